Background: an optimization exercise with open tools, aiming at a short achievable clock period and few clock cycles per item. Do not read the settings as production practice.
Where RTL was checked, it was by simulation tests only, not by an equivalence proof against the original.
Order is by start time. A run may have started before the one above it ended, and the first run may already hold edits.
Some runs may be left out. An edit can pass the tests and still lose a function that they never use.
No functional check of the RTL was part of runs 2 and 3.

## flow/run.sh

```bash
#!/bin/bash
# synth_recipe.tcl (not shown) runs the flow's synth.tcl, then flattens the netlist and writes it again
# the make line also repeats each setting of config.mk as NAME=value (left out here)
make -C /OpenROAD-flow-scripts/flow DESIGN_CONFIG=/design/flow/config.mk WORK_HOME=/design/flow/orfs CLKGATE_MAP_FILE= SYNTH_SCRIPT=/design/flow/synth_recipe.tcl finish
```

## flow/design.v

```verilog
typedef enum logic[6:0]
{
    LUI = 7'b0110111,
    AUIPC = 7'b0010111,
    JAL = 7'b1101111,
    JALR = 7'b1100111,
    BRANCH = 7'b1100011 
} opcode_t;
typedef struct packed 
{
    logic [24:0]    body;
    opcode_t        opcode;
} any_type_instr_t;
typedef struct packed 
{
    logic [19:0]    imm;
    logic [4:0]     rd;
    opcode_t        opcode;
} u_type_instr_t;
typedef struct packed 
{
    logic [11:0]    imm;
    logic [4:0]     rs1;
    logic [2:0]     funct3;
    logic [4:0]     rd;
    opcode_t        opcode;
} i_type_instr_t;
typedef struct packed
{   
    logic [6:0]     imm_pt2;
    logic [4:0]     rs2;
    logic [4:0]     rs1;
    logic [2:0]     funct3;
    logic [4:0]     imm_pt1;
    opcode_t        opcode;
} b_type_instr_t;
typedef union packed
{
    logic [31:0]        word;
    any_type_instr_t    any;
    u_type_instr_t      utype;
    i_type_instr_t      itype;
    b_type_instr_t      btype;
} instr_t;
typedef struct packed
{
    logic       pc_in_sel;
    logic [1:0] rd_in_sel;
    logic [2:0] alu_sel;
    logic       rs1_sel;
    logic       rs2_sel;
    logic       regfile_we;
} decoder_ctl_signals_t;
typedef enum logic [2:0]
{
    ADD = 0,
    SUB = 1,
    XOR = 2,
    OR  = 3,
    AND = 4,
    LSR = 5,
    LSL = 6
} alu_op_t;
typedef struct packed 
{
    logic zero;
    logic sign;
    logic overflow;
} alu_flags_t;
typedef enum logic [2:0]
{
    BEQ = 3'b000,
    BNE = 3'b001,
    BLT = 3'b100,
    BGE = 3'b101,
    BLTU = 3'b110,
    BGEU = 3'b111
} branch_t;
typedef struct packed
{
    logic alu_ce;
    logic gp_regfile_we;
    logic fetch_en;
    logic memory_ce;
    logic gp_regfile_ce;
    logic instrdec_ce;
    logic pc_inc;
    logic branch_taken;
} main_ctl_signals;
module main_ctl 
(
    input clk,
    input ce,
    input reset,
    input instr_t instr,
    input alu_flags_t alu_flags,
    output main_ctl_signals ctl_signals
);
    typedef enum reg[2:0] {RESET, FETCH, DECODE, EXECUTE, WRITEBACK} state_t;
    state_t state, next_state;
    always @ (posedge clk)
    begin
        if (reset)
        begin
            state <= RESET;
        end 
        else if (ce)
        begin
            state <= next_state;
        end 
    end
    logic branch_taken;
    assign branch_taken = (instr.any.opcode == BRANCH) && ( 
       ( (instr.btype.funct3 == BEQ) && alu_flags.zero )    ||
       ( (instr.btype.funct3 == BNE) && !alu_flags.zero )   ||
       ( (instr.btype.funct3 == BLT) && alu_flags.sign )    ||
       ( (instr.btype.funct3 == BGE) && !alu_flags.sign) 
    );
    assign ctl_signals.branch_taken = branch_taken;     
    always @ (state, instr)
    begin
        case (state)
            RESET: next_state = FETCH;
            FETCH: next_state = DECODE; 
            DECODE: next_state = EXECUTE;
            EXECUTE: next_state = (instr.any.opcode == LUI) ? FETCH : WRITEBACK;
            WRITEBACK: next_state = FETCH;
            default: next_state = RESET;
        endcase
    end
    assign ctl_signals.memory_ce     = (state == WRITEBACK || state == FETCH) ? 1 : 0;
    assign ctl_signals.gp_regfile_ce = (state == DECODE || state == EXECUTE  || state == WRITEBACK) ? 1 : 0;
    assign ctl_signals.instrdec_ce   = (state == DECODE) ? 1 : 0;
    assign ctl_signals.pc_inc        = (state == EXECUTE && 
                                        instr.any.opcode != JAL &&
                                        instr.any.opcode != JALR &&
                                        instr.any.opcode != BRANCH ) ||
                                        (state == WRITEBACK && (
                                        instr.any.opcode == JAL || 
                                        instr.any.opcode == JALR ||
                                        instr.any.opcode == BRANCH)
                                        ) ? 1 : 0;
    assign ctl_signals.fetch_en      = (state == FETCH) ? 1 : 0;
    assign ctl_signals.gp_regfile_we = (state == WRITEBACK && instr.any.opcode == AUIPC) ||
                                       (state == EXECUTE && (
                                            instr.any.opcode == JAL ||
                                            instr.any.opcode == JALR 
                                        )) ? 1 : 0;
    assign ctl_signals.alu_ce        = (state == EXECUTE && instr.any.opcode != LUI ) ? 1 : 0;
endmodule
module instr_decoder
(
    input clk,
    input ce,
    input instr_t instr,
    output decoder_ctl_signals_t ctl_signals,
    output [4:0] rd_idx,
    output [4:0] rs1_idx,
    output [4:0] rs2_idx,
    output [31:0] rd_in
);
    assign ctl_signals.regfile_we = (instr.any.opcode == LUI) ? 1 : 0;
    assign rs1_idx = (instr.any.opcode == JALR ||
                      instr.any.opcode == BRANCH) ? instr.itype.rs1 : 5'b0;
    assign rs2_idx = (instr.any.opcode == BRANCH) ? instr.btype.rs2 : 5'b0;
    assign rd_idx = (
            instr.any.opcode == LUI
        ||  instr.any.opcode == AUIPC
        ||  instr.any.opcode == JAL
        ||  instr.any.opcode == JALR
    ) ? instr.utype.rd : 5'b0; 
    wire signed [31:0] jimm;
    assign jimm[20] = instr.utype.imm[19];
    assign jimm[10:1] = instr.utype.imm[18:9];
    assign jimm[0] = 0;
    assign jimm[11] = instr.utype.imm[8];
    assign jimm[19:12] = instr.utype.imm[7:0];
    assign jimm[31:21] = (instr.utype.imm[19]) ? 11'h7FF : 11'b0;
    wire signed [31:0] iimm;
    assign iimm[11:0] = instr.itype.imm;
    assign iimm[31:12] = (instr.itype.imm[11]) ? 20'hFFFFF : 20'b0;
    wire signed [31:0] bimm;
    assign bimm[31:12] = (instr.btype.imm_pt2[6]) ? 20'hFFFFF : 20'b0;
    assign bimm[10:5] = instr.btype.imm_pt2[5:0];
    assign bimm[4:1] = instr.btype.imm_pt1[4:1];
    assign bimm[0] = 0;
    assign bimm[11] = instr.btype.imm_pt1[0];
    assign rd_in = 
        (instr.any.opcode == LUI || instr.any.opcode == AUIPC) ? { instr.utype.imm, 12'b0 } :
        (instr.any.opcode == JAL) ? jimm :
        (instr.any.opcode == JALR) ? iimm : 
        (instr.any.opcode == BRANCH) ? bimm :
        32'b0;    
    assign ctl_signals.rs1_sel = (instr.any.opcode == AUIPC || instr.any.opcode == JAL) ? 0 : 1;
    assign ctl_signals.rs2_sel = (instr.any.opcode == AUIPC || instr.any.opcode == JAL || instr.any.opcode == JALR) ? 0 : 1;
    assign ctl_signals.rd_in_sel  = (instr.any.opcode == AUIPC) ? 2'b10 : 
                                    (instr.any.opcode == JAL || instr.any.opcode == JALR) ? 2'b00 : 2'b01;
    assign ctl_signals.alu_sel = (instr.any.opcode == AUIPC) ? ADD :
                                 (instr.any.opcode == BRANCH ) ? SUB : 0;
    assign ctl_signals.pc_in_sel = (instr.any.opcode == JAL || instr.any.opcode == JALR) ? 0 : 1; 
endmodule
module alu
(
    input clk,
    input ce,
    input alu_op_t op_sel,
    input [31:0] operand1,
    input [31:0] operand2,
    output reg [31:0] result,
    output alu_flags_t flags
);
    reg overflow;
    always @ (posedge clk)
    begin
            if (ce)
            begin
                overflow <= 0;
                case (op_sel)
                    ADD: {overflow, result} <= operand1 + operand2;
                    SUB: {overflow, result} <= operand1 - operand2;
                    XOR: result <= operand1 ^ operand2;
                    OR: result <= operand1 | operand2;
                    AND: result <= operand1 & operand2;
                    LSR: result <= operand1 >> operand2;
                    LSL: result <= operand1 << operand2;
                    default: result <= 32'b0;
                endcase
            end 
    end
    assign flags.zero = result == 32'b0;
    assign flags.sign = result[31];
    assign flags.overflow = overflow;
endmodule 
module register_file #(
    parameter REGISTER_WIDTH = 32,
    NREGS = 32
)
(
    input clk,
    input ce,
    input [4:0] rd_idx,
    input [REGISTER_WIDTH-1:0] data_in,
    input write_en,
    input [4:0] rs1_idx,
    input [4:0] rs2_idx,
    output reg [REGISTER_WIDTH-1:0] rs1,
    output reg [REGISTER_WIDTH-1:0] rs2
);
    reg [REGISTER_WIDTH-1:0] regs[NREGS-1:1];
    always @ (posedge clk)
    begin
        if (ce)
        begin
            if (write_en && rd_idx != 5'b0)
            begin
                regs[rd_idx] <= data_in;
            end
            rs1 <= (rs1_idx == 5'b0) ? {REGISTER_WIDTH{1'b0}} : regs[rs1_idx];
            rs2 <= (rs2_idx == 5'b0) ? {REGISTER_WIDTH{1'b0}} : regs[rs2_idx];
        end 
    end
endmodule
module core
(
    input clk,
    input ce,
    input reset,
    input [31:0] memout,
    output [31:0] memaddr,
    output memrd
);
    reg [31:0] pc;  
    reg [31:0] ir;  
    main_ctl_signals mctl_signals;
    decoder_ctl_signals_t dctl_signals;
    wire [4:0] rd_idx;
    wire [4:0] rs1_idx;
    wire [4:0] rs2_idx;
    wire [31:0] rs1;
    wire [31:0] rs2;
    wire [31:0] rd_in;
    wire [31:0] imm;
    wire [31:0] alu_lhs;
    wire [31:0] alu_rhs;
    wire [31:0] alu_result;
    alu_flags_t alu_flags; 
    assign memaddr = pc;
    assign memrd = mctl_signals.fetch_en;
    always @ (posedge clk)
    begin
        if (ce)
        begin
            if (mctl_signals.pc_inc)
            begin
                if (dctl_signals.pc_in_sel)
                begin
                    if (mctl_signals.branch_taken)
                    begin
                        pc <= pc + imm;
                    end
                    else
                    begin
                        pc <= pc + 4;
                    end
                end 
                else
                    pc <= {alu_result[31:1], 1'b0};
            end
            if (mctl_signals.fetch_en)
            begin
                ir <= memout;
            end
        end
        if (reset)
        begin   
                pc <= 32'b0;
                ir <= 32'b0;
        end
    end  
    main_ctl mctl(
        .clk(clk),
        .ce(ce),
        .reset(reset),
        .instr(ir),
        .ctl_signals(mctl_signals),
        .alu_flags(alu_flags)
    );
    instr_decoder id(
        .clk(clk),
        .ce(mctl_signals.instrdec_ce),
        .instr(ir),
        .ctl_signals(dctl_signals),
        .rd_idx(rd_idx),
        .rs1_idx(rs1_idx),
        .rs2_idx(rs2_idx),
        .rd_in(imm)
    ); 
    register_file gp_regfile(
        .clk(clk),
        .ce(ce & mctl_signals.gp_regfile_ce),
        .rd_idx(rd_idx),
        .data_in(rd_in),
        .write_en(dctl_signals.regfile_we | mctl_signals.gp_regfile_we),
        .rs1_idx(rs1_idx),
        .rs2_idx(rs2_idx),
        .rs1(rs1),
        .rs2(rs2)
    );
    alu main_alu(
        .clk(clk),
        .ce(ce & mctl_signals.alu_ce),
        .op_sel(dctl_signals.alu_sel),
        .operand1(alu_lhs),
        .operand2(alu_rhs),
        .result(alu_result),
        .flags(alu_flags)
    );
    assign alu_lhs = dctl_signals.rs1_sel ? rs1 : pc;
    assign alu_rhs = dctl_signals.rs2_sel ? rs2 : imm;
    assign rd_in =  dctl_signals.rd_in_sel == 2'b01  ? imm : 
                    dctl_signals.rd_in_sel == 2'b10  ? alu_result :
                                                       pc + 4; 
endmodule
```

## flow/constraint.sdc

```tcl
create_clock -name core_clock -period 10.0 [get_ports {clk}]
set_input_delay 2.0000 -clock core_clock [delete_from_list [all_inputs] [get_ports {clk}]]
set_output_delay 2.0000 -clock core_clock [all_outputs]
set_load 0.01 [all_outputs]
```

## flow/config.mk

```make
export PLATFORM = sky130hd
export DESIGN_NAME = core
export DESIGN_NICKNAME = core
export VERILOG_FILES = /design/flow/design.v
export SDC_FILE = /design/flow/constraint.sdc
export NUM_CORES = 4
export LEC_CHECK = 0
export CAP_MARGIN = 20
export CORE_MARGIN = 2
export CORE_UTILIZATION = 40
export PLACE_DENSITY = 0.6
export SLEW_MARGIN = 20
```

==> results of run 1 <==
-- worst paths after layout --
path / endpoint
worst max-delay path: main_alu.result[28]
worst min-delay path: ir[0]
worst max register to register: main_alu.result[28]
worst min register to register: ir[0]
-- cell type report --
cell class                      instances  share of cell area [%]
Sequential cell                      1155                    51.3
Multi-Input combinational cell       3486                    35.8
Clock buffer                          151                    4.87
Tap cell                             1917                    3.62
Timing Repair Buffer                  203                    2.70
Clock inverter                         77                    1.42
Inverter                               43                   0.245
Antenna cell                            3                  0.0113
-- worst register-to-register path, delay by kind of cell (launching register included) --
family / cells / cell delay [ns]
compound gates: 12 / 2.43
buf+inv: 2 / 1.05
simple gates: 2 / 1.01
flops: 1 / 0.69
fa+ha+maj: 2 / 0.66
xor+xnor: 2 / 0.32
-- kinds of logic (layout without fill, tap and decap cells) --
group / Yosys count / in the layout / synth area share [%]
compound gates: 1354 / 1354 / 15.4
other cells: 0 / 3 / 0
xor+xnor: 110 / 110 / 1.64
flops: 1155 / 1155 / 57.9
simple gates: 1613 / 1613 / 12.0
buf+inv: 445 / 474 / 2.98
fa+ha+maj: 66 / 66 / 1.43
mux: 343 / 343 / 8.65
-- state kept, by name, summed over array words and instances, names as in the netlist --
name / flops
main_alu.result: 32
gp_regfile.regs: 992
pc: 32
gp_regfile.rs2: 32
ir: 32
mctl.state: 3
gp_regfile.rs1: 32
-- through the flow --
stage          instances  hold slack (ns)  setup slack [ns]  area [um2]  util (%)
6_report            7035            0.509              3.61       66300      45.5
4_1_cts             7032            0.511              3.68       66300      45.5
3_3_place_gp        6803            0.490              3.78       62100      42.6
3_5_place_dp        6804            0.500              3.70       62100      42.6
2_1_floorplan       5086            0.458              2.07       58800         -
5_1_grt             7032            0.531              3.13       66300      45.5
-- per-layer routing --
metal / GRT usage, % / vias up / routed length (um)
li1: - / 19600 / -
met1: 36.8 / 22800 / 82300
met2: 41.7 / 2950 / 92900
met3: 5.94 / 503 / 24100
met4: 9.66 / 8 / 7630
met5: 0 / - / 54
-- cell usage after synthesis, types with 85 or more instances --
| cell | count |
|---|---|
| edfxtp_1 | 1088 |
| nand2_1 | 791 |
| nor2_1 | 333 |
| a21oi_1 | 311 |
| clkbuf_1 | 297 |
| a211oi_1 | 187 |
| o21ai_0 | 182 |
| mux2i_1 | 173 |
| nand3_1 | 168 |
| o22ai_1 | 163 |
| o221ai_1 | 143 |
| mux4_2 | 128 |
| nor2b_1 | 99 |
| a31oi_1 | 85 |
==> results by group, run 1 <==
Die
  – Die area: 150000 um2
  – Die width: 387 um
  – Die Ht: 387 um
  – IO Count: 68
  – Core Footprint: 146000 um2
  – Starting Density: 40.3%
  – Rows: 140

Synth
  – Post-synth ARST share: 0%
  – Yosys warns: 4
  – Register area share after synthesis: 57.9%
  – Synth area leader: edfxtp_1
  – Count of cell types in the netlist: 79
  – Top cells by area, synth: edfxtp_1 (56%), nand2_1 (5.1%), mux4_2 (4.9%)
  – Dominant synthesized flop cell: edfxtp_1
  – Avg Cell Area, Syn: 11.6 um2
  – Mapped Cells: 5086
  – Post-Syn Area: 58800 um2
  – EDFF count, synth: 1088
  – Synth top area share: 55.6%
  – Register bit count reported by yosys: 1155

Timing
  – Final Setup Violations: 0
  – Max Slew Vio Count: 0
  – Slew HR: 15.6%
  – Final Hold Fails: 0
  – Min Tclk post-route: 6.39 ns
  – RSZ-0062 raised after global routing: no
  – Worst-margin pin slew: 1.25 ns
  – Setup Skew: 0.0279 ns
  – Period utilization: 63.9%
  – TNS Setup: 0 ns
  – Max Clk Rate: 0.156 GHz

Clock network
  – H-tree levels: 3
  – Register clock-pin slew on the reported worst setup and hold paths: 0.06 ns
  – Post-CTS Setup Inserts: 0
  – Clock Path Buffers: 3
  – Clock Sinks: 1155
  – Clock Latency Late Sink: 0.75 ns
  – CTS tree: done
  – CTS resizes: 0
  – Hold buffers post-CTS: 0
  – Clk Tree Root Cell: clkbuf_16
  – Clock buffer count from CTS: 121

Place
  – HPWL Detailed: 123000 um
  – RD Place Congestion: 0.913
  – PortBufs: 67

Final layout
  – Share of layout cells above drive strength 1: 11.8%
  – Area Overhead vs Synth: 12.8%
  – Commonest non-fill, non-tap cell in the layout: edfxtp_1
  – Commonest non-fill, non-tap cells in the layout: edfxtp_1 (1088), nand2_1 (779), a21oi_1 (306)
  – FILL cells: 13200
  – Sequential cell area: 34000 um2
  – Post-layout net count: 5111
  – Area occupied by multi-input gates: 23800 um2

Min path
  – HP Start: ir[0]
  – Worst hold path depth: 2
  – Class of the worst hold path: flip-flop to flip-flop

Worst setup path
  – Levels on crit path: 20
  – R2R setup slack: 3.61 ns
  – Setup Crit Path Kind: flip-flop to flip-flop
  – Slowest cell on crit path: buf_4
  – WP data arrival: 6.88 ns
  – Worst Setup End Kind: flip-flop
  – CP startpoint: ir[2]
  – Dominant delay contributor by cell family on the critical path: compound AO/OA/AOI/OAI gates
  – Crit path max fanout: 54
  – Critical path cell sequence: inv_1 > nor3_4 > buf_4 > a22oi_1 > ha_1 > o311a_1 > o2111ai_1 > a21o_1 > o31ai_1 > xor2_1 > ha_1 > o21ai_0 > o21bai_1 > a21o_1 > a21o_1 > o21ai_0 > nor4b_1 > o21ai_0 > o41ai_1 > xnor2_1
  – Register-to-Register Path Depth: 20
  – R2R Path Start: ir[2]
  – Worst path required time: 10.49 ns
  – CP Launch Type: flip-flop
  – Buf/Inv on CP: 2
  – CP peak stage delay: 0.78 ns

Flow run
  – # Max-Cap Violations: 0

Global routing
  – Largest net degree at the start of global routing: 146
  – First-pass GRT wire length: 299000 um
  – Vias in the first global route: 43800
  – Initial antenna violation count: 6
  – GRT overflow: 0
  – GRT Util Overall: 26.8%

Drt
  – WL/cell: 29.4 um
  – Vias per cell: 6.52
  – # DRC: 0
  – Final wirelength: 207000 um
  – Final antenna-violating net count: 0
  – Initial DRC count: 6247
  – Vias: 45900
  – Pre-antenna DRT Iters: 8

Outcome
  – Outcome: finished clean
Testbench counts, summed over its fixed seeds: cycles 122,637, fetches 32,768.
Power of run 1 is not shown: the default activity estimate is doubtful for this run.
==> run 2: changes to the inputs <==
==> flow/design.v (replaced) <==
typedef enum logic[6:0]
{
    LUI = 7'b0110111,
    AUIPC = 7'b0010111,
    JAL = 7'b1101111,
    JALR = 7'b1100111,
    BRANCH = 7'b1100011 
} opcode_t;
typedef struct packed 
{
    logic [24:0]    body;
    opcode_t        opcode;
} any_type_instr_t;
typedef struct packed 
{
    logic [19:0]    imm;
    logic [4:0]     rd;
    opcode_t        opcode;
} u_type_instr_t;
typedef struct packed 
{
    logic [11:0]    imm;
    logic [4:0]     rs1;
    logic [2:0]     funct3;
    logic [4:0]     rd;
    opcode_t        opcode;
} i_type_instr_t;
typedef struct packed
{   
    logic [6:0]     imm_pt2;
    logic [4:0]     rs2;
    logic [4:0]     rs1;
    logic [2:0]     funct3;
    logic [4:0]     imm_pt1;
    opcode_t        opcode;
} b_type_instr_t;
typedef union packed
{
    logic [31:0]        word;
    any_type_instr_t    any;
    u_type_instr_t      utype;
    i_type_instr_t      itype;
    b_type_instr_t      btype;
} instr_t;
typedef struct packed
{
    logic       pc_in_sel;
    logic [1:0] rd_in_sel;
    logic [2:0] alu_sel;
    logic       rs1_sel;
    logic       rs2_sel;
    logic       regfile_we;
} decoder_ctl_signals_t;
typedef enum logic [2:0]
{
    ADD = 0,
    SUB = 1,
    XOR = 2,
    OR  = 3,
    AND = 4,
    LSR = 5,
    LSL = 6
} alu_op_t;
typedef struct packed 
{
    logic zero;
    logic sign;
    logic overflow;
} alu_flags_t;
typedef enum logic [2:0]
{
    BEQ = 3'b000,
    BNE = 3'b001,
    BLT = 3'b100,
    BGE = 3'b101,
    BLTU = 3'b110,
    BGEU = 3'b111
} branch_t;
module core
(
    input clk,
    input ce,
    input reset,
    input [31:0] memout,
    output [31:0] memaddr,
    output memrd
);
    reg [31:0] pc;
    reg run;
    reg [31:0] regs [1:31];
    wire [6:0] op  = memout[6:0];
    wire [4:0] rd  = memout[11:7];
    wire [2:0] f3  = memout[14:12];
    wire [4:0] rs1 = memout[19:15];
    wire [4:0] rs2 = memout[24:20];
    wire is_lui   = op == 7'b0110111;
    wire is_auipc = op == 7'b0010111;
    wire is_jal   = op == 7'b1101111;
    wire is_jalr  = op == 7'b1100111;
    wire is_br    = op == 7'b1100011;
    wire [31:0] uimm = {memout[31:12], 12'b0};
    wire [31:0] iimm = {{20{memout[31]}}, memout[31:20]};
    wire [31:0] jimm = {{12{memout[31]}}, memout[19:12], memout[20], memout[30:21], 1'b0};
    wire [31:0] bimm = {{20{memout[31]}}, memout[7], memout[30:25], memout[11:8], 1'b0};
    wire [31:0] a = (rs1 == 5'd0) ? 32'd0 : regs[rs1];
    wire [31:0] b = (rs2 == 5'd0) ? 32'd0 : regs[rs2];
    wire [31:0] pc4   = pc + 32'd4;
    wire [31:0] jal_t = pc + jimm;
    wire [31:0] br_t  = pc + bimm;
    wire [31:0] jalr_t = a + iimm;
    wire [31:0] diff = a - b;
    wire eq = a == b;
    reg taken;
    always @*
    begin
        case (f3)
            3'b000: taken = eq;
            3'b001: taken = !eq;
            3'b100: taken = diff[31];
            3'b101: taken = !diff[31];
            default: taken = 1'b0;
        endcase
    end
    wire [31:0] npc = is_jalr ? {jalr_t[31:1], 1'b0} :
                      is_jal  ? {jal_t[31:1], 1'b0} :
                      (is_br && taken) ? br_t : pc4;
    wire we = is_lui | is_auipc | is_jal | is_jalr;
    wire [31:0] wdata = is_lui   ? uimm :
                        is_auipc ? pc + uimm : pc4;
    assign memaddr = pc;
    assign memrd = run;
    always @ (posedge clk)
    begin
        if (reset)
        begin
            pc <= 32'd0;
            run <= 1'b1;
        end
        else if (ce)
        begin
            pc <= npc;
            if (we && rd != 5'd0)
                regs[rd] <= wdata;
        end
    end
endmodule
==> run 2 against run 1 <==
Net effect: still clean; die area is 6.3% lower; worst setup slack got worse by 1.5 ns; final cell count down 17%; sequential cell count decreased by 132; utilization fell by 0.13 points; non-clock buffer count increased by 13; synthesized cell count down 24%; routed wire length shrank 7.4%; first-iteration DRC count decreased by 16%; critical endpoint is now pc[28]; largest cell class unchanged; highest routed layer is now met4.
==> results by group, run 2 <==
Outcome
  – Outcome: finished clean

Clock network
  – Clk Tree Root Cell: clkbuf_16
  – Clock Path Buffers: 3
  – Clock buffer count from CTS: 105
  – CTS resizes: 0
  – Post-CTS Setup Inserts: 0
  – CTS tree: done
  – Clock Latency Late Sink: 0.74 ns
  – Clock Sinks: 1023
  – Hold buffers post-CTS: 0
  – H-tree levels: 3
  – Register clock-pin slew on the reported worst setup and hold paths: 0.07 ns

Worst setup path
  – WP data arrival: 8.52 ns
  – Worst path required time: 10.61 ns
  – Crit path max fanout: 52
  – Reg2reg end: pc[28]
  – R2R Path Start: regs[18][25]
  – R2R setup slack: 4.21 ns
  – CP Launch Type: primary input
  – Setup Crit Path Kind: primary input to flip-flop
  – Dominant delay contributor by cell family on the critical path: compound AO/OA/AOI/OAI gates
  – CP peak stage delay: 0.92 ns
  – Buf/Inv on CP: 2
  – Critical path cell sequence: buf_8 > buf_12 > mux2_2 > a21oi_1 > o21ai_0 > o22ai_1 > nor3b_1 > o21ai_0 > ha_1 > nand4_1 > nor3_1 > nand2_1 > nor4b_2 > nand4_1 > o211ai_2 > xor2_1 > a21oi_2 > mux2i_2 > mux2_1 > o21ai_1 > o31ai_1
  – Register-to-Register Path Depth: 19
  – Worst Setup End Kind: flip-flop
  – Slowest cell on crit path: mux2i_2

Die
  – Starting Density: 40.2%
  – Die Ht: 375 um
  – Core Footprint: 137000 um2
  – Die area: 141000 um2
  – IO Count: 68
  – Rows: 136
  – Die width: 375 um

Min path
  – Hold endpoint: pc[10]
  – Class of the worst hold path: flip-flop to flip-flop
  – Worst hold path depth: 2
  – HP Start: pc[10]

Timing
  – Worst-margin pin slew: 1.33 ns
  – Slew HR: 11.2%
  – RSZ-0062 raised after global routing: no
  – Max Clk Rate: 0.127 GHz
  – Period utilization: 79.0%
  – Min Tclk post-route: 7.90 ns
  – Final Hold Fails: 0
  – TNS Setup: 0 ns
  – Max Slew Vio Count: 0
  – Setup Skew: 0.0414 ns
  – Final Setup Violations: 0

Drt
  – Initial DRC count: 5229
  – Pre-antenna DRT Iters: 6
  – Vias per cell: 6.58
  – Final wirelength: 192000 um
  – Final antenna-violating net count: 0
  – WL/cell: 33.0 um
  – Vias: 38300
  – # DRC: 0

Final layout
  – Post-layout net count: 4076
  – Max reg flops: 992
  – Share of layout cells above drive strength 1: 19.9%
  – Largest Register: regs
  – Commonest non-fill, non-tap cells in the layout: edfxtp_1 (992), mux2i_1 (356), mux4_2 (341)
  – Area Overhead vs Synth: 12.9%
  – Non-Filler Cell Area, Final: 62200 um2
  – Top Registers: regs: 992 flops, pc: 31 flops
  – Commonest non-fill, non-tap cell in the layout: edfxtp_1

Synth
  – Count of cell types in the netlist: 95
  – Register area share after synthesis: 55.3%
  – Post-synth top cells: edfxtp_1 (992), mux2i_1 (356), mux4_2 (341), a21oi_1 (239), nor2_1 (232)
  – Register bit count reported by yosys: 1023
  – Avg Cell Area, Syn: 14.3 um2
  – Synth area leader: edfxtp_1
  – Post-synth ARST share: 0%
  – Post-Syn Area: 55000 um2
  – Yosys warns: 1
  – Top-count cell post-synth: edfxtp_1
  – EDFF count, synth: 992
  – Top cells by area, synth: edfxtp_1 (54%), mux4_2 (14%), mux2i_1 (6.5%)
  – Mapped Cells: 3855
  – Synth top area share: 54.1%
  – Dominant synthesized flop cell: edfxtp_1

Place
  – RD Place Congestion: 0.919
  – Post-DP Area: 58600 um2
  – PortBufs: 65
  – HPWL Detailed: 117000 um

Global routing
  – First-pass GRT wire length: 271000 um
  – Initial antenna violation count: 6
  – GRT overflow: 0
  – GRT Util Overall: 26.8%
  – Vias in the first global route: 36800
  – Largest net degree at the start of global routing: 110

Flow run
  – # Max-Cap Violations: 0
==> run 2: cell count changes in the layout (fill, tap and decap cells not counted), moves of 41 or more <==
cell / before / now
nand2_1: 779 / 151
mux4_2: 128 / 341
mux2i_1: 173 / 356
nand3_1: 168 / 41
a211oi_1: 186 / 78
edfxtp_1: 1088 / 992
nor2_1: 297 / 201
o221ai_1: 143 / 57
a21oi_1: 306 / 221
nor2b_1: 99 / 26
o22ai_1: 163 / 92
a31oi_1: 84 / 24
a221oi_1: 52 / 10
o21ai_0: 178 / 137
==> run 2: logic make-up after synthesis <==
| family | share of synthesized area (%) |
|---|---|
| AOI/OAI and AO/OA | 10.6 |
| DFF | 55.3 |
| xor gates and xnor gates | 2.02 |
| other | 0.0136 |
| and+or+nand+nor | 5.62 |
| muxes | 21.4 |
| buffers and inverters | 2.50 |
| adders and majority gates | 2.68 |
==> run 2: layout make-up <==
cell class,count,area (um2)
inverters,38,145
fillers,11900,74800
flip-flops and latches,1023,30400
clock buffers,119,2680
diodes,1,2.50
repair buffers,216,1950
clock inverters,74,925
multi-input cells,2550,23800
well taps,1794,2240
==> run 2: worst max path at each step <==
stage	startpoint	end	slack, ns	cells past startpoint
3_5_place_dp	memout[16]	pc[28]	1.52	19
4_1_cts	memout[16]	pc[28]	2.31	19
5_1_grt	memout[20]	pc[28]	1.99	21
2_1_floorplan	memout[15]	pc[30]	1.93	27
3_3_place_gp	memout[16]	pc[7]	1.56	20
6_report	memout[20]	pc[28]	2.10	21
==> run 2: per-stage QoR <==
stage | utilization (%) | instances | hold WS, ns | setup WS (ns)
after global placement | 42.7 | 5621 | 0.593 | 1.56
final | 45.4 | 5815 | 0.608 | 2.10
after global routing | 45.4 | 5814 | 0.634 | 1.99
after floorplan | - | 3886 | 0.541 | 1.93
after CTS | 45.4 | 5814 | 0.606 | 2.31
after detailed placement | 42.7 | 5621 | 0.596 | 1.52
==> run 2: worst register-to-register path: cells and delay by family (launching register included) <==
kind | cells | cell delay, ns
and+or+nand+nor | 6 | 1.49
xor gates and xnor gates | 1 | 0.09
DFF | 1 | 0.40
adders and majority gates | 1 | 0.28
AOI/OAI and AO/OA | 8 | 1.83
muxes | 3 | 1.60
==> run 2: routing by layer <==
layer,wire (um),GRT usage (%)
met4,9480,12.5
met5,0,0
met2,87600,42.0
met1,75100,36.5
met3,19400,4.68
Power of run 2 is not shown: the default activity estimate is doubtful for this run.
==> run 3: changes to the inputs <==
--- a/flow/config.mk
+++ b/flow/config.mk
@@ -5,8 +5,11 @@
 export SDC_FILE = /design/flow/constraint.sdc
 export NUM_CORES = 4
 export LEC_CHECK = 0
+export ABC_CLOCK_PERIOD_IN_PS = 4000
 export CAP_MARGIN = 20
 export CORE_MARGIN = 2
 export CORE_UTILIZATION = 40
 export PLACE_DENSITY = 0.6
+export SETUP_SLACK_MARGIN = 5
 export SLEW_MARGIN = 20
+export TNS_END_PERCENT = 100
==> run 3 against run 2 <==
Net effect: the layout now fails its checks (capacitance limit, slew limit); first-iteration DRC count grew 13%; critical path depth decreased by 2; clock skew increased by 0.019 ns; critical path type unchanged; largest cell class unchanged; highest routed layer is now met5.
==> results by group, run 3 <==
Synth
  – Register area share after synthesis: 55.3%
  – Top cells by area, synth: edfxtp_1 (54%), mux4_2 (14%), mux2i_1 (6.5%)
  – Top-count cell post-synth: edfxtp_1
  – Avg Cell Area, Syn: 14.3 um2
  – Synth area leader: edfxtp_1
  – Count of cell types in the netlist: 95
  – Post-synth ARST share: 0%
  – Post-Syn Area: 55000 um2
  – Synth top area share: 54.1%
  – Register bit count reported by yosys: 1023
  – Dominant synthesized flop cell: edfxtp_1
  – Post-synth top cells: edfxtp_1 (992), mux2i_1 (356), mux4_2 (341), a21oi_1 (239), nor2_1 (232)
  – Yosys warns: 1
  – Mapped Cells: 3855
  – EDFF count, synth: 992

Final layout
  – Area Overhead vs Synth: 21.2%
  – Core Util, Final: 48.7%
  – Top Registers: regs: 992 flops, pc: 31 flops
  – Commonest non-fill, non-tap cell in the layout: edfxtp_1
  – Fin cells: 6011
  – Largest Register: regs
  – Max reg flops: 992
  – Commonest non-fill, non-tap cells in the layout: edfxtp_1 (992), mux2i_1 (346), mux4_2 (341)
  – Post-layout net count: 4265
  – Share of layout cells above drive strength 1: 27.3%

Timing
  – Final Hold Fails: 0
  – Slew HR: -3.12%
  – Max Slew Vio Count: 4
  – Min Tclk post-route: 6.30 ns
  – Max Clk Rate: 0.159 GHz
  – TNS Setup: 0 ns
  – Final Setup Violations: 0
  – Worst-margin pin slew: 1.54 ns
  – Period utilization: 63.0%
  – Setup Skew: 0.0606 ns
  – RSZ-0062 raised after global routing: yes

Global routing
  – Initial antenna violation count: 3
  – Vias in the first global route: 38300
  – First-pass GRT wire length: 290000 um
  – Largest net degree at the start of global routing: 55
  – GRT overflow: 0
  – GRT Util Overall: 29.1%

Drt
  – Initial DRC count: 5887
  – Vias: 40000
  – WL/cell: 35.0 um
  – Pre-antenna DRT Iters: 6
  – Vias per cell: 6.65
  – Final antenna-violating net count: 0
  – # DRC: 0
  – Final wirelength: 211000 um

Clock network
  – Clock buffer count from CTS: 107
  – Clock Path Buffers: 3
  – CTS tree: done
  – H-tree levels: 3
  – Register clock-pin slew on the reported worst setup and hold paths: 0.06 ns
  – Clk Tree Root Cell: clkbuf_16
  – Hold buffers post-CTS: 0
  – Clock Latency Late Sink: 0.76 ns
  – Clock Sinks: 1023

Worst setup path
  – Crit path max fanout: 19
  – Worst Setup End Kind: flip-flop
  – Worst path required time: 10.65 ns
  – CP Launch Type: primary input
  – WP data arrival: 6.94 ns
  – Setup Crit Path Kind: primary input to flip-flop

Outcome
  – Layout check failures: capacitance limit, slew limit
  – Outcome: finished with violations

Die
  – Core Footprint: 137000 um2
  – Die area: 141000 um2
  – Die Ht: 375 um
  – Die width: 375 um
  – Starting Density: 40.2%
  – Rows: 136
  – IO Count: 68

Place
  – HPWL Detailed: 116000 um
  – Placed insts: 5622
  – RD Place Congestion: 0.906
  – PortBufs: 65

Min path
  – Class of the worst hold path: flip-flop to flip-flop

Flow run
  – # Max-Cap Violations: 1
==> run 3: critical path, stage by stage <==
cell	delay, ns
buf_4	0.22
inv_4	0.24
buf_6	0.39
buf_4	0.46
a211oi_1	0.15
o21ai_0	0.26
ha_1	0.30
a21o_1	0.26
maj3_1	0.41
a221oi_4	0.39
o211ai_2	0.16
xor2_2	0.18
a21oi_4	0.28
mux2i_4	0.35
buf_4	0.17
buf_12	0.13
mux2i_2	0.21
a211oi_1	0.07
a221o_1	0.26
==> run 3: cell type report <==
class,instances,area (um2)
antenna,3,7.51
clock buffer,124,2760
clock inverter,76,749
fill,11500,70300
inverter,38,161
multi-input combinational,2558,25000
sequential,1023,30400
tap,1794,2240
timing repair buffer,395,5330
==> run 3: timing repair <==
item | CTS | global route
gates resized for setup | 313 | 128
setup buffers | 95 | 45
gates cloned | 39 | 7
pin swaps | 68 | 59
setup endpoints to repair | 1362 | 1052
==> run 3: worst paths after layout <==
| kind | start | slack (ns) | cells after the start | endpoint |
|---|---|---|---|---|
| worst max-delay path | memout[22] | 3.70 | 19 | pc[16] |
| worst min-delay path | pc[20] | 0.59 | 2 | pc[20] |
| worst max register to register | regs[11][25] | 4.96 | 20 | pc[16] |
| worst min register to register | pc[20] | 0.59 | 2 | pc[20] |
==> run 3: through the flow <==
| stage | instance area, um2 | hold WS [ns] | setup slack, ns |
|---|---|---|---|
| 2_1_floorplan | 55800 | 0.541 | 2.99 |
| 3_3_place_gp | 58600 | 0.564 | 1.43 |
| 3_5_place_dp | 58700 | 0.574 | 1.44 |
| 4_1_cts | 65500 | 0.583 | 3.82 |
| 5_1_grt | 66700 | 0.604 | 3.58 |
| 6_report | 66700 | 0.589 | 3.70 |
==> run 3: routing by layer <==
layer / vias to the layer above / share of wire, % / track usage (%)
li1: 16200 / - / -
met1: 20500 / 37 / 38.4
met2: 2667 / 45 / 45.5
met3: 578 / 11 / 5.79
met4: 2 / 5.8 / 15.1
met5: - / 0.0062 / 0
==> run 3: cell families after synthesis <==
logic type	after synthesis	synth area share, %
AOI/OAI and AO/OA	887	10.6
xor gates and xnor gates	127	2.02
adders and majority gates	118	2.68
buffers and inverters	313	2.50
DFF	1023	55.3
muxes	742	21.4
other	2	0.0136
and+or+nand+nor	643	5.62
Power of run 3 is not shown: the default activity estimate is doubtful for this run.
==> run 4: changes to the inputs <==
--- a/flow/design.v
+++ b/flow/design.v
@@ -76,6 +76,252 @@
     BLTU = 3'b110,
     BGEU = 3'b111
 } branch_t;
+module pg_node_p
+(
+    input g_hi, p_hi, g_lo, p_lo,
+    output ng, np
+);
+    assign ng = ~(g_hi | (p_hi & g_lo));
+    assign np = ~(p_hi & p_lo);
+endmodule
+module pg_node_n
+(
+    input ng_hi, np_hi, ng_lo, np_lo,
+    output g, p
+);
+    assign g = ~(ng_hi & (np_hi | ng_lo));
+    assign p = ~(np_hi | np_lo);
+endmodule
+module pg_inv
+(
+    input g_in, p_in,
+    output g, p
+);
+    assign g = ~g_in;
+    assign p = ~p_in;
+endmodule
+module add_gp
+(
+    input a, b,
+    output g, p
+);
+    assign g = a & b;
+    assign p = a | b;
+endmodule
+module bit_xor
+(
+    input a, b,
+    output x
+);
+    assign x = a ^ b;
+endmodule
+module add32
+(
+    input [31:0] a,
+    input [31:0] b,
+    output [31:0] s
+);
+    wire [31:0] x;
+    wire [31:0] g0, p0, g1, p1, g2, p2, g3, p3, g4, p4, g5, p5;
+    genvar i;
+    generate
+        for (i = 0; i < 32; i = i + 1)
+        begin : lv0
+            add_gp l (.a(a[i]), .b(b[i]), .g(g0[i]), .p(p0[i]));
+            bit_xor xl (.a(a[i]), .b(b[i]), .x(x[i]));
+        end
+        for (i = 0; i < 32; i = i + 1)
+        begin : lv1
+            if (i >= 1)
+                pg_node_p n (.g_hi(g0[i]), .p_hi(p0[i]), .g_lo(g0[i-1]), .p_lo(p0[i-1]), .ng(g1[i]), .np(p1[i]));
+            else
+                pg_inv n (.g_in(g0[i]), .p_in(p0[i]), .g(g1[i]), .p(p1[i]));
+        end
+        for (i = 0; i < 32; i = i + 1)
+        begin : lv2
+            if (i >= 2)
+                pg_node_n n (.ng_hi(g1[i]), .np_hi(p1[i]), .ng_lo(g1[i-2]), .np_lo(p1[i-2]), .g(g2[i]), .p(p2[i]));
+            else
+                pg_inv n (.g_in(g1[i]), .p_in(p1[i]), .g(g2[i]), .p(p2[i]));
+        end
+        for (i = 0; i < 32; i = i + 1)
+        begin : lv3
+            if (i >= 4)
+                pg_node_p n (.g_hi(g2[i]), .p_hi(p2[i]), .g_lo(g2[i-4]), .p_lo(p2[i-4]), .ng(g3[i]), .np(p3[i]));
+            else
+                pg_inv n (.g_in(g2[i]), .p_in(p2[i]), .g(g3[i]), .p(p3[i]));
+        end
+        for (i = 0; i < 32; i = i + 1)
+        begin : lv4
+            if (i >= 8)
+                pg_node_n n (.ng_hi(g3[i]), .np_hi(p3[i]), .ng_lo(g3[i-8]), .np_lo(p3[i-8]), .g(g4[i]), .p(p4[i]));
+            else
+                pg_inv n (.g_in(g3[i]), .p_in(p3[i]), .g(g4[i]), .p(p4[i]));
+        end
+        for (i = 0; i < 32; i = i + 1)
+        begin : lv5
+            if (i >= 16)
+                pg_node_p n (.g_hi(g4[i]), .p_hi(p4[i]), .g_lo(g4[i-16]), .p_lo(p4[i-16]), .ng(g5[i]), .np(p5[i]));
+            else
+                pg_inv n (.g_in(g4[i]), .p_in(p4[i]), .g(g5[i]), .p(p5[i]));
+        end
+    endgenerate
+    assign s = {x[31:1] ^ ~g5[30:0], x[0]};
+endmodule
+module cmp_leaf
+(
+    input [1:0] a,
+    input [1:0] b,
+    input [1:0] e,
+    output lt,
+    output eq
+);
+    wire lt1 = ~a[1] & b[1];
+    wire lt0 = ~a[0] & b[0];
+    assign lt = lt1 | (e[1] & lt0);
+    assign eq = e[1] & e[0];
+endmodule
+module cmp31
+(
+    input [30:0] a,
+    input [30:0] b,
+    output lt_low,
+    output eq_low
+);
+    wire [31:0] ta = {1'b0, a};
+    wire [31:0] tb = {1'b0, b};
+    wire [31:0] te;
+    assign te[31] = 1'b1;
+    wire [15:0] lt1, eq1;
+    wire [7:0]  nlt2, neq2;
+    wire [3:0]  lt3, eq3;
+    wire [1:0]  nlt4, neq4;
+    genvar gi;
+    generate
+        for (gi = 0; gi < 31; gi = gi + 1)
+        begin : g0
+            bit_xor xb (.a(a[gi]), .b(~b[gi]), .x(te[gi]));
+        end
+        for (gi = 0; gi < 16; gi = gi + 1)
+        begin : g1
+            cmp_leaf n (.a(ta[2*gi +: 2]), .b(tb[2*gi +: 2]), .e(te[2*gi +: 2]), .lt(lt1[gi]), .eq(eq1[gi]));
+        end
+        for (gi = 0; gi < 8; gi = gi + 1)
+        begin : g2
+            pg_node_p n (.g_hi(lt1[2*gi+1]), .p_hi(eq1[2*gi+1]), .g_lo(lt1[2*gi]), .p_lo(eq1[2*gi]),
+                         .ng(nlt2[gi]), .np(neq2[gi]));
+        end
+        for (gi = 0; gi < 4; gi = gi + 1)
+        begin : g3
+            pg_node_n n (.ng_hi(nlt2[2*gi+1]), .np_hi(neq2[2*gi+1]), .ng_lo(nlt2[2*gi]), .np_lo(neq2[2*gi]),
+                         .g(lt3[gi]), .p(eq3[gi]));
+        end
+        for (gi = 0; gi < 2; gi = gi + 1)
+        begin : g4
+            pg_node_p n (.g_hi(lt3[2*gi+1]), .p_hi(eq3[2*gi+1]), .g_lo(lt3[2*gi]), .p_lo(eq3[2*gi]),
+                         .ng(nlt4[gi]), .np(neq4[gi]));
+        end
+    endgenerate
+    pg_node_n g5 (.ng_hi(nlt4[1]), .np_hi(neq4[1]), .ng_lo(nlt4[0]), .np_lo(neq4[0]),
+                  .g(lt_low), .p(eq_low));
+endmodule
+module late_sel
+(
+    input eq_low, lt_low,
+    input v_eq, v_lt, v_ge,
+    output q
+);
+    assign q = eq_low ? v_eq : (lt_low ? v_lt : v_ge);
+endmodule
+module rf_dec
+(
+    input [4:0] idx,
+    output [31:0] sel
+);
+    genvar gi;
+    generate
+        for (gi = 0; gi < 32; gi = gi + 1)
+        begin : d
+            assign sel[gi] = (gi != 0) && (idx == gi);
+        end
+    endgenerate
+endmodule
+module g_aoi22
+(
+    input s0, d0, s1, d1,
+    output y
+);
+    assign y = ~((s0 & d0) | (s1 & d1));
+endmodule
+module g_nand4
+(
+    input a, b, c, d,
+    output y
+);
+    assign y = ~(a & b & c & d);
+endmodule
+module g_nor2
+(
+    input a, b,
+    output y
+);
+    assign y = ~(a | b);
+endmodule
+module g_nand2
+(
+    input a, b,
+    output y
+);
+    assign y = ~(a & b);
+endmodule
+module rf_bit
+(
+    input [31:0] sel,
+    input [31:0] d,
+    output q
+);
+    wire [15:0] t;
+    wire [3:0] u;
+    wire [1:0] v;
+    genvar gi;
+    generate
+        for (gi = 0; gi < 16; gi = gi + 1)
+        begin : a
+            g_aoi22 g (.s0(sel[2*gi]), .d0(d[2*gi]), .s1(sel[2*gi+1]), .d1(d[2*gi+1]), .y(t[gi]));
+        end
+        for (gi = 0; gi < 4; gi = gi + 1)
+        begin : b
+            g_nand4 g (.a(t[4*gi]), .b(t[4*gi+1]), .c(t[4*gi+2]), .d(t[4*gi+3]), .y(u[gi]));
+        end
+        for (gi = 0; gi < 2; gi = gi + 1)
+        begin : c
+            g_nor2 g (.a(u[2*gi]), .b(u[2*gi+1]), .y(v[gi]));
+        end
+    endgenerate
+    g_nand2 g (.a(v[0]), .b(v[1]), .y(q));
+endmodule
+module rf_read
+(
+    input [31*32-1:0] regs,
+    input [4:0] idx,
+    output [31:0] q
+);
+    wire [31:0] sel;
+    rf_dec dec (.idx(idx), .sel(sel));
+    genvar gb, gi;
+    generate
+        for (gb = 0; gb < 32; gb = gb + 1)
+        begin : bit_
+            wire [31:0] d;
+            assign d[0] = 1'b0;
+            for (gi = 1; gi < 32; gi = gi + 1)
+            begin : r
+                assign d[gi] = regs[(gi-1)*32 + gb];
+            end
+            rf_bit rb (.sel(sel), .d(d), .q(q[gb]));
+        end
+    endgenerate
+endmodule
 module core
 (
     input clk,
@@ -85,9 +331,21 @@
     output [31:0] memaddr,
     output memrd
 );
-    reg [31:0] pc;
+    reg [31:0] seq_r;     
+    reg [31:0] tgt_r;     
+    reg [31:0] jalr_r;    
+    reg use_tgt, use_jalr;
     reg run;
     reg [31:0] regs [1:31];
+    wire [31*32-1:0] regs_flat;
+    genvar gi;
+    generate
+        for (gi = 1; gi < 32; gi = gi + 1)
+        begin : flat
+            assign regs_flat[(gi-1)*32 +: 32] = regs[gi];
+        end
+    endgenerate
+    wire [31:0] pc = use_jalr ? jalr_r : use_tgt ? tgt_r : seq_r;
     wire [6:0] op  = memout[6:0];
     wire [4:0] rd  = memout[11:7];
     wire [2:0] f3  = memout[14:12];
@@ -102,45 +360,58 @@
     wire [31:0] iimm = {{20{memout[31]}}, memout[31:20]};
     wire [31:0] jimm = {{12{memout[31]}}, memout[19:12], memout[20], memout[30:21], 1'b0};
     wire [31:0] bimm = {{20{memout[31]}}, memout[7], memout[30:25], memout[11:8], 1'b0};
-    wire [31:0] a = (rs1 == 5'd0) ? 32'd0 : regs[rs1];
-    wire [31:0] b = (rs2 == 5'd0) ? 32'd0 : regs[rs2];
-    wire [31:0] pc4   = pc + 32'd4;
-    wire [31:0] jal_t = pc + jimm;
-    wire [31:0] br_t  = pc + bimm;
-    wire [31:0] jalr_t = a + iimm;
-    wire [31:0] diff = a - b;
-    wire eq = a == b;
-    reg taken;
+    wire [31:0] a, b;
+    rf_read rd_a (.regs(regs_flat), .idx(rs1), .q(a));
+    rf_read rd_b (.regs(regs_flat), .idx(rs2), .q(b));
+    wire lt_low, eq_low;
+    cmp31 cmp (.a(a[30:0]), .b(b[30:0]), .lt_low(lt_low), .eq_low(eq_low));
+    wire sdiff = a[31] ^ b[31];
+    reg t_eq, t_lt, t_ge;
     always @*
     begin
         case (f3)
-            3'b000: taken = eq;
-            3'b001: taken = !eq;
-            3'b100: taken = diff[31];
-            3'b101: taken = !diff[31];
-            default: taken = 1'b0;
+            3'b000: begin t_eq = !sdiff; t_lt = 1'b0;    t_ge = 1'b0;    end
+            3'b001: begin t_eq = sdiff;  t_lt = 1'b1;    t_ge = 1'b1;    end
+            3'b100: begin t_eq = sdiff;  t_lt = !sdiff;  t_ge = sdiff;   end
+            3'b101: begin t_eq = !sdiff; t_lt = sdiff;   t_ge = !sdiff;  end
+            default: begin t_eq = 1'b0;  t_lt = 1'b0;    t_ge = 1'b0;    end
         endcase
     end
-    wire [31:0] npc = is_jalr ? {jalr_t[31:1], 1'b0} :
-                      is_jal  ? {jal_t[31:1], 1'b0} :
-                      (is_br && taken) ? br_t : pc4;
+    wire go = ce & !reset;
+    wire use_tgt_d;
+    late_sel ls (.eq_low(eq_low), .lt_low(lt_low),
+                 .v_eq(go & (is_jal | (is_br & t_eq))),
+                 .v_lt(go & (is_jal | (is_br & t_lt))),
+                 .v_ge(go & (is_jal | (is_br & t_ge))),
+                 .q(use_tgt_d));
+    wire [31:0] pc4, tgt, jalr_t, pc_u;
+    add32 add_seq  (.a(pc), .b(32'd4), .s(pc4));
+    add32 add_tgt  (.a(pc), .b(is_jal ? jimm : bimm), .s(tgt));
+    add32 add_jalr (.a(a), .b(iimm), .s(jalr_t));
+    add32 add_u    (.a(pc), .b(uimm), .s(pc_u));
     wire we = is_lui | is_auipc | is_jal | is_jalr;
     wire [31:0] wdata = is_lui   ? uimm :
-                        is_auipc ? pc + uimm : pc4;
+                        is_auipc ? pc_u : pc4;
     assign memaddr = pc;
     assign memrd = run;
     always @ (posedge clk)
     begin
+        tgt_r <= tgt;
+        jalr_r <= {jalr_t[31:1], 1'b0};
+        use_tgt <= use_tgt_d;
+        use_jalr <= go & is_jalr;
         if (reset)
         begin
-            pc <= 32'd0;
+            seq_r <= 32'd0;
             run <= 1'b1;
         end
         else if (ce)
         begin
-            pc <= npc;
+            seq_r <= pc4;
             if (we && rd != 5'd0)
                 regs[rd] <= wdata;
         end
+        else
+            seq_r <= pc;
     end
 endmodule
--- a/flow/config.mk
+++ b/flow/config.mk
@@ -5,11 +5,12 @@
 export SDC_FILE = /design/flow/constraint.sdc
 export NUM_CORES = 4
 export LEC_CHECK = 0
-export ABC_CLOCK_PERIOD_IN_PS = 4000
 export CAP_MARGIN = 20
 export CORE_MARGIN = 2
 export CORE_UTILIZATION = 40
 export PLACE_DENSITY = 0.6
 export SETUP_SLACK_MARGIN = 5
 export SLEW_MARGIN = 20
+export SYNTH_HIERARCHICAL = 1
+export SYNTH_MINIMUM_KEEP_SIZE = 0
 export TNS_END_PERCENT = 100
==> run 4 against run 3 <==
Net effect: the run now finishes clean; area after synthesis up 11%; worst setup slack better by 1.3 ns; fmax up 25%; utilization down 0.87 points; clock skew down 0.0081 ns; final area up 8.8%; synthesized cell count up 21%; register-to-register slack better by 0.74 ns; final cell count up 23%; die area up 11%; critical path depth up 1; hold slack better by 0.084 ns.
==> results by group, run 4 <==
Global routing
  – Grt peak-use layer: met2
  – GRT Util Overall: 29.2%
  – GRT overflow: 0
  – Initial antenna violation count: 10
  – Met1 Use GR: 39.5%
  – Met2 Use GR: 44.4%
  – First-pass GRT wire length: 324000 um
  – Largest net degree at the start of global routing: 68
  – Met3 Resource Use GR: 5.76%
  – Vias in the first global route: 43400

Timing
  – Max Slew Vio Count: 0
  – Max Clk Rate: 0.199 GHz
  – Final Hold Fails: 0
  – Final Setup Violations: 0
  – RSZ-0062 raised after global routing: no
  – Worst-margin pin slew: 1.22 ns
  – TNS Setup: 0 ns
  – Period utilization: 50.2%
  – Final Worst Setup Slack: 4.98 ns
  – Min Tclk post-route: 5.02 ns
  – Setup Skew: 0.0525 ns
  – Slew HR: 18.7%

Place
  – PortBufs: 66
  – RD Place Congestion: 0.979
  – Setup WS pre-CTS: 2.78 ns
  – Post-DP Area: 66400 um2
  – HPWL Detailed: 150000 um

Drt
  – WL/cell: 32.1 um
  – Final wirelength: 238000 um
  – Vias: 45400
  – Initial DRC count: 5159
  – Vias per cell: 6.14
  – Pre-antenna DRT Iters: 6
  – # DRC: 0
  – Final antenna-violating net count: 0

Die
  – Core Footprint: 152000 um2
  – Rows: 143
  – Starting Density: 40.2%
  – IO Count: 68
  – Die area: 156000 um2
  – Die width: 395 um
  – Die Ht: 395 um

Final layout
  – Share of layout cells above drive strength 1: 45.9%
  – Commonest non-fill, non-tap cells in the layout: a22oi_2 (1024), edfxtp_1 (992), nand2_1 (325)
  – Commonest non-fill, non-tap cell in the layout: a22oi_2
  – Area Overhead vs Synth: 18.9%
  – Core Util, Final: 47.8%
  – FILL cells: 13600
  – Max reg flops: 992
  – Non-Filler Cell Area, Final: 72600 um2
  – Post-layout net count: 5311
  – Largest Register: regs
  – Top Registers: regs: 992 flops, seq_r: 32 flops, tgt_r: 32 flops

Clock network
  – CTS tree: done
  – H-tree levels: 3
  – Clock Path Buffers: 3
  – Clk Tree Root Cell: clkbuf_16
  – Register clock-pin slew on the reported worst setup and hold paths: 0.06 ns
  – Clock Latency Late Sink: 0.80 ns
  – Clock buffer count from CTS: 117
  – Hold buffers post-CTS: 0
  – Clock Sinks: 1089

Worst setup path
  – CP peak stage delay: 0.45 ns
  – Crit path max fanout: 16
  – Worst path required time: 10.64 ns
  – Slowest cell on crit path: clkdlybuf4s50_1
  – CP Launch Type: primary input
  – WP data arrival: 5.66 ns
  – R2R setup slack: 5.70 ns
  – Critical path cell sequence: clkdlybuf4s50_1 > buf_12 > or3b_4 > nor2_4 > buf_4 > buf_12 > buf_4 > a22oi_2 > nand4_1 > nor2_2 > nand2_1 > inv_1 > xor2_1 > and2_1 > nand2_1 > o21ai_2 > a21oi_2 > o21ai_4 > mux2i_1 > o21ai_1
  – Worst Setup End Kind: flip-flop
  – Setup Crit Path Kind: primary input to flip-flop

Synth
  – Mapped Cells: 4673
  – Avg Cell Area, Syn: 13.1 um2
  – Yosys warns: 7
  – Post-Syn Area: 61000 um2

Min path
  – Class of the worst hold path: flip-flop to flip-flop

Flow run
  – # Max-Cap Violations: 0

Outcome
  – Outcome: finished clean
[run 4: metal layers]
metal  routed length (um)  vias to the layer above
li1                     -                    19400
met1                96800                    23100
met2               104000                     2356
met3                22300                      489
met4                14100                        4
met5                   46                        -
[run 4: metrics by stage]
step                      instances  hold slack (ns)
final                          7396            0.673
after global placement         7047            0.659
after global routing           7391            0.734
after floorplan                4866            0.623
after CTS                      7335            0.682
after detailed placement       7047            0.658
[run 4: layout make-up]
class                      count  area [um2]  area share, %
antenna                        7        17.5         0.0241
clock buffer                 155        3100           4.27
clock inverter                47         467          0.643
inverter                     173         649          0.895
multi-input combinational   3558       30600           42.1
sequential                  1089       31700           43.7
tap                         2030        2540           3.50
timing repair buffer         337        3490           4.81
[run 4: worst paths after layout]
| path | startpoint | end | cells after the start |
|---|---|---|---|
| worst max register to register | use_tgt | regs[23][23] | 12 |
| worst max-delay path | memout[22] | use_tgt | 20 |
| worst min-delay path | use_jalr | seq_r[0] | 3 |
| worst min register to register | use_jalr | seq_r[0] | 3 |
[run 4: repair_timing]
item	CTS	global route
setup buffers	82	44
resized for setup	209	173
pin swaps	59	64
endpoints found under the setup margin	36	28
gates cloned	4	8
[run 4: critical path: cells and delay by family]
kind | cells | cell delay, ns
AOI/OAI and AO/OA | 5 | 0.61
xor gates and xnor gates | 1 | 0.17
buffers and inverters | 6 | 1.14
muxes | 1 | 0.21
and+or+nand+nor | 7 | 1.48
Testbench counts for the RTL of run 4, summed over its fixed seeds: cycles 32,896, fetches 32,768.
Power of run 4 is not shown: the default activity estimate is doubtful for this run.
==> run 5: changes to the inputs <==
==> flow/flow/run.sh (new file) <==
#!/bin/bash
set -euo pipefail
bash standard.sh SETUP_SLACK_MARGIN=6.2 MATCH_CELL_FOOTPRINT=0 finish > flow_make.log 2>&1
==> flow/standard.sh (new file) <==
#!/bin/bash
# synth_recipe.tcl (not shown) runs the flow's synth.tcl, then flattens the netlist and writes it again
# the make line also repeats each setting of config.mk as NAME=value (left out here)
make -C /OpenROAD-flow-scripts/flow DESIGN_CONFIG=/design/flow/config.mk WORK_HOME=/design/flow/orfs CLKGATE_MAP_FILE= SYNTH_SCRIPT=/design/flow/synth_recipe.tcl "${@:-finish}"
--- a/flow/config.mk
+++ b/flow/config.mk
@@ -9,7 +9,6 @@
 export CORE_MARGIN = 2
 export CORE_UTILIZATION = 40
 export PLACE_DENSITY = 0.6
-export SETUP_SLACK_MARGIN = 5
 export SLEW_MARGIN = 20
 export SYNTH_HIERARCHICAL = 1
 export SYNTH_MINIMUM_KEEP_SIZE = 0
removed: flow/run.sh
==> run 5 against run 4 <==
Net effect: still clean; final cell count is 3.6% higher; final area increased by 7.9%; non-clock buffer count increased by 242; die area unchanged; fmax increased by 6.9%; clock skew increased by 0.0046 ns; sequential cell count stayed put; area after synthesis is the same; utilization is 3.8 points higher; worst setup slack better by 0.33 ns; synthesized cell count did not move; largest cell class is now multi-input gates.
==> results by group, run 5 <==
Final layout
  – FILL cells: 13000
  – Largest Register: regs
  – Post-layout net count: 5561
  – Commonest non-fill, non-tap cell in the layout: a22oi_2
  – Commonest non-fill, non-tap cells in the layout: a22oi_2 (1024), edfxtp_1 (992), buf_4 (278)
  – Max reg flops: 992
  – Top Registers: regs: 992 flops, seq_r: 32 flops, tgt_r: 32 flops
  – Share of layout cells above drive strength 1: 53.3%
  – Non-Filler Cell Area, Final: 78300 um2
  – Area Overhead vs Synth: 28.3%

Clock network
  – Hold buffers post-CTS: 0
  – Register clock-pin slew on the reported worst setup and hold paths: 0.06 ns
  – Clk Tree Root Cell: clkbuf_16
  – CTS tree: done
  – Clock Path Buffers: 3
  – Clock buffer count from CTS: 116
  – Clock Sinks: 1089
  – Clock Latency Late Sink: 0.79 ns
  – H-tree levels: 3

Timing
  – Setup Skew: 0.0571 ns
  – Slew HR: 37.4%
  – Worst-margin pin slew: 0.940 ns
  – Max Slew Vio Count: 0
  – Final Hold Fails: 0
  – TNS Setup: 0 ns
  – Period utilization: 47.0%
  – Final Setup Violations: 0
  – RSZ-0062 raised after global routing: yes
  – Min Tclk post-route: 4.70 ns
  – Max Clk Rate: 0.213 GHz

Synth
  – Avg Cell Area, Syn: 13.1 um2
  – Post-Syn Area: 61000 um2
  – Mapped Cells: 4673
  – Yosys warns: 7

Drt
  – Final wirelength: 258000 um
  – Initial DRC count: 5714
  – WL/cell: 33.7 um
  – Vias per cell: 6.24
  – Final antenna-violating net count: 0
  – Pre-antenna DRT Iters: 6
  – Vias: 47800
  – # DRC: 0

Worst setup path
  – R2R setup slack: 5.92 ns
  – Crit path max fanout: 32
  – WP data arrival: 5.37 ns
  – Buf/Inv on CP: 4
  – Slowest cell on crit path: nand4_1
  – CP peak stage delay: 0.50 ns
  – CP Launch Type: primary input
  – Dominant delay contributor by cell family on the critical path: simple AND/OR/NAND/NOR gates
  – Worst Setup End Kind: flip-flop
  – Setup Crit Path Kind: primary input to flip-flop
  – Critical path cell sequence: clkbuf_4 > nand3b_1 > buf_4 > nor2_4 > buf_6 > a22oi_2 > nand4_1 > nor2_4 > nand2_2 > inv_1 > xor2_1 > and2_1 > a21oi_2 > o21ai_2 > a21oi_2 > o21ai_2 > mux2i_1 > o21ai_1
  – Worst path required time: 10.68 ns

Place
  – Post-DP Area: 67200 um2
  – RD Place Congestion: 0.947
  – HPWL Detailed: 154000 um
  – PortBufs: 66

Die
  – Rows: 143
  – IO Count: 68
  – Die area: 156000 um2
  – Starting Density: 40.2%
  – Die Ht: 395 um
  – Core Footprint: 152000 um2
  – Die width: 395 um

Outcome
  – Outcome: finished clean

Global routing
  – GRT overflow: 0
  – Vias in the first global route: 45700
  – Largest net degree at the start of global routing: 64
  – Initial antenna violation count: 13
  – GRT Util Overall: 31.9%
  – First-pass GRT wire length: 351000 um

Flow run
  – # Max-Cap Violations: 0

Min path
  – Class of the worst hold path: flip-flop to flip-flop
[run 5: what timing repair did]
action                                   CTS  global route
endpoints found under the setup margin  2016           860
cloned                                    33             6
gates resized for setup                  812           179
pin swaps                                276            91
setup buffers                            291            59
[run 5: path summary, 6_finish.rpt]
path / end / cells past startpoint / start
max: use_tgt / 18 / memout[22]
min: seq_r[0] / 4 / seq_r[0]
max reg2reg: regs[17][31] / 21 / use_tgt
min reg2reg: seq_r[0] / 4 / seq_r[0]
[run 5: metrics by stage]
stage,std cells,utilization (%),hold slack [ns],worst slack (ns)
finish,7663,51.6,0.776,5.30
global route,7658,51.6,0.804,5.33
CTS,7589,50.6,0.705,5.55
detailed placement,7049,44.3,0.674,2.95
global placement,7049,44.3,0.662,3.03
floorplan,4866,-,0.623,5.34
[run 5: worst reg2reg max path, cell delays in order (launching register included)]
cell	delay, ns
dfxtp_4	0.44
buf_6	0.13
clkbuf_16	0.14
buf_6	0.11
mux2_4	0.30
mux2_4	0.33
buf_6	0.13
buf_6	0.11
buf_12	0.13
or2_4	0.28
a21oi_4	0.17
buf_6	0.12
o21ai_4	0.07
a21oi_2	0.19
buf_4	0.13
buf_4	0.11
o21ai_2	0.06
a21oi_2	0.11
xnor2_1	0.15
mux2i_1	0.15
o21ai_4	0.20
buf_12	0.23
[run 5: final cells by class]
| class | count | area, um2 | share of cell area [%] |
|---|---|---|---|
| inverters | 173 | 667 | 0.852 |
| well taps | 2030 | 2540 | 3.24 |
| multi-input cells | 3567 | 32800 | 41.9 |
| repair buffers | 579 | 6750 | 8.62 |
| flip-flops and latches | 1089 | 31700 | 40.5 |
| diodes | 9 | 22.5 | 0.0288 |
| clock inverters | 79 | 728 | 0.930 |
| clock buffers | 137 | 3010 | 3.84 |
[run 5: routing by layer]
layer	vias to the layer above	wire, um	GRT usage, %
met2	2716	112000	47.4
met4	0	18100	18.9
li1	20000	-	-
met3	676	28900	8.56
met1	24400	98900	41.5
met5	-	0	0
Power of run 5 is not shown: the default activity estimate is doubtful for this run.
==> run 6: changes to the inputs <==
--- a/flow/design.v
+++ b/flow/design.v
@@ -168,70 +168,272 @@
     endgenerate
     assign s = {x[31:1] ^ ~g5[30:0], x[0]};
 endmodule
-module cmp_leaf
+module lt_leaf
 (
-    input [1:0] a,
-    input [1:0] b,
-    input [1:0] e,
-    output lt,
-    output eq
-);
-    wire lt1 = ~a[1] & b[1];
-    wire lt0 = ~a[0] & b[0];
-    assign lt = lt1 | (e[1] & lt0);
-    assign eq = e[1] & e[0];
+    input a, b,
+    output lt, le
+);
+    assign lt = ~a & b;
+    assign le = ~a | b;
+endmodule
+module lt_node_p
+(
+    input lt_hi, le_hi, lt_lo, le_lo,
+    output nlt, nle
+);
+    assign nlt = ~(lt_hi | (le_hi & lt_lo));
+    assign nle = ~(lt_hi | (le_hi & le_lo));
+endmodule
+module lt_node_n
+(
+    input nlt_hi, nle_hi, nlt_lo, nle_lo,
+    output lt, le
+);
+    assign lt = ~(nlt_hi & (nle_hi | nlt_lo));
+    assign le = ~(nlt_hi & (nle_hi | nle_lo));
+endmodule
+module bit_xnor
+(
+    input a, b,
+    output e
+);
+    assign e = ~(a ^ b);
+endmodule
+module g_mux2i
+(
+    input s, a1, a0,
+    output y
+);
+    assign y = ~(s ? a1 : a0);
+endmodule
+module g_a21oi
+(
+    input a1, a2, b1,
+    output y
+);
+    assign y = ~((a1 & a2) | b1);
+endmodule
+module late_sel
+(
+    input lt_hi, le_hi, lt_lo,
+    input eq_low,
+    input v_eq, v_lt, v_ge,
+    output q
+);
+    wire nlt, nw;
+    g_a21oi l (.a1(le_hi), .a2(lt_lo), .b1(lt_hi), .y(nlt));
+    g_mux2i m1 (.s(nlt), .a1(v_ge), .a0(v_lt), .y(nw));
+    g_mux2i m2 (.s(eq_low), .a1(~v_eq), .a0(nw), .y(q));
 endmodule
 module cmp31
 (
     input [30:0] a,
     input [30:0] b,
-    output lt_low,
+    output lt_hi, le_hi, lt_lo, le_lo,
     output eq_low
 );
-    wire [31:0] ta = {1'b0, a};
-    wire [31:0] tb = {1'b0, b};
-    wire [31:0] te;
-    assign te[31] = 1'b1;
-    wire [15:0] lt1, eq1;
-    wire [7:0]  nlt2, neq2;
-    wire [3:0]  lt3, eq3;
-    wire [1:0]  nlt4, neq4;
+    wire [31:0] lt0, le0;
+    assign lt0[31] = 1'b0;
+    assign le0[31] = 1'b1;
+    wire [15:0] nlt1, nle1;
+    wire [7:0]  lt2, le2;
+    wire [3:0]  nlt3, nle3;
+    wire [1:0]  lt4, le4;
+    wire [30:0] e;
+    wire [7:0] ne1;
+    wire [3:0] eq2;
+    wire [1:0] neq3;
     genvar gi;
     generate
         for (gi = 0; gi < 31; gi = gi + 1)
         begin : g0
-            bit_xor xb (.a(a[gi]), .b(~b[gi]), .x(te[gi]));
+            lt_leaf l (.a(a[gi]), .b(b[gi]), .lt(lt0[gi]), .le(le0[gi]));
+            bit_xnor x (.a(a[gi]), .b(b[gi]), .e(e[gi]));
         end
         for (gi = 0; gi < 16; gi = gi + 1)
         begin : g1
-            cmp_leaf n (.a(ta[2*gi +: 2]), .b(tb[2*gi +: 2]), .e(te[2*gi +: 2]), .lt(lt1[gi]), .eq(eq1[gi]));
+            lt_node_p n (.lt_hi(lt0[2*gi+1]), .le_hi(le0[2*gi+1]), .lt_lo(lt0[2*gi]), .le_lo(le0[2*gi]),
+                         .nlt(nlt1[gi]), .nle(nle1[gi]));
         end
         for (gi = 0; gi < 8; gi = gi + 1)
         begin : g2
-            pg_node_p n (.g_hi(lt1[2*gi+1]), .p_hi(eq1[2*gi+1]), .g_lo(lt1[2*gi]), .p_lo(eq1[2*gi]),
-                         .ng(nlt2[gi]), .np(neq2[gi]));
+            lt_node_n n (.nlt_hi(nlt1[2*gi+1]), .nle_hi(nle1[2*gi+1]), .nlt_lo(nlt1[2*gi]), .nle_lo(nle1[2*gi]),
+                         .lt(lt2[gi]), .le(le2[gi]));
         end
         for (gi = 0; gi < 4; gi = gi + 1)
         begin : g3
-            pg_node_n n (.ng_hi(nlt2[2*gi+1]), .np_hi(neq2[2*gi+1]), .ng_lo(nlt2[2*gi]), .np_lo(neq2[2*gi]),
-                         .g(lt3[gi]), .p(eq3[gi]));
+            lt_node_p n (.lt_hi(lt2[2*gi+1]), .le_hi(le2[2*gi+1]), .lt_lo(lt2[2*gi]), .le_lo(le2[2*gi]),
+                         .nlt(nlt3[gi]), .nle(nle3[gi]));
         end
         for (gi = 0; gi < 2; gi = gi + 1)
         begin : g4
-            pg_node_p n (.g_hi(lt3[2*gi+1]), .p_hi(eq3[2*gi+1]), .g_lo(lt3[2*gi]), .p_lo(eq3[2*gi]),
-                         .ng(nlt4[gi]), .np(neq4[gi]));
+            lt_node_n n (.nlt_hi(nlt3[2*gi+1]), .nle_hi(nle3[2*gi+1]), .nlt_lo(nlt3[2*gi]), .nle_lo(nle3[2*gi]),
+                         .lt(lt4[gi]), .le(le4[gi]));
+        end
+        for (gi = 0; gi < 8; gi = gi + 1)
+        begin : e1
+            if (gi < 7)
+                g_nand4 n (.a(e[4*gi]), .b(e[4*gi+1]), .c(e[4*gi+2]), .d(e[4*gi+3]), .y(ne1[gi]));
+            else
+                g_nand4 n (.a(e[28]), .b(e[29]), .c(e[30]), .d(1'b1), .y(ne1[gi]));
+        end
+        for (gi = 0; gi < 4; gi = gi + 1)
+        begin : e2
+            g_nor2 n (.a(ne1[2*gi]), .b(ne1[2*gi+1]), .y(eq2[gi]));
+        end
+        for (gi = 0; gi < 2; gi = gi + 1)
+        begin : e3
+            g_nand2 n (.a(eq2[2*gi]), .b(eq2[2*gi+1]), .y(neq3[gi]));
         end
     endgenerate
-    pg_node_n g5 (.ng_hi(nlt4[1]), .np_hi(neq4[1]), .ng_lo(nlt4[0]), .np_lo(neq4[0]),
-                  .g(lt_low), .p(eq_low));
+    g_nor2 e4 (.a(neq3[0]), .b(neq3[1]), .y(eq_low));
+    assign lt_hi = lt4[1];
+    assign le_hi = le4[1];
+    assign lt_lo = lt4[0];
+    assign le_lo = le4[0];
 endmodule
-module late_sel
+module jalr_hi_bit
 (
-    input eq_low, lt_low,
-    input v_eq, v_lt, v_ge,
-    output q
+    input h, inc, dec, s, is_jalr, tgt,
+    output y1, y0
 );
-    assign q = eq_low ? v_eq : (lt_low ? v_lt : v_ge);
+    assign y1 = is_jalr ? (s ? h : inc) : tgt;
+    assign y0 = is_jalr ? (s ? dec : h) : tgt;
+endmodule
+module bit_xnor2
+(
+    input a, b,
+    output y
+);
+    assign y = ~(a ^ b);
+endmodule
+module jalr_hi
+(
+    input [19:0] h,
+    input s,
+    input is_jalr,
+    input [19:0] tgt,
+    output [19:0] y1,     
+    output [19:0] y0
+);
+    wire [19:0] o1, o2, o3, o4, o5, z1, z2, z3, z4, z5;
+    wire [19:0] inc, dec;
+    genvar i;
+    generate
+        for (i = 0; i < 20; i = i + 1)
+        begin : t
+            if (i >= 1) begin : l1
+                g_nand2 a (.a(h[i]), .b(h[i-1]), .y(o1[i]));
+                g_nor2  b (.a(h[i]), .b(h[i-1]), .y(z1[i]));
+            end else begin : l1p
+                assign o1[i] = ~h[i];
+                assign z1[i] = ~h[i];
+            end
+            if (i >= 2) begin : l2
+                g_nor2  a (.a(o1[i]), .b(o1[i-2]), .y(o2[i]));
+                g_nand2 b (.a(z1[i]), .b(z1[i-2]), .y(z2[i]));
+            end else begin : l2p
+                assign o2[i] = ~o1[i];
+                assign z2[i] = ~z1[i];
+            end
+            if (i >= 4) begin : l3
+                g_nand2 a (.a(o2[i]), .b(o2[i-4]), .y(o3[i]));
+                g_nor2  b (.a(z2[i]), .b(z2[i-4]), .y(z3[i]));
+            end else begin : l3p
+                assign o3[i] = ~o2[i];
+                assign z3[i] = ~z2[i];
+            end
+            if (i >= 8) begin : l4
+                g_nor2  a (.a(o3[i]), .b(o3[i-8]), .y(o4[i]));
+                g_nand2 b (.a(z3[i]), .b(z3[i-8]), .y(z4[i]));
+            end else begin : l4p
+                assign o4[i] = ~o3[i];
+                assign z4[i] = ~z3[i];
+            end
+            if (i >= 16) begin : l5
+                g_nand2 a (.a(o4[i]), .b(o4[i-16]), .y(o5[i]));
+                g_nor2  b (.a(z4[i]), .b(z4[i-16]), .y(z5[i]));
+            end else begin : l5p
+                assign o5[i] = ~o4[i];
+                assign z5[i] = ~z4[i];
+            end
+            if (i == 0) begin : b0
+                assign inc[i] = ~h[i];
+                assign dec[i] = ~h[i];
+            end else begin : bn
+                bit_xnor2 xi (.a(h[i]), .b(o5[i-1]), .y(inc[i]));
+                bit_xor   xd (.a(h[i]), .b(z5[i-1]), .x(dec[i]));
+            end
+            jalr_hi_bit hb (.h(h[i]), .inc(inc[i]), .dec(dec[i]), .s(s), .is_jalr(is_jalr), .tgt(tgt[i]),
+                            .y1(y1[i]), .y0(y0[i]));
+        end
+    endgenerate
+endmodule
+module csel
+(
+    input c, y1, y0,
+    output y
+);
+    assign y = c ? y1 : y0;
+endmodule
+module jalr_sel
+(
+    input [31:0] a,
+    input [11:0] imm,
+    input is_jalr,
+    input [31:0] tgt,
+    output [31:0] d
+);
+    wire [11:0] x, g0, p0, g1, p1, g2, p2, g3, p3, g4, p4;
+    genvar i;
+    generate
+        for (i = 0; i < 12; i = i + 1)
+        begin : lv0
+            add_gp l (.a(a[i]), .b(imm[i]), .g(g0[i]), .p(p0[i]));
+            bit_xor xl (.a(a[i]), .b(imm[i]), .x(x[i]));
+        end
+        for (i = 0; i < 12; i = i + 1)
+        begin : lv1
+            if (i >= 1)
+                pg_node_p n (.g_hi(g0[i]), .p_hi(p0[i]), .g_lo(g0[i-1]), .p_lo(p0[i-1]), .ng(g1[i]), .np(p1[i]));
+            else
+                pg_inv n (.g_in(g0[i]), .p_in(p0[i]), .g(g1[i]), .p(p1[i]));
+        end
+        for (i = 0; i < 12; i = i + 1)
+        begin : lv2
+            if (i >= 2)
+                pg_node_n n (.ng_hi(g1[i]), .np_hi(p1[i]), .ng_lo(g1[i-2]), .np_lo(p1[i-2]), .g(g2[i]), .p(p2[i]));
+            else
+                pg_inv n (.g_in(g1[i]), .p_in(p1[i]), .g(g2[i]), .p(p2[i]));
+        end
+        for (i = 0; i < 12; i = i + 1)
+        begin : lv3
+            if (i >= 4)
+                pg_node_p n (.g_hi(g2[i]), .p_hi(p2[i]), .g_lo(g2[i-4]), .p_lo(p2[i-4]), .ng(g3[i]), .np(p3[i]));
+            else
+                pg_inv n (.g_in(g2[i]), .p_in(p2[i]), .g(g3[i]), .p(p3[i]));
+        end
+        for (i = 0; i < 12; i = i + 1)
+        begin : lv4
+            if (i >= 8)
+                pg_node_n n (.ng_hi(g3[i]), .np_hi(p3[i]), .ng_lo(g3[i-8]), .np_lo(p3[i-8]), .g(g4[i]), .p(p4[i]));
+            else
+                pg_inv n (.g_in(g3[i]), .p_in(p3[i]), .g(g4[i]), .p(p4[i]));
+        end
+        for (i = 1; i < 12; i = i + 1)
+        begin : lo
+            csel c (.c(g4[i-1]), .y1(is_jalr ? ~x[i] : tgt[i]), .y0(is_jalr ? x[i] : tgt[i]), .y(d[i]));
+        end
+    endgenerate
+    assign d[0] = is_jalr ? 1'b0 : tgt[0];
+    wire [19:0] y1, y0;
+    jalr_hi hi (.h(a[31:12]), .s(imm[11]), .is_jalr(is_jalr), .tgt(tgt[31:12]), .y1(y1), .y0(y0));
+    generate
+        for (i = 12; i < 32; i = i + 1)
+        begin : hi_sel
+            csel c (.c(g4[11]), .y1(y1[i-12]), .y0(y0[i-12]), .y(d[i]));
+        end
+    endgenerate
 endmodule
 module rf_dec
 (
@@ -332,9 +534,9 @@
     output memrd
 );
     reg [31:0] seq_r;     
-    reg [31:0] tgt_r;     
-    reg [31:0] jalr_r;    
-    reg use_tgt, use_jalr;
+    reg [31:0] alt_r;     
+    reg use_alt;
+    reg [3:0] use_alt_o;  
     reg run;
     reg [31:0] regs [1:31];
     wire [31*32-1:0] regs_flat;
@@ -345,7 +547,14 @@
             assign regs_flat[(gi-1)*32 +: 32] = regs[gi];
         end
     endgenerate
-    wire [31:0] pc = use_jalr ? jalr_r : use_tgt ? tgt_r : seq_r;
+    wire [31:0] pc = use_alt ? alt_r : seq_r;
+    genvar gk;
+    generate
+        for (gk = 0; gk < 4; gk = gk + 1)
+        begin : out_sel
+            assign memaddr[8*gk +: 8] = use_alt_o[gk] ? alt_r[8*gk +: 8] : seq_r[8*gk +: 8];
+        end
+    endgenerate
     wire [6:0] op  = memout[6:0];
     wire [4:0] rd  = memout[11:7];
     wire [2:0] f3  = memout[14:12];
@@ -363,8 +572,9 @@
     wire [31:0] a, b;
     rf_read rd_a (.regs(regs_flat), .idx(rs1), .q(a));
     rf_read rd_b (.regs(regs_flat), .idx(rs2), .q(b));
-    wire lt_low, eq_low;
-    cmp31 cmp (.a(a[30:0]), .b(b[30:0]), .lt_low(lt_low), .eq_low(eq_low));
+    wire lt_hi, le_hi, lt_lo, le_lo, eq_low;
+    cmp31 cmp (.a(a[30:0]), .b(b[30:0]), .lt_hi(lt_hi), .le_hi(le_hi), .lt_lo(lt_lo), .le_lo(le_lo),
+               .eq_low(eq_low));
     wire sdiff = a[31] ^ b[31];
     reg t_eq, t_lt, t_ge;
     always @*
@@ -378,28 +588,35 @@
         endcase
     end
     wire go = ce & !reset;
-    wire use_tgt_d;
-    late_sel ls (.eq_low(eq_low), .lt_low(lt_low),
-                 .v_eq(go & (is_jal | (is_br & t_eq))),
-                 .v_lt(go & (is_jal | (is_br & t_lt))),
-                 .v_ge(go & (is_jal | (is_br & t_ge))),
-                 .q(use_tgt_d));
-    wire [31:0] pc4, tgt, jalr_t, pc_u;
+    wire jump = is_jal | is_jalr;
+    wire v_eq = go & (jump | (is_br & t_eq));
+    wire v_lt = go & (jump | (is_br & t_lt));
+    wire v_ge = go & (jump | (is_br & t_ge));
+    wire use_alt_d;
+    wire [3:0] use_alt_o_d;
+    late_sel ls (.lt_hi(lt_hi), .le_hi(le_hi), .lt_lo(lt_lo), .eq_low(eq_low),
+                 .v_eq(v_eq), .v_lt(v_lt), .v_ge(v_ge), .q(use_alt_d));
+    generate
+        for (gk = 0; gk < 4; gk = gk + 1)
+        begin : out_dec
+            late_sel ls (.lt_hi(lt_hi), .le_hi(le_hi), .lt_lo(lt_lo), .eq_low(eq_low),
+                         .v_eq(v_eq), .v_lt(v_lt), .v_ge(v_ge), .q(use_alt_o_d[gk]));
+        end
+    endgenerate
+    wire [31:0] pc4, tgt, pc_u, alt_d;
+    jalr_sel js (.a(a), .imm(memout[31:20]), .is_jalr(is_jalr), .tgt(tgt), .d(alt_d));
     add32 add_seq  (.a(pc), .b(32'd4), .s(pc4));
     add32 add_tgt  (.a(pc), .b(is_jal ? jimm : bimm), .s(tgt));
-    add32 add_jalr (.a(a), .b(iimm), .s(jalr_t));
     add32 add_u    (.a(pc), .b(uimm), .s(pc_u));
     wire we = is_lui | is_auipc | is_jal | is_jalr;
     wire [31:0] wdata = is_lui   ? uimm :
                         is_auipc ? pc_u : pc4;
-    assign memaddr = pc;
     assign memrd = run;
     always @ (posedge clk)
     begin
-        tgt_r <= tgt;
-        jalr_r <= {jalr_t[31:1], 1'b0};
-        use_tgt <= use_tgt_d;
-        use_jalr <= go & is_jalr;
+        alt_r <= alt_d;
+        use_alt <= use_alt_d;
+        use_alt_o <= use_alt_o_d;
         if (reset)
         begin
             seq_r <= 32'd0;
==> run 6 against run 5 <==
Net effect: worst setup slack better by 0.16 ns; fmax is 3.6% higher; area after synthesis is 0.85% higher; still clean on timing, DRC and antenna; critical path type unchanged.
==> results by group, run 6 <==
Outcome
  – Outcome: finished clean

Place
  – HPWL Detailed: 149000 um
  – RD Place Congestion: 0.936
  – PortBufs: 66

Drt
  – Vias per cell: 6.30
  – Pre-antenna DRT Iters: 6
  – Final antenna-violating net count: 0
  – Final wirelength: 257000 um
  – Initial DRC count: 5757
  – WL/cell: 33.5 um
  – # DRC: 0
  – Vias: 48400

Die
  – Die width: 396 um
  – Starting Density: 40.4%
  – Core Footprint: 152000 um2
  – IO Count: 68
  – Die Ht: 396 um
  – Rows: 143
  – Die area: 157000 um2

Timing
  – Slew HR: 15.8%
  – Max Clk Rate: 0.221 GHz
  – Setup Skew: 0.0446 ns
  – TNS Setup: 0 ns
  – Final Setup Violations: 0
  – Period utilization: 45.3%
  – RSZ-0062 raised after global routing: yes
  – Worst-margin pin slew: 1.26 ns
  – Min Tclk post-route: 4.53 ns
  – Final Hold Fails: 0
  – Max Slew Vio Count: 0

Synth
  – Yosys warns: 7
  – Post-Syn Area: 61500 um2
  – Avg Cell Area, Syn: 12.9 um2
  – Mapped Cells: 4759

Global routing
  – First-pass GRT wire length: 346000 um
  – Largest net degree at the start of global routing: 67
  – Vias in the first global route: 46700
  – GRT Util Overall: 30.7%
  – GRT overflow: 0
  – Initial antenna violation count: 12

Final layout
  – Sequential cell area: 31200 um2
  – Top Registers: regs: 992 flops, alt_r: 32 flops, seq_r: 32 flops
  – Max reg flops: 992
  – Post-layout net count: 5593
  – Area occupied by multi-input gates: 34500 um2
  – Commonest non-fill, non-tap cell in the layout: a22oi_2
  – Commonest non-fill, non-tap cells in the layout: a22oi_2 (1024), edfxtp_1 (992), nand2_1 (279)
  – Share of layout cells above drive strength 1: 51.2%
  – FILL cells: 12900
  – Core Util, Final: 51.5%
  – Area Overhead vs Synth: 27.7%
  – Largest Register: regs

Worst setup path
  – Worst Setup End Kind: flip-flop
  – Worst path required time: 10.60 ns
  – WP data arrival: 5.13 ns
  – Setup Crit Path Kind: primary input to flip-flop
  – CP Launch Type: primary input
  – Crit path max fanout: 8

Flow run
  – # Max-Cap Violations: 0

Clock network
  – Clock Sinks: 1061
  – Clk Tree Root Cell: clkbuf_16
  – H-tree levels: 3
  – Clock Latency Late Sink: 0.77 ns
  – Hold buffers post-CTS: 0
  – Clock Path Buffers: 3
  – Clock buffer count from CTS: 116
  – CTS tree: done
  – Register clock-pin slew on the reported worst setup and hold paths: 0.06 ns

Min path
  – Class of the worst hold path: flip-flop to flip-flop
[run 6: final cells by class]
class | instances | area share (%)
diodes | 6 | 0.0191
clock inverters | 73 | 1.02
flip-flops and latches | 1061 | 39.7
well taps | 2030 | 3.23
inverters | 139 | 0.675
repair buffers | 495 | 7.68
multi-input cells | 3745 | 43.9
clock buffers | 140 | 3.82
[run 6: metrics by stage]
step	hold slack, ns	cells	area, um2	worst slack, ns
after floorplan	0.658	4953	63400	4.92
after global placement	0.749	7108	67100	2.87
after detailed placement	0.755	7108	67100	2.82
after CTS	0.778	7591	76700	5.61
after global routing	0.826	7683	78600	5.42
final	0.793	7689	78600	5.47
[run 6: what timing repair did]
action                                  in CTS  in global routing
setup buffers                              210                 71
gates resized for setup                    797                288
endpoints found under the hold margin        0                  0
cloned                                      60                 21
endpoints found under the setup margin    2053                766
pin swaps                                  231                131
[run 6: metal layers]
| metal | share of wire (%) | GRT usage [%] | up-vias | wire length [um] |
|---|---|---|---|---|
| met4 | 6.7 | 15.8 | 4 | 17200 |
| met2 | 44 | 47.6 | 2747 | 113000 |
| met5 | 0.011 | 0 | - | 28 |
| met1 | 40 | 40.9 | 24800 | 103000 |
| met3 | 9.6 | 6.06 | 595 | 24600 |
| li1 | - | - | 20300 | - |
[run 6: worst paths after layout]
path	startpoint	endpoint	slack, ns	cells after the start
worst max-delay path	memout[22]	use_alt_o[1]	5.47	18
worst min register to register	seq_r[31]	seq_r[31]	0.79	3
worst max register to register	use_alt	regs[13][23]	6.02	10
worst min-delay path	seq_r[31]	seq_r[31]	0.79	3
[run 6: critical path, stage by stage]
cell and delay, ns:
buf_8 0.12, buf_8 0.15, or3b_4 0.32, nor2_4 0.07, buf_12 0.15, buf_8 0.18
a22oi_2 0.20, nand4_1 0.20, nor2_2 0.23, nand2_1 0.14, nand2b_1 0.16, a21oi_1 0.17
o21ai_2 0.12, a21oi_4 0.30, o21ai_4 0.13, a21oi_2 0.17, mux2i_1 0.19, mux2i_1 0.10
Testbench counts for the RTL of run 6, summed over its fixed seeds: cycles 32,896, fetches 32,768.
Power of run 6 is not shown: the default activity estimate is doubtful for this run.
==> run 7: changes to the inputs <==
--- a/flow/design.v
+++ b/flow/design.v
@@ -435,16 +435,49 @@
         end
     endgenerate
 endmodule
+module g_nand3
+(
+    input a, b, c,
+    output y
+);
+    assign y = ~(a & b & c);
+endmodule
+module g_inv
+(
+    input a,
+    output y
+);
+    assign y = ~a;
+endmodule
 module rf_dec
 (
     input [4:0] idx,
     output [31:0] sel
 );
+    wire [4:0] n;
+    wire [3:0] p2;
+    wire [7:0] p3;
     genvar gi;
     generate
+        for (gi = 0; gi < 5; gi = gi + 1)
+        begin : iv
+            g_inv v (.a(idx[gi]), .y(n[gi]));
+        end
+        for (gi = 0; gi < 4; gi = gi + 1)
+        begin : d2
+            g_nand2 g (.a(gi[0] ? idx[0] : n[0]), .b(gi[1] ? idx[1] : n[1]), .y(p2[gi]));
+        end
+        for (gi = 0; gi < 8; gi = gi + 1)
+        begin : d3
+            g_nand3 g (.a(gi[0] ? idx[2] : n[2]), .b(gi[1] ? idx[3] : n[3]), .c(gi[2] ? idx[4] : n[4]),
+                       .y(p3[gi]));
+        end
         for (gi = 0; gi < 32; gi = gi + 1)
         begin : d
-            assign sel[gi] = (gi != 0) && (idx == gi);
+            if (gi == 0)
+                assign sel[gi] = 1'b0;
+            else
+                g_nor2 g (.a(p3[gi / 4]), .b(p2[gi % 4]), .y(sel[gi]));
         end
     endgenerate
 endmodule
@@ -483,24 +516,31 @@
     output q
 );
     wire [15:0] t;
-    wire [3:0] u;
-    wire [1:0] v;
+    wire [7:0] u;
+    wire [3:0] v;
+    wire [1:0] w;
+    wire nq;
     genvar gi;
     generate
         for (gi = 0; gi < 16; gi = gi + 1)
         begin : a
             g_aoi22 g (.s0(sel[2*gi]), .d0(d[2*gi]), .s1(sel[2*gi+1]), .d1(d[2*gi+1]), .y(t[gi]));
         end
-        for (gi = 0; gi < 4; gi = gi + 1)
+        for (gi = 0; gi < 8; gi = gi + 1)
         begin : b
-            g_nand4 g (.a(t[4*gi]), .b(t[4*gi+1]), .c(t[4*gi+2]), .d(t[4*gi+3]), .y(u[gi]));
+            g_nand2 g (.a(t[2*gi]), .b(t[2*gi+1]), .y(u[gi]));
         end
-        for (gi = 0; gi < 2; gi = gi + 1)
+        for (gi = 0; gi < 4; gi = gi + 1)
         begin : c
             g_nor2 g (.a(u[2*gi]), .b(u[2*gi+1]), .y(v[gi]));
         end
+        for (gi = 0; gi < 2; gi = gi + 1)
+        begin : d_
+            g_nand2 g (.a(v[2*gi]), .b(v[2*gi+1]), .y(w[gi]));
+        end
     endgenerate
-    g_nand2 g (.a(v[0]), .b(v[1]), .y(q));
+    g_nor2 g (.a(w[0]), .b(w[1]), .y(nq));
+    g_inv gq (.a(nq), .y(q));
 endmodule
 module rf_read
 (
==> run 7 against run 6 <==
Net effect: synthesized cell count grew 12%; die area increased by 2.4%; critical endpoint is now use_alt_o[3]; register-to-register slack gained 0.13 ns; highest routed layer unchanged; clock skew rose by 0.0094 ns; critical path type unchanged; utilization is 0.23 points higher; worst setup slack got worse by 0.17 ns; sequential share of layout area decreased by 1.2 points; hold slack got worse by 0.0075 ns; final area up 3.0%; routed wire length increased by 4.3%.
==> results by group, run 7 <==
Final layout
  – Post-layout net count: 6170
  – Share of layout cells above drive strength 1: 49.3%
  – Commonest non-fill, non-tap cell in the layout: a22oi_2
  – Largest Register: regs
  – Area Overhead vs Synth: 28.5%
  – Core Util, Final: 51.8%
  – Commonest non-fill, non-tap cells in the layout: a22oi_2 (1024), edfxtp_1 (992), nand2_1 (801)
  – Max reg flops: 992
  – Top Registers: regs: 992 flops, alt_r: 32 flops, seq_r: 32 flops

Timing
  – Final Setup Violations: 0
  – Period utilization: 47.0%
  – Max Clk Rate: 0.213 GHz
  – Worst-margin pin slew: 1.02 ns
  – Max Slew Vio Count: 0
  – Slew HR: 31.8%
  – Min Tclk post-route: 4.70 ns
  – RSZ-0062 raised after global routing: yes
  – TNS Setup: 0 ns
  – Setup Skew: 0.0540 ns
  – Final Hold Fails: 0
  – Hold_ws: 0.786 ns

Global routing
  – Grt peak-use layer: met2
  – Largest net degree at the start of global routing: 85
  – Met2 Use GR: 44.1%
  – GRT overflow: 0
  – Initial antenna violation count: 26
  – GRT Util Overall: 31.0%
  – First-pass GRT wire length: 357000 um
  – Met3 Resource Use GR: 7.81%
  – Met1 Use GR: 43.5%
  – Vias in the first global route: 47600

Die
  – Core Footprint: 156000 um2
  – IO Count: 68
  – Die Ht: 401 um
  – Rows: 145
  – Starting Density: 40.3%
  – Die area: 161000 um2
  – Die width: 401 um

Drt
  – Final antenna-violating net count: 0
  – Vias: 50800
  – # DRC: 0
  – Pre-antenna DRT Iters: 6
  – WL/cell: 32.3 um
  – Vias per cell: 6.11
  – Final wirelength: 268000 um
  – Initial DRC count: 7289

Clock network
  – Clock Sinks: 1061
  – Hold buffers post-CTS: 0
  – Clock buffer count from CTS: 119
  – Clock Latency Late Sink: 0.77 ns
  – H-tree levels: 3
  – Register clock-pin slew on the reported worst setup and hold paths: 0.06 ns
  – Clock Path Buffers: 3
  – CTS tree: done
  – Clk Tree Root Cell: clkbuf_16

Place
  – HPWL Detailed: 155000 um
  – RD Place Congestion: 0.936
  – PortBufs: 66

Worst setup path
  – Critical path cell sequence: clkbuf_2 > buf_12 > clkinvlp_4 > nand2_8 > buf_4 > nor2_4 > clkbuf_16 > a22oi_2 > nand2_1 > nor2_4 > nand2_1 > nor2_1 > inv_1 > nor2b_2 > a21oi_1 > o21ai_2 > a21oi_4 > o21ai_4 > a21oi_2 > mux2i_1 > mux2i_1
  – Slowest cell on crit path: nor2_4
  – CP peak stage delay: 0.26 ns
  – Crit path max fanout: 8
  – Worst path required time: 10.61 ns
  – Setup Crit Path Kind: primary input to flip-flop
  – CP Launch Type: primary input
  – Worst Setup End Kind: flip-flop
  – WP data arrival: 5.32 ns

Outcome
  – Outcome: finished clean

Synth
  – Mapped Cells: 5339
  – Avg Cell Area, Syn: 11.8 um2
  – Yosys warns: 7
  – Post-Syn Area: 63000 um2

Flow run
  – # Max-Cap Violations: 0

Min path
  – Class of the worst hold path: flip-flop to flip-flop
## run 7: what timing repair did
item	in CTS	in global routing
resized for setup	1020	282
setup endpoints to repair	1960	1396
cloned	57	28
buffers inserted	213	50
pin swaps	211	104
## run 7: per-layer routing
metal	vias to the layer above	part of all wire, %
met3	611	13
met1	25600	40
met2	3112	41
met5	-	0.027
met4	12	6.4
li1	21400	-
## run 7: layout make-up
type | count | area (um2)
fillers | 13300 | 75400
diodes | 14 | 35.0
well taps | 2058 | 2570
multi-input cells | 4258 | 36500
clock inverters | 75 | 706
repair buffers | 482 | 5970
clock buffers | 145 | 3120
inverters | 213 | 883
flip-flops and latches | 1061 | 31200
## run 7: final timing paths
check	cells after the start	slack, ns	startpoint	to
worst min register to register	3	0.79	seq_r[31]	seq_r[31]
worst max-delay path	21	5.30	memout[20]	use_alt_o[3]
worst max register to register	10	6.15	use_alt	regs[22][22]
worst min-delay path	3	0.79	seq_r[31]	seq_r[31]
## run 7: stage by stage
| step | cell area, um2 | setup WS, ns | instances |
|---|---|---|---|
| global route | 80900 | 5.28 | 8294 |
| detailed placement | 68700 | 2.71 | 7724 |
| global placement | 68700 | 2.53 | 7724 |
| floorplan | 64900 | 5.04 | 5533 |
| finish | 81000 | 5.30 | 8306 |
| CTS | 79100 | 5.54 | 8214 |
## run 7: worst max-delay path: cells and delay by family
kind	cells	cell delay, ns
AO/OA/AOI/OAI	6	1.01
AND/OR/NAND/NOR	7	1.07
multiplexers	2	0.30
buffers and inverters	6	0.91
Testbench counts for the RTL of run 7, summed over its fixed seeds: cycles 32,896, fetches 32,768.
Power of run 7 is not shown: the default activity estimate is doubtful for this run.
==> run 8: changes to the inputs <==
--- a/flow/design.v
+++ b/flow/design.v
@@ -294,11 +294,16 @@
 endmodule
 module jalr_hi_bit
 (
-    input h, inc, dec, s, is_jalr, tgt,
-    output y1, y0
+    input h, na, z, s, is_jalr, tgt, c,
+    output y
 );
-    assign y1 = is_jalr ? (s ? h : inc) : tgt;
-    assign y0 = is_jalr ? (s ? dec : h) : tgt;
+    wire k1 = is_jalr ? (s ? h : ~h) : tgt;    
+    wire k0 = is_jalr ? h : tgt;               
+    wire m1 = is_jalr ? (s ? ~h : h) : tgt;    
+    wire y1n, y0n;
+    g_mux2i p1 (.s(na), .a1(k0), .a0(k1), .y(y1n));
+    g_mux2i p0 (.s(z), .a1(m1), .a0(k0), .y(y0n));
+    g_mux2i pc (.s(c), .a1(y1n), .a0(y0n), .y(y));
 endmodule
 module bit_xnor2
 (
@@ -313,11 +318,10 @@
     input s,
     input is_jalr,
     input [19:0] tgt,
-    output [19:0] y1,     
-    output [19:0] y0
+    input c,              
+    output [19:0] y
 );
     wire [19:0] o1, o2, o3, o4, o5, z1, z2, z3, z4, z5;
-    wire [19:0] inc, dec;
     genvar i;
     generate
         for (i = 0; i < 20; i = i + 1)
@@ -358,14 +362,12 @@
                 assign z5[i] = ~z4[i];
             end
             if (i == 0) begin : b0
-                assign inc[i] = ~h[i];
-                assign dec[i] = ~h[i];
+                jalr_hi_bit hb (.h(h[i]), .na(1'b0), .z(1'b1), .s(s), .is_jalr(is_jalr), .tgt(tgt[i]), .c(c),
+                                .y(y[i]));
             end else begin : bn
-                bit_xnor2 xi (.a(h[i]), .b(o5[i-1]), .y(inc[i]));
-                bit_xor   xd (.a(h[i]), .b(z5[i-1]), .x(dec[i]));
+                jalr_hi_bit hb (.h(h[i]), .na(o5[i-1]), .z(z5[i-1]), .s(s), .is_jalr(is_jalr), .tgt(tgt[i]), .c(c),
+                                .y(y[i]));
             end
-            jalr_hi_bit hb (.h(h[i]), .inc(inc[i]), .dec(dec[i]), .s(s), .is_jalr(is_jalr), .tgt(tgt[i]),
-                            .y1(y1[i]), .y0(y0[i]));
         end
     endgenerate
 endmodule
@@ -422,18 +424,11 @@
         end
         for (i = 1; i < 12; i = i + 1)
         begin : lo
-            csel c (.c(g4[i-1]), .y1(is_jalr ? ~x[i] : tgt[i]), .y0(is_jalr ? x[i] : tgt[i]), .y(d[i]));
+            g_mux2i c (.s(g4[i-1]), .a1(is_jalr ? x[i] : ~tgt[i]), .a0(is_jalr ? ~x[i] : ~tgt[i]), .y(d[i]));
         end
     endgenerate
     assign d[0] = is_jalr ? 1'b0 : tgt[0];
-    wire [19:0] y1, y0;
-    jalr_hi hi (.h(a[31:12]), .s(imm[11]), .is_jalr(is_jalr), .tgt(tgt[31:12]), .y1(y1), .y0(y0));
-    generate
-        for (i = 12; i < 32; i = i + 1)
-        begin : hi_sel
-            csel c (.c(g4[11]), .y1(y1[i-12]), .y0(y0[i-12]), .y(d[i]));
-        end
-    endgenerate
+    jalr_hi hi (.h(a[31:12]), .s(imm[11]), .is_jalr(is_jalr), .tgt(tgt[31:12]), .c(g4[11]), .y(d[31:12]));
 endmodule
 module g_nand3
 (
@@ -548,10 +543,13 @@
     input [4:0] idx,
     output [31:0] q
 );
-    wire [31:0] sel;
-    rf_dec dec (.idx(idx), .sel(sel));
+    wire [4*32-1:0] sel;
     genvar gb, gi;
     generate
+        for (gb = 0; gb < 4; gb = gb + 1)
+        begin : dec_
+            rf_dec dec (.idx(idx), .sel(sel[32*gb +: 32]));
+        end
         for (gb = 0; gb < 32; gb = gb + 1)
         begin : bit_
             wire [31:0] d;
@@ -560,7 +558,7 @@
             begin : r
                 assign d[gi] = regs[(gi-1)*32 + gb];
             end
-            rf_bit rb (.sel(sel), .d(d), .q(q[gb]));
+            rf_bit rb (.sel(sel[32*(gb/8) +: 32]), .d(d), .q(q[gb]));
         end
     endgenerate
 endmodule
==> run 8 against run 7 <==
Net effect: still clean on timing, DRC and antenna; sequential cell count is the same; fmax grew 4.8%; clock skew grew 0.016 ns; critical path type unchanged.
==> results by group, run 8 <==
Worst setup path
  – WP data arrival: 5.14 ns
  – Crit path max fanout: 8
  – Worst Setup End Kind: flip-flop
  – Setup Crit Path Kind: primary input to flip-flop
  – Worst path required time: 10.65 ns
  – CP Launch Type: primary input

Place
  – Post-DP Area: 71700 um2
  – PortBufs: 66
  – HPWL Detailed: 163000 um
  – RD Place Congestion: 0.994
  – Setup WS pre-CTS: 3.62 ns

Global routing
  – Initial antenna violation count: 10
  – Vias in the first global route: 49100
  – First-pass GRT wire length: 342000 um
  – GRT overflow: 0
  – GRT Util Overall: 28.8%
  – Largest net degree at the start of global routing: 80

Clock network
  – Clock Sinks: 1061
  – Clock buffer count from CTS: 118
  – CTS tree: done
  – Clock Latency Late Sink: 0.80 ns
  – Clock Path Buffers: 3
  – Clk Tree Root Cell: clkbuf_16
  – Register clock-pin slew on the reported worst setup and hold paths: 0.06 ns
  – H-tree levels: 3

Synth
  – Post-Syn Area: 64400 um2
  – Avg Cell Area, Syn: 11.4 um2
  – Yosys warns: 7
  – Mapped Cells: 5632

Timing
  – Final Setup Violations: 0
  – Final Worst Setup Slack: 5.51 ns
  – Slew HR: 20.9%
  – TNS Setup: 0 ns
  – RSZ-0062 raised after global routing: yes
  – Period utilization: 44.9%
  – Max Slew Vio Count: 0
  – Setup Skew: 0.0701 ns
  – Final Hold Fails: 0
  – Max Clk Rate: 0.223 GHz
  – Min Tclk post-route: 4.49 ns
  – Worst-margin pin slew: 1.19 ns

Drt
  – Initial DRC count: 4710
  – Pre-antenna DRT Iters: 8
  – Top layer in use: met5
  – Metal2 WL: 111000 um
  – Vias: 49900
  – WL met3: 17800 um
  – Vias per cell: 5.79
  – WL/cell: 28.5 um
  – Final wirelength: 245000 um
  – Final antenna-violating net count: 0
  – M1 WL: 103000 um
  – # DRC: 0

Final layout
  – Max reg flops: 992
  – Non-Filler Cell Area, Final: 82400 um2
  – Largest Register: regs
  – Commonest non-fill, non-tap cells in the layout: a22oi_2 (1024), edfxtp_1 (992), nand2_1 (818)
  – Post-layout net count: 6385
  – Area Overhead vs Synth: 28.1%
  – Top Registers: regs: 992 flops, alt_r: 32 flops, seq_r: 32 flops
  – Share of layout cells above drive strength 1: 49.3%
  – Commonest non-fill, non-tap cell in the layout: a22oi_2

Die
  – Die width: 405 um
  – Starting Density: 40.2%
  – Rows: 147
  – Core Footprint: 160000 um2
  – Die area: 164000 um2
  – IO Count: 68
  – Die Ht: 405 um

Flow run
  – # Max-Cap Violations: 0

Min path
  – Class of the worst hold path: flip-flop to flip-flop

Outcome
  – Outcome: finished clean
run 8: cell type report:
type	instances	area [um2]
sequential	1061	31200
tap	2160	2700
clock buffer	139	3100
fill	13900	77800
inverter	242	1040
multi-input combinational	4491	38800
antenna	8	20.0
clock inverter	81	992
timing repair buffer	436	4610
run 8: timing repair:
action	4_1_cts	5_1_grt
buffers inserted	160	147
gates resized for setup	508	298
setup endpoints to repair	2053	1067
pin swaps	148	216
cloned	25	9
hold buffers	0	0
run 8: path summary, 6_finish.rpt:
check	start	end	slack, ns	cells after the start
worst min-delay path	seq_r[31]	seq_r[31]	0.74	3
worst max-delay path	memout[22]	use_alt_o[2]	5.51	20
worst min register to register	seq_r[31]	seq_r[31]	0.74	3
worst max register to register	use_alt	regs[23][25]	5.60	9
run 8: worst max-delay path, cell delays in order:
cell        delay [ns]
buf_12            0.12
buf_16            0.20
clkinvlp_4        0.31
nand3_4           0.22
buf_4             0.14
nor2_4            0.07
a22oi_2           0.17
nand2_1           0.07
nor2_1            0.19
nand2_2           0.15
nor2_2            0.12
inv_1             0.09
nor2b_2           0.17
a21oi_2           0.18
o21ai_2           0.11
a21oi_2           0.17
o21ai_4           0.12
a21oi_2           0.19
mux2i_1           0.22
mux2i_1           0.09
run 8: routing by layer:
layer / up-vias / GRT usage (%)
met2: 2033 / 45.6
met3: 552 / 5.01
met5: - / 0
li1: 22200 / -
met1: 25100 / 38.4
met4: 4 / 13.2
run 8: metrics by stage:
step | hold slack [ns] | instances | utilization [%]
finish | 0.738 | 8618 | 51.5
global route | 0.801 | 8613 | 51.4
detailed placement | 0.715 | 8049 | 44.7
floorplan | 0.658 | 5826 | -
global placement | 0.695 | 8048 | 44.7
CTS | 0.730 | 8454 | 49.9
Testbench counts for the RTL of run 8, summed over its fixed seeds: cycles 32,896, fetches 32,768.
Power of run 8 is not shown: the default activity estimate is doubtful for this run.
==> run 9: changes to the inputs <==
--- a/flow/design.v
+++ b/flow/design.v
@@ -225,12 +225,14 @@
     g_mux2i m1 (.s(nlt), .a1(v_ge), .a0(v_lt), .y(nw));
     g_mux2i m2 (.s(eq_low), .a1(~v_eq), .a0(nw), .y(q));
 endmodule
-module cmp31
+module cmp31 #(
+    parameter NC = 1      
+)
 (
     input [30:0] a,
     input [30:0] b,
-    output lt_hi, le_hi, lt_lo, le_lo,
-    output eq_low
+    output [NC-1:0] lt_hi, le_hi, lt_lo, le_lo,
+    output [NC-1:0] eq_low
 );
     wire [31:0] lt0, le0;
     assign lt0[31] = 1'b0;
@@ -238,7 +240,6 @@
     wire [15:0] nlt1, nle1;
     wire [7:0]  lt2, le2;
     wire [3:0]  nlt3, nle3;
-    wire [1:0]  lt4, le4;
     wire [30:0] e;
     wire [7:0] ne1;
     wire [3:0] eq2;
@@ -265,10 +266,13 @@
             lt_node_p n (.lt_hi(lt2[2*gi+1]), .le_hi(le2[2*gi+1]), .lt_lo(lt2[2*gi]), .le_lo(le2[2*gi]),
                          .nlt(nlt3[gi]), .nle(nle3[gi]));
         end
-        for (gi = 0; gi < 2; gi = gi + 1)
+        for (gi = 0; gi < NC; gi = gi + 1)
         begin : g4
-            lt_node_n n (.nlt_hi(nlt3[2*gi+1]), .nle_hi(nle3[2*gi+1]), .nlt_lo(nlt3[2*gi]), .nle_lo(nle3[2*gi]),
-                         .lt(lt4[gi]), .le(le4[gi]));
+            lt_node_n nh (.nlt_hi(nlt3[3]), .nle_hi(nle3[3]), .nlt_lo(nlt3[2]), .nle_lo(nle3[2]),
+                          .lt(lt_hi[gi]), .le(le_hi[gi]));
+            lt_node_n nl (.nlt_hi(nlt3[1]), .nle_hi(nle3[1]), .nlt_lo(nlt3[0]), .nle_lo(nle3[0]),
+                          .lt(lt_lo[gi]), .le(le_lo[gi]));
+            g_nor2 e4 (.a(neq3[0]), .b(neq3[1]), .y(eq_low[gi]));
         end
         for (gi = 0; gi < 8; gi = gi + 1)
         begin : e1
@@ -286,11 +290,6 @@
             g_nand2 n (.a(eq2[2*gi]), .b(eq2[2*gi+1]), .y(neq3[gi]));
         end
     endgenerate
-    g_nor2 e4 (.a(neq3[0]), .b(neq3[1]), .y(eq_low));
-    assign lt_hi = lt4[1];
-    assign le_hi = le4[1];
-    assign lt_lo = lt4[0];
-    assign le_lo = le4[0];
 endmodule
 module jalr_hi_bit
 (
@@ -430,6 +429,28 @@
     assign d[0] = is_jalr ? 1'b0 : tgt[0];
     jalr_hi hi (.h(a[31:12]), .s(imm[11]), .is_jalr(is_jalr), .tgt(tgt[31:12]), .c(g4[11]), .y(d[31:12]));
 endmodule
+module vcalc
+(
+    input go, jump, is_br,
+    input [2:0] f3,
+    input sdiff,
+    output v_eq, v_lt, v_ge
+);
+    reg t_eq, t_lt, t_ge;
+    always @*
+    begin
+        case (f3)
+            3'b000: begin t_eq = !sdiff; t_lt = 1'b0;    t_ge = 1'b0;    end
+            3'b001: begin t_eq = sdiff;  t_lt = 1'b1;    t_ge = 1'b1;    end
+            3'b100: begin t_eq = sdiff;  t_lt = !sdiff;  t_ge = sdiff;   end
+            3'b101: begin t_eq = !sdiff; t_lt = sdiff;   t_ge = !sdiff;  end
+            default: begin t_eq = 1'b0;  t_lt = 1'b0;    t_ge = 1'b0;    end
+        endcase
+    end
+    assign v_eq = go & (jump | (is_br & t_eq));
+    assign v_lt = go & (jump | (is_br & t_lt));
+    assign v_ge = go & (jump | (is_br & t_ge));
+endmodule
 module g_nand3
 (
     input a, b, c,
@@ -444,14 +465,13 @@
 );
     assign y = ~a;
 endmodule
-module rf_dec
+module rf_predec
 (
     input [4:0] idx,
-    output [31:0] sel
+    output [3:0] p2,
+    output [7:0] p3
 );
     wire [4:0] n;
-    wire [3:0] p2;
-    wire [7:0] p3;
     genvar gi;
     generate
         for (gi = 0; gi < 5; gi = gi + 1)
@@ -467,6 +487,16 @@
             g_nand3 g (.a(gi[0] ? idx[2] : n[2]), .b(gi[1] ? idx[3] : n[3]), .c(gi[2] ? idx[4] : n[4]),
                        .y(p3[gi]));
         end
+    endgenerate
+endmodule
+module rf_dec
+(
+    input [3:0] p2,
+    input [7:0] p3,
+    output [31:0] sel
+);
+    genvar gi;
+    generate
         for (gi = 0; gi < 32; gi = gi + 1)
         begin : d
             if (gi == 0)
@@ -544,11 +574,14 @@
     output [31:0] q
 );
     wire [4*32-1:0] sel;
+    wire [3:0] p2;
+    wire [7:0] p3;
+    rf_predec pd (.idx(idx), .p2(p2), .p3(p3));
     genvar gb, gi;
     generate
         for (gb = 0; gb < 4; gb = gb + 1)
         begin : dec_
-            rf_dec dec (.idx(idx), .sel(sel[32*gb +: 32]));
+            rf_dec dec (.p2(p2), .p3(p3), .sel(sel[32*gb +: 32]));
         end
         for (gb = 0; gb < 32; gb = gb + 1)
         begin : bit_
@@ -571,10 +604,13 @@
     output [31:0] memaddr,
     output memrd
 );
+    localparam NG = 5;
     reg [31:0] seq_r;     
     reg [31:0] alt_r;     
-    reg use_alt;
-    reg [3:0] use_alt_o;  
+    reg [NG-1:0] r_lt_hi, r_le_hi, r_lt_lo, r_eq_low;
+    reg [NG-1:0] r_v_eq, r_v_lt, r_v_ge;
+    wire [3:0] use_alt_i;  
+    wire [15:0] use_alt_o;  
     reg run;
     reg [31:0] regs [1:31];
     wire [31*32-1:0] regs_flat;
@@ -585,14 +621,22 @@
             assign regs_flat[(gi-1)*32 +: 32] = regs[gi];
         end
     endgenerate
-    wire [31:0] pc = use_alt ? alt_r : seq_r;
     genvar gk;
     generate
+        for (gk = 0; gk < 16; gk = gk + 1)
+        begin : out_dec
+            late_sel ls (.lt_hi(r_lt_hi[gk / 4]), .le_hi(r_le_hi[gk / 4]), .lt_lo(r_lt_lo[gk / 4]),
+                         .eq_low(r_eq_low[gk / 4]), .v_eq(r_v_eq[gk / 4]), .v_lt(r_v_lt[gk / 4]),
+                         .v_ge(r_v_ge[gk / 4]), .q(use_alt_o[gk]));
+            assign memaddr[2*gk +: 2] = use_alt_o[gk] ? alt_r[2*gk +: 2] : seq_r[2*gk +: 2];
+        end
         for (gk = 0; gk < 4; gk = gk + 1)
-        begin : out_sel
-            assign memaddr[8*gk +: 8] = use_alt_o[gk] ? alt_r[8*gk +: 8] : seq_r[8*gk +: 8];
+        begin : int_dec
+            late_sel ls (.lt_hi(r_lt_hi[4]), .le_hi(r_le_hi[4]), .lt_lo(r_lt_lo[4]), .eq_low(r_eq_low[4]),
+                         .v_eq(r_v_eq[4]), .v_lt(r_v_lt[4]), .v_ge(r_v_ge[4]), .q(use_alt_i[gk]));
         end
     endgenerate
+    wire [31:0] pc = use_alt_i[3] ? alt_r : seq_r;
     wire [6:0] op  = memout[6:0];
     wire [4:0] rd  = memout[11:7];
     wire [2:0] f3  = memout[14:12];
@@ -604,48 +648,38 @@
     wire is_jalr  = op == 7'b1100111;
     wire is_br    = op == 7'b1100011;
     wire [31:0] uimm = {memout[31:12], 12'b0};
-    wire [31:0] iimm = {{20{memout[31]}}, memout[31:20]};
     wire [31:0] jimm = {{12{memout[31]}}, memout[19:12], memout[20], memout[30:21], 1'b0};
     wire [31:0] bimm = {{20{memout[31]}}, memout[7], memout[30:25], memout[11:8], 1'b0};
     wire [31:0] a, b;
     rf_read rd_a (.regs(regs_flat), .idx(rs1), .q(a));
     rf_read rd_b (.regs(regs_flat), .idx(rs2), .q(b));
-    wire lt_hi, le_hi, lt_lo, le_lo, eq_low;
-    cmp31 cmp (.a(a[30:0]), .b(b[30:0]), .lt_hi(lt_hi), .le_hi(le_hi), .lt_lo(lt_lo), .le_lo(le_lo),
-               .eq_low(eq_low));
+    wire [NG-1:0] lt_hi, le_hi, lt_lo, le_lo, eq_low;
+    cmp31 #(.NC(NG)) cmp (.a(a[30:0]), .b(b[30:0]), .lt_hi(lt_hi), .le_hi(le_hi), .lt_lo(lt_lo),
+                          .le_lo(le_lo), .eq_low(eq_low));
     wire sdiff = a[31] ^ b[31];
-    reg t_eq, t_lt, t_ge;
-    always @*
-    begin
-        case (f3)
-            3'b000: begin t_eq = !sdiff; t_lt = 1'b0;    t_ge = 1'b0;    end
-            3'b001: begin t_eq = sdiff;  t_lt = 1'b1;    t_ge = 1'b1;    end
-            3'b100: begin t_eq = sdiff;  t_lt = !sdiff;  t_ge = sdiff;   end
-            3'b101: begin t_eq = !sdiff; t_lt = sdiff;   t_ge = !sdiff;  end
-            default: begin t_eq = 1'b0;  t_lt = 1'b0;    t_ge = 1'b0;    end
-        endcase
-    end
     wire go = ce & !reset;
     wire jump = is_jal | is_jalr;
-    wire v_eq = go & (jump | (is_br & t_eq));
-    wire v_lt = go & (jump | (is_br & t_lt));
-    wire v_ge = go & (jump | (is_br & t_ge));
-    wire use_alt_d;
-    wire [3:0] use_alt_o_d;
-    late_sel ls (.lt_hi(lt_hi), .le_hi(le_hi), .lt_lo(lt_lo), .eq_low(eq_low),
-                 .v_eq(v_eq), .v_lt(v_lt), .v_ge(v_ge), .q(use_alt_d));
+    wire [NG-1:0] v_eq, v_lt, v_ge;
     generate
-        for (gk = 0; gk < 4; gk = gk + 1)
-        begin : out_dec
-            late_sel ls (.lt_hi(lt_hi), .le_hi(le_hi), .lt_lo(lt_lo), .eq_low(eq_low),
-                         .v_eq(v_eq), .v_lt(v_lt), .v_ge(v_ge), .q(use_alt_o_d[gk]));
+        for (gk = 0; gk < NG; gk = gk + 1)
+        begin : vc
+            vcalc c (.go(go), .jump(jump), .is_br(is_br), .f3(f3), .sdiff(sdiff),
+                     .v_eq(v_eq[gk]), .v_lt(v_lt[gk]), .v_ge(v_ge[gk]));
         end
     endgenerate
-    wire [31:0] pc4, tgt, pc_u, alt_d;
+    wire [31:0] pc4, pc_u, alt_d;
+    wire [31:0] alt4, seq4, altu, sequ;
+    add32 add_a4 (.a(alt_r), .b(32'd4), .s(alt4));
+    add32 add_s4 (.a(seq_r), .b(32'd4), .s(seq4));
+    add32 add_au (.a(alt_r), .b(uimm), .s(altu));
+    add32 add_su (.a(seq_r), .b(uimm), .s(sequ));
+    assign pc4  = use_alt_i[0] ? alt4 : seq4;
+    assign pc_u = use_alt_i[2] ? altu : sequ;
+    wire [31:0] tj, tb;
+    add32 add_tj (.a(pc), .b(jimm), .s(tj));
+    add32 add_tb (.a(pc), .b(bimm), .s(tb));
+    wire [31:0] tgt = is_jal ? tj : tb;
     jalr_sel js (.a(a), .imm(memout[31:20]), .is_jalr(is_jalr), .tgt(tgt), .d(alt_d));
-    add32 add_seq  (.a(pc), .b(32'd4), .s(pc4));
-    add32 add_tgt  (.a(pc), .b(is_jal ? jimm : bimm), .s(tgt));
-    add32 add_u    (.a(pc), .b(uimm), .s(pc_u));
     wire we = is_lui | is_auipc | is_jal | is_jalr;
     wire [31:0] wdata = is_lui   ? uimm :
                         is_auipc ? pc_u : pc4;
@@ -653,8 +687,13 @@
     always @ (posedge clk)
     begin
         alt_r <= alt_d;
-        use_alt <= use_alt_d;
-        use_alt_o <= use_alt_o_d;
+        r_lt_hi <= lt_hi;
+        r_le_hi <= le_hi;
+        r_lt_lo <= lt_lo;
+        r_eq_low <= eq_low;
+        r_v_eq <= v_eq;
+        r_v_lt <= v_lt;
+        r_v_ge <= v_ge;
         if (reset)
         begin
             seq_r <= 32'd0;
==> run 9 against run 8 <==
Net effect: still clean; die area up 14%; register-to-register slack better by 0.23 ns; routed wire length increased by 23%; via count is 21% higher; global-route usage rose by 2.5 points; sequential cell count up 30; sequential share of layout area shrank 4.4 points; hold slack better by 0.25 ns; final cell count rose by 21%; synthesized cell count increased by 22%; critical endpoint is now alt_r[15].
==> results by group, run 9 <==
Clock network
  – Clock Path Buffers: 3
  – H-tree levels: 3
  – Clock Sinks: 1091
  – CTS tree: done
  – Clk Tree Root Cell: clkbuf_16
  – Clock buffer count from CTS: 118
  – Register clock-pin slew on the reported worst setup and hold paths: 0.07 ns
  – Clock Latency Late Sink: 0.80 ns

Die
  – Starting Density: 40.2%
  – Die area: 187000 um2
  – Core Footprint: 183000 um2
  – IO Count: 68
  – Rows: 157
  – Die width: 433 um
  – Die Ht: 433 um

Timing
  – Slew HR: 30.5%
  – Final Hold Fails: 0
  – Worst-margin pin slew: 1.01 ns
  – RSZ-0062 raised after global routing: yes
  – Max Slew Vio Count: 0
  – Max Clk Rate: 0.223 GHz
  – Period utilization: 44.9%
  – Min Tclk post-route: 4.49 ns
  – TNS Setup: 0 ns
  – Final Setup Violations: 0
  – Setup Skew: 0.0690 ns

Final layout
  – Post-layout net count: 7883
  – Area occupied by multi-input gates: 47100 um2
  – Area Overhead vs Synth: 29.6%
  – Core Util, Final: 52.1%
  – Share of layout cells above drive strength 1: 49.3%
  – Non-Filler Cell Area, Final: 95300 um2
  – FILL cells: 16000
  – Commonest non-fill, non-tap cell in the layout: a22oi_2
  – Max reg flops: 992
  – Fin cells: 10400
  – Commonest non-fill, non-tap cells in the layout: a22oi_2 (1024), edfxtp_1 (992), nand2_1 (949)
  – Sequential cell area: 31800 um2
  – Largest Register: regs
  – Top Registers: regs: 992 flops, alt_r: 32 flops, seq_r: 32 flops

Place
  – Post-DP Area: 80600 um2
  – Placed insts: 9786
  – RD Place Congestion: 0.985
  – HPWL Detailed: 203000 um
  – PortBufs: 66

Synth
  – Yosys warns: 8
  – Mapped Cells: 6851
  – Avg Cell Area, Syn: 10.7 um2
  – Post-Syn Area: 73500 um2

Drt
  – Final antenna-violating net count: 0
  – # DRC: 0
  – Vias: 60500
  – Pre-antenna DRT Iters: 8
  – WL/cell: 28.9 um
  – Initial DRC count: 5465
  – Final wirelength: 301000 um
  – Vias per cell: 5.80

Global routing
  – Met3 Resource Use GR: 4.69%
  – GRT Util Overall: 31.2%
  – Largest net degree at the start of global routing: 87
  – First-pass GRT wire length: 421000 um
  – Met2 Use GR: 49.0%
  – Grt peak-use layer: met2
  – GRT overflow: 0
  – Initial antenna violation count: 7
  – Met1 Use GR: 41.4%
  – Vias in the first global route: 59900

Worst setup path
  – Setup Crit Path Kind: primary input to flip-flop
  – WP data arrival: 5.15 ns
  – Worst Setup End Kind: flip-flop
  – Worst path required time: 10.66 ns
  – CP Launch Type: primary input
  – Crit path max fanout: 7

Outcome
  – Outcome: finished clean

Min path
  – Class of the worst hold path: flip-flop to flip-flop

Flow run
  – # Max-Cap Violations: 0
## run 9: cell types whose count changed in the layout (fill, tap and decap cells not counted), moves of 79 or more
cell | before | now
a21oi_2 | 219 | 444
o21ai_2 | 174 | 327
nand2_1 | 818 | 949
conb_1 | 210 | 340
xnor2_1 | 126 | 239
inv_1 | 158 | 260
xor2_1 | 104 | 206
and2_2 | 95 | 188
or2_1 | 68 | 152
buf_12 | 44 | 123
nor2_2 | 113 | 192
## run 9: critical path, stage by stage
cell and delay [ns]:
buf_8 0.10, buf_12 0.14, clkinvlp_4 0.16, nand3_4 0.26, buf_6 0.24, nor2_4 0.30
buf_12 0.15, a22oi_2 0.06, nand2_1 0.09, nor2_2 0.05, nand2_2 0.12, nor2_2 0.06
inv_2 0.08, or2_4 0.17, nand2_4 0.07, o21ai_4 0.22, clkinv_4 0.12, buf_12 0.16
o21ai_4 0.18, buf_6 0.16, mux2i_1 0.21
## run 9: area by class of cell
| class | count | share of cell area [%] |
|---|---|---|
| Multi-Input combinational cell | 5709 | 49.4 |
| Tap cell | 2464 | 3.24 |
| Timing Repair Buffer | 610 | 8.00 |
| Antenna cell | 8 | 0.0210 |
| Sequential cell | 1091 | 33.4 |
| Clock inverter | 86 | 1.25 |
| Clock buffer | 139 | 3.28 |
| Inverter | 318 | 1.36 |
## run 9: final timing paths
path / from / endpoint / slack [ns] / depth (start not counted)
max reg2reg: r_le_hi[4] / alt_r[20] / 5.83 / 16
min: seq_r[31] / seq_r[31] / 0.99 / 3
max: memout[18] / alt_r[15] / 5.51 / 21
min reg2reg: seq_r[31] / seq_r[31] / 0.99 / 3
## run 9: layer usage
layer | up-vias | part of all wire (%)
li1 | 26800 | -
met1 | 30400 | 41
met2 | 2639 | 45
met3 | 658 | 7.8
met4 | 0 | 6.2
met5 | - | 0
## run 9: what timing repair did
action | 4_1_cts | 5_1_grt
gates resized for setup | 1450 | 287
gates cloned | 42 | 10
pin swaps | 223 | 142
setup buffers | 272 | 82
setup endpoints to repair | 1838 | 965
hold buffers | 0 | 0
## run 9: through the flow
stage                     hold slack, ns  worst slack [ns]
after global placement             0.942              2.53
after global routing               0.998              5.49
after floorplan                    0.798              5.07
after CTS                          0.964              5.66
final                              0.988              5.51
after detailed placement           0.945              2.57
Testbench counts for the RTL of run 9, summed over its fixed seeds: cycles 32,896, fetches 32,768.
Power of run 9 is not shown: the default activity estimate is doubtful for this run.
==> run 10: changes to the inputs <==
--- a/flow/design.v
+++ b/flow/design.v
@@ -317,7 +317,7 @@
     input s,
     input is_jalr,
     input [19:0] tgt,
-    input c,              
+    input [3:0] c,        
     output [19:0] y
 );
     wire [19:0] o1, o2, o3, o4, o5, z1, z2, z3, z4, z5;
@@ -361,10 +361,10 @@
                 assign z5[i] = ~z4[i];
             end
             if (i == 0) begin : b0
-                jalr_hi_bit hb (.h(h[i]), .na(1'b0), .z(1'b1), .s(s), .is_jalr(is_jalr), .tgt(tgt[i]), .c(c),
+                jalr_hi_bit hb (.h(h[i]), .na(1'b0), .z(1'b1), .s(s), .is_jalr(is_jalr), .tgt(tgt[i]), .c(c[i / 5]),
                                 .y(y[i]));
             end else begin : bn
-                jalr_hi_bit hb (.h(h[i]), .na(o5[i-1]), .z(z5[i-1]), .s(s), .is_jalr(is_jalr), .tgt(tgt[i]), .c(c),
+                jalr_hi_bit hb (.h(h[i]), .na(o5[i-1]), .z(z5[i-1]), .s(s), .is_jalr(is_jalr), .tgt(tgt[i]), .c(c[i / 5]),
                                 .y(y[i]));
             end
         end
@@ -427,7 +427,14 @@
         end
     endgenerate
     assign d[0] = is_jalr ? 1'b0 : tgt[0];
-    jalr_hi hi (.h(a[31:12]), .s(imm[11]), .is_jalr(is_jalr), .tgt(tgt[31:12]), .c(g4[11]), .y(d[31:12]));
+    wire [3:0] c12, c12p;
+    generate
+        for (i = 0; i < 4; i = i + 1)
+        begin : cc
+            pg_node_n n (.ng_hi(g3[11]), .np_hi(p3[11]), .ng_lo(g3[3]), .np_lo(p3[3]), .g(c12[i]), .p(c12p[i]));
+        end
+    endgenerate
+    jalr_hi hi (.h(a[31:12]), .s(imm[11]), .is_jalr(is_jalr), .tgt(tgt[31:12]), .c(c12), .y(d[31:12]));
 endmodule
 module vcalc
 (
==> run 10 against run 9 <==
Net effect: still clean on timing, DRC and antenna; routed wire length rose by 3.1%; via count up 1.5%; critical path depth down 15; worst setup slack improved by 0.14 ns; first-iteration DRC count rose by 16%; critical endpoint is now memaddr[20]; clock skew rose by 0.013 ns; global-route usage grew 0.28 points; non-clock buffer count up 58; critical path type is now flip-flop to primary output.
==> results by group, run 10 <==
Final layout
  – Largest Register: regs
  – Share of layout cells above drive strength 1: 50.2%
  – Commonest non-fill, non-tap cells in the layout: a22oi_2 (1024), edfxtp_1 (992), nand2_1 (930)
  – Sequential cell area: 31800 um2
  – Max reg flops: 992
  – FILL cells: 15800
  – Area occupied by multi-input gates: 47800 um2
  – Top Registers: regs: 992 flops, alt_r: 32 flops, seq_r: 32 flops
  – Core Util, Final: 53.0%
  – Post-layout net count: 7955
  – Commonest non-fill, non-tap cell in the layout: a22oi_2
  – Area Overhead vs Synth: 31.7%

Clock network
  – Clock Path Buffers: 3
  – Clk Tree Root Cell: clkbuf_16
  – Clock Latency Late Sink: 0.79 ns
  – Clock buffer count from CTS: 118
  – H-tree levels: 3
  – CTS tree: done
  – Clock Sinks: 1091
  – Register clock-pin slew on the reported worst setup and hold paths: 0.06 ns

Worst setup path
  – Critical path cell sequence: a21oi_2 > mux2i_1 > mux2i_2 > buf_4 > mux2_4 > buf_6
  – CP Launch Type: flip-flop
  – Buf/Inv on CP: 2
  – Crit path max fanout: 4
  – WP data arrival: 2.35 ns
  – Setup Crit Path Kind: flip-flop to primary output
  – Worst Setup End Kind: primary output
  – Worst path required time: 8.00 ns
  – Slowest cell on crit path: dfxtp_2
  – CP peak stage delay: 0.44 ns
  – Dominant delay contributor by cell family on the critical path: multiplexers

Drt
  – # DRC: 0
  – Final wirelength: 310000 um
  – Final antenna-violating net count: 0
  – Pre-antenna DRT Iters: 6
  – WL/cell: 29.6 um
  – Vias: 61400
  – Vias per cell: 5.85
  – Initial DRC count: 6352

Timing
  – Final Hold Fails: 0
  – RSZ-0062 raised after global routing: yes
  – Min Tclk post-route: 4.35 ns
  – Worst-margin pin slew: 1.25 ns
  – Max Slew Vio Count: 0
  – Slew HR: 14.5%
  – Setup Skew: 0.0820 ns
  – Final Setup Violations: 0
  – Period utilization: 43.5%
  – TNS Setup: 0 ns
  – Max Clk Rate: 0.230 GHz

Place
  – PortBufs: 66
  – RD Place Congestion: 0.993
  – HPWL Detailed: 206000 um

Outcome
  – Outcome: finished clean

Die
  – Starting Density: 40.2%
  – Die Ht: 433 um
  – Rows: 157
  – Die area: 187000 um2
  – Die width: 433 um
  – IO Count: 68
  – Core Footprint: 183000 um2

Global routing
  – Largest net degree at the start of global routing: 75
  – GRT overflow: 0
  – First-pass GRT wire length: 425000 um
  – GRT Util Overall: 31.5%
  – Initial antenna violation count: 15
  – Vias in the first global route: 59900

Flow run
  – # Max-Cap Violations: 0

Synth
  – Mapped Cells: 6854
  – Yosys warns: 8
  – Post-Syn Area: 73500 um2
  – Avg Cell Area, Syn: 10.7 um2

Min path
  – Class of the worst hold path: flip-flop to flip-flop
## run 10: timing repair
item | CTS | global route
hold endpoints to repair | 0 | 0
pin swaps | 296 | 218
hold buffers | 0 | 0
gates resized for setup | 1152 | 444
gates cloned | 44 | 25
setup buffers | 328 | 108
endpoints found under the setup margin | 2068 | 1416
## run 10: per-stage QoR
step / setup WS [ns] / std cells / hold slack, ns / instance area (um2)
2_1_floorplan: 5.43 / 7178 / 0.798 / 77500
3_3_place_gp: 3.16 / 9759 / 0.862 / 81700
3_5_place_dp: 3.10 / 9759 / 0.876 / 81700
4_1_cts: 5.67 / 10300 / 0.887 / 93600
5_1_grt: 5.62 / 10500 / 0.931 / 96900
6_report: 5.65 / 10500 / 0.889 / 96900
## run 10: cell type report
class | instances | share of cell area (%)
repair inverters | 3 | 0.0220
flip-flops and latches | 1091 | 32.8
well taps | 2464 | 3.18
clock buffers | 136 | 3.18
diodes | 9 | 0.0232
clock inverters | 81 | 1.04
repair buffers | 668 | 8.95
inverters | 318 | 1.38
multi-input cells | 5720 | 49.4
## run 10: routing by layer
layer  vias to the layer above  GRT usage, %  routed length, um
met5                         -             0                 63
met4                         8          16.6              19300
met3                       780          4.77              24400
met2                      2800          50.1             140000
met1                     30900          41.4             126000
li1                      26900             -                  -
## run 10: worst paths after layout
path / start / to / slack [ns] / cells after the start
min reg2reg: seq_r[31] / seq_r[31] / 0.89 / 3
max: r_lt_lo[2] / memaddr[20] / 5.65 / 6
min: seq_r[31] / seq_r[31] / 0.89 / 3
max reg2reg: r_le_hi[4] / alt_r[18] / 5.90 / 16
## run 10: worst register-to-register path: cells and delay by family (launching register included)
family | cells | cell delay [ns]
multiplexers | 7 | 1.91
AND/OR/NAND/NOR | 1 | 0.36
flip-flops | 1 | 0.40
XOR/XNOR | 1 | 0.14
buffers and inverters | 1 | 0.29
AO/OA/AOI/OAI | 6 | 0.87
Testbench counts for the RTL of run 10, summed over its fixed seeds: cycles 32,896, fetches 32,768.
Power of run 10 is not shown: the default activity estimate is doubtful for this run.
==> run 11: changes to the inputs <==
--- a/flow/design.v
+++ b/flow/design.v
@@ -108,6 +108,14 @@
     assign g = a & b;
     assign p = a | b;
 endmodule
+module add_gp_n
+(
+    input a, b,
+    output ng, np
+);
+    assign ng = ~(a & b);
+    assign np = ~(a | b);
+endmodule
 module bit_xor
 (
     input a, b,
@@ -293,7 +301,7 @@
 endmodule
 module jalr_hi_bit
 (
-    input h, na, z, s, is_jalr, tgt, c,
+    input h, na, z, s, is_jalr, tgt, cn,
     output y
 );
     wire k1 = is_jalr ? (s ? h : ~h) : tgt;    
@@ -302,7 +310,7 @@
     wire y1n, y0n;
     g_mux2i p1 (.s(na), .a1(k0), .a0(k1), .y(y1n));
     g_mux2i p0 (.s(z), .a1(m1), .a0(k0), .y(y0n));
-    g_mux2i pc (.s(c), .a1(y1n), .a0(y0n), .y(y));
+    g_mux2i pc (.s(cn), .a1(y0n), .a0(y1n), .y(y));
 endmodule
 module bit_xnor2
 (
@@ -317,7 +325,7 @@
     input s,
     input is_jalr,
     input [19:0] tgt,
-    input [3:0] c,        
+    input [3:0] cn,       
     output [19:0] y
 );
     wire [19:0] o1, o2, o3, o4, o5, z1, z2, z3, z4, z5;
@@ -361,10 +369,10 @@
                 assign z5[i] = ~z4[i];
             end
             if (i == 0) begin : b0
-                jalr_hi_bit hb (.h(h[i]), .na(1'b0), .z(1'b1), .s(s), .is_jalr(is_jalr), .tgt(tgt[i]), .c(c[i / 5]),
+                jalr_hi_bit hb (.h(h[i]), .na(1'b0), .z(1'b1), .s(s), .is_jalr(is_jalr), .tgt(tgt[i]), .cn(cn[i / 5]),
                                 .y(y[i]));
             end else begin : bn
-                jalr_hi_bit hb (.h(h[i]), .na(o5[i-1]), .z(z5[i-1]), .s(s), .is_jalr(is_jalr), .tgt(tgt[i]), .c(c[i / 5]),
+                jalr_hi_bit hb (.h(h[i]), .na(o5[i-1]), .z(z5[i-1]), .s(s), .is_jalr(is_jalr), .tgt(tgt[i]), .cn(cn[i / 5]),
                                 .y(y[i]));
             end
         end
@@ -390,40 +398,40 @@
     generate
         for (i = 0; i < 12; i = i + 1)
         begin : lv0
-            add_gp l (.a(a[i]), .b(imm[i]), .g(g0[i]), .p(p0[i]));
+            add_gp_n l (.a(a[i]), .b(imm[i]), .ng(g0[i]), .np(p0[i]));
             bit_xor xl (.a(a[i]), .b(imm[i]), .x(x[i]));
         end
         for (i = 0; i < 12; i = i + 1)
         begin : lv1
             if (i >= 1)
-                pg_node_p n (.g_hi(g0[i]), .p_hi(p0[i]), .g_lo(g0[i-1]), .p_lo(p0[i-1]), .ng(g1[i]), .np(p1[i]));
+                pg_node_n n (.ng_hi(g0[i]), .np_hi(p0[i]), .ng_lo(g0[i-1]), .np_lo(p0[i-1]), .g(g1[i]), .p(p1[i]));
             else
                 pg_inv n (.g_in(g0[i]), .p_in(p0[i]), .g(g1[i]), .p(p1[i]));
         end
         for (i = 0; i < 12; i = i + 1)
         begin : lv2
             if (i >= 2)
-                pg_node_n n (.ng_hi(g1[i]), .np_hi(p1[i]), .ng_lo(g1[i-2]), .np_lo(p1[i-2]), .g(g2[i]), .p(p2[i]));
+                pg_node_p n (.g_hi(g1[i]), .p_hi(p1[i]), .g_lo(g1[i-2]), .p_lo(p1[i-2]), .ng(g2[i]), .np(p2[i]));
             else
                 pg_inv n (.g_in(g1[i]), .p_in(p1[i]), .g(g2[i]), .p(p2[i]));
         end
         for (i = 0; i < 12; i = i + 1)
         begin : lv3
             if (i >= 4)
-                pg_node_p n (.g_hi(g2[i]), .p_hi(p2[i]), .g_lo(g2[i-4]), .p_lo(p2[i-4]), .ng(g3[i]), .np(p3[i]));
+                pg_node_n n (.ng_hi(g2[i]), .np_hi(p2[i]), .ng_lo(g2[i-4]), .np_lo(p2[i-4]), .g(g3[i]), .p(p3[i]));
             else
                 pg_inv n (.g_in(g2[i]), .p_in(p2[i]), .g(g3[i]), .p(p3[i]));
         end
         for (i = 0; i < 12; i = i + 1)
         begin : lv4
             if (i >= 8)
-                pg_node_n n (.ng_hi(g3[i]), .np_hi(p3[i]), .ng_lo(g3[i-8]), .np_lo(p3[i-8]), .g(g4[i]), .p(p4[i]));
+                pg_node_p n (.g_hi(g3[i]), .p_hi(p3[i]), .g_lo(g3[i-8]), .p_lo(p3[i-8]), .ng(g4[i]), .np(p4[i]));
             else
                 pg_inv n (.g_in(g3[i]), .p_in(p3[i]), .g(g4[i]), .p(p4[i]));
         end
         for (i = 1; i < 12; i = i + 1)
         begin : lo
-            g_mux2i c (.s(g4[i-1]), .a1(is_jalr ? x[i] : ~tgt[i]), .a0(is_jalr ? ~x[i] : ~tgt[i]), .y(d[i]));
+            g_mux2i c (.s(g4[i-1]), .a1(is_jalr ? ~x[i] : ~tgt[i]), .a0(is_jalr ? x[i] : ~tgt[i]), .y(d[i]));
         end
     endgenerate
     assign d[0] = is_jalr ? 1'b0 : tgt[0];
@@ -431,10 +439,10 @@
     generate
         for (i = 0; i < 4; i = i + 1)
         begin : cc
-            pg_node_n n (.ng_hi(g3[11]), .np_hi(p3[11]), .ng_lo(g3[3]), .np_lo(p3[3]), .g(c12[i]), .p(c12p[i]));
+            pg_node_p n (.g_hi(g3[11]), .p_hi(p3[11]), .g_lo(g3[3]), .p_lo(p3[3]), .ng(c12[i]), .np(c12p[i]));
         end
     endgenerate
-    jalr_hi hi (.h(a[31:12]), .s(imm[11]), .is_jalr(is_jalr), .tgt(tgt[31:12]), .c(c12), .y(d[31:12]));
+    jalr_hi hi (.h(a[31:12]), .s(imm[11]), .is_jalr(is_jalr), .tgt(tgt[31:12]), .cn(c12), .y(d[31:12]));
 endmodule
 module vcalc
 (
@@ -614,6 +622,7 @@
     localparam NG = 5;
     reg [31:0] seq_r;     
     reg [31:0] alt_r;     
+    reg [31:0] seq_n_r, alt_n_r;    
     reg [NG-1:0] r_lt_hi, r_le_hi, r_lt_lo, r_eq_low;
     reg [NG-1:0] r_v_eq, r_v_lt, r_v_ge;
     wire [3:0] use_alt_i;  
@@ -635,7 +644,8 @@
             late_sel ls (.lt_hi(r_lt_hi[gk / 4]), .le_hi(r_le_hi[gk / 4]), .lt_lo(r_lt_lo[gk / 4]),
                          .eq_low(r_eq_low[gk / 4]), .v_eq(r_v_eq[gk / 4]), .v_lt(r_v_lt[gk / 4]),
                          .v_ge(r_v_ge[gk / 4]), .q(use_alt_o[gk]));
-            assign memaddr[2*gk +: 2] = use_alt_o[gk] ? alt_r[2*gk +: 2] : seq_r[2*gk +: 2];
+            g_mux2i m0 (.s(use_alt_o[gk]), .a1(alt_n_r[2*gk]), .a0(seq_n_r[2*gk]), .y(memaddr[2*gk]));
+            g_mux2i m1 (.s(use_alt_o[gk]), .a1(alt_n_r[2*gk+1]), .a0(seq_n_r[2*gk+1]), .y(memaddr[2*gk+1]));
         end
         for (gk = 0; gk < 4; gk = gk + 1)
         begin : int_dec
@@ -694,6 +704,7 @@
     always @ (posedge clk)
     begin
         alt_r <= alt_d;
+        alt_n_r <= ~alt_d;
         r_lt_hi <= lt_hi;
         r_le_hi <= le_hi;
         r_lt_lo <= lt_lo;
@@ -704,15 +715,20 @@
         if (reset)
         begin
             seq_r <= 32'd0;
+            seq_n_r <= ~32'd0;
             run <= 1'b1;
         end
         else if (ce)
         begin
             seq_r <= pc4;
+            seq_n_r <= ~pc4;
             if (we && rd != 5'd0)
                 regs[rd] <= wdata;
         end
         else
+        begin
             seq_r <= pc;
+            seq_n_r <= ~pc;
+        end
     end
 endmodule
==> run 11 against run 10 <==
Net effect: still clean; critical path depth is 15 higher; final area increased by 2.2%; fmax is 5.6% lower; synthesized cell count up 2.1%; first-iteration DRC count fell by 4.0%; non-clock buffer count grew 22; worst setup slack lost 0.26 ns; clock skew is 0.032 ns lower; critical path type is now primary input to flip-flop; critical endpoint is now alt_n_r[14].
==> results by group, run 11 <==
Final layout
  – FILL cells: 16100
  – Commonest non-fill, non-tap cells in the layout: a22oi_2 (1024), edfxtp_1 (992), nand2_1 (918)
  – Share of layout cells above drive strength 1: 49.8%
  – Commonest non-fill, non-tap cell in the layout: a22oi_2
  – Area Overhead vs Synth: 31.5%
  – Largest Register: regs
  – Max reg flops: 992
  – Post-layout net count: 8110

Die
  – IO Count: 68
  – Die width: 438 um
  – Core Footprint: 187000 um2
  – Starting Density: 40.2%
  – Die area: 192000 um2
  – Rows: 159
  – Die Ht: 438 um

Clock network
  – Clk Tree Root Cell: clkbuf_16
  – Clock Path Buffers: 3
  – CTS tree: done
  – H-tree levels: 3
  – Clock buffer count from CTS: 121
  – Clock Sinks: 1155
  – Clock Latency Late Sink: 0.81 ns
  – Register clock-pin slew on the reported worst setup and hold paths: 0.06 ns
  – Hold buffers post-CTS: 0

Worst setup path
  – Reg2reg end: alt_r[27]
  – Crit path max fanout: 8
  – CP Launch Type: primary input
  – CP most frequent cell: nor2_4
  – Setup Crit Path Kind: primary input to flip-flop
  – R2R setup slack: 5.62 ns
  – WP data arrival: 5.26 ns
  – R2R Path Start: r_lt_lo[4]
  – Levels on crit path: 21
  – Crit path to: alt_n_r[14]
  – Worst Setup End Kind: flip-flop
  – Dominant delay contributor by cell family on the critical path: buffers and inverters
  – Register-to-Register Path Depth: 16
  – CP startpoint: memout[15]
  – CP peak stage delay: 0.35 ns
  – Worst path required time: 10.65 ns
  – Buf/Inv on CP: 9
  – Critical path cell sequence: buf_6 > buf_12 > clkinvlp_4 > buf_6 > nand2_8 > buf_16 > nor2_4 > a22oi_2 > nand2_1 > nor2_2 > nand2_2 > nor2_4 > clkinv_4 > nor2_4 > o21ai_4 > a21oi_4 > inv_4 > a21oi_4 > buf_12 > mux2i_4 > inv_1
  – Slowest cell on crit path: mux2i_4

Timing
  – Min Tclk post-route: 4.61 ns
  – Worst-margin pin slew: 1.14 ns
  – Final Setup Violations: 0
  – RSZ-0062 raised after global routing: yes
  – Period utilization: 46.1%
  – TNS Setup: 0 ns
  – Max Slew Vio Count: 0
  – Slew HR: 21.6%
  – Setup Skew: 0.0502 ns
  – Final Hold Fails: 0
  – Max Clk Rate: 0.217 GHz

Global routing
  – First-pass GRT wire length: 451000 um
  – Vias in the first global route: 62100
  – Initial antenna violation count: 27
  – GRT overflow: 0
  – GRT Util Overall: 32.8%
  – Largest net degree at the start of global routing: 78

Outcome
  – Outcome: finished clean

Drt
  – Initial DRC count: 6095
  – Final antenna-violating net count: 0
  – WL/cell: 30.6 um
  – Final wirelength: 327000 um
  – Pre-antenna DRT Iters: 6
  – Vias: 63000
  – Vias per cell: 5.89
  – # DRC: 0

Min path
  – Class of the worst hold path: flip-flop to flip-flop

Place
  – RD Place Congestion: 1.04
  – HPWL Detailed: 215000 um
  – PortBufs: 66

Synth
  – Avg Cell Area, Syn: 10.8 um2
  – Mapped Cells: 6999
  – Yosys warns: 8
  – Post-Syn Area: 75300 um2

Flow run
  – # Max-Cap Violations: 0
==> run 11: cell count changes in the layout (fill, tap and decap cells not counted), moves of 17 or more <==
cell      change
dfxtp_1      +64
buf_6        -43
inv_1        +37
a211o_1      +32
buf_2        +30
mux2i_1      -26
a21oi_2      +24
mux2i_4      +23
mux2_4       -22
buf_12       +21
clkinv_2     +21
mux2i_2      +21
nand2_2      +20
buf_4        +17
==> run 11: worst min path at each step <==
stage                         start        end  slack, ns  cells after the start
final                     seq_r[31]  seq_r[31]       0.95                      3
after global routing      seq_r[31]  seq_r[31]       0.97                      3
after CTS                 seq_r[31]  seq_r[31]       0.93                      3
after detailed placement  seq_r[31]  seq_r[31]       0.92                      3
after global placement    seq_r[31]  seq_r[31]       0.91                      3
after floorplan           alt_r[31]  seq_r[31]       0.81                      3
==> run 11: worst reg2reg max path, cell delays in order, from the launching register on <==
cell and delay (ns):
dfxtp_1 0.52, a21oi_2 0.11, mux2i_1 0.16, mux2i_4 0.18, buf_8 0.33, mux2_2 0.60, or2_1 0.31, a21oi_2 0.23
o21ai_2 0.12, a21oi_2 0.21, o21ai_2 0.10, a21oi_2 0.19, xnor2_1 0.18, mux2_1 0.38, mux2_2 0.30, mux2i_1 0.23
mux2i_4 0.11
==> run 11: metrics by stage <==
stage	setup slack, ns	area (um2)	std cells	hold slack (ns)	utilization, %
floorplan	5.25	77800	7323	0.814	-
detailed placement	2.32	82300	9961	0.924	43.9
finish	5.39	99000	10700	0.947	52.8
global route	5.39	99000	10700	0.966	52.8
CTS	5.57	97000	10600	0.933	51.7
global placement	2.40	82300	9958	0.913	43.9
==> run 11: layout make-up <==
class,count,area [um2],area share (%)
multi-input combinational,5746,48200,48.7
sequential,1155,33100,33.4
timing repair buffer,690,9020,9.12
clock buffer,137,3130,3.16
tap,2495,3120,3.15
inverter,361,1490,1.50
clock inverter,92,913,0.923
antenna,12,30.0,0.0303
==> run 11: what timing repair did <==
item | in CTS | in global routing
hold endpoints to repair | 0 | 0
setup endpoints to repair | 1725 | 1284
gates cloned | 58 | 12
buffers inserted | 346 | 70
pin swaps | 361 | 170
gates resized for setup | 1673 | 274
==> run 11: layer usage <==
metal / vias to the layer above / GRT usage [%] / part of all wire (%)
met3: 958 / 7.51 / 9.3
met4: 6 / 20.5 / 7.4
met1: 31600 / 40.5 / 38
met5: - / 0 / 0.014
met2: 3100 / 52.0 / 45
li1: 27400 / - / -
Testbench counts for the RTL of run 11, summed over its fixed seeds: cycles 32,896, fetches 32,768.
Power of run 11 is not shown: the default activity estimate is doubtful for this run.
==> run 12: changes to the inputs <==
--- a/flow/design.v
+++ b/flow/design.v
@@ -108,6 +108,45 @@
     assign g = a & b;
     assign p = a | b;
 endmodule
+module carry3n
+(
+    input ng_a, np_a, ng_b, np_b, ng_c,
+    output cn
+);
+    assign cn = ng_a & (np_a | ng_b) & (np_a | np_b | ng_c);
+endmodule
+module add_gp_n2
+(
+    input a0, a1, b,
+    output ng, np
+);
+    assign ng = ~((a0 | a1) & b);
+    assign np = ~(a0 | a1 | b);
+endmodule
+module bit_xor2
+(
+    input a0, a1, b,
+    output x
+);
+    assign x = (a0 | a1) ^ b;
+endmodule
+module lt_leaf2
+(
+    input a0, a1, b0, b1,
+    output lt, le
+);
+    wire a = a0 | a1;
+    wire b = b0 | b1;
+    assign lt = ~a & b;
+    assign le = ~a | b;
+endmodule
+module bit_xnor4
+(
+    input a0, a1, b0, b1,
+    output e
+);
+    assign e = ~((a0 | a1) ^ (b0 | b1));
+endmodule
 module add_gp_n
 (
     input a, b,
@@ -237,8 +276,8 @@
     parameter NC = 1      
 )
 (
-    input [30:0] a,
-    input [30:0] b,
+    input [30:0] a0, a1,      
+    input [30:0] b0, b1,      
     output [NC-1:0] lt_hi, le_hi, lt_lo, le_lo,
     output [NC-1:0] eq_low
 );
@@ -256,8 +295,8 @@
     generate
         for (gi = 0; gi < 31; gi = gi + 1)
         begin : g0
-            lt_leaf l (.a(a[gi]), .b(b[gi]), .lt(lt0[gi]), .le(le0[gi]));
-            bit_xnor x (.a(a[gi]), .b(b[gi]), .e(e[gi]));
+            lt_leaf2 l (.a0(a0[gi]), .a1(a1[gi]), .b0(b0[gi]), .b1(b1[gi]), .lt(lt0[gi]), .le(le0[gi]));
+            bit_xnor4 x (.a0(a0[gi]), .a1(a1[gi]), .b0(b0[gi]), .b1(b1[gi]), .e(e[gi]));
         end
         for (gi = 0; gi < 16; gi = gi + 1)
         begin : g1
@@ -302,7 +341,7 @@
 module jalr_hi_bit
 (
     input h, na, z, s, is_jalr, tgt, cn,
-    output y
+    output y, yn
 );
     wire k1 = is_jalr ? (s ? h : ~h) : tgt;    
     wire k0 = is_jalr ? h : tgt;               
@@ -311,6 +350,10 @@
     g_mux2i p1 (.s(na), .a1(k0), .a0(k1), .y(y1n));
     g_mux2i p0 (.s(z), .a1(m1), .a0(k0), .y(y0n));
     g_mux2i pc (.s(cn), .a1(y0n), .a0(y1n), .y(y));
+    wire y1, y0;
+    g_mux2i q1 (.s(na), .a1(~k0), .a0(~k1), .y(y1));
+    g_mux2i q0 (.s(z), .a1(~m1), .a0(~k0), .y(y0));
+    g_mux2i qc (.s(cn), .a1(y0), .a0(y1), .y(yn));
 endmodule
 module bit_xnor2
 (
@@ -326,7 +369,8 @@
     input is_jalr,
     input [19:0] tgt,
     input [3:0] cn,       
-    output [19:0] y
+    output [19:0] y,
+    output [19:0] yn      
 );
     wire [19:0] o1, o2, o3, o4, o5, z1, z2, z3, z4, z5;
     genvar i;
@@ -370,10 +414,10 @@
             end
             if (i == 0) begin : b0
                 jalr_hi_bit hb (.h(h[i]), .na(1'b0), .z(1'b1), .s(s), .is_jalr(is_jalr), .tgt(tgt[i]), .cn(cn[i / 5]),
-                                .y(y[i]));
+                                .y(y[i]), .yn(yn[i]));
             end else begin : bn
                 jalr_hi_bit hb (.h(h[i]), .na(o5[i-1]), .z(z5[i-1]), .s(s), .is_jalr(is_jalr), .tgt(tgt[i]), .cn(cn[i / 5]),
-                                .y(y[i]));
+                                .y(y[i]), .yn(yn[i]));
             end
         end
     endgenerate
@@ -387,19 +431,20 @@
 endmodule
 module jalr_sel
 (
-    input [31:0] a,
+    input [31:0] a0, a1,      
     input [11:0] imm,
     input is_jalr,
     input [31:0] tgt,
-    output [31:0] d
+    output [31:0] d,
+    output [31:0] dn      
 );
     wire [11:0] x, g0, p0, g1, p1, g2, p2, g3, p3, g4, p4;
     genvar i;
     generate
         for (i = 0; i < 12; i = i + 1)
         begin : lv0
-            add_gp_n l (.a(a[i]), .b(imm[i]), .ng(g0[i]), .np(p0[i]));
-            bit_xor xl (.a(a[i]), .b(imm[i]), .x(x[i]));
+            add_gp_n2 l (.a0(a0[i]), .a1(a1[i]), .b(imm[i]), .ng(g0[i]), .np(p0[i]));
+            bit_xor2 xl (.a0(a0[i]), .a1(a1[i]), .b(imm[i]), .x(x[i]));
         end
         for (i = 0; i < 12; i = i + 1)
         begin : lv1
@@ -432,17 +477,26 @@
         for (i = 1; i < 12; i = i + 1)
         begin : lo
             g_mux2i c (.s(g4[i-1]), .a1(is_jalr ? ~x[i] : ~tgt[i]), .a0(is_jalr ? x[i] : ~tgt[i]), .y(d[i]));
+            g_mux2i cn (.s(g4[i-1]), .a1(is_jalr ? x[i] : tgt[i]), .a0(is_jalr ? ~x[i] : tgt[i]), .y(dn[i]));
         end
     endgenerate
     assign d[0] = is_jalr ? 1'b0 : tgt[0];
-    wire [3:0] c12, c12p;
+    assign dn[0] = ~d[0];
+    wire [3:0] c12;
     generate
         for (i = 0; i < 4; i = i + 1)
         begin : cc
-            pg_node_p n (.g_hi(g3[11]), .p_hi(p3[11]), .g_lo(g3[3]), .p_lo(p3[3]), .ng(c12[i]), .np(c12p[i]));
+            carry3n n (.ng_a(g2[11]), .np_a(p2[11]), .ng_b(g2[7]), .np_b(p2[7]), .ng_c(g2[3]), .cn(c12[i]));
+        end
+    endgenerate
+    wire [31:12] ah;
+    generate
+        for (i = 12; i < 32; i = i + 1)
+        begin : aor
+            g_or2 o (.a(a0[i]), .b(a1[i]), .y(ah[i]));
         end
     endgenerate
-    jalr_hi hi (.h(a[31:12]), .s(imm[11]), .is_jalr(is_jalr), .tgt(tgt[31:12]), .cn(c12), .y(d[31:12]));
+    jalr_hi hi (.h(ah), .s(imm[11]), .is_jalr(is_jalr), .tgt(tgt[31:12]), .cn(c12), .y(d[31:12]), .yn(dn[31:12]));
 endmodule
 module vcalc
 (
@@ -542,6 +596,13 @@
 );
     assign y = ~(a | b);
 endmodule
+module g_or2
+(
+    input a, b,
+    output y
+);
+    assign y = a | b;
+endmodule
 module g_nand2
 (
     input a, b,
@@ -553,13 +614,12 @@
 (
     input [31:0] sel,
     input [31:0] d,
-    output q
+    output w0, w1
 );
     wire [15:0] t;
     wire [7:0] u;
     wire [3:0] v;
     wire [1:0] w;
-    wire nq;
     genvar gi;
     generate
         for (gi = 0; gi < 16; gi = gi + 1)
@@ -579,14 +639,15 @@
             g_nand2 g (.a(v[2*gi]), .b(v[2*gi+1]), .y(w[gi]));
         end
     endgenerate
-    g_nor2 g (.a(w[0]), .b(w[1]), .y(nq));
-    g_inv gq (.a(nq), .y(q));
+    assign w0 = w[0];
+    assign w1 = w[1];
 endmodule
 module rf_read
 (
     input [31*32-1:0] regs,
     input [4:0] idx,
-    output [31:0] q
+    output [31:0] w0,     
+    output [31:0] w1
 );
     wire [4*32-1:0] sel;
     wire [3:0] p2;
@@ -606,7 +667,7 @@
             begin : r
                 assign d[gi] = regs[(gi-1)*32 + gb];
             end
-            rf_bit rb (.sel(sel[32*(gb/8) +: 32]), .d(d), .q(q[gb]));
+            rf_bit rb (.sel(sel[32*(gb/8) +: 32]), .d(d), .w0(w0[gb]), .w1(w1[gb]));
         end
     endgenerate
 endmodule
@@ -619,7 +680,7 @@
     output [31:0] memaddr,
     output memrd
 );
-    localparam NG = 5;
+    localparam NG = 9;
     reg [31:0] seq_r;     
     reg [31:0] alt_r;     
     reg [31:0] seq_n_r, alt_n_r;    
@@ -641,16 +702,16 @@
     generate
         for (gk = 0; gk < 16; gk = gk + 1)
         begin : out_dec
-            late_sel ls (.lt_hi(r_lt_hi[gk / 4]), .le_hi(r_le_hi[gk / 4]), .lt_lo(r_lt_lo[gk / 4]),
-                         .eq_low(r_eq_low[gk / 4]), .v_eq(r_v_eq[gk / 4]), .v_lt(r_v_lt[gk / 4]),
-                         .v_ge(r_v_ge[gk / 4]), .q(use_alt_o[gk]));
+            late_sel ls (.lt_hi(r_lt_hi[gk / 2]), .le_hi(r_le_hi[gk / 2]), .lt_lo(r_lt_lo[gk / 2]),
+                         .eq_low(r_eq_low[gk / 2]), .v_eq(r_v_eq[gk / 2]), .v_lt(r_v_lt[gk / 2]),
+                         .v_ge(r_v_ge[gk / 2]), .q(use_alt_o[gk]));
             g_mux2i m0 (.s(use_alt_o[gk]), .a1(alt_n_r[2*gk]), .a0(seq_n_r[2*gk]), .y(memaddr[2*gk]));
             g_mux2i m1 (.s(use_alt_o[gk]), .a1(alt_n_r[2*gk+1]), .a0(seq_n_r[2*gk+1]), .y(memaddr[2*gk+1]));
         end
         for (gk = 0; gk < 4; gk = gk + 1)
         begin : int_dec
-            late_sel ls (.lt_hi(r_lt_hi[4]), .le_hi(r_le_hi[4]), .lt_lo(r_lt_lo[4]), .eq_low(r_eq_low[4]),
-                         .v_eq(r_v_eq[4]), .v_lt(r_v_lt[4]), .v_ge(r_v_ge[4]), .q(use_alt_i[gk]));
+            late_sel ls (.lt_hi(r_lt_hi[8]), .le_hi(r_le_hi[8]), .lt_lo(r_lt_lo[8]), .eq_low(r_eq_low[8]),
+                         .v_eq(r_v_eq[8]), .v_lt(r_v_lt[8]), .v_ge(r_v_ge[8]), .q(use_alt_i[gk]));
         end
     endgenerate
     wire [31:0] pc = use_alt_i[3] ? alt_r : seq_r;
@@ -667,13 +728,16 @@
     wire [31:0] uimm = {memout[31:12], 12'b0};
     wire [31:0] jimm = {{12{memout[31]}}, memout[19:12], memout[20], memout[30:21], 1'b0};
     wire [31:0] bimm = {{20{memout[31]}}, memout[7], memout[30:25], memout[11:8], 1'b0};
-    wire [31:0] a, b;
-    rf_read rd_a (.regs(regs_flat), .idx(rs1), .q(a));
-    rf_read rd_b (.regs(regs_flat), .idx(rs2), .q(b));
+    wire [31:0] aw0, aw1, bw0, bw1;
+    rf_read rd_a (.regs(regs_flat), .idx(rs1), .w0(aw0), .w1(aw1));
+    rf_read rd_b (.regs(regs_flat), .idx(rs2), .w0(bw0), .w1(bw1));
+    wire a31, b31;
+    g_or2 oa (.a(aw0[31]), .b(aw1[31]), .y(a31));
+    g_or2 ob (.a(bw0[31]), .b(bw1[31]), .y(b31));
     wire [NG-1:0] lt_hi, le_hi, lt_lo, le_lo, eq_low;
-    cmp31 #(.NC(NG)) cmp (.a(a[30:0]), .b(b[30:0]), .lt_hi(lt_hi), .le_hi(le_hi), .lt_lo(lt_lo),
+    cmp31 #(.NC(NG)) cmp (.a0(aw0[30:0]), .a1(aw1[30:0]), .b0(bw0[30:0]), .b1(bw1[30:0]), .lt_hi(lt_hi), .le_hi(le_hi), .lt_lo(lt_lo),
                           .le_lo(le_lo), .eq_low(eq_low));
-    wire sdiff = a[31] ^ b[31];
+    wire sdiff = a31 ^ b31;
     wire go = ce & !reset;
     wire jump = is_jal | is_jalr;
     wire [NG-1:0] v_eq, v_lt, v_ge;
@@ -684,7 +748,7 @@
                      .v_eq(v_eq[gk]), .v_lt(v_lt[gk]), .v_ge(v_ge[gk]));
         end
     endgenerate
-    wire [31:0] pc4, pc_u, alt_d;
+    wire [31:0] pc4, pc_u, alt_d, alt_dn;
     wire [31:0] alt4, seq4, altu, sequ;
     add32 add_a4 (.a(alt_r), .b(32'd4), .s(alt4));
     add32 add_s4 (.a(seq_r), .b(32'd4), .s(seq4));
@@ -696,7 +760,7 @@
     add32 add_tj (.a(pc), .b(jimm), .s(tj));
     add32 add_tb (.a(pc), .b(bimm), .s(tb));
     wire [31:0] tgt = is_jal ? tj : tb;
-    jalr_sel js (.a(a), .imm(memout[31:20]), .is_jalr(is_jalr), .tgt(tgt), .d(alt_d));
+    jalr_sel js (.a0(aw0), .a1(aw1), .imm(memout[31:20]), .is_jalr(is_jalr), .tgt(tgt), .d(alt_d), .dn(alt_dn));
     wire we = is_lui | is_auipc | is_jal | is_jalr;
     wire [31:0] wdata = is_lui   ? uimm :
                         is_auipc ? pc_u : pc4;
@@ -704,7 +768,7 @@
     always @ (posedge clk)
     begin
         alt_r <= alt_d;
-        alt_n_r <= ~alt_d;
+        alt_n_r <= alt_dn;
         r_lt_hi <= lt_hi;
         r_le_hi <= le_hi;
         r_lt_lo <= lt_lo;
==> run 12 against run 11 <==
Net effect: still clean; count of clock-buffer cells in the layout grew 31; worst setup slack gained 0.16 ns; final area grew 3.8%.
==> results by group, run 12 <==
Synth
  – Post-Syn Area: 77700 um2
  – Avg Cell Area, Syn: 10.7 um2
  – Mapped Cells: 7257
  – Yosys warns: 8

Timing
  – TNS Setup: 0 ns
  – Slew HR: 29.1%
  – Final Hold Fails: 0
  – Setup Skew: 0.0495 ns
  – Min Tclk post-route: 4.45 ns
  – Period utilization: 44.5%
  – Max Clk Rate: 0.225 GHz
  – Final Setup Violations: 0
  – Worst-margin pin slew: 1.06 ns
  – Hold_ws: 0.905 ns
  – RSZ-0062 raised after global routing: yes
  – Max Slew Vio Count: 0

Final layout
  – FILL cells: 16300
  – Core Util, Final: 53.3%
  – Share of layout cells above drive strength 1: 50.1%
  – Area Overhead vs Synth: 32.2%
  – Commonest non-fill, non-tap cells in the layout: a22oi_2 (1024), edfxtp_1 (992), nand2_1 (903)
  – Largest Register: regs
  – Commonest non-fill, non-tap cell in the layout: a22oi_2
  – Post-layout net count: 8395
  – Max reg flops: 992

Die
  – IO Count: 68
  – Die width: 445 um
  – Die Ht: 445 um
  – Core Footprint: 193000 um2
  – Die area: 198000 um2
  – Rows: 161
  – Starting Density: 40.3%

Drt
  – Pre-antenna DRT Iters: 6
  – Final wirelength: 333000 um
  – Vias: 65100
  – Vias per cell: 5.92
  – WL/cell: 30.3 um
  – Final antenna-violating net count: 0
  – Initial DRC count: 6876
  – # DRC: 0

Flow run
  – # Max-Cap Violations: 0

Global routing
  – Initial antenna violation count: 18
  – GRT Util Overall: 32.1%
  – Vias in the first global route: 63500
  – GRT overflow: 0
  – First-pass GRT wire length: 457000 um
  – Largest net degree at the start of global routing: 64

Clock network
  – Clk Tree Root Cell: clkbuf_16
  – Clock Latency Late Sink: 0.81 ns
  – Hold buffers post-CTS: 0
  – Register clock-pin slew on the reported worst setup and hold paths: 0.06 ns
  – Clock buffer count from CTS: 132
  – CTS tree: done
  – Clock Sinks: 1183
  – H-tree levels: 4
  – Clock Path Buffers: 3

Min path
  – Class of the worst hold path: flip-flop to flip-flop
  – Worst hold path depth: 3

Worst setup path
  – R2R Path Start: r_le_hi[8]
  – Worst path required time: 10.71 ns
  – Crit path to: alt_r[12]
  – Crit path max fanout: 8
  – WP data arrival: 5.16 ns
  – Setup Crit Path Kind: primary input to flip-flop
  – Reg2reg end: alt_r[14]
  – CP Launch Type: primary input
  – Worst Setup End Kind: flip-flop
  – CP startpoint: memout[15]
  – Register-to-Register Path Depth: 17
  – R2R setup slack: 5.80 ns

Place
  – RD Place Congestion: 0.990
  – HPWL Detailed: 217000 um
  – PortBufs: 66

Outcome
  – Outcome: finished clean
[run 12: final cells by class]
class	instances	area, um2	share of cell area [%]
Clock buffer	168	3570	3.48
Antenna cell	4	10.0	0.00975
Inverter	266	1040	1.02
Timing Repair Buffer	715	9260	9.02
Sequential cell	1183	33600	32.7
Tap cell	2526	3160	3.08
Multi-Input combinational cell	6062	51200	49.8
Clock inverter	70	846	0.823
[run 12: worst min-delay path by stage]
stage                     startpoint         to  slack [ns]
after floorplan            alt_r[31]  seq_r[31]        0.81
after global placement     seq_r[31]  seq_r[31]        0.85
after detailed placement   seq_r[31]  seq_r[31]        0.87
after CTS                  seq_r[31]  seq_r[31]        0.89
after global routing       seq_r[31]  seq_r[31]        0.97
final                      seq_r[31]  seq_r[31]        0.91
[run 12: metal layers]
layer | up-vias | GRT usage (%) | wire length, um
met5 | - | 0 | 19
met4 | 4 | 19.0 | 24700
met3 | 886 | 6.83 | 30400
met2 | 3247 | 50.6 | 148000
met1 | 32500 | 40.7 | 129000
li1 | 28500 | - | -
[run 12: per-stage QoR]
stage                     setup slack [ns]  area [um2]  instances
after floorplan                       5.39       80800       7583
final                                 5.55      103000      11000
after detailed placement              3.03       85100      10200
after CTS                             5.56      100000      10900
after global placement                3.11       85000      10200
after global routing                  5.53      103000      11000
[run 12: what timing repair did]
action	in CTS	in global routing
gates cloned	55	19
resized for setup	1619	276
pin swaps	400	201
setup buffers	391	81
endpoints found under the setup margin	1909	1181
[run 12: worst max-delay path, cell delays in order]
cell and delay (ns):
buf_6 0.08, buf_12 0.13, clkinvlp_4 0.16, buf_12 0.17
buf_12 0.15, nand2_8 0.10, buf_12 0.15, buf_6 0.11
nor2_4 0.07, a22oi_2 0.20, nand2_1 0.10, nor2_2 0.15
nand2_4 0.11, nor3_4 0.25, o21ai_4 0.13, a21oi_4 0.21
buf_12 0.17, nor3_4 0.05, nor2_4 0.17, clkbuf_16 0.19
mux2i_2 0.24
Testbench counts for the RTL of run 12, summed over its fixed seeds: cycles 32,896, fetches 32,768.
Power of run 12 is not shown: the default activity estimate is doubtful for this run.
==> run 13: changes to the inputs <==
--- a/flow/design.v
+++ b/flow/design.v
@@ -108,53 +108,6 @@
     assign g = a & b;
     assign p = a | b;
 endmodule
-module carry3n
-(
-    input ng_a, np_a, ng_b, np_b, ng_c,
-    output cn
-);
-    assign cn = ng_a & (np_a | ng_b) & (np_a | np_b | ng_c);
-endmodule
-module add_gp_n2
-(
-    input a0, a1, b,
-    output ng, np
-);
-    assign ng = ~((a0 | a1) & b);
-    assign np = ~(a0 | a1 | b);
-endmodule
-module bit_xor2
-(
-    input a0, a1, b,
-    output x
-);
-    assign x = (a0 | a1) ^ b;
-endmodule
-module lt_leaf2
-(
-    input a0, a1, b0, b1,
-    output lt, le
-);
-    wire a = a0 | a1;
-    wire b = b0 | b1;
-    assign lt = ~a & b;
-    assign le = ~a | b;
-endmodule
-module bit_xnor4
-(
-    input a0, a1, b0, b1,
-    output e
-);
-    assign e = ~((a0 | a1) ^ (b0 | b1));
-endmodule
-module add_gp_n
-(
-    input a, b,
-    output ng, np
-);
-    assign ng = ~(a & b);
-    assign np = ~(a | b);
-endmodule
 module bit_xor
 (
     input a, b,
@@ -162,6 +115,13 @@
 );
     assign x = a ^ b;
 endmodule
+module carry3
+(
+    input g_a, p_a, g_b, p_b, g_c,
+    output c
+);
+    assign c = g_a | (p_a & g_b) | (p_a & p_b & g_c);
+endmodule
 module add32
 (
     input [31:0] a,
@@ -276,8 +236,8 @@
     parameter NC = 1      
 )
 (
-    input [30:0] a0, a1,      
-    input [30:0] b0, b1,      
+    input [30:0] a,
+    input [30:0] b,
     output [NC-1:0] lt_hi, le_hi, lt_lo, le_lo,
     output [NC-1:0] eq_low
 );
@@ -295,8 +255,8 @@
     generate
         for (gi = 0; gi < 31; gi = gi + 1)
         begin : g0
-            lt_leaf2 l (.a0(a0[gi]), .a1(a1[gi]), .b0(b0[gi]), .b1(b1[gi]), .lt(lt0[gi]), .le(le0[gi]));
-            bit_xnor4 x (.a0(a0[gi]), .a1(a1[gi]), .b0(b0[gi]), .b1(b1[gi]), .e(e[gi]));
+            lt_leaf l (.a(a[gi]), .b(b[gi]), .lt(lt0[gi]), .le(le0[gi]));
+            bit_xnor x (.a(a[gi]), .b(b[gi]), .e(e[gi]));
         end
         for (gi = 0; gi < 16; gi = gi + 1)
         begin : g1
@@ -340,8 +300,8 @@
 endmodule
 module jalr_hi_bit
 (
-    input h, na, z, s, is_jalr, tgt, cn,
-    output y, yn
+    input h, na, z, s, is_jalr, tgt, c,
+    output y
 );
     wire k1 = is_jalr ? (s ? h : ~h) : tgt;    
     wire k0 = is_jalr ? h : tgt;               
@@ -349,11 +309,7 @@
     wire y1n, y0n;
     g_mux2i p1 (.s(na), .a1(k0), .a0(k1), .y(y1n));
     g_mux2i p0 (.s(z), .a1(m1), .a0(k0), .y(y0n));
-    g_mux2i pc (.s(cn), .a1(y0n), .a0(y1n), .y(y));
-    wire y1, y0;
-    g_mux2i q1 (.s(na), .a1(~k0), .a0(~k1), .y(y1));
-    g_mux2i q0 (.s(z), .a1(~m1), .a0(~k0), .y(y0));
-    g_mux2i qc (.s(cn), .a1(y0), .a0(y1), .y(yn));
+    g_mux2i pc (.s(c), .a1(y1n), .a0(y0n), .y(y));
 endmodule
 module bit_xnor2
 (
@@ -368,9 +324,8 @@
     input s,
     input is_jalr,
     input [19:0] tgt,
-    input [3:0] cn,       
-    output [19:0] y,
-    output [19:0] yn      
+    input [3:0] c,        
+    output [19:0] y
 );
     wire [19:0] o1, o2, o3, o4, o5, z1, z2, z3, z4, z5;
     genvar i;
@@ -413,11 +368,11 @@
                 assign z5[i] = ~z4[i];
             end
             if (i == 0) begin : b0
-                jalr_hi_bit hb (.h(h[i]), .na(1'b0), .z(1'b1), .s(s), .is_jalr(is_jalr), .tgt(tgt[i]), .cn(cn[i / 5]),
-                                .y(y[i]), .yn(yn[i]));
+                jalr_hi_bit hb (.h(h[i]), .na(1'b0), .z(1'b1), .s(s), .is_jalr(is_jalr), .tgt(tgt[i]), .c(c[i / 5]),
+                                .y(y[i]));
             end else begin : bn
-                jalr_hi_bit hb (.h(h[i]), .na(o5[i-1]), .z(z5[i-1]), .s(s), .is_jalr(is_jalr), .tgt(tgt[i]), .cn(cn[i / 5]),
-                                .y(y[i]), .yn(yn[i]));
+                jalr_hi_bit hb (.h(h[i]), .na(o5[i-1]), .z(z5[i-1]), .s(s), .is_jalr(is_jalr), .tgt(tgt[i]), .c(c[i / 5]),
+                                .y(y[i]));
             end
         end
     endgenerate
@@ -431,72 +386,62 @@
 endmodule
 module jalr_sel
 (
-    input [31:0] a0, a1,      
+    input [31:0] a,
     input [11:0] imm,
     input is_jalr,
     input [31:0] tgt,
-    output [31:0] d,
-    output [31:0] dn      
+    output [31:0] d
 );
     wire [11:0] x, g0, p0, g1, p1, g2, p2, g3, p3, g4, p4;
     genvar i;
     generate
         for (i = 0; i < 12; i = i + 1)
         begin : lv0
-            add_gp_n2 l (.a0(a0[i]), .a1(a1[i]), .b(imm[i]), .ng(g0[i]), .np(p0[i]));
-            bit_xor2 xl (.a0(a0[i]), .a1(a1[i]), .b(imm[i]), .x(x[i]));
+            add_gp l (.a(a[i]), .b(imm[i]), .g(g0[i]), .p(p0[i]));
+            bit_xor xl (.a(a[i]), .b(imm[i]), .x(x[i]));
         end
         for (i = 0; i < 12; i = i + 1)
         begin : lv1
             if (i >= 1)
-                pg_node_n n (.ng_hi(g0[i]), .np_hi(p0[i]), .ng_lo(g0[i-1]), .np_lo(p0[i-1]), .g(g1[i]), .p(p1[i]));
+                pg_node_p n (.g_hi(g0[i]), .p_hi(p0[i]), .g_lo(g0[i-1]), .p_lo(p0[i-1]), .ng(g1[i]), .np(p1[i]));
             else
                 pg_inv n (.g_in(g0[i]), .p_in(p0[i]), .g(g1[i]), .p(p1[i]));
         end
         for (i = 0; i < 12; i = i + 1)
         begin : lv2
             if (i >= 2)
-                pg_node_p n (.g_hi(g1[i]), .p_hi(p1[i]), .g_lo(g1[i-2]), .p_lo(p1[i-2]), .ng(g2[i]), .np(p2[i]));
+                pg_node_n n (.ng_hi(g1[i]), .np_hi(p1[i]), .ng_lo(g1[i-2]), .np_lo(p1[i-2]), .g(g2[i]), .p(p2[i]));
             else
                 pg_inv n (.g_in(g1[i]), .p_in(p1[i]), .g(g2[i]), .p(p2[i]));
         end
         for (i = 0; i < 12; i = i + 1)
         begin : lv3
             if (i >= 4)
-                pg_node_n n (.ng_hi(g2[i]), .np_hi(p2[i]), .ng_lo(g2[i-4]), .np_lo(p2[i-4]), .g(g3[i]), .p(p3[i]));
+                pg_node_p n (.g_hi(g2[i]), .p_hi(p2[i]), .g_lo(g2[i-4]), .p_lo(p2[i-4]), .ng(g3[i]), .np(p3[i]));
             else
                 pg_inv n (.g_in(g2[i]), .p_in(p2[i]), .g(g3[i]), .p(p3[i]));
         end
         for (i = 0; i < 12; i = i + 1)
         begin : lv4
             if (i >= 8)
-                pg_node_p n (.g_hi(g3[i]), .p_hi(p3[i]), .g_lo(g3[i-8]), .p_lo(p3[i-8]), .ng(g4[i]), .np(p4[i]));
+                pg_node_n n (.ng_hi(g3[i]), .np_hi(p3[i]), .ng_lo(g3[i-8]), .np_lo(p3[i-8]), .g(g4[i]), .p(p4[i]));
             else
                 pg_inv n (.g_in(g3[i]), .p_in(p3[i]), .g(g4[i]), .p(p4[i]));
         end
         for (i = 1; i < 12; i = i + 1)
         begin : lo
-            g_mux2i c (.s(g4[i-1]), .a1(is_jalr ? ~x[i] : ~tgt[i]), .a0(is_jalr ? x[i] : ~tgt[i]), .y(d[i]));
-            g_mux2i cn (.s(g4[i-1]), .a1(is_jalr ? x[i] : tgt[i]), .a0(is_jalr ? ~x[i] : tgt[i]), .y(dn[i]));
+            g_mux2i c (.s(g4[i-1]), .a1(is_jalr ? x[i] : ~tgt[i]), .a0(is_jalr ? ~x[i] : ~tgt[i]), .y(d[i]));
         end
     endgenerate
     assign d[0] = is_jalr ? 1'b0 : tgt[0];
-    assign dn[0] = ~d[0];
     wire [3:0] c12;
     generate
         for (i = 0; i < 4; i = i + 1)
         begin : cc
-            carry3n n (.ng_a(g2[11]), .np_a(p2[11]), .ng_b(g2[7]), .np_b(p2[7]), .ng_c(g2[3]), .cn(c12[i]));
+            carry3 n (.g_a(g2[11]), .p_a(p2[11]), .g_b(g2[7]), .p_b(p2[7]), .g_c(g2[3]), .c(c12[i]));
         end
     endgenerate
-    wire [31:12] ah;
-    generate
-        for (i = 12; i < 32; i = i + 1)
-        begin : aor
-            g_or2 o (.a(a0[i]), .b(a1[i]), .y(ah[i]));
-        end
-    endgenerate
-    jalr_hi hi (.h(ah), .s(imm[11]), .is_jalr(is_jalr), .tgt(tgt[31:12]), .cn(c12), .y(d[31:12]), .yn(dn[31:12]));
+    jalr_hi hi (.h(a[31:12]), .s(imm[11]), .is_jalr(is_jalr), .tgt(tgt[31:12]), .c(c12), .y(d[31:12]));
 endmodule
 module vcalc
 (
@@ -596,13 +541,6 @@
 );
     assign y = ~(a | b);
 endmodule
-module g_or2
-(
-    input a, b,
-    output y
-);
-    assign y = a | b;
-endmodule
 module g_nand2
 (
     input a, b,
@@ -614,12 +552,13 @@
 (
     input [31:0] sel,
     input [31:0] d,
-    output w0, w1
+    output q
 );
     wire [15:0] t;
     wire [7:0] u;
     wire [3:0] v;
     wire [1:0] w;
+    wire nq;
     genvar gi;
     generate
         for (gi = 0; gi < 16; gi = gi + 1)
@@ -639,15 +578,14 @@
             g_nand2 g (.a(v[2*gi]), .b(v[2*gi+1]), .y(w[gi]));
         end
     endgenerate
-    assign w0 = w[0];
-    assign w1 = w[1];
+    g_nor2 g (.a(w[0]), .b(w[1]), .y(nq));
+    g_inv gq (.a(nq), .y(q));
 endmodule
 module rf_read
 (
     input [31*32-1:0] regs,
     input [4:0] idx,
-    output [31:0] w0,     
-    output [31:0] w1
+    output [31:0] q
 );
     wire [4*32-1:0] sel;
     wire [3:0] p2;
@@ -667,7 +605,7 @@
             begin : r
                 assign d[gi] = regs[(gi-1)*32 + gb];
             end
-            rf_bit rb (.sel(sel[32*(gb/8) +: 32]), .d(d), .w0(w0[gb]), .w1(w1[gb]));
+            rf_bit rb (.sel(sel[32*(gb/8) +: 32]), .d(d), .q(q[gb]));
         end
     endgenerate
 endmodule
@@ -680,10 +618,9 @@
     output [31:0] memaddr,
     output memrd
 );
-    localparam NG = 9;
+    localparam NG = 5;
     reg [31:0] seq_r;     
     reg [31:0] alt_r;     
-    reg [31:0] seq_n_r, alt_n_r;    
     reg [NG-1:0] r_lt_hi, r_le_hi, r_lt_lo, r_eq_low;
     reg [NG-1:0] r_v_eq, r_v_lt, r_v_ge;
     wire [3:0] use_alt_i;  
@@ -702,16 +639,16 @@
     generate
         for (gk = 0; gk < 16; gk = gk + 1)
         begin : out_dec
-            late_sel ls (.lt_hi(r_lt_hi[gk / 2]), .le_hi(r_le_hi[gk / 2]), .lt_lo(r_lt_lo[gk / 2]),
-                         .eq_low(r_eq_low[gk / 2]), .v_eq(r_v_eq[gk / 2]), .v_lt(r_v_lt[gk / 2]),
-                         .v_ge(r_v_ge[gk / 2]), .q(use_alt_o[gk]));
-            g_mux2i m0 (.s(use_alt_o[gk]), .a1(alt_n_r[2*gk]), .a0(seq_n_r[2*gk]), .y(memaddr[2*gk]));
-            g_mux2i m1 (.s(use_alt_o[gk]), .a1(alt_n_r[2*gk+1]), .a0(seq_n_r[2*gk+1]), .y(memaddr[2*gk+1]));
+            late_sel ls (.lt_hi(r_lt_hi[gk / 4]), .le_hi(r_le_hi[gk / 4]), .lt_lo(r_lt_lo[gk / 4]),
+                         .eq_low(r_eq_low[gk / 4]), .v_eq(r_v_eq[gk / 4]), .v_lt(r_v_lt[gk / 4]),
+                         .v_ge(r_v_ge[gk / 4]), .q(use_alt_o[gk]));
+            g_mux2i m0 (.s(use_alt_o[gk]), .a1(~alt_r[2*gk]), .a0(~seq_r[2*gk]), .y(memaddr[2*gk]));
+            g_mux2i m1 (.s(use_alt_o[gk]), .a1(~alt_r[2*gk+1]), .a0(~seq_r[2*gk+1]), .y(memaddr[2*gk+1]));
         end
         for (gk = 0; gk < 4; gk = gk + 1)
         begin : int_dec
-            late_sel ls (.lt_hi(r_lt_hi[8]), .le_hi(r_le_hi[8]), .lt_lo(r_lt_lo[8]), .eq_low(r_eq_low[8]),
-                         .v_eq(r_v_eq[8]), .v_lt(r_v_lt[8]), .v_ge(r_v_ge[8]), .q(use_alt_i[gk]));
+            late_sel ls (.lt_hi(r_lt_hi[4]), .le_hi(r_le_hi[4]), .lt_lo(r_lt_lo[4]), .eq_low(r_eq_low[4]),
+                         .v_eq(r_v_eq[4]), .v_lt(r_v_lt[4]), .v_ge(r_v_ge[4]), .q(use_alt_i[gk]));
         end
     endgenerate
     wire [31:0] pc = use_alt_i[3] ? alt_r : seq_r;
@@ -728,16 +665,13 @@
     wire [31:0] uimm = {memout[31:12], 12'b0};
     wire [31:0] jimm = {{12{memout[31]}}, memout[19:12], memout[20], memout[30:21], 1'b0};
     wire [31:0] bimm = {{20{memout[31]}}, memout[7], memout[30:25], memout[11:8], 1'b0};
-    wire [31:0] aw0, aw1, bw0, bw1;
-    rf_read rd_a (.regs(regs_flat), .idx(rs1), .w0(aw0), .w1(aw1));
-    rf_read rd_b (.regs(regs_flat), .idx(rs2), .w0(bw0), .w1(bw1));
-    wire a31, b31;
-    g_or2 oa (.a(aw0[31]), .b(aw1[31]), .y(a31));
-    g_or2 ob (.a(bw0[31]), .b(bw1[31]), .y(b31));
+    wire [31:0] a, b;
+    rf_read rd_a (.regs(regs_flat), .idx(rs1), .q(a));
+    rf_read rd_b (.regs(regs_flat), .idx(rs2), .q(b));
     wire [NG-1:0] lt_hi, le_hi, lt_lo, le_lo, eq_low;
-    cmp31 #(.NC(NG)) cmp (.a0(aw0[30:0]), .a1(aw1[30:0]), .b0(bw0[30:0]), .b1(bw1[30:0]), .lt_hi(lt_hi), .le_hi(le_hi), .lt_lo(lt_lo),
+    cmp31 #(.NC(NG)) cmp (.a(a[30:0]), .b(b[30:0]), .lt_hi(lt_hi), .le_hi(le_hi), .lt_lo(lt_lo),
                           .le_lo(le_lo), .eq_low(eq_low));
-    wire sdiff = a31 ^ b31;
+    wire sdiff = a[31] ^ b[31];
     wire go = ce & !reset;
     wire jump = is_jal | is_jalr;
     wire [NG-1:0] v_eq, v_lt, v_ge;
@@ -748,7 +682,7 @@
                      .v_eq(v_eq[gk]), .v_lt(v_lt[gk]), .v_ge(v_ge[gk]));
         end
     endgenerate
-    wire [31:0] pc4, pc_u, alt_d, alt_dn;
+    wire [31:0] pc4, pc_u, alt_d;
     wire [31:0] alt4, seq4, altu, sequ;
     add32 add_a4 (.a(alt_r), .b(32'd4), .s(alt4));
     add32 add_s4 (.a(seq_r), .b(32'd4), .s(seq4));
@@ -760,7 +694,7 @@
     add32 add_tj (.a(pc), .b(jimm), .s(tj));
     add32 add_tb (.a(pc), .b(bimm), .s(tb));
     wire [31:0] tgt = is_jal ? tj : tb;
-    jalr_sel js (.a0(aw0), .a1(aw1), .imm(memout[31:20]), .is_jalr(is_jalr), .tgt(tgt), .d(alt_d), .dn(alt_dn));
+    jalr_sel js (.a(a), .imm(memout[31:20]), .is_jalr(is_jalr), .tgt(tgt), .d(alt_d));
     wire we = is_lui | is_auipc | is_jal | is_jalr;
     wire [31:0] wdata = is_lui   ? uimm :
                         is_auipc ? pc_u : pc4;
@@ -768,7 +702,6 @@
     always @ (posedge clk)
     begin
         alt_r <= alt_d;
-        alt_n_r <= alt_dn;
         r_lt_hi <= lt_hi;
         r_le_hi <= le_hi;
         r_lt_lo <= lt_lo;
@@ -779,20 +712,15 @@
         if (reset)
         begin
             seq_r <= 32'd0;
-            seq_n_r <= ~32'd0;
             run <= 1'b1;
         end
         else if (ce)
         begin
             seq_r <= pc4;
-            seq_n_r <= ~pc4;
             if (we && rd != 5'd0)
                 regs[rd] <= wdata;
         end
         else
-        begin
             seq_r <= pc;
-            seq_n_r <= ~pc;
-        end
     end
 endmodule
==> run 13 against run 12 <==
Net effect: final cell count shrank 4.5%; largest cell class unchanged; critical path type is now flip-flop to primary output; routed wire length shrank 7.7%; final area shrank 6.2%; sequential share of layout area grew 0.25 points.
==> results by group, run 13 <==
Place
  – RD Place Congestion: 0.976
  – HPWL Detailed: 202000 um
  – PortBufs: 66
  – Setup WS pre-CTS: 2.62 ns

Worst setup path
  – Crit path to: memaddr[20]
  – Worst Setup End Kind: primary output
  – Crit path max fanout: 4
  – WP data arrival: 2.35 ns
  – CP startpoint: r_le_hi[2]
  – Setup Crit Path Kind: flip-flop to primary output
  – R2R Path Start: r_eq_low[4]
  – Register-to-Register Path Depth: 14
  – Reg2reg end: alt_r[31]
  – CP Launch Type: flip-flop
  – Worst path required time: 8.00 ns
  – R2R setup slack: 5.88 ns

Final layout
  – Post-layout net count: 7954
  – Commonest non-fill, non-tap cells in the layout: a22oi_2 (1024), edfxtp_1 (992), nand2_1 (943)
  – Largest Register: regs
  – Max reg flops: 992
  – Commonest non-fill, non-tap cell in the layout: a22oi_2
  – Area Overhead vs Synth: 30.7%
  – Share of layout cells above drive strength 1: 49.0%
  – Top Registers: regs: 992 flops, alt_r: 32 flops, seq_r: 32 flops
  – FILL cells: 15900

Drt
  – Vias per cell: 5.84
  – Metal2 WL: 139000 um
  – Top layer in use: met5
  – Pre-antenna DRT Iters: 6
  – WL met3: 25400 um
  – Final antenna-violating net count: 0
  – Final wirelength: 307000 um
  – Vias: 61300
  – Initial DRC count: 6182
  – # DRC: 0
  – WL/cell: 29.2 um
  – M1 WL: 123000 um

Synth
  – Mapped Cells: 6924
  – Post-Syn Area: 73700 um2
  – Avg Cell Area, Syn: 10.7 um2
  – Yosys warns: 8

Global routing
  – GRT overflow: 0
  – Vias in the first global route: 60300
  – Largest net degree at the start of global routing: 68
  – GRT Util Overall: 31.7%
  – First-pass GRT wire length: 428000 um
  – Initial antenna violation count: 7

Clock network
  – Clock buffer count from CTS: 120
  – Clock Sinks: 1091
  – CTS tree: done
  – Register clock-pin slew on the reported worst setup and hold paths: 0.06 ns
  – Clock Path Buffers: 3
  – Clock Latency Late Sink: 0.80 ns
  – Clk Tree Root Cell: clkbuf_16
  – H-tree levels: 3

Min path
  – Class of the worst hold path: flip-flop to flip-flop

Timing
  – RSZ-0062 raised after global routing: yes
  – Setup Skew: 0.0422 ns
  – Hold_ws: 0.949 ns
  – Min Tclk post-route: 4.35 ns
  – Max Slew Vio Count: 0
  – Final Setup Violations: 0
  – TNS Setup: 0 ns
  – Worst-margin pin slew: 1.19 ns
  – Max Clk Rate: 0.230 GHz
  – Final Hold Fails: 0
  – Slew HR: 19.1%
  – Final Worst Setup Slack: 5.65 ns
  – Period utilization: 43.5%

Outcome
  – Outcome: finished clean

Flow run
  – # Max-Cap Violations: 0

Die
  – Rows: 157
  – Core Footprint: 183000 um2
  – Die Ht: 433 um
  – Starting Density: 40.3%
  – Die width: 433 um
  – IO Count: 68
  – Die area: 188000 um2
-- run 13: cell types whose count changed in the layout (fill, tap and decap cells not counted), moves of 39 or more --
cell     before  now
a21oi_1      67   24
nor2_2      242  199
mux2i_1     174  135
inv_1       225  320
dfxtp_1     172   85
buf_4       300  237
nand2_1     903  943
a21o_1       40    0
-- run 13: cell type report --
type / instances / area (um2) / area share [%]
multi-input cells: 5725 / 47700 / 49.5
flip-flops and latches: 1091 / 31800 / 33.0
repair buffers: 599 / 7980 / 8.28
clock buffers: 144 / 3190 / 3.31
well taps: 2464 / 3080 / 3.20
inverters: 382 / 1550 / 1.61
clock inverters: 80 / 1060 / 1.10
diodes: 10 / 25.0 / 0.0260
-- run 13: what timing repair did --
item | CTS | global route
hold buffers | 0 | 0
setup buffers | 291 | 62
pin swaps | 315 | 161
resized for setup | 1521 | 270
gates cloned | 51 | 11
endpoints found under the setup margin | 2052 | 1399
-- run 13: worst min-delay path by stage --
stage               from        end  slack (ns)  cells after the start
2_1_floorplan  seq_r[31]  seq_r[31]        0.80                      3
3_3_place_gp   seq_r[31]  seq_r[31]        0.88                      3
3_5_place_dp   seq_r[31]  seq_r[31]        0.91                      3
4_1_cts        seq_r[31]  seq_r[31]        0.92                      3
5_1_grt        seq_r[18]  seq_r[18]        0.98                      3
6_report       seq_r[31]  seq_r[31]        0.95                      3
-- run 13: routing by layer --
| layer | vias to the layer above | GRT usage, % |
|---|---|---|
| met3 | 690 | 5.21 |
| met1 | 30800 | 41.1 |
| li1 | 26900 | - |
| met5 | - | 0 |
| met4 | 2 | 16.8 |
| met2 | 2895 | 50.5 |
-- run 13: worst max-delay path, cell delays in order (launching register included) --
cell and delay, ns:
dfxtp_4 0.38, a21oi_4 0.19, mux2i_2 0.31, mux2i_2 0.11
buf_4 0.18, mux2i_2 0.20, buf_2 0.18
-- run 13: through the flow --
step | instances | utilization, % | area [um2]
3_3_place_gp | 9839 | 44.2 | 80800
4_1_cts | 10400 | 51.5 | 94400
5_1_grt | 10500 | 52.6 | 96400
3_5_place_dp | 9844 | 44.2 | 81000
2_1_floorplan | 7248 | - | 76600
6_report | 10500 | 52.6 | 96400
Testbench counts for the RTL of run 13, summed over its fixed seeds: cycles 32,896, fetches 32,768.
Power of run 13 is not shown: the default activity estimate is doubtful for this run.
==> run 14: changes to the inputs <==
--- a/flow/design.v
+++ b/flow/design.v
@@ -618,13 +618,13 @@
     output [31:0] memaddr,
     output memrd
 );
-    localparam NG = 5;
+    localparam NG = 9;
     reg [31:0] seq_r;     
     reg [31:0] alt_r;     
     reg [NG-1:0] r_lt_hi, r_le_hi, r_lt_lo, r_eq_low;
     reg [NG-1:0] r_v_eq, r_v_lt, r_v_ge;
     wire [3:0] use_alt_i;  
-    wire [15:0] use_alt_o;  
+    wire [31:0] use_alt_o;  
     reg run;
     reg [31:0] regs [1:31];
     wire [31*32-1:0] regs_flat;
@@ -637,18 +637,17 @@
     endgenerate
     genvar gk;
     generate
-        for (gk = 0; gk < 16; gk = gk + 1)
+        for (gk = 0; gk < 32; gk = gk + 1)
         begin : out_dec
             late_sel ls (.lt_hi(r_lt_hi[gk / 4]), .le_hi(r_le_hi[gk / 4]), .lt_lo(r_lt_lo[gk / 4]),
                          .eq_low(r_eq_low[gk / 4]), .v_eq(r_v_eq[gk / 4]), .v_lt(r_v_lt[gk / 4]),
                          .v_ge(r_v_ge[gk / 4]), .q(use_alt_o[gk]));
-            g_mux2i m0 (.s(use_alt_o[gk]), .a1(~alt_r[2*gk]), .a0(~seq_r[2*gk]), .y(memaddr[2*gk]));
-            g_mux2i m1 (.s(use_alt_o[gk]), .a1(~alt_r[2*gk+1]), .a0(~seq_r[2*gk+1]), .y(memaddr[2*gk+1]));
+            g_mux2i m (.s(use_alt_o[gk]), .a1(~alt_r[gk]), .a0(~seq_r[gk]), .y(memaddr[gk]));
         end
         for (gk = 0; gk < 4; gk = gk + 1)
         begin : int_dec
-            late_sel ls (.lt_hi(r_lt_hi[4]), .le_hi(r_le_hi[4]), .lt_lo(r_lt_lo[4]), .eq_low(r_eq_low[4]),
-                         .v_eq(r_v_eq[4]), .v_lt(r_v_lt[4]), .v_ge(r_v_ge[4]), .q(use_alt_i[gk]));
+            late_sel ls (.lt_hi(r_lt_hi[8]), .le_hi(r_le_hi[8]), .lt_lo(r_lt_lo[8]), .eq_low(r_eq_low[8]),
+                         .v_eq(r_v_eq[8]), .v_lt(r_v_lt[8]), .v_ge(r_v_ge[8]), .q(use_alt_i[gk]));
         end
     endgenerate
     wire [31:0] pc = use_alt_i[3] ? alt_r : seq_r;
==> run 14 against run 13 <==
Net effect: register-to-register slack worse by 0.17 ns; critical endpoint is now r_lt_hi[1]; sequential share of layout area down 0.55 points; hold slack better by 0.00071 ns; final area up 3.6%; final cell count up 3.1%; still clean on timing, DRC and antenna; non-clock buffer count up 121.
==> results by group, run 14 <==
Clock network
  – Clock Path Buffers: 3
  – Clk Tree Root Cell: clkbuf_16
  – Clock Latency Late Sink: 0.82 ns
  – Hold buffers post-CTS: 0
  – Register clock-pin slew on the reported worst setup and hold paths: 0.06 ns
  – Clock Sinks: 1119
  – H-tree levels: 3
  – Clock buffer count from CTS: 121
  – CTS tree: done

Worst setup path
  – Register-to-Register Path Depth: 14
  – R2R Path Start: r_eq_low[8]
  – Crit path max fanout: 9
  – Setup Crit Path Kind: primary input to flip-flop
  – R2R setup slack: 5.71 ns
  – WP data arrival: 5.04 ns
  – Worst path required time: 10.63 ns
  – Worst Setup End Kind: flip-flop
  – CP Launch Type: primary input
  – Reg2reg end: alt_r[18]
  – CP startpoint: memout[17]

Place
  – Placed insts: 10000
  – Post-DP Area: 83500 um2
  – Setup WS pre-CTS: 2.96 ns
  – HPWL Detailed: 201000 um
  – PortBufs: 66
  – RD Place Congestion: 0.982

Min path
  – Worst hold path depth: 3
  – Hold endpoint: seq_r[31]
  – HP Start: seq_r[31]
  – Class of the worst hold path: flip-flop to flip-flop

Final layout
  – Commonest non-fill, non-tap cell in the layout: a22oi_2
  – Area Overhead vs Synth: 32.8%
  – Post-layout net count: 8238
  – Max reg flops: 992
  – Commonest non-fill, non-tap cells in the layout: a22oi_2 (1024), edfxtp_1 (992), nand2_1 (955)
  – Top Registers: regs: 992 flops, alt_r: 32 flops, seq_r: 32 flops
  – Share of layout cells above drive strength 1: 49.7%
  – Largest Register: regs
  – Non-Filler Cell Area, Final: 99900 um2
  – Fin cells: 10800

Global routing
  – First-pass GRT wire length: 434000 um
  – Largest net degree at the start of global routing: 78
  – GRT Util Overall: 31.5%
  – Vias in the first global route: 61600
  – Initial antenna violation count: 10
  – GRT overflow: 0

Die
  – Core Footprint: 187000 um2
  – IO Count: 68
  – Rows: 159
  – Die width: 438 um
  – Die Ht: 438 um
  – Die area: 191000 um2
  – Starting Density: 40.2%

Drt
  – Final wirelength: 315000 um
  – # DRC: 0
  – Pre-antenna DRT Iters: 6
  – Vias: 62400
  – WL/cell: 29.1 um
  – Initial DRC count: 6268
  – Vias per cell: 5.77
  – Final antenna-violating net count: 0

Timing
  – Worst-margin pin slew: 1.13 ns
  – RSZ-0062 raised after global routing: yes
  – Max Slew Vio Count: 0
  – Max Clk Rate: 0.227 GHz
  – Slew HR: 22.9%
  – Min Tclk post-route: 4.41 ns
  – Period utilization: 44.1%
  – Final Hold Fails: 0
  – Final Worst Setup Slack: 5.59 ns
  – TNS Setup: 0 ns
  – Final Setup Violations: 0
  – Setup Skew: 0.115 ns

Synth
  – Avg Cell Area, Syn: 10.6 um2
  – Post-Syn Area: 75200 um2
  – Mapped Cells: 7076
  – Yosys warns: 8

Outcome
  – Outcome: finished clean

Flow run
  – # Max-Cap Violations: 0
==> run 14: how the worst max path moves through the flow <==
stage / end / slack (ns) / cells after the start
floorplan: alt_r[2] / 5.43 / 9
CTS: memaddr[0] / 5.63 / 5
global route: r_lt_lo[1] / 5.49 / 22
detailed placement: r_lt_hi[4] / 2.96 / 16
finish: r_lt_hi[1] / 5.59 / 21
global placement: r_lt_hi[4] / 3.04 / 16
==> run 14: worst max-delay path, cell delays in order <==
cell,delay (ns)
buf_8,0.10
buf_12,0.14
clkinvlp_4,0.10
buf_6,0.10
nand3_4,0.18
buf_12,0.24
buf_4,0.15
nor2_4,0.28
a22oi_2,0.13
nand2_1,0.07
nor2_1,0.05
nand2_1,0.22
nor2_4,0.12
inv_6,0.14
nand2b_1,0.08
a21oi_2,0.20
o21ai_4,0.08
a21oi_4,0.16
buf_12,0.16
buf_12,0.17
o21ai_1,0.09
==> run 14: area by class of cell <==
class | instances | area [um2]
antenna | 14 | 35.0
clock buffer | 133 | 3110
clock inverter | 97 | 1250
fill | 16000 | 87300
inverter | 398 | 1620
multi-input combinational | 5841 | 48800
sequential | 1119 | 32400
tap | 2495 | 3120
timing repair buffer | 720 | 9480
timing repair inverter | 2 | 12.5
==> run 14: timing repair <==
| action | 4_1_cts | 5_1_grt |
|---|---|---|
| resized for setup | 1160 | 330 |
| gates cloned | 57 | 23 |
| endpoints found under the setup margin | 1770 | 1302 |
| buffers inserted | 392 | 98 |
| pin swaps | 313 | 193 |
==> run 14: through the flow <==
stage               utilization [%]  hold WS, ns
floorplan                         -        0.800
global placement               44.6        0.931
detailed placement             44.6        0.936
CTS                            51.9        0.944
global route                   53.3         1.00
finish                         53.4        0.950
==> run 14: routing by layer <==
| layer | routed length [um] | part of all wire [%] | up-vias | GRT usage [%] |
|---|---|---|---|---|
| met5 | 0 | 0 | - | 0 |
| met4 | 25400 | 8.1 | 0 | 20.7 |
| met2 | 141000 | 45 | 2797 | 49.8 |
| met1 | 123000 | 39 | 31100 | 39.1 |
| li1 | - | - | 27700 | - |
| met3 | 25400 | 8.1 | 819 | 6.18 |
Testbench counts for the RTL of run 14, summed over its fixed seeds: cycles 32,896, fetches 32,768.
Power of run 14 is not shown: the default activity estimate is doubtful for this run.
==> run 15: changes to the inputs <==
--- a/flow/design.v
+++ b/flow/design.v
@@ -108,19 +108,59 @@
     assign g = a & b;
     assign p = a | b;
 endmodule
-module bit_xor
+module carry3n
 (
-    input a, b,
+    input ng_a, np_a, ng_b, np_b, ng_c,
+    output cn
+);
+    assign cn = ng_a & (np_a | ng_b) & (np_a | np_b | ng_c);
+endmodule
+module add_gp_n2
+(
+    input a0, a1, b,
+    output ng, np
+);
+    assign ng = ~((a0 | a1) & b);
+    assign np = ~(a0 | a1 | b);
+endmodule
+module bit_xor2
+(
+    input a0, a1, b,
     output x
 );
-    assign x = a ^ b;
+    assign x = (a0 | a1) ^ b;
+endmodule
+module lt_leaf2
+(
+    input a0, a1, b0, b1,
+    output lt, le
+);
+    wire a = a0 | a1;
+    wire b = b0 | b1;
+    assign lt = ~a & b;
+    assign le = ~a | b;
 endmodule
-module carry3
+module bit_xnor4
 (
-    input g_a, p_a, g_b, p_b, g_c,
-    output c
+    input a0, a1, b0, b1,
+    output e
 );
-    assign c = g_a | (p_a & g_b) | (p_a & p_b & g_c);
+    assign e = ~((a0 | a1) ^ (b0 | b1));
+endmodule
+module add_gp_n
+(
+    input a, b,
+    output ng, np
+);
+    assign ng = ~(a & b);
+    assign np = ~(a | b);
+endmodule
+module bit_xor
+(
+    input a, b,
+    output x
+);
+    assign x = a ^ b;
 endmodule
 module add32
 (
@@ -236,8 +276,8 @@
     parameter NC = 1      
 )
 (
-    input [30:0] a,
-    input [30:0] b,
+    input [30:0] a0, a1,      
+    input [30:0] b0, b1,      
     output [NC-1:0] lt_hi, le_hi, lt_lo, le_lo,
     output [NC-1:0] eq_low
 );
@@ -255,8 +295,8 @@
     generate
         for (gi = 0; gi < 31; gi = gi + 1)
         begin : g0
-            lt_leaf l (.a(a[gi]), .b(b[gi]), .lt(lt0[gi]), .le(le0[gi]));
-            bit_xnor x (.a(a[gi]), .b(b[gi]), .e(e[gi]));
+            lt_leaf2 l (.a0(a0[gi]), .a1(a1[gi]), .b0(b0[gi]), .b1(b1[gi]), .lt(lt0[gi]), .le(le0[gi]));
+            bit_xnor4 x (.a0(a0[gi]), .a1(a1[gi]), .b0(b0[gi]), .b1(b1[gi]), .e(e[gi]));
         end
         for (gi = 0; gi < 16; gi = gi + 1)
         begin : g1
@@ -300,7 +340,7 @@
 endmodule
 module jalr_hi_bit
 (
-    input h, na, z, s, is_jalr, tgt, c,
+    input h, na, z, s, is_jalr, tgt, cn,
     output y
 );
     wire k1 = is_jalr ? (s ? h : ~h) : tgt;    
@@ -309,7 +349,7 @@
     wire y1n, y0n;
     g_mux2i p1 (.s(na), .a1(k0), .a0(k1), .y(y1n));
     g_mux2i p0 (.s(z), .a1(m1), .a0(k0), .y(y0n));
-    g_mux2i pc (.s(c), .a1(y1n), .a0(y0n), .y(y));
+    g_mux2i pc (.s(cn), .a1(y0n), .a0(y1n), .y(y));
 endmodule
 module bit_xnor2
 (
@@ -324,7 +364,7 @@
     input s,
     input is_jalr,
     input [19:0] tgt,
-    input [3:0] c,        
+    input [3:0] cn,       
     output [19:0] y
 );
     wire [19:0] o1, o2, o3, o4, o5, z1, z2, z3, z4, z5;
@@ -368,10 +408,10 @@
                 assign z5[i] = ~z4[i];
             end
             if (i == 0) begin : b0
-                jalr_hi_bit hb (.h(h[i]), .na(1'b0), .z(1'b1), .s(s), .is_jalr(is_jalr), .tgt(tgt[i]), .c(c[i / 5]),
+                jalr_hi_bit hb (.h(h[i]), .na(1'b0), .z(1'b1), .s(s), .is_jalr(is_jalr), .tgt(tgt[i]), .cn(cn[i / 5]),
                                 .y(y[i]));
             end else begin : bn
-                jalr_hi_bit hb (.h(h[i]), .na(o5[i-1]), .z(z5[i-1]), .s(s), .is_jalr(is_jalr), .tgt(tgt[i]), .c(c[i / 5]),
+                jalr_hi_bit hb (.h(h[i]), .na(o5[i-1]), .z(z5[i-1]), .s(s), .is_jalr(is_jalr), .tgt(tgt[i]), .cn(cn[i / 5]),
                                 .y(y[i]));
             end
         end
@@ -386,7 +426,7 @@
 endmodule
 module jalr_sel
 (
-    input [31:0] a,
+    input [31:0] a0, a1,      
     input [11:0] imm,
     input is_jalr,
     input [31:0] tgt,
@@ -397,40 +437,40 @@
     generate
         for (i = 0; i < 12; i = i + 1)
         begin : lv0
-            add_gp l (.a(a[i]), .b(imm[i]), .g(g0[i]), .p(p0[i]));
-            bit_xor xl (.a(a[i]), .b(imm[i]), .x(x[i]));
+            add_gp_n2 l (.a0(a0[i]), .a1(a1[i]), .b(imm[i]), .ng(g0[i]), .np(p0[i]));
+            bit_xor2 xl (.a0(a0[i]), .a1(a1[i]), .b(imm[i]), .x(x[i]));
         end
         for (i = 0; i < 12; i = i + 1)
         begin : lv1
             if (i >= 1)
-                pg_node_p n (.g_hi(g0[i]), .p_hi(p0[i]), .g_lo(g0[i-1]), .p_lo(p0[i-1]), .ng(g1[i]), .np(p1[i]));
+                pg_node_n n (.ng_hi(g0[i]), .np_hi(p0[i]), .ng_lo(g0[i-1]), .np_lo(p0[i-1]), .g(g1[i]), .p(p1[i]));
             else
                 pg_inv n (.g_in(g0[i]), .p_in(p0[i]), .g(g1[i]), .p(p1[i]));
         end
         for (i = 0; i < 12; i = i + 1)
         begin : lv2
             if (i >= 2)
-                pg_node_n n (.ng_hi(g1[i]), .np_hi(p1[i]), .ng_lo(g1[i-2]), .np_lo(p1[i-2]), .g(g2[i]), .p(p2[i]));
+                pg_node_p n (.g_hi(g1[i]), .p_hi(p1[i]), .g_lo(g1[i-2]), .p_lo(p1[i-2]), .ng(g2[i]), .np(p2[i]));
             else
                 pg_inv n (.g_in(g1[i]), .p_in(p1[i]), .g(g2[i]), .p(p2[i]));
         end
         for (i = 0; i < 12; i = i + 1)
         begin : lv3
             if (i >= 4)
-                pg_node_p n (.g_hi(g2[i]), .p_hi(p2[i]), .g_lo(g2[i-4]), .p_lo(p2[i-4]), .ng(g3[i]), .np(p3[i]));
+                pg_node_n n (.ng_hi(g2[i]), .np_hi(p2[i]), .ng_lo(g2[i-4]), .np_lo(p2[i-4]), .g(g3[i]), .p(p3[i]));
             else
                 pg_inv n (.g_in(g2[i]), .p_in(p2[i]), .g(g3[i]), .p(p3[i]));
         end
         for (i = 0; i < 12; i = i + 1)
         begin : lv4
             if (i >= 8)
-                pg_node_n n (.ng_hi(g3[i]), .np_hi(p3[i]), .ng_lo(g3[i-8]), .np_lo(p3[i-8]), .g(g4[i]), .p(p4[i]));
+                pg_node_p n (.g_hi(g3[i]), .p_hi(p3[i]), .g_lo(g3[i-8]), .p_lo(p3[i-8]), .ng(g4[i]), .np(p4[i]));
             else
                 pg_inv n (.g_in(g3[i]), .p_in(p3[i]), .g(g4[i]), .p(p4[i]));
         end
         for (i = 1; i < 12; i = i + 1)
         begin : lo
-            g_mux2i c (.s(g4[i-1]), .a1(is_jalr ? x[i] : ~tgt[i]), .a0(is_jalr ? ~x[i] : ~tgt[i]), .y(d[i]));
+            g_mux2i c (.s(g4[i-1]), .a1(is_jalr ? ~x[i] : ~tgt[i]), .a0(is_jalr ? x[i] : ~tgt[i]), .y(d[i]));
         end
     endgenerate
     assign d[0] = is_jalr ? 1'b0 : tgt[0];
@@ -438,10 +478,17 @@
     generate
         for (i = 0; i < 4; i = i + 1)
         begin : cc
-            carry3 n (.g_a(g2[11]), .p_a(p2[11]), .g_b(g2[7]), .p_b(p2[7]), .g_c(g2[3]), .c(c12[i]));
+            carry3n n (.ng_a(g2[11]), .np_a(p2[11]), .ng_b(g2[7]), .np_b(p2[7]), .ng_c(g2[3]), .cn(c12[i]));
         end
     endgenerate
-    jalr_hi hi (.h(a[31:12]), .s(imm[11]), .is_jalr(is_jalr), .tgt(tgt[31:12]), .c(c12), .y(d[31:12]));
+    wire [31:12] ah;
+    generate
+        for (i = 12; i < 32; i = i + 1)
+        begin : aor
+            g_or2 o (.a(a0[i]), .b(a1[i]), .y(ah[i]));
+        end
+    endgenerate
+    jalr_hi hi (.h(ah), .s(imm[11]), .is_jalr(is_jalr), .tgt(tgt[31:12]), .cn(c12), .y(d[31:12]));
 endmodule
 module vcalc
 (
@@ -541,6 +588,13 @@
 );
     assign y = ~(a | b);
 endmodule
+module g_or2
+(
+    input a, b,
+    output y
+);
+    assign y = a | b;
+endmodule
 module g_nand2
 (
     input a, b,
@@ -552,13 +606,12 @@
 (
     input [31:0] sel,
     input [31:0] d,
-    output q
+    output w0, w1
 );
     wire [15:0] t;
     wire [7:0] u;
     wire [3:0] v;
     wire [1:0] w;
-    wire nq;
     genvar gi;
     generate
         for (gi = 0; gi < 16; gi = gi + 1)
@@ -578,14 +631,15 @@
             g_nand2 g (.a(v[2*gi]), .b(v[2*gi+1]), .y(w[gi]));
         end
     endgenerate
-    g_nor2 g (.a(w[0]), .b(w[1]), .y(nq));
-    g_inv gq (.a(nq), .y(q));
+    assign w0 = w[0];
+    assign w1 = w[1];
 endmodule
 module rf_read
 (
     input [31*32-1:0] regs,
     input [4:0] idx,
-    output [31:0] q
+    output [31:0] w0,     
+    output [31:0] w1
 );
     wire [4*32-1:0] sel;
     wire [3:0] p2;
@@ -605,7 +659,7 @@
             begin : r
                 assign d[gi] = regs[(gi-1)*32 + gb];
             end
-            rf_bit rb (.sel(sel[32*(gb/8) +: 32]), .d(d), .q(q[gb]));
+            rf_bit rb (.sel(sel[32*(gb/8) +: 32]), .d(d), .w0(w0[gb]), .w1(w1[gb]));
         end
     endgenerate
 endmodule
@@ -618,13 +672,13 @@
     output [31:0] memaddr,
     output memrd
 );
-    localparam NG = 9;
+    localparam NG = 5;
     reg [31:0] seq_r;     
     reg [31:0] alt_r;     
     reg [NG-1:0] r_lt_hi, r_le_hi, r_lt_lo, r_eq_low;
     reg [NG-1:0] r_v_eq, r_v_lt, r_v_ge;
     wire [3:0] use_alt_i;  
-    wire [31:0] use_alt_o;  
+    wire [15:0] use_alt_o;  
     reg run;
     reg [31:0] regs [1:31];
     wire [31*32-1:0] regs_flat;
@@ -637,17 +691,18 @@
     endgenerate
     genvar gk;
     generate
-        for (gk = 0; gk < 32; gk = gk + 1)
+        for (gk = 0; gk < 16; gk = gk + 1)
         begin : out_dec
             late_sel ls (.lt_hi(r_lt_hi[gk / 4]), .le_hi(r_le_hi[gk / 4]), .lt_lo(r_lt_lo[gk / 4]),
                          .eq_low(r_eq_low[gk / 4]), .v_eq(r_v_eq[gk / 4]), .v_lt(r_v_lt[gk / 4]),
                          .v_ge(r_v_ge[gk / 4]), .q(use_alt_o[gk]));
-            g_mux2i m (.s(use_alt_o[gk]), .a1(~alt_r[gk]), .a0(~seq_r[gk]), .y(memaddr[gk]));
+            g_mux2i m0 (.s(use_alt_o[gk]), .a1(~alt_r[2*gk]), .a0(~seq_r[2*gk]), .y(memaddr[2*gk]));
+            g_mux2i m1 (.s(use_alt_o[gk]), .a1(~alt_r[2*gk+1]), .a0(~seq_r[2*gk+1]), .y(memaddr[2*gk+1]));
         end
         for (gk = 0; gk < 4; gk = gk + 1)
         begin : int_dec
-            late_sel ls (.lt_hi(r_lt_hi[8]), .le_hi(r_le_hi[8]), .lt_lo(r_lt_lo[8]), .eq_low(r_eq_low[8]),
-                         .v_eq(r_v_eq[8]), .v_lt(r_v_lt[8]), .v_ge(r_v_ge[8]), .q(use_alt_i[gk]));
+            late_sel ls (.lt_hi(r_lt_hi[4]), .le_hi(r_le_hi[4]), .lt_lo(r_lt_lo[4]), .eq_low(r_eq_low[4]),
+                         .v_eq(r_v_eq[4]), .v_lt(r_v_lt[4]), .v_ge(r_v_ge[4]), .q(use_alt_i[gk]));
         end
     endgenerate
     wire [31:0] pc = use_alt_i[3] ? alt_r : seq_r;
@@ -664,13 +719,16 @@
     wire [31:0] uimm = {memout[31:12], 12'b0};
     wire [31:0] jimm = {{12{memout[31]}}, memout[19:12], memout[20], memout[30:21], 1'b0};
     wire [31:0] bimm = {{20{memout[31]}}, memout[7], memout[30:25], memout[11:8], 1'b0};
-    wire [31:0] a, b;
-    rf_read rd_a (.regs(regs_flat), .idx(rs1), .q(a));
-    rf_read rd_b (.regs(regs_flat), .idx(rs2), .q(b));
+    wire [31:0] aw0, aw1, bw0, bw1;
+    rf_read rd_a (.regs(regs_flat), .idx(rs1), .w0(aw0), .w1(aw1));
+    rf_read rd_b (.regs(regs_flat), .idx(rs2), .w0(bw0), .w1(bw1));
+    wire a31, b31;
+    g_or2 oa (.a(aw0[31]), .b(aw1[31]), .y(a31));
+    g_or2 ob (.a(bw0[31]), .b(bw1[31]), .y(b31));
     wire [NG-1:0] lt_hi, le_hi, lt_lo, le_lo, eq_low;
-    cmp31 #(.NC(NG)) cmp (.a(a[30:0]), .b(b[30:0]), .lt_hi(lt_hi), .le_hi(le_hi), .lt_lo(lt_lo),
+    cmp31 #(.NC(NG)) cmp (.a0(aw0[30:0]), .a1(aw1[30:0]), .b0(bw0[30:0]), .b1(bw1[30:0]), .lt_hi(lt_hi), .le_hi(le_hi), .lt_lo(lt_lo),
                           .le_lo(le_lo), .eq_low(eq_low));
-    wire sdiff = a[31] ^ b[31];
+    wire sdiff = a31 ^ b31;
     wire go = ce & !reset;
     wire jump = is_jal | is_jalr;
     wire [NG-1:0] v_eq, v_lt, v_ge;
@@ -693,7 +751,7 @@
     add32 add_tj (.a(pc), .b(jimm), .s(tj));
     add32 add_tb (.a(pc), .b(bimm), .s(tb));
     wire [31:0] tgt = is_jal ? tj : tb;
-    jalr_sel js (.a(a), .imm(memout[31:20]), .is_jalr(is_jalr), .tgt(tgt), .d(alt_d));
+    jalr_sel js (.a0(aw0), .a1(aw1), .imm(memout[31:20]), .is_jalr(is_jalr), .tgt(tgt), .d(alt_d));
     wire we = is_lui | is_auipc | is_jal | is_jalr;
     wire [31:0] wdata = is_lui   ? uimm :
                         is_auipc ? pc_u : pc4;
@@ -720,6 +778,8 @@
                 regs[rd] <= wdata;
         end
         else
+        begin
             seq_r <= pc;
+        end
     end
 endmodule
==> run 15 against run 14 <==
Net effect: still clean on timing, DRC and antenna; synthesized cell count fell by 2.0%; count of clock-buffer cells in the layout rose by 4; clock skew fell by 0.062 ns; hold slack improved by 0.019 ns; sequential share of layout area fell by 0.12 points; critical path type unchanged.
==> results by group, run 15 <==
Drt
  – Pre-antenna DRT Iters: 8
  – Final antenna-violating net count: 0
  – Final wirelength: 305000 um
  – WL/cell: 28.8 um
  – # DRC: 0
  – Initial DRC count: 6229
  – Vias per cell: 5.85
  – Vias: 61900

Timing
  – Slew HR: 25.4%
  – Setup Skew: 0.0523 ns
  – RSZ-0062 raised after global routing: yes
  – TNS Setup: 0 ns
  – Final Hold Fails: 0
  – Period utilization: 43.6%
  – Max Clk Rate: 0.229 GHz
  – Final Setup Violations: 0
  – Worst-margin pin slew: 1.09 ns
  – Max Slew Vio Count: 0
  – Min Tclk post-route: 4.36 ns

Die
  – Die Ht: 434 um
  – Die area: 189000 um2
  – Rows: 157
  – Core Footprint: 183000 um2
  – Starting Density: 40.3%
  – IO Count: 68
  – Die width: 434 um

Final layout
  – Area occupied by multi-input gates: 49000 um2
  – Top Registers: regs: 992 flops, alt_r: 32 flops, seq_r: 32 flops
  – Post-layout net count: 8039
  – Largest Register: regs
  – Share of layout cells above drive strength 1: 51.9%
  – Area Overhead vs Synth: 32.9%
  – Sequential cell area: 31800 um2
  – FILL cells: 15600
  – Commonest non-fill, non-tap cells in the layout: a22oi_2 (1024), edfxtp_1 (992), nand2_1 (848)
  – Non-Filler Cell Area, Final: 98400 um2
  – Commonest non-fill, non-tap cell in the layout: a22oi_2
  – Max reg flops: 992

Outcome
  – Outcome: finished clean

Global routing
  – GRT Util Overall: 30.7%
  – Initial antenna violation count: 14
  – Largest net degree at the start of global routing: 65
  – Vias in the first global route: 60300
  – GRT overflow: 0
  – First-pass GRT wire length: 419000 um

Worst setup path
  – Slowest cell on crit path: nor3_4
  – Worst Setup End Kind: flip-flop
  – Critical path cell sequence: buf_6 > buf_12 > clkinvlp_4 > buf_4 > nand3_4 > buf_12 > nor2_4 > a22oi_2 > nand2_1 > nor2_2 > nand2_2 > nor3_4 > nor2_2 > a21oi_4 > buf_12 > nor3_4 > nor2_4 > buf_12 > mux2i_4
  – CP most frequent cell: buf_12
  – CP Launch Type: primary input
  – WP data arrival: 5.00 ns
  – Setup Crit Path Kind: primary input to flip-flop
  – Crit path max fanout: 8
  – CP peak stage delay: 0.32 ns
  – Worst path required time: 10.65 ns

Synth
  – Mapped Cells: 6932
  – Post-Syn Area: 74000 um2
  – Yosys warns: 8
  – Avg Cell Area, Syn: 10.7 um2

Clock network
  – Hold buffers post-CTS: 0
  – CTS tree: done
  – H-tree levels: 3
  – Clock buffer count from CTS: 119
  – Register clock-pin slew on the reported worst setup and hold paths: 0.06 ns
  – Clock Latency Late Sink: 0.78 ns
  – Clk Tree Root Cell: clkbuf_16
  – Clock Sinks: 1091
  – Clock Path Buffers: 3

Place
  – Post-DP Area: 80900 um2
  – RD Place Congestion: 0.983
  – PortBufs: 66
  – HPWL Detailed: 201000 um

Flow run
  – # Max-Cap Violations: 0

Min path
  – Class of the worst hold path: flip-flop to flip-flop
run 15: timing repair:
action                                  in CTS  in global routing
pin swaps                                  424                219
cloned                                      53                 26
gates resized for setup                   1817                279
buffers inserted                           302                108
endpoints found under the setup margin    1710               1637
hold endpoints to repair                     0                  0
run 15: critical path: cells and delay by family:
kind,cells,cell delay (ns)
multiplexers,1,0.29
AO/OA/AOI/OAI,2,0.38
AND/OR/NAND/NOR,9,1.19
buffers and inverters,7,1.11
run 15: area by class of cell:
class | instances | area share [%]
antenna | 14 | 0.0356
clock buffer | 137 | 3.13
clock inverter | 86 | 1.24
inverter | 329 | 1.30
multi-input combinational | 5781 | 49.8
sequential | 1091 | 32.3
tap | 2464 | 3.13
timing repair buffer | 682 | 9.04
run 15: per-layer routing:
layer / vias to the layer above / global-route usage [%] / part of all wire, %
li1: 27300 / - / -
met1: 30700 / 39.1 / 39
met2: 3135 / 48.0 / 44
met3: 834 / 6.75 / 9.7
met4: 2 / 17.5 / 7.0
met5: - / 0 / 0.0039
run 15: worst paths after layout:
path              startpoint        end  slack, ns  cells past startpoint
hold / removal     seq_r[20]  seq_r[20]       0.97                      3
hold reg to reg    seq_r[20]  seq_r[20]       0.97                      3
setup reg to reg  r_lt_lo[4]  alt_r[29]       5.85                     17
setup / recovery  memout[18]  alt_r[16]       5.64                     19
run 15: stage by stage:
stage / util [%] / instances / worst slack [ns] / hold WS, ns
floorplan: - / 7256 / 5.39 / 0.800
global placement: 44.0 / 9853 / 2.60 / 0.925
finish: 53.6 / 10600 / 5.64 / 0.969
global route: 53.6 / 10600 / 5.64 / 1.01
detailed placement: 44.1 / 9858 / 2.61 / 0.935
CTS: 52.1 / 10400 / 5.74 / 0.944
Testbench counts for the RTL of run 15, summed over its fixed seeds: cycles 32,896, fetches 32,768.
Power of run 15 is not shown: the default activity estimate is doubtful for this run.
==> run 16: changes to the inputs <==
--- a/flow/design.v
+++ b/flow/design.v
@@ -672,13 +672,13 @@
     output [31:0] memaddr,
     output memrd
 );
-    localparam NG = 5;
+    localparam NG = 9;
     reg [31:0] seq_r;     
     reg [31:0] alt_r;     
     reg [NG-1:0] r_lt_hi, r_le_hi, r_lt_lo, r_eq_low;
     reg [NG-1:0] r_v_eq, r_v_lt, r_v_ge;
     wire [3:0] use_alt_i;  
-    wire [15:0] use_alt_o;  
+    wire [31:0] use_alt_o;  
     reg run;
     reg [31:0] regs [1:31];
     wire [31*32-1:0] regs_flat;
@@ -691,18 +691,17 @@
     endgenerate
     genvar gk;
     generate
-        for (gk = 0; gk < 16; gk = gk + 1)
+        for (gk = 0; gk < 32; gk = gk + 1)
         begin : out_dec
             late_sel ls (.lt_hi(r_lt_hi[gk / 4]), .le_hi(r_le_hi[gk / 4]), .lt_lo(r_lt_lo[gk / 4]),
                          .eq_low(r_eq_low[gk / 4]), .v_eq(r_v_eq[gk / 4]), .v_lt(r_v_lt[gk / 4]),
                          .v_ge(r_v_ge[gk / 4]), .q(use_alt_o[gk]));
-            g_mux2i m0 (.s(use_alt_o[gk]), .a1(~alt_r[2*gk]), .a0(~seq_r[2*gk]), .y(memaddr[2*gk]));
-            g_mux2i m1 (.s(use_alt_o[gk]), .a1(~alt_r[2*gk+1]), .a0(~seq_r[2*gk+1]), .y(memaddr[2*gk+1]));
+            g_mux2i m (.s(use_alt_o[gk]), .a1(~alt_r[gk]), .a0(~seq_r[gk]), .y(memaddr[gk]));
         end
         for (gk = 0; gk < 4; gk = gk + 1)
         begin : int_dec
-            late_sel ls (.lt_hi(r_lt_hi[4]), .le_hi(r_le_hi[4]), .lt_lo(r_lt_lo[4]), .eq_low(r_eq_low[4]),
-                         .v_eq(r_v_eq[4]), .v_lt(r_v_lt[4]), .v_ge(r_v_ge[4]), .q(use_alt_i[gk]));
+            late_sel ls (.lt_hi(r_lt_hi[8]), .le_hi(r_le_hi[8]), .lt_lo(r_lt_lo[8]), .eq_low(r_eq_low[8]),
+                         .v_eq(r_v_eq[8]), .v_lt(r_v_lt[8]), .v_ge(r_v_ge[8]), .q(use_alt_i[gk]));
         end
     endgenerate
     wire [31:0] pc = use_alt_i[3] ? alt_r : seq_r;
==> run 16 against run 15 <==
Net effect: critical path depth decreased by 1; final cell count increased by 2.1%; critical endpoint unchanged; die area increased by 1.9%; sequential share of layout area decreased by 0.13 points; register-to-register slack about the same; hold slack got worse by 0.0081 ns; sequential cell count increased by 28; count of clock-buffer cells in the layout increased by 17; fmax increased by 0.24%; area after synthesis increased by 2.0%; critical path type unchanged; non-clock buffer count increased by 23; synthesized cell count increased by 2.2%.
==> results by group, run 16 <==
Outcome
  – Outcome: finished clean

Place
  – RD Place Congestion: 0.980
  – HPWL Detailed: 206000 um
  – Post-DP Area: 82500 um2
  – PortBufs: 66
  – Placed insts: 10000

Global routing
  – Initial antenna violation count: 11
  – GRT Util Overall: 32.2%
  – First-pass GRT wire length: 445000 um
  – Vias in the first global route: 62400
  – Largest net degree at the start of global routing: 67
  – GRT overflow: 0

Worst setup path
  – Reg2reg end: alt_r[31]
  – CP peak stage delay: 0.32 ns
  – R2R setup slack: 5.86 ns
  – Crit path max fanout: 8
  – Critical path cell sequence: buf_8 > buf_12 > clkinvlp_4 > nand2_8 > clkbuf_16 > buf_12 > nor2_4 > a22oi_2 > nand2_2 > nor2_4 > nand2_4 > nor3_4 > o21ai_2 > a21oi_2 > buf_6 > o21ai_4 > nor2_4 > mux2i_1
  – Slowest cell on crit path: nor3_4
  – CP most frequent cell: nor2_4
  – Register-to-Register Path Depth: 16
  – R2R Path Start: r_le_hi[8]
  – Setup Crit Path Kind: primary input to flip-flop
  – Worst path required time: 10.70 ns
  – CP Launch Type: primary input
  – Worst Setup End Kind: flip-flop
  – WP data arrival: 5.05 ns
  – Dominant delay contributor by cell family on the critical path: simple AND/OR/NAND/NOR gates
  – Buf/Inv on CP: 6

Drt
  – Initial DRC count: 7031
  – WL/cell: 30.0 um
  – # DRC: 0
  – Vias per cell: 5.93
  – Final antenna-violating net count: 0
  – Final wirelength: 324000 um
  – Pre-antenna DRT Iters: 8
  – Vias: 64000

Timing
  – TNS Setup: 0 ns
  – Slew HR: 25.1%
  – Final Hold Fails: 0
  – Setup Skew: 0.0456 ns
  – RSZ-0062 raised after global routing: yes
  – Min Tclk post-route: 4.35 ns
  – Worst-margin pin slew: 1.09 ns
  – Final Setup Violations: 0
  – Period utilization: 43.5%
  – Max Clk Rate: 0.230 GHz
  – Max Slew Vio Count: 0

Final layout
  – Area occupied by multi-input gates: 50000 um2
  – Area Overhead vs Synth: 33.4%
  – Fin cells: 10800
  – Post-layout net count: 8228
  – Sequential cell area: 32400 um2
  – Share of layout cells above drive strength 1: 51.3%
  – Top Registers: regs: 992 flops, alt_r: 32 flops, seq_r: 32 flops
  – Max reg flops: 992
  – Commonest non-fill, non-tap cells in the layout: a22oi_2 (1024), edfxtp_1 (992), nand2_1 (867)
  – Commonest non-fill, non-tap cell in the layout: a22oi_2
  – FILL cells: 15800
  – Largest Register: regs
  – Non-Filler Cell Area, Final: 101000 um2

Synth
  – Post-Syn Area: 75500 um2
  – Yosys warns: 8
  – Avg Cell Area, Syn: 10.7 um2
  – Mapped Cells: 7084

Min path
  – Hold endpoint: seq_r[31]
  – HP Start: seq_r[31]
  – Worst hold path depth: 3
  – Class of the worst hold path: flip-flop to flip-flop

Clock network
  – Clock Latency Late Sink: 0.81 ns
  – Clk Tree Root Cell: clkbuf_16
  – Register clock-pin slew on the reported worst setup and hold paths: 0.06 ns
  – Clock buffer count from CTS: 130
  – Clock Path Buffers: 3
  – H-tree levels: 4
  – Clock Sinks: 1119
  – CTS tree: done

Die
  – Rows: 159
  – Die area: 192000 um2
  – Core Footprint: 188000 um2
  – Die width: 438 um
  – IO Count: 68
  – Die Ht: 438 um
  – Starting Density: 40.2%

Flow run
  – # Max-Cap Violations: 0
## run 16: area by class of cell
class	count	area share, %
sequential	1119	32.2
clock inverter	85	0.908
clock buffer	154	3.45
multi-input combinational	5892	49.6
inverter	345	1.33
antenna	9	0.0224
tap	2495	3.10
timing repair buffer	705	9.35
## run 16: through the flow
stage          setup WS [ns]  utilization (%)  hold WS, ns
6_report                5.65             53.7        0.961
5_1_grt                 5.65             53.7        0.967
2_1_floorplan           5.39                -        0.800
4_1_cts                 5.67             52.3        0.940
3_3_place_gp            2.81             43.9        0.920
3_5_place_dp            2.71             44.0        0.930
## run 16: timing repair
| action | 4_1_cts | 5_1_grt |
|---|---|---|
| buffers inserted | 353 | 77 |
| setup endpoints to repair | 2110 | 1541 |
| pin swaps | 481 | 184 |
| gates cloned | 64 | 20 |
| hold buffers | 0 | 0 |
| gates resized for setup | 1916 | 277 |
## run 16: worst max path at each step
stage                     slack [ns]    endpoint  depth (start not counted)  startpoint
final                           5.65   alt_r[16]                         18  memout[15]
after global routing            5.65   alt_r[16]                         18  memout[15]
after global placement          2.81  r_lt_lo[5]                         14  memout[22]
after CTS                       5.67  memaddr[2]                          5  r_lt_lo[0]
after floorplan                 5.39   alt_r[31]                          8   memout[5]
after detailed placement        2.71  r_lt_lo[8]                         14  memout[22]
## run 16: worst reg2reg max path: stages, from the launching register on
cell and delay [ns]:
dfxtp_1 0.35, a21oi_2 0.17, mux2i_1 0.30, mux2i_4 0.11, clkbuf_8 0.26, mux2_1 0.79
or2_1 0.27, nand2_1 0.12, nor2_1 0.19, nand2_1 0.12, nor2_1 0.21, a21oi_4 0.13
xnor2_1 0.14, mux2_2 0.32, mux2_2 0.29, mux2i_1 0.18, mux2i_2 0.10
## run 16: routing by layer
| layer | up-vias | routed length (um) | global-route usage, % | share of wire (%) |
|---|---|---|---|---|
| met2 | 3238 | 145000 | 50.6 | 45 |
| met1 | 32000 | 126000 | 41.2 | 39 |
| li1 | 27800 | - | - | - |
| met4 | 0 | 25800 | 20.1 | 8.0 |
| met3 | 918 | 27400 | 5.44 | 8.5 |
| met5 | - | 0 | 0 | 0 |
Testbench counts for the RTL of run 16, summed over its fixed seeds: cycles 32,896, fetches 32,768.
Power of run 16 is not shown: the default activity estimate is doubtful for this run.
==> run 17: changes to the inputs <==
==> flow/design.v: back to that of run 13 <==
--- a/flow/config.mk
+++ b/flow/config.mk
@@ -7,7 +7,7 @@
 export LEC_CHECK = 0
 export CAP_MARGIN = 20
 export CORE_MARGIN = 2
-export CORE_UTILIZATION = 40
+export CORE_UTILIZATION = 48
 export PLACE_DENSITY = 0.6
 export SLEW_MARGIN = 20
 export SYNTH_HIERARCHICAL = 1
==> run 17 against run 16 <==
Net effect: still clean on timing, DRC and antenna; non-clock buffer count fell by 110; sequential share of layout area rose by 0.94 points; die area fell by 18%; sequential cell count fell by 28; first-iteration DRC count fell by 11%; highest routed layer is now met5.
==> results by group, run 17 <==
Final layout
  – Sequential cell area: 31800 um2
  – Largest Register: regs
  – Post-layout net count: 7965
  – Commonest non-fill, non-tap cell in the layout: a22oi_2
  – FILL cells: 12000
  – Share of layout cells above drive strength 1: 49.2%
  – Area Overhead vs Synth: 30.2%
  – Area occupied by multi-input gates: 47900 um2
  – Max reg flops: 992
  – Top Registers: regs: 992 flops, alt_r: 32 flops, seq_r: 32 flops
  – Commonest non-fill, non-tap cells in the layout: a22oi_2 (1024), edfxtp_1 (992), nand2_1 (910)

Timing
  – Max Clk Rate: 0.233 GHz
  – Hold_ws: 0.895 ns
  – Period utilization: 42.9%
  – RSZ-0062 raised after global routing: yes
  – Final Hold Fails: 0
  – Setup Skew: 0.0389 ns
  – Worst-margin pin slew: 1.22 ns
  – Final Setup Violations: 0
  – Slew HR: 16.4%
  – Min Tclk post-route: 4.29 ns
  – Max Slew Vio Count: 0
  – TNS Setup: 0 ns

Clock network
  – Clk Tree Root Cell: clkbuf_16
  – Register clock-pin slew on the reported worst setup and hold paths: 0.06 ns
  – Clock Latency Late Sink: 0.79 ns
  – H-tree levels: 4
  – Clock buffer count from CTS: 130
  – Hold buffers post-CTS: 0
  – CTS tree: done
  – Clock Sinks: 1091
  – Clock Path Buffers: 3

Die
  – Die Ht: 396 um
  – Die width: 396 um
  – Die area: 157000 um2
  – IO Count: 68
  – Core Footprint: 152000 um2
  – Rows: 143
  – Starting Density: 48.4%

Global routing
  – Initial antenna violation count: 8
  – Largest net degree at the start of global routing: 66
  – Met3 Resource Use GR: 7.47%
  – First-pass GRT wire length: 430000 um
  – Met2 Use GR: 59.6%
  – Vias in the first global route: 60300
  – Grt peak-use layer: met2
  – GRT overflow: 0
  – Met1 Use GR: 50.2%
  – GRT Util Overall: 38.3%

Drt
  – Pre-antenna DRT Iters: 6
  – Vias: 61600
  – Final wirelength: 311000 um
  – # DRC: 0
  – Final antenna-violating net count: 0
  – WL/cell: 30.9 um
  – Initial DRC count: 6292
  – Vias per cell: 6.13

Min path
  – HP Start: seq_r[31]
  – Hold endpoint: seq_r[31]
  – Class of the worst hold path: flip-flop to flip-flop
  – Worst hold path depth: 3

Worst setup path
  – Worst path required time: 10.65 ns
  – R2R Path Start: r_le_hi[4]
  – CP Launch Type: primary input
  – Register-to-Register Path Depth: 16
  – Worst Setup End Kind: flip-flop
  – CP startpoint: memout[16]
  – Reg2reg end: alt_r[18]
  – Setup Crit Path Kind: primary input to flip-flop
  – WP data arrival: 4.94 ns
  – R2R setup slack: 5.94 ns
  – Crit path max fanout: 8

Synth
  – Mapped Cells: 6924
  – Yosys warns: 8
  – Post-Syn Area: 73700 um2
  – Avg Cell Area, Syn: 10.7 um2

Place
  – HPWL Detailed: 203000 um
  – RD Place Congestion: 0.988
  – PortBufs: 66

Outcome
  – Outcome: finished clean

Flow run
  – # Max-Cap Violations: 0
## run 17: cell count changes in the layout (fill, tap and decap cells not counted), moves of 25 or more
| cell | change |
|---|---|
| nor2b_2 | +25 |
| mux2i_4 | +28 |
| buf_4 | -60 |
| nor2_1 | +45 |
| a21oi_2 | -29 |
| nor3_2 | -28 |
| nand2_1 | +43 |
| o21ai_1 | -34 |
| nor2_4 | -64 |
| mux2i_1 | -29 |
| nor2_2 | -33 |
## run 17: stage by stage
stage	instance area (um2)	std cells	worst slack (ns)	utilization, %
floorplan	76600	7248	5.36	-
global placement	80200	9391	2.97	52.7
detailed placement	80400	9400	2.90	52.8
CTS	94100	9970	5.75	61.8
global route	96000	10100	5.68	63.0
finish	96000	10100	5.71	63.0
## run 17: routing by layer
layer  routed length (um)  up-vias
li1                     -    27000
met1               122000    30800
met2               139000     3051
met3                27800      841
met4                22400        4
met5                   22        -
## run 17: worst max-delay path, stage by stage
cell	delay [ns]
buf_6	0.07
buf_12	0.12
clkinvlp_4	0.10
buf_12	0.15
nand2_8	0.17
clkbuf_16	0.20
nor2_4	0.04
buf_12	0.14
buf_6	0.12
a22oi_2	0.14
nand2_1	0.10
nor2_1	0.13
nand2_1	0.09
nor2_2	0.14
inv_2	0.07
or2_4	0.28
a21oi_4	0.20
o21ai_4	0.15
a21oi_4	0.17
nand2_4	0.12
mux2i_2	0.17
## run 17: how the worst max path moves through the flow
| stage | endpoint | slack [ns] | cells after the start |
|---|---|---|---|
| 2_1_floorplan | alt_r[12] | 5.36 | 15 |
| 3_3_place_gp | alt_r[26] | 2.97 | 17 |
| 3_5_place_dp | alt_r[21] | 2.90 | 17 |
| 4_1_cts | memaddr[1] | 5.75 | 6 |
| 5_1_grt | alt_r[8] | 5.68 | 21 |
| 6_report | alt_r[18] | 5.71 | 21 |
## run 17: repair_timing
action                                  in CTS  in global routing
endpoints found under the setup margin    1896               1268
buffers inserted                           289                 71
cloned                                      56                 12
resized for setup                         1583                218
pin swaps                                  377                129
## run 17: cell type report
class	count	share of cell area [%]
inverter	382	1.61
tap	2030	2.65
clock inverter	65	0.753
sequential	1091	33.1
multi-input combinational	5729	49.9
timing repair inverter	1	0.00782
timing repair buffer	595	8.30
clock buffer	160	3.60
antenna	5	0.0130
Testbench counts for the RTL of run 17, summed over its fixed seeds: cycles 32,896, fetches 32,768.
Power of run 17 is not shown: the default activity estimate is doubtful for this run.
==> run 18: changes to the inputs <==
==> flow/design.v: back to that of run 16 <==
==> run 18 against run 17 <==
Net effect: fmax decreased by 1.2%; still clean; routed wire length increased by 2.6%; final cell count increased by 2.8%.
==> results by group, run 18 <==
Timing
  – Final Hold Fails: 0
  – TNS Setup: 0 ns
  – Slew HR: 40.9%
  – RSZ-0062 raised after global routing: yes
  – Worst-margin pin slew: 0.862 ns
  – Max Slew Vio Count: 0
  – Period utilization: 43.4%
  – Min Tclk post-route: 4.34 ns
  – Setup Skew: 0.0612 ns
  – Final Setup Violations: 0
  – Max Clk Rate: 0.230 GHz
  – Hold_ws: 0.907 ns

Place
  – PortBufs: 66
  – RD Place Congestion: 0.996
  – HPWL Detailed: 208000 um

Clock network
  – H-tree levels: 3
  – CTS tree: done
  – Clock Path Buffers: 3
  – Clock Sinks: 1119
  – Clk Tree Root Cell: clkbuf_16
  – Clock Latency Late Sink: 0.80 ns
  – Register clock-pin slew on the reported worst setup and hold paths: 0.06 ns
  – Clock buffer count from CTS: 121
  – Hold buffers post-CTS: 0

Final layout
  – Post-layout net count: 8203
  – Commonest non-fill, non-tap cell in the layout: a22oi_2
  – Largest Register: regs
  – Max reg flops: 992
  – Area Overhead vs Synth: 30.7%
  – Top Registers: regs: 992 flops, alt_r: 32 flops, seq_r: 32 flops
  – Commonest non-fill, non-tap cells in the layout: a22oi_2 (1024), edfxtp_1 (992), nand2_1 (859)
  – Share of layout cells above drive strength 1: 50.6%

Die
  – Die Ht: 401 um
  – Core Footprint: 156000 um2
  – Die width: 401 um
  – Starting Density: 48.3%
  – Rows: 145
  – IO Count: 68
  – Die area: 160000 um2

Synth
  – Post-Syn Area: 75500 um2
  – Avg Cell Area, Syn: 10.7 um2
  – Mapped Cells: 7084
  – Yosys warns: 8

Global routing
  – GRT Util Overall: 37.9%
  – First-pass GRT wire length: 440000 um
  – GRT overflow: 0
  – Initial antenna violation count: 14
  – Vias in the first global route: 62000
  – Largest net degree at the start of global routing: 76

Worst setup path
  – Critical path cell sequence: buf_6 > buf_12 > buf_6 > buf_8 > buf_8 > or2_4 > a21oi_4 > o21ai_2 > a21oi_2 > buf_4 > o21ai_2 > a21oi_2 > xnor2_1 > mux2_4 > mux2i_4 > mux2i_4 > buf_12
  – Setup Crit Path Kind: primary input to flip-flop
  – Worst Setup End Kind: flip-flop
  – Slowest cell on crit path: mux2i_4
  – WP data arrival: 4.93 ns
  – CP Launch Type: primary input
  – Worst path required time: 10.58 ns
  – Crit path max fanout: 16
  – CP peak stage delay: 0.48 ns

Drt
  – Vias: 63700
  – WL/cell: 30.9 um
  – Vias per cell: 6.16
  – Initial DRC count: 6647
  – Final wirelength: 319000 um
  – # DRC: 0
  – Final antenna-violating net count: 0
  – Pre-antenna DRT Iters: 5

Flow run
  – # Max-Cap Violations: 0

Min path
  – Class of the worst hold path: flip-flop to flip-flop

Outcome
  – Outcome: finished clean
run 18: final cells by class:
| type | instances | area [um2] |
|---|---|---|
| Timing Repair Buffer | 685 | 8740 |
| Multi-Input combinational cell | 5896 | 49300 |
| Clock inverter | 85 | 1040 |
| Clock buffer | 144 | 3180 |
| Fill cell | 12300 | 57500 |
| Tap cell | 2058 | 2570 |
| Inverter | 345 | 1340 |
| Antenna cell | 7 | 17.5 |
| Sequential cell | 1119 | 32400 |
run 18: final timing paths:
path	startpoint	to	slack (ns)	depth (start not counted)
worst max-delay path	memout[17]	regs[28][28]	5.66	17
worst min-delay path	seq_r[11]	seq_r[11]	0.91	3
worst min register to register	seq_r[11]	seq_r[11]	0.91	3
worst max register to register	r_le_hi[8]	alt_r[28]	5.86	16
run 18: what timing repair did:
action / CTS / global route
endpoints found under the setup margin: 1931 / 1412
buffers inserted: 286 / 133
gates resized for setup: 1410 / 576
gates cloned: 50 / 15
pin swaps: 280 / 263
run 18: metrics by stage:
| stage | area, um2 | util (%) | setup WS (ns) | std cells |
|---|---|---|---|---|
| floorplan | 78000 | - | 5.39 | 7408 |
| global placement | 82000 | 52.5 | 2.56 | 9617 |
| detailed placement | 82000 | 52.5 | 2.53 | 9618 |
| CTS | 94900 | 60.7 | 5.53 | 10200 |
| global route | 98600 | 63.1 | 5.66 | 10300 |
| finish | 98700 | 63.2 | 5.66 | 10300 |
run 18: critical path: cells and delay by family:
kind,cells,cell delay (ns)
AOI/OAI and AO/OA,5,0.67
buffers and inverters,7,0.97
and+or+nand+nor,1,0.28
xor gates and xnor gates,1,0.20
muxes,3,0.77
run 18: routing by layer:
metal,wire length [um],global-route usage [%],share of wire [%],up-vias
li1,-,-,-,27800
met1,124000,49.0,39,31600
met2,142000,59.8,45,3373
met3,30500,7.31,9.6,987
met4,23000,21.2,7.2,8
met5,50,0,0.016,-
Testbench counts for the RTL of run 18, summed over its fixed seeds: cycles 32,896, fetches 32,768.
Power of run 18 is not shown: the default activity estimate is doubtful for this run.
==> run 19: changes to the inputs <==
==> flow/design.v: back to that of run 13 <==
--- a/flow/config.mk
+++ b/flow/config.mk
@@ -7,7 +7,7 @@
 export LEC_CHECK = 0
 export CAP_MARGIN = 20
 export CORE_MARGIN = 2
-export CORE_UTILIZATION = 48
+export CORE_UTILIZATION = 55
 export PLACE_DENSITY = 0.6
 export SLEW_MARGIN = 20
 export SYNTH_HIERARCHICAL = 1
==> run 19 against run 18 <==
Net effect: critical path depth decreased by 11; global-route usage increased by 5.5 points; clock skew decreased by 0.0014 ns; synthesized cell count decreased by 2.3%; worst setup slack got worse by 0.060 ns; area after synthesis decreased by 2.3%; fmax decreased by 1.4%; final cell count decreased by 4.4%; via count increased by 0.61%; final area decreased by 2.5%; still clean; largest cell class unchanged; sequential share of layout area increased by 0.19 points; register-to-register slack got worse by 0.05 ns.
==> results by group, run 19 <==
Outcome
  – Outcome: finished clean

Clock network
  – Clock buffer count from CTS: 117
  – Register clock-pin slew on the reported worst setup and hold paths: 0.07 ns
  – Clock Sinks: 1091
  – H-tree levels: 3
  – CTS tree: done
  – Clock Latency Late Sink: 0.79 ns
  – Clk Tree Root Cell: clkbuf_16
  – Clock Path Buffers: 3

Die
  – Die area: 137000 um2
  – Core Footprint: 133000 um2
  – Starting Density: 55.3%
  – Die width: 370 um
  – Rows: 134
  – Die Ht: 370 um
  – IO Count: 68

Worst setup path
  – Slowest cell on crit path: dfxtp_4
  – Critical path cell sequence: a21oi_2 > mux2i_1 > mux2i_2 > buf_4 > mux2i_2 > buf_2
  – R2R setup slack: 5.81 ns
  – Worst Setup End Kind: primary output
  – R2R Path Start: r_lt_lo[4]
  – Reg2reg end: alt_r[27]
  – WP data arrival: 2.40 ns
  – CP startpoint: r_lt_lo[3]
  – Register-to-Register Path Depth: 16
  – CP most frequent cell: mux2i_2
  – CP peak stage delay: 0.40 ns
  – Crit path to: memaddr[25]
  – CP Launch Type: flip-flop
  – Setup Crit Path Kind: flip-flop to primary output
  – Worst path required time: 8.00 ns
  – Crit path max fanout: 4

Global routing
  – Largest net degree at the start of global routing: 65
  – Initial antenna violation count: 16
  – Vias in the first global route: 60600
  – GRT Util Overall: 43.4%
  – First-pass GRT wire length: 427000 um
  – GRT overflow: 0

Final layout
  – Core Util, Final: 72.2%
  – Area Overhead vs Synth: 30.5%
  – Commonest non-fill, non-tap cells in the layout: a22oi_2 (1024), edfxtp_1 (992), nand2_1 (945)
  – Commonest non-fill, non-tap cell in the layout: a22oi_2
  – Fin cells: 9889
  – Max reg flops: 992
  – FILL cells: 9420
  – Post-layout net count: 8042
  – Top Registers: regs: 992 flops, alt_r: 32 flops, seq_r: 32 flops
  – Largest Register: regs
  – Share of layout cells above drive strength 1: 49.5%

Min path
  – Class of the worst hold path: flip-flop to flip-flop

Place
  – Placed insts: 9142
  – RD Place Congestion: 1.06
  – HPWL Detailed: 198000 um
  – PortBufs: 66

Drt
  – # DRC: 0
  – WL/cell: 31.4 um
  – Final wirelength: 311000 um
  – Final antenna-violating net count: 0
  – Vias: 64100
  – Initial DRC count: 9141
  – Vias per cell: 6.48
  – Pre-antenna DRT Iters: 8

Flow run
  – # Max-Cap Violations: 0

Synth
  – Mapped Cells: 6924
  – Yosys warns: 8
  – Avg Cell Area, Syn: 10.7 um2
  – Post-Syn Area: 73700 um2

Timing
  – RSZ-0062 raised after global routing: yes
  – Max Clk Rate: 0.227 GHz
  – Period utilization: 44.0%
  – Hold_ws: 0.963 ns
  – Max Slew Vio Count: 0
  – TNS Setup: 0 ns
  – Slew HR: 18.4%
  – Final Setup Violations: 0
  – Min Tclk post-route: 4.40 ns
  – Final Hold Fails: 0
  – Setup Skew: 0.0598 ns
  – Worst-margin pin slew: 1.19 ns
[run 19: repair_timing]
| action | 4_1_cts | 5_1_grt |
|---|---|---|
| hold buffers | 0 | 0 |
| setup endpoints to repair | 1861 | 1933 |
| pin swaps | 285 | 185 |
| buffers inserted | 323 | 120 |
| cloned | 55 | 16 |
| gates resized for setup | 1485 | 326 |
[run 19: metal layers]
metal	vias up	share of wire, %	global-route usage [%]
li1	27100	-	-
met5	-	0.014	0
met3	1017	13	13.3
met1	31600	39	59.0
met4	6	6.9	23.6
met2	4370	41	61.7
[run 19: how the worst min path moves through the flow]
stage	start	to	slack, ns	cells past startpoint
floorplan	seq_r[31]	seq_r[31]	0.80	3
global placement	seq_r[31]	seq_r[31]	0.87	3
detailed placement	seq_r[31]	seq_r[31]	0.89	3
CTS	seq_r[31]	seq_r[31]	0.91	3
global route	seq_r[31]	seq_r[31]	0.98	3
finish	seq_r[31]	seq_r[31]	0.96	3
[run 19: layout make-up]
class / instances / area [um2] / area share [%]
diodes: 12 / 30.0 / 0.0312
clock buffers: 136 / 3020 / 3.14
clock inverters: 85 / 836 / 0.869
inverters: 382 / 1530 / 1.59
multi-input cells: 5726 / 47700 / 49.6
flip-flops and latches: 1091 / 31800 / 33.1
well taps: 1768 / 2210 / 2.30
repair buffers: 689 / 9080 / 9.43
[run 19: per-stage QoR]
step	instance area, um2	worst slack (ns)
after floorplan	76600	5.36
after global placement	79900	2.86
after detailed placement	80000	2.78
after CTS	93500	5.66
after global routing	96200	5.60
final	96200	5.60
[run 19: critical path, delay by kind of cell, from the launching register on]
family	cells	cell delay (ns)
muxes	3	0.70
buffers and inverters	2	0.37
DFF	1	0.40
AOI/OAI and AO/OA	1	0.16
Testbench counts for the RTL of run 19, summed over its fixed seeds: cycles 32,896, fetches 32,768.
Power of run 19 is not shown: the default activity estimate is doubtful for this run.

[what the ideal ports hide]
How much do the figures lean on ideal ports? The routed layouts below were timed once more, with nothing changed but the port constraints.
Step 1 sets driving cells, clkbuf_16 on the clock port and buf_2 on the other inputs (assumed; they add their load-dependent delay and slew).
Step 2, shift: input delay + t, output delay - t, t = (earliest + latest rising clock arrival at the registers) / 2. This alone moves slack from input paths to output paths.
Three values: ideal ports, drivers, drivers and shift; two values: the first two.
run | shift t [ns] | slack for setup (ns) | latest minus earliest clock arrival (ns) | worst register clock-pin slew, ns | cell pins on the clock port's net
run 1 | 0.812 | 3.605 / 3.605 / 3.605 | 0.035 / 0.035 | 0.07 / 0.07 | 1
run 2 | 0.796 | 2.097 / 2.119 / 1.322 | 0.053 / 0.053 | 0.07 / 0.07 | 1
run 3 | 0.803 | 3.704 / 3.394 / 2.591 | 0.069 / 0.070 | 0.07 / 0.07 | 1
run 4 | 0.847 | 4.978 / 5.027 / 4.180 | 0.053 / 0.053 | 0.07 / 0.07 | 1
run 5 | 0.837 | 5.304 / 5.334 / 4.497 | 0.058 / 0.058 | 0.07 / 0.07 | 1
run 6 | 0.827 | 5.466 / 5.463 / 4.637 | 0.045 / 0.045 | 0.07 / 0.07 | 1
run 7 | 0.830 | 5.295 / 5.344 / 4.514 | 0.054 / 0.054 | 0.07 / 0.07 | 1
run 8 | 0.846 | 5.513 / 5.526 / 4.682 | 0.070 / 0.071 | 0.07 / 0.07 | 1
run 9 | 0.853 | 5.512 / 5.552 / 4.699 | 0.070 / 0.070 | 0.07 / 0.07 | 1
run 10 | 0.835 | 5.651 / 5.570 / 4.878 | 0.082 / 0.083 | 0.07 / 0.07 | 1
run 11 | 0.864 | 5.392 / 5.426 / 4.562 | 0.052 / 0.052 | 0.07 / 0.07 | 1
run 12 | 0.870 | 5.554 / 5.479 / 4.612 | 0.054 / 0.054 | 0.07 / 0.07 | 1
run 13 | 0.850 | 5.655 / 5.582 / 4.844 | 0.042 / 0.042 | 0.07 / 0.07 | 1
run 14 | 0.845 | 5.586 / 5.581 / 4.787 | 0.115 / 0.114 | 0.07 / 0.07 | 1
run 15 | 0.838 | 5.641 / 5.555 / 4.717 | 0.053 / 0.052 | 0.07 / 0.07 | 1
run 16 | 0.867 | 5.651 / 5.604 / 4.810 | 0.046 / 0.045 | 0.07 / 0.07 | 1
run 17 | 0.863 | 5.708 / 5.637 / 4.890 | 0.039 / 0.039 | 0.08 / 0.08 | 1
run 18 | 0.851 | 5.658 / 5.667 / 4.816 | 0.062 / 0.062 | 0.07 / 0.07 | 1
run 19 | 0.830 | 5.598 / 5.519 / 4.829 | 0.073 / 0.073 | 0.07 / 0.07 | 1
The setup slack of run 3, which loses most, moves by -0.310 ns with the drivers and by -1.113 ns with both steps.
